From an optimization exercise on the open Yosys and OpenROAD flow, aimed at small area; shortcuts taken in it are not production practice.
At most, simulation tests tie the RTL to the original design; equivalence was not proved.
Order is by start time. A run may have started before the one above it ended, and the first run may already hold edits.
Some runs may be left out. An edit can pass the tests and still lose a function that they never use.
The RTL of runs 2 to 8, 11, 12, 18 to 20, 27 and 28 was laid out without a check of its function.
No activity file was given, so power comes from the tool's default toggle rates.

==> flow/design.v <==
module alu (
    input clk,
    input [31:0] a,
    input [31:0] b,
    input [4:0] op,
    output reg [31:0] out,
    output reg zflag,       
    output reg nflag,       
    output reg cflag,        
    output reg vflag,        
    output wire sflag,        
    output reg hflag        
);
    assign sflag = nflag ^ vflag;
    always @(posedge clk) begin
        case (op)
            5'h01: begin
                out = a;
            end
            5'h03: begin
                out = a + b;
                cflag = (out < a);
                vflag = (out[31] && a[31]==0 && b[31]==0)||(~out[31] && a[31] && b[31]);    
                hflag = ((a[15:0] + b[15:0]) < a[15:0]);     
                zflag = (out == 0);
                nflag = (out[31]);
            end
            5'h04: begin
                out = a - b;
                cflag = (out > a);
                hflag = ((a[15:0] + b[15:0]) > a[15:0]);     
                zflag = (out == 0);
                nflag = (out[31]);
                vflag = (out[31] && a[31]==0 && b[31]==0)||(~out[31] && a[31] && b[31]);    
            end
            5'h05: begin 
                out = a & b;
                cflag = 0;
                hflag = 0;
                zflag = (out == 0);
                nflag = (out[31]);
                vflag = 0;    
            end
            5'h06: begin
                out = a | b;
                cflag = 0;
                hflag = 0;
                zflag = (out == 0);
                nflag = (out[31]);
                vflag = 0;    
            end
            5'h07: begin
                out = a ^ b;
                cflag = 0;
                hflag = 0;
                zflag = (out == 0);
                nflag = (out[31]);
                vflag = (out[31] && a[31]==0 && b[31]==0)||(~out[31] && a[31] && b[31]);;    
            end
            5'h08: begin 
                out = ~a;
                cflag = 0;
                hflag = 0;
                zflag = (out == 0);
                nflag = (out[31]);
                vflag = 0;    
            end
            5'h09: begin
                out = a << (b-1);
                cflag = out[31];
                hflag = out[15];     
                out = out << 1;
                zflag = (out == 0);
                nflag = (out[31]);
                vflag = (out[31] && a[31]==0 && b[31]==0)||(~out[31] && a[31] && b[31]);;    
            end
            5'h0A: begin
                out = a >> (b-1);
                cflag = out[0];
                hflag = out[16];     
                out = out >> 1;
                zflag = (out == 0);
                nflag = (out[31]);
                vflag = (out[31] && a[31]==0 && b[31]==0)||(~out[31] && a[31] && b[31]);;    
            end
        endcase
    end
endmodule
==> flow/run.sh <==
#!/bin/bash
# synth_recipe.tcl (not shown) runs the flow's synth.tcl, then flattens the netlist and writes it again
# the make line also repeats each setting of config.mk as NAME=value (left out here)
make -C /OpenROAD-flow-scripts/flow DESIGN_CONFIG=/design/flow/config.mk WORK_HOME=/design/flow/orfs CLKGATE_MAP_FILE= SYNTH_SCRIPT=/design/flow/synth_recipe.tcl finish
==> flow/config.mk <==
export PLATFORM = sky130hd
export DESIGN_NAME = alu
export DESIGN_NICKNAME = alu
export VERILOG_FILES = /design/flow/design.v
export SDC_FILE = /design/flow/constraint.sdc
export NUM_CORES = 4
export LEC_CHECK = 0
export CAP_MARGIN = 20
export CORE_MARGIN = 2
export CORE_UTILIZATION = 40
export SLEW_MARGIN = 20
==> flow/constraint.sdc <==
create_clock -name core_clock -period 6.5 [get_ports {clk}]
set_input_delay 1.3000 -clock core_clock [delete_from_list [all_inputs] [get_ports {clk}]]
set_output_delay 1.3000 -clock core_clock [all_outputs]
set_load 0.01 [all_outputs]
==> qor.yml, run 1 <==
job:
  maxCapViolations: 0
power_and_ir_drop:
  seqPwrFrac_pct: 13.2
  vdd_drop_max_mv: 0.1310
  power.density_nw_per_um2: 150.3
  combPwrFrac_pct: 75.1
  power.leakage_uw: 0.006439
  power.share.clock_pct: 11.7
  switching_share_pct: 52.42
  power.switching_uw: 1226
  p_int_uw: 1113
clock_tree:
  htree_levels: 2
  clock_sinks: 37
  clk_pin_slew_worst_paths_ns: 0.08
  cts_setup_buffers: 0
  cts_made_buffers: 5
  cts_root_buf: "clkbuf_16"
  cts_tree: "yes"
  clock_path_buffers: 2
worst_hold_path:
  hp-class: "in -> reg"
  hold_depth: 3
  hp-start: "a[3]"
  min_to: "out[3]"
routing:
  routed_wl_um: 72370
  drtAntennaViolNets: 0
  drt_drc_violations_left: 0
  num_vias: 16160
  first_pass_iters: 8
  routedWlPerCell_um: 30.92
  viasPerCell: 6.904
  dr.first_iter.drc_count: 2427
layout:
  fill_cells: 3270
  final_cell_area_um2: 15570
  nets: 2130
  area_growth_pct: 19.39
  drive_above_1_share_pct: 13.97
synthesis:
  async_flop_share_pct: 0
  ys.flop_type: "edfxtp_1"
  yosys_warnings: 1
  post_synth_num_cell_types: 85
  synth_commonest_cells: "ha_1, nor2_1, a21oi_1"
  synth-edff-count: 37
  ys_ff_latch: 37
  yosysTopAreaCellShare_pct: 15.55
  synth_nets: 1998
  ys_seq_area_share_pct: 8.521
  avgSynthCellArea_um2: 7.392
  yosysTopAreaCell: "ha_1"
  syn_inst: 1764
  synthTopCellsByArea: "ha_1, edfxtp_1, mux4_2"
  yosysMostFrequentCell: "ha_1"
  synth_area_um2: 13040
worst_setup_path:
  start_kind: "primary input"
  crit_arrival_ns: 6.21
  cp.required_ns: 6.55
  cp_max_fo: 3
  crit_type: "in -> reg"
  cp-end-kind: "flip-flop"
global_routing:
  grt_pass1_wl_um: 105100
  grt_pass1_vias: 15220
  antenna_found_initial: 6
  grt-ovfl-total: 0
  grt_max_degree: 79
  grt_usage_pct: 41.91
timing:
  setup_viol: 0
  totalNegativeSetupSlack_ns: 0
  maxSlewHeadroom_pct: 31.90
  worst_slew_pin_slew_ns: 1.012
  slew_violations: 0
  period_share_pct: 94.84
  finalCriticalPeriod_ns: 6.164
  hold_viol: 0
  rsz0062_at_grt: "false"
  fmax_mhz: 162.2
floorplanning:
  die_x_um: 184.5
  io_pins: 108
  die_area_um2: 34060
  start_util_pct: 40.38
  coreArea_um2: 32290
  die_h_um: 184.5
  rows: 66
placement:
  gp_congestion: 1.065
  post_dp_cell_area_um2: 15410
  dp_hpwl_um: 58140
  portBuffers: 107
outcome:
  status: "timing/DRC/antenna clean"
==> critical path, stage by stage <==
cell and delay (ns):
clkdlybuf4s50_1 0.53, inv_1 0.11, ha_1 0.33, or2_2 0.31, a2111oi_0 0.47, buf_4 0.20, o22a_1 0.22, nand3_1 0.23
nand3_1 0.20, a311oi_1 0.14, buf_4 0.17, o211ai_1 0.15, o41ai_1 0.10, a211oi_1 0.47, ha_1 0.35, nor2b_1 0.13
o21ai_0 0.14, nand2b_1 0.07, a21oi_1 0.16, o21ai_0 0.10, o21ai_0 0.19, o211ai_1 0.14
==> power groups by stage <==
stage	Clock [µW]	Sequential, µW	Combinational, µW
2_1_floorplan	0	325	964
3_3_place_gp	0	312	1690
3_5_place_dp	0	313	1690
4_1_cts	274	307	1690
5_1_grt	281	310	1850
6_report	274	308	1760
==> timing repair <==
action                                  4_1_cts  5_1_grt
resized for setup                             0        1
hold buffers                                  0        0
endpoints found under the setup margin        0        1
==> layout by cell type (no fill, tap or decap), types with 48 or more instances in the layout <==
| cell type | Yosys | final |
|---|---|---|
| ha_1 | 162 | 161 |
| buf_4 | 0 | 159 |
| nor2_1 | 156 | 155 |
| a21oi_1 | 144 | 144 |
| nand2_1 | 116 | 116 |
| inv_1 | 115 | 115 |
| clkdlybuf4s50_1 | 0 | 106 |
| o21ai_0 | 87 | 87 |
| mux2i_1 | 60 | 60 |
| nor3_1 | 57 | 57 |
| xnor2_1 | 50 | 48 |
==> cell type report <==
type / instances / area, µm² / area share (%)
Multi-Input combinational cell: 1465 / 10970 / 70.50
Timing Repair Buffer: 269 / 2335 / 15.00
Sequential cell: 37 / 1111 / 7.137
Tap cell: 442 / 553.0 / 3.552
Inverter: 118 / 442.9 / 2.845
Clock buffer: 5 / 125.1 / 0.8037
Clock inverter: 3 / 21.27 / 0.1366
Antenna cell: 2 / 5.005 / 0.03215
==> flip-flops by register name (all words and copies together) (netlist names) <==
register	count
cflag	1
hflag	1
nflag	1
out	32
vflag	1
zflag	1
==> kinds of logic (layout without fill, tap and decap cells) <==
logic type                 Yosys count  count (layout)  synth area share, %
other                                0               2                    0
adders and majority gates          164             164                15.85
AOI/OAI and AO/OA                  550             550                28.28
buffers and inverters              262             395                7.734
muxes                              128             128                13.85
xor gates and xnor gates            61              61                4.097
DFF                                 37              37                8.521
and+or+nand+nor                    562             562                21.67
==> worst max path at each step <==
stage | slack, ns | to | startpoint
5_1_grt | 0.06 | cflag | a[1]
3_3_place_gp | 0.17 | cflag | a[1]
3_5_place_dp | 0.07 | cflag | a[7]
4_1_cts | 0.38 | cflag | a[7]
6_report | 0.34 | cflag | a[1]
2_1_floorplan | 0.85 | zflag | b[0]
==> metal layers <==
| metal | part of all wire [%] | routed length, µm | global-route usage [%] | up-vias |
|---|---|---|---|---|
| li1 | - | - | - | 6956 |
| met1 | 40 | 29050 | 56.30 | 7836 |
| met2 | 44 | 31910 | 65.80 | 1148 |
| met3 | 11 | 7656 | 7.034 | 216 |
| met4 | 5.1 | 3704 | 18.46 | 6 |
| met5 | 0.062 | 45 | 0 | - |
==> stage by stage <==
step,total power (µW),instances,utilization (%),hold slack (ns),setup slack (ns)
floorplan,1289,1764,-,1.595,0.8534
global placement,1999,2331,47.73,2.114,0.1686
detailed placement,2000,2331,47.73,2.107,0.07245
CTS,2275,2339,48.18,1.842,0.3806
global route,2440,2339,48.20,1.899,0.05795
finish,2339,2341,48.21,1.845,0.3356
==> run 2, diff against run 1 <==
==> flow/design.v (replaced) <==
module alu (
    input clk,
    input [31:0] a,
    input [31:0] b,
    input [4:0] op,
    output reg [31:0] out,
    output reg zflag,
    output reg nflag,
    output reg cflag,
    output reg vflag,
    output wire sflag,
    output reg hflag
);
    assign sflag = nflag ^ vflag;
    wire op_ld  = (op == 5'h01);
    wire op_add = (op == 5'h03);
    wire op_sub = (op == 5'h04);
    wire op_and = (op == 5'h05);
    wire op_or  = (op == 5'h06);
    wire op_xor = (op == 5'h07);
    wire op_not = (op == 5'h08);
    wire op_sl  = (op == 5'h09);
    wire op_sr  = (op == 5'h0A);
    wire upd_f  = op_add | op_sub | op_and | op_or | op_xor | op_not | op_sl | op_sr;
    wire upd_o  = upd_f | op_ld;
    wire arith  = op_add | op_sub;
    wire bsel1 = op_add | op_xor | op_and | op_or | op_not;    
    wire bsel0 = op_sub | op_not;                             
    wire [31:0] bb = (b & {32{bsel1}}) | (~b & {32{bsel0}});
    wire [31:0] g  = a & bb;
    wire [31:0] t  = a | bb;
    wire [31:0] q  = a ^ bb;
    wire [7:0] bg, bp;
    genvar k;
    generate
        for (k = 0; k < 8; k = k + 1) begin : blk
            assign bg[k] = g[4*k+3] | (t[4*k+3] & g[4*k+2]) | (t[4*k+3] & t[4*k+2] & g[4*k+1])
                         | (t[4*k+3] & t[4*k+2] & t[4*k+1] & g[4*k]);
            assign bp[k] = t[4*k+3] & t[4*k+2] & t[4*k+1] & t[4*k];
        end
    endgenerate
    wire [8:0] bc;
    assign bc[0] = op_sub;
    generate
        for (k = 0; k < 8; k = k + 1) begin : bcar
            assign bc[k+1] = bg[k] | (bp[k] & bc[k]);
        end
    endgenerate
    wire [32:0] c;
    generate
        for (k = 0; k < 8; k = k + 1) begin : icar
            assign c[4*k]   = bc[k];
            assign c[4*k+1] = g[4*k]   | (t[4*k]   & c[4*k]);
            assign c[4*k+2] = g[4*k+1] | (t[4*k+1] & c[4*k+1]);
            assign c[4*k+3] = g[4*k+2] | (t[4*k+2] & c[4*k+2]);
        end
    endgenerate
    assign c[32] = bc[8];
    wire [31:0] kk  = ({32{arith}} & c[31:0]) | ({32{op_or}} & g) | ({32{op_and}} & t);
    wire [31:0] sum = q ^ kk;
    wire [15:0] hg = a[15:0] & b[15:0];
    wire [15:0] ht = a[15:0] | b[15:0];
    wire [3:0] hbg, hbp;
    generate
        for (k = 0; k < 4; k = k + 1) begin : hblk
            assign hbg[k] = hg[4*k+3] | (ht[4*k+3] & hg[4*k+2]) | (ht[4*k+3] & ht[4*k+2] & hg[4*k+1])
                          | (ht[4*k+3] & ht[4*k+2] & ht[4*k+1] & hg[4*k]);
            assign hbp[k] = ht[4*k+3] & ht[4*k+2] & ht[4*k+1] & ht[4*k];
        end
    endgenerate
    wire hc1 = hbg[0];
    wire hc2 = hbg[1] | (hbp[1] & hc1);
    wire hc3 = hbg[2] | (hbp[2] & hc2);
    wire k16 = hbg[3] | (hbp[3] & hc3);
    wire [4:0] s = b[4:0] - 5'd1;
    wire sh_ok = (b[31:6] == 26'd0) & (b[5] ? (b[4:0] == 5'd0) : (b[4:0] != 5'd0));
    wire [31:0] ar;
    generate
        for (k = 0; k < 32; k = k + 1) begin : rev
            assign ar[k] = a[31-k];
        end
    endgenerate
    wire [31:0] x  = op_sr ? ar : a;
    wire [31:0] x1 = s[0] ? {x[30:0], 1'b0} : x;
    wire [31:0] x2 = s[1] ? {x1[29:0], 2'b0} : x1;
    wire [31:0] x3 = s[2] ? {x2[27:0], 4'b0} : x2;
    wire [31:0] x4 = s[3] ? {x3[23:0], 8'b0} : x3;
    wire [31:0] sh = s[4] ? {x4[15:0], 16'b0} : x4;
    wire [31:0] shr;
    generate
        for (k = 0; k < 31; k = k + 1) begin : rev2
            assign shr[k] = sh[30-k];
        end
    endgenerate
    assign shr[31] = 1'b0;
    wire en_sl = op_sl & sh_ok;
    wire en_sr = op_sr & sh_ok;
    wire sel_sum = op_ld | op_add | op_sub | op_and | op_or | op_xor | op_not;
    wire [31:0] res = ({32{sel_sum}} & sum)
                    | ({32{en_sl}} & {sh[30:0], 1'b0})
                    | ({32{en_sr}} & shr);
    wire vv = (res[31] & ~a[31] & ~b[31]) | (~res[31] & a[31] & b[31]);
    wire z_n = (res == 32'd0);
    wire n_n = res[31];
    wire v_n = (arith | op_xor | op_sl | op_sr) & vv;
    wire c_n = (op_add & c[32]) | (op_sub & ~c[32]) | ((en_sl | en_sr) & sh[31]);
    wire h_n = (op_add & c[16]) | (op_sub & ~k16 & (b[15:0] != 16'd0)) | ((en_sl | en_sr) & sh[15]);
    wire [31:0] out_n = res | ({32{~upd_o}} & out);
    wire [4:0] fl = {zflag, nflag, cflag, vflag, hflag};
    wire [4:0] fl_n = ({5{upd_f}} & {z_n, n_n, c_n, v_n, h_n}) | ({5{~upd_f}} & fl);
    always @(posedge clk) begin
        out <= out_n;
        {zflag, nflag, cflag, vflag, hflag} <= fl_n;
    end
endmodule
==> flow/flow/run.sh (new file) <==
#!/bin/bash
# Own layout flow: the standard ORFS flow (standard.sh) with two changes:
#  - synthesis runs synth_recipe.tcl with Yosys's abc pass pointed at an
#    area-oriented ABC mapping script (flow/abc_area.script);
#  - the port buffers that global placement inserts are buf_1 cells.
set -euo pipefail
W=$(pwd)
{ head -1 synth_recipe.tcl; cat flow/my_abc_proc.tcl; tail -n +2 synth_recipe.tcl; } > my_synth.tcl
export MY_ABC_SCRIPT=$W/flow/abc_area.script
bash standard.sh SYNTH_SCRIPT=$W/my_synth.tcl \
  "BUFFER_PORTS_ARGS=-buffer_cell sky130_fd_sc_hd__buf_1" finish > standard_flow.log 2>&1
==> flow/flow/abc_area.script (new file) <==
strash
dch
map -D 3500
topo
stime -c
buffer -c
upsize -c
dnsize -c
==> flow/flow/my_abc_proc.tcl (new file) <==
# Yosys's abc pass runs the ABC script named by MY_ABC_SCRIPT instead of
# ORFS's abc_area/abc_speed script; everything else is synth_recipe.tcl.
proc abc {args} {
  if {[info exists ::env(MY_ABC_SCRIPT)] && $::env(MY_ABC_SCRIPT) ne ""} {
    set i [lsearch $args -script]
    if {$i >= 0} { set args [lreplace $args [expr {$i+1}] [expr {$i+1}] $::env(MY_ABC_SCRIPT)] }
  }
  puts "my_synth: abc [lsearch -inline -all $args *.script]"
  yosys abc {*}$args
}
==> flow/standard.sh (new file) <==
#!/bin/bash
# synth_recipe.tcl (not shown) runs the flow's synth.tcl, then flattens the netlist and writes it again
# the make line also repeats each setting of config.mk as NAME=value (left out here)
make -C /OpenROAD-flow-scripts/flow DESIGN_CONFIG=/design/flow/config.mk WORK_HOME=/design/flow/orfs CLKGATE_MAP_FILE= SYNTH_SCRIPT=/design/flow/synth_recipe.tcl "${@:-finish}"
--- a/flow/config.mk
+++ b/flow/config.mk
@@ -5,6 +5,7 @@
 export SDC_FILE = /design/flow/constraint.sdc
 export NUM_CORES = 4
 export LEC_CHECK = 0
+export ABC_AREA = 1
 export CAP_MARGIN = 20
 export CORE_MARGIN = 2
 export CORE_UTILIZATION = 40
removed: flow/run.sh
==> run 2 against run 1 <==
Hold slack lost 1.4 ns; critical path type unchanged; largest cell class unchanged; fmax grew 3.5%; combinational power shrank 65%; cell area shrank 51%.
==> qor.yml, run 2 <==
outcome:
  status: "timing/DRC/antenna clean"  # unchanged
synthesis:
  yosys_warnings: 1  # unchanged
  yosysMostFrequentCell: "nand2_1"  # was ha_1
  ys_ff_latch: 37  # unchanged
  async_flop_share_pct: 0  # unchanged
  yosysTopAreaCellShare_pct: 13.68  # was 15.55%
  post_synth_num_cell_types: 60  # was 85
  syn_inst: 1133  # was 1764
  synth_nets: 1268  # was 1998
  synth_area_um2: 6775  # was 13040 µm²
  yosysTopAreaCell: "nand2_1"  # was ha_1
  synth-edff-count: 5  # was 37
  ys.flop_type: "dfxtp_1"  # was edfxtp_1
  avgSynthCellArea_um2: 5.980  # was 7.392 µm²
  ys_seq_area_share_pct: 11.67  # was 8.521%
  synthTopCellsByArea: "nand2_1, ha_1, o21ai_0"  # was ha_1, edfxtp_1, mux4_2
  synth_commonest_cells: "nand2_1, inv_1, o21ai_0"  # was ha_1, nor2_1, a21oi_1
global_routing:
  grt_max_degree: 38  # was 79
  grt-ovfl-total: 0  # unchanged
  antenna_found_initial: 0  # was 6
  grt_pass1_wl_um: 40720  # was 105100 µm
  grt_pass1_vias: 7422  # was 15.22k
  grt_usage_pct: 28.99  # was 41.91%
power_and_ir_drop:
  switching_share_pct: 44.83  # was 52.42%
  power.share.clock_pct: 20.7  # was 11.7%
  vdd_drop_max_mv: 0.1302  # was 0.1310 mV
  power.density_nw_per_um2: 154.9  # was 150.3 nW/µm²
  p_total_uw: 1187  # was 2339 µW
  combPwrFrac_pct: 51.9  # was 75.1%
  power.leakage_uw: 0.003208  # was 0.006439 µW
  seqPwrFrac_pct: 27.4  # was 13.2%
  p_int_uw: 654.8  # was 1113 µW
  power.switching_uw: 532.1  # was 1226 µW
clock_tree:
  htree_levels: 2  # unchanged
  hold_buffers: 0  # unchanged
  cts_root_buf: "clkbuf_16"  # unchanged
  clock_sinks: 37  # unchanged
  cts_tree: "yes"  # unchanged
  cts_setup_buffers: 0  # unchanged
  clock_path_buffers: 2  # unchanged
  clkLatencyLatePin_ns: 0.28
  cts_made_buffers: 5  # unchanged
  clk_pin_slew_worst_paths_ns: 0.06  # was 0.08 ns
worst_hold_path:
  hp-class: "reg -> reg"  # was in -> reg
  hp-start: "out[8]"  # was a[3]
  min_to: "out[8]"  # was out[3]
  hold_depth: 2  # was 3
placement:
  place_ws_ns: 0.2351  # was 0.07245 ns
  dpl.cell_count: 1433  # was 2331
  gp_congestion: 1.005  # was 1.065
  dp_hpwl_um: 21750  # was 58140 µm
  portBuffers: 107  # unchanged
routing:
  drtAntennaViolNets: 0  # unchanged
  drt_drc_violations_left: 0  # unchanged
  dr_wl_met3_um: 1970  # was 7656 µm
  routedWlPerCell_um: 18.27  # was 30.92 µm
  first_pass_iters: 8  # unchanged
  dr.first_iter.drc_count: 711  # was 2427
  met1_length_um: 11500  # was 29050 µm
  highest_layer: "met4"  # was met5
  viasPerCell: 5.580  # was 6.904
  routed-wl-met2_um: 11870  # was 31910 µm
  routed_wl_um: 26330  # was 72370 µm
  num_vias: 8041  # was 16.16k
worst_setup_path:
  cp-end-kind: "flip-flop"  # unchanged
  crit_type: "in -> reg"  # unchanged
  cp_max_fo: 10  # was 3
  max_stage_delay_ns: 0.33  # was 0.53 ns
  rr_startpoint: "out[18]"
  crit_slowest_cell: "nor3_1"  # was clkdlybuf4s50_1
  worstReg2RegEnd: "out[18]"
  cp.required_ns: 6.60  # was 6.55 ns
  cpLargestDelayFamily: "simple AND/OR/NAND/NOR gates"  # was compound AO/OA/AOI/OAI gates
  ff2ff_setup_slack_ns: 5.80
  path_buf_inv: 8  # was 4
  crit_arrival_ns: 6.06  # was 6.21 ns
  start_kind: "primary input"  # unchanged
  ff2ff_path_depth: 1
timing:
  worst_slew_pin_slew_ns: 0.7874  # was 1.012 ns
  hold_viol: 0  # unchanged
  totalNegativeSetupSlack_ns: 0  # unchanged
  slew_violations: 0  # unchanged
  finalCriticalPeriod_ns: 5.954  # was 6.164 ns
  setup_viol: 0  # unchanged
  period_share_pct: 91.60  # was 94.84%
  rsz0062_at_grt: "false"  # unchanged
  fmax_mhz: 167.9  # was 162.2 MHz
  maxSlewHeadroom_pct: 47.38  # was 31.90%
  setup_ws_ns: 0.5457  # was 0.3356 ns
  finClkSkew_ns: 0
floorplanning:
  io_pins: 108  # unchanged
  rows: 47  # was 66
  start_util_pct: 40.86  # was 40.38%
  coreArea_um2: 16580  # was 32290 µm²
  die_area_um2: 17990  # was 34060 µm²
  die_x_um: 134.1  # was 184.5 µm
  die_h_um: 134.1  # was 184.5 µm
job:
  maxCapViolations: 0  # unchanged
layout:
  nets: 1355  # was 2130
  mostFrequentLayoutCells: "nand2_1, inv_1, o21ai_0, buf_1, nor2_1"  # was ha_1, buf_4, nor2_1, a21oi_1, nand2_1
  final_cells: 1441  # was 2341
  antenna_cells: 0  # was 2
  drive_above_1_share_pct: 9.664  # was 13.97%
  fin_util_pct: 46.21  # was 48.21%
  layout_commonest_cell: "nand2_1"  # was ha_1
  area_growth_pct: 13.11  # was 19.39%
-- run 2: cells by family (layout without fill, tap and decap cells) --
family	count (synthesis)	in the layout	synth area share (%)
simple gates	429	429	26.54
compound gates	335	335	31.03
buf+inv	227	315	13.35
fa+ha+maj	65	65	12.00
flops	37	37	11.67
xor+xnor	27	27	3.490
mux	13	13	1.921
-- run 2: timing repair --
item,CTS,global route
resized for setup,0,5
endpoints found under the hold margin,0,0
setup endpoints to repair,0,1
-- run 2: power groups by stage --
stage	combinational, µW	clock (µW)	sequential [µW]
after floorplan	361	0	350
after global placement	600	0	331
after detailed placement	601	0	330
after CTS	605	248	325
after global routing	680	257	329
final	616	246	325
-- run 2: area by class of cell --
cell class / instances / area [µm²]
inverters: 163 / 613.1
flip-flops and latches: 37 / 790.8
well taps: 220 / 275.3
multi-input cells: 869 / 5139
fillers: 1835 / 8920
clock inverters: 2 / 13.76
clock buffers: 6 / 138.9
repair buffers: 144 / 693.2
-- run 2: how the worst max path moves through the flow --
stage               cells after the start         to  slack [ns]  start
floorplan                              41  flip-flop        1.06  op[2]
global placement                       38  flip-flop        0.35  op[2]
detailed placement                     36  flip-flop        0.24  op[2]
CTS                                    36  flip-flop        0.48  op[2]
global route                           37  flip-flop        0.02  op[3]
finish                                 38  flip-flop        0.55  op[2]
-- run 2: per-layer routing --
layer / up-vias / GRT usage (%)
met1: 3663 / 38.53
met2: 316 / 47.58
met3: 53 / 5.064
li1: 4009 / -
met5: - / 0
met4: 0 / 9.766
-- run 2: through the flow --
step	hold slack, ns	area (µm²)
after floorplan	0.4944	6775
after global placement	0.4616	7483
after detailed placement	0.4648	7483
after CTS	0.4738	7636
after global routing	0.4853	7664
final	0.4716	7664
==> run 3, diff against run 2 <==
==> flow/flow/abc_area.script (replaced) <==
strash
dch
map -D 3000
topo
stime -c
buffer -c
upsize -c
dnsize -c
==> run 3 against run 2 <==
First-iteration DRC count grew 22%; routed wire length shrank 0.38%; register-to-register slack gained 0.08 ns; critical path depth shrank 6; largest cell class unchanged; highest routed layer unchanged.
==> qor.yml, run 3 <==
outcome:
  status: "timing/DRC/antenna clean"  # unchanged
routing:
  dr.first_iter.drc_count: 867  # was 711
  first_pass_iters: 6  # was 8
  viasPerCell: 5.623  # was 5.580
  routed_wl_um: 26230  # was 26330 µm
  routed-wl-met2_um: 11940  # was 11870 µm
  dr_wl_met3_um: 2014  # was 1970 µm
  highest_layer: "met4"  # unchanged
  routedWlPerCell_um: 18.29  # was 18.27 µm
  met1_length_um: 11540  # was 11500 µm
  drt_drc_violations_left: 0  # unchanged
  num_vias: 8063  # was 8041
  drtAntennaViolNets: 0  # unchanged
synthesis:
  yosysMostFrequentCell: "nand2_1"  # unchanged
  synth-edff-count: 5  # unchanged
  async_flop_share_pct: 0  # unchanged
  ys_ff_latch: 37  # unchanged
  yosys_warnings: 1  # unchanged
  avgSynthCellArea_um2: 5.958  # was 5.980 µm²
  synthTopCellsByArea: "nand2_1, ha_1, o21ai_0"  # unchanged
  post_synth_num_cell_types: 60  # unchanged
  ys.flop_type: "dfxtp_1"  # unchanged
  yosysTopAreaCell: "nand2_1"  # unchanged
  yosysTopAreaCellShare_pct: 14.27  # was 13.68%
  synth_commonest_cells: "nand2_1, inv_1, o21ai_0"  # unchanged
  synth_area_um2: 6733  # was 6775 µm²
  synth_nets: 1265  # was 1268
  ys_seq_area_share_pct: 11.75  # was 11.67%
  syn_inst: 1130  # was 1133
floorplanning:
  io_pins: 108  # unchanged
  start_util_pct: 40.74  # was 40.86%
  die_h_um: 133.7  # was 134.1 µm
  die_x_um: 133.7  # was 134.1 µm
  die_area_um2: 17890  # was 17990 µm²
  rows: 47  # unchanged
  coreArea_um2: 16520  # was 16580 µm²
clock_tree:
  htree_levels: 2  # unchanged
  cts_tree: "yes"  # unchanged
  clkLatencyLatePin_ns: 0.28  # about the same
  clock_path_buffers: 2  # unchanged
  hold_buffers: 0  # unchanged
  cts_root_buf: "clkbuf_16"  # unchanged
  clk_pin_slew_worst_paths_ns: 0.05  # was 0.06 ns
  clock_sinks: 37  # unchanged
  post_cts_resized: 0  # unchanged
  cts_made_buffers: 5  # unchanged
  cts_setup_buffers: 0  # unchanged
timing:
  finalCriticalPeriod_ns: 6.074  # was 5.954 ns
  maxSlewHeadroom_pct: 35.92  # was 47.38%
  slew_violations: 0  # unchanged
  hold_viol: 0  # unchanged
  finClkSkew_ns: 0  # unchanged
  worst_slew_pin_slew_ns: 0.9589  # was 0.7874 ns
  rsz0062_at_grt: "false"  # unchanged
  fmax_mhz: 164.6  # was 167.9 MHz
  totalNegativeSetupSlack_ns: 0  # unchanged
  setup_viol: 0  # unchanged
  period_share_pct: 93.45  # was 91.60%
power_and_ir_drop:
  power.density_nw_per_um2: 155.4  # was 154.9 nW/µm²
  vdd_drop_max_mv: 0.1304  # was 0.1302 mV
  power.leakage_uw: 0.003204  # was 0.003208 µW
worst_setup_path:
  crit_arrival_ns: 6.20  # was 6.06 ns
  crit_type: "in -> reg"  # unchanged
  start_kind: "primary input"  # unchanged
  cp.required_ns: 6.63  # was 6.60 ns
  crit_slowest_cell: "a221oi_1"  # was nor3_1
  cp-end-kind: "flip-flop"  # unchanged
  max_stage_delay_ns: 0.57  # was 0.33 ns
  cp_max_fo: 7  # was 10
layout:
  fin_util_pct: 45.70  # was 46.21%
  antenna_cells: 0  # unchanged
  drive_above_1_share_pct: 7.578  # was 9.664%
  layout_commonest_cell: "nand2_1"  # unchanged
  nets: 1349  # was 1355
  mostFrequentLayoutCells: "nand2_1, inv_1, o21ai_0, buf_1, nor2_1"  # unchanged
  area_growth_pct: 12.17  # was 13.11%
global_routing:
  grt_max_degree: 48  # was 38
  antenna_found_initial: 0  # unchanged
  grt_pass1_wl_um: 40420  # was 40720 µm
  grt_usage_pct: 28.68  # was 28.99%
  grt_pass1_vias: 7363  # was 7422
  grt-ovfl-total: 0  # unchanged
placement:
  gp_congestion: 0.9647  # was 1.005
  portBuffers: 107  # unchanged
  dp_hpwl_um: 21500  # was 21750 µm
worst_hold_path:
  hp-class: "reg -> reg"  # unchanged
job:
  maxCapViolations: 0  # unchanged
[run 3: cell count changes after synthesis, sizes merged, moves of 2 or more]
| cell | change |
|---|---|
| clkbuf | +2 |
| o21ai | -5 |
| nand4 | +3 |
| nor2 | -9 |
| nand3 | -2 |
| a31oi | +2 |
| nand3b | +2 |
| nand2 | +9 |
| o211ai | -2 |
| a22oi | +2 |
| buf | -4 |
| o221ai | +3 |
[run 3: per-stage QoR]
step / hold WS [ns] / setup WS (ns) / instances / area, µm² / power [µW]
floorplan: 0.4944 / 1.002 / 1130 / 6733 / 709.6
global route: 0.4904 / 0.001982 / 1434 / 7552 / 1252
CTS: 0.4745 / 0.5484 / 1434 / 7552 / 1162
global placement: 0.4625 / 0.2845 / 1427 / 7407 / 922.4
finish: 0.4727 / 0.4261 / 1434 / 7552 / 1174
detailed placement: 0.4653 / 0.2976 / 1427 / 7407 / 921.7
[run 3: metal layers]
layer / vias up / track usage (%)
met3: 47 / 5.061
met2: 357 / 48.12
met4: 0 / 7.920
met1: 3663 / 37.75
li1: 3996 / -
met5: - / 0
[run 3: cell type report]
class / instances / area (µm²)
clock inverter: 1 / 6.256
inverter: 162 / 608.1
multi-input combinational: 869 / 5090
fill: 1826 / 8972
timing repair buffer: 139 / 643.1
clock buffer: 6 / 138.9
sequential: 37 / 790.8
tap: 220 / 275.3
[run 3: cells by family after synthesis]
group | synth area share (%)
mux | 1.784
simple gates | 26.74
compound gates | 31.02
flops | 11.74
fa+ha+maj | 12.08
xor+xnor | 3.512
buf+inv | 13.12
[run 3: path summary, 6_finish.rpt]
kind / slack, ns / depth (start not counted) / from / endpoint
min reg2reg: 0.47 / 2 / out[14] / out[14]
max reg2reg: 5.88 / 1 / out[6] / out[6]
max: 0.43 / 32 / op[2] / flip-flop
min: 0.47 / 2 / out[14] / out[14]
[run 3: critical path, delay by kind of cell]
family	cells	cell delay, ns
buffers and inverters	8	0.70
XOR/XNOR	1	0.19
AO/OA/AOI/OAI	7	1.46
AND/OR/NAND/NOR	15	2.35
adder cells (fa/ha/maj)	1	0.20
[run 3: where the power goes]
part           leakage, µW  internal, µW  switching [µW]
Sequential        0.000309           291            33.1
Clock            0.0000733           150            91.2
Combinational      0.00282           207             401
==> run 4, diff against run 3 <==
==> flow/flow/run.sh (replaced) <==
#!/bin/bash
# Own layout flow: the standard ORFS flow (standard.sh) with two changes:
#  - synthesis runs synth_recipe.tcl with Yosys's abc pass pointed at an
#    area-oriented ABC mapping script (flow/abc_area.script);
#  - no full/half-adder extraction before ABC (ADDER_MAP_FILE empty);
#  - the port buffers that global placement inserts are buf_1 cells.
set -euo pipefail
W=$(pwd)
{ head -1 synth_recipe.tcl; cat flow/my_abc_proc.tcl; tail -n +2 synth_recipe.tcl; } > my_synth.tcl
export MY_ABC_SCRIPT=$W/flow/abc_area.script
bash standard.sh SYNTH_SCRIPT=$W/my_synth.tcl \
  "BUFFER_PORTS_ARGS=-buffer_cell sky130_fd_sc_hd__buf_1" ADDER_MAP_FILE= finish > standard_flow.log 2>&1
==> flow/flow/abc_area.script (replaced) <==
strash
dch
map -D 3000
==> run 4 against run 3 <==
Critical path depth fell by 6; core utilization rose by 1.6 points; non-clock buffer count fell by 13; flip-flop and latch count did not move; highest routed layer unchanged.
==> qor.yml, run 4 <==
outcome:
  status: "timing/DRC/antenna clean"  # unchanged
layout:
  fill_cells: 1639  # was 1826
  antenna_cells: 0  # unchanged
  mostFrequentLayoutCells: "nand2_1, o21ai_0, nor2_1, clkinv_1, buf_1"  # was nand2_1, inv_1, o21ai_0, buf_1, nor2_1
  drive_above_1_share_pct: 3.797  # was 7.578%
  fin_util_pct: 47.26  # was 45.70%
  nets: 1333  # was 1349
  layout_commonest_cell: "nand2_1"  # unchanged
  area_growth_pct: 15.96  # was 12.17%
routing:
  dr.first_iter.drc_count: 869  # was 867
  drtAntennaViolNets: 0  # unchanged
  viasPerCell: 5.894  # was 5.623
  routed_wl_um: 24960  # was 26230 µm
  drt_drc_violations_left: 0  # unchanged
  num_vias: 8534  # was 8063
  first_pass_iters: 8  # was 6
  routedWlPerCell_um: 17.24  # was 18.29 µm
timing:
  rsz0062_at_grt: "false"  # unchanged
  period_share_pct: 85.07  # was 93.45%
  hold_viol: 0  # unchanged
  finalCriticalPeriod_ns: 5.529  # was 6.074 ns
  setup_viol: 0  # unchanged
  finClkSkew_ns: 0  # unchanged
  fmax_mhz: 180.9  # was 164.6 MHz
  slew_violations: 0  # unchanged
  totalNegativeSetupSlack_ns: 0  # unchanged
  worst_slew_pin_slew_ns: 0.7778  # was 0.9589 ns
  maxSlewHeadroom_pct: 47.49  # was 35.92%
synthesis:
  synth-edff-count: 5  # unchanged
  yosysTopAreaCell: "nand2_1"  # unchanged
  synth_area_um2: 5878  # was 6733 µm²
  post_synth_num_cell_types: 37  # was 60
  ys_ff_latch: 37  # unchanged
  ys.flop_type: "dfxtp_1"  # unchanged
  yosysTopAreaCellShare_pct: 20.37  # was 14.27%
  synth_commonest_cells: "nand2_1, o21ai_0, nor2_1"  # was nand2_1, inv_1, o21ai_0
  yosysMostFrequentCell: "nand2_1"  # unchanged
  synth_nets: 1200  # was 1265
  ys_seq_area_share_pct: 13.45  # was 11.75%
  syn_inst: 1130  # unchanged
  avgSynthCellArea_um2: 5.202  # was 5.958 µm²
  yosys_warnings: 1  # unchanged
  synthTopCellsByArea: "nand2_1, o21ai_0, dfxtp_1"  # was nand2_1, ha_1, o21ai_0
  async_flop_share_pct: 0  # unchanged
clock_tree:
  htree_levels: 2  # unchanged
  cts_made_buffers: 5  # unchanged
  clock_sinks: 37  # unchanged
  clk_pin_slew_worst_paths_ns: 0.06  # was 0.05 ns
  clock_path_buffers: 2  # unchanged
  cts_tree: "yes"  # unchanged
  post_cts_resized: 0  # unchanged
  cts_root_buf: "clkbuf_16"  # unchanged
  hold_buffers: 0  # unchanged
  cts_setup_buffers: 0  # unchanged
  clkLatencyLatePin_ns: 0.28  # about the same
placement:
  portBuffers: 107  # unchanged
  gp_congestion: 1.029  # was 0.9647
  dp_hpwl_um: 20160  # was 21500 µm
floorplanning:
  die_h_um: 125.2  # was 133.7 µm
  start_util_pct: 40.75  # was 40.74%
  io_pins: 108  # unchanged
  coreArea_um2: 14420  # was 16520 µm²
  die_area_um2: 15680  # was 17890 µm²
  rows: 44  # was 47
  die_x_um: 125.2  # was 133.7 µm
power_and_ir_drop:
  power.density_nw_per_um2: 161.7  # was 155.4 nW/µm²
  power.leakage_uw: 0.002542  # was 0.003204 µW
  vdd_drop_max_mv: 0.1175  # was 0.1304 mV
global_routing:
  grt_pass1_vias: 7433  # was 7363
  grt_max_degree: 63  # was 48
  antenna_found_initial: 0  # unchanged
  grt_pass1_wl_um: 39540  # was 40420 µm
  grt_usage_pct: 31.07  # was 28.68%
  grt-ovfl-total: 0  # unchanged
worst_setup_path:
  crit_slowest_cell: "a221oi_1"  # unchanged
  start_kind: "primary input"  # unchanged
  cp-end-kind: "flip-flop"  # unchanged
  crit_arrival_ns: 5.65  # was 6.20 ns
  crit_type: "in -> reg"  # unchanged
  path_common_cell: "nor2_1"
  cp.required_ns: 6.62  # was 6.63 ns
  ff2ff_setup_slack_ns: 5.76  # was 5.88 ns
  max_stage_delay_ns: 0.39  # was 0.57 ns
  cp_max_fo: 10  # was 7
job:
  maxCapViolations: 0  # unchanged
worst_hold_path:
  hp-class: "reg -> reg"  # unchanged
run 4: cell types whose count changed after synthesis, moves of 29 or more:
cell	previous run	this run
a21oi_1	41	70
clkbuf_1	43	0
clkinv_1	2	141
ha_1	65	0
inv_1	157	0
nand2_1	256	319
nor2_1	101	160
o21ai_0	133	164
run 4: final timing paths:
kind | start | end | depth (start not counted)
setup / recovery | op[3] | flip-flop | 26
hold / removal | out[2] | out[2] | 2
setup reg to reg | out[17] | out[17] | 2
hold reg to reg | out[2] | out[2] | 2
run 4: layout make-up:
cell class	count	area (µm²)	area share, %
flip-flops and latches	37	790.8	11.60
inverters	141	529.3	7.764
clock inverters	3	17.52	0.2570
well taps	184	230.2	3.377
multi-input cells	952	4579	67.18
repair buffers	126	544.3	7.985
clock buffers	5	125.1	1.836
run 4: metal layers:
layer,track usage (%),wire [µm]
met1,43.22,10530
met2,48.69,10810
met5,0,0
met3,4.151,2530
met4,12.29,1090
run 4: per-stage QoR:
step	hold slack (ns)	std cells	total power [µW]	cell area, µm²	setup WS [ns]
floorplan	0.4771	1130	658.6	5878	0.3222
global placement	0.4440	1440	857.1	6674	0.8325
detailed placement	0.4457	1440	858.5	6674	0.8258
CTS	0.4546	1448	1092	6817	1.080
global route	0.4855	1448	1182	6817	0.4439
finish	0.4529	1448	1102	6817	0.9707
run 4: cells by family after synthesis:
group / Yosys count / share of synthesized area [%]
muxes: 2 / 0.3406
and+or+nand+nor: 582 / 40.23
xor gates and xnor gates: 3 / 0.4471
buffers and inverters: 141 / 9.004
AOI/OAI and AO/OA: 365 / 36.53
DFF: 37 / 13.45
run 4: critical path: cells and delay by family:
family	cells	cell delay, ns
buffers and inverters	1	0.10
AOI/OAI and AO/OA	9	2.10
and+or+nand+nor	16	2.15
run 4: power by group:
part | switching [µW] | internal (µW) | leakage (µW)
sequential | 32.1 | 290 | 0.000309
clock | 94.0 | 140 | 0.0000696
combinational | 378 | 167 | 0.00216
total | 505 | 598 | 0.00254
==> run 5, diff against run 4 <==
==> flow/flow/abc_area.script (replaced) <==
strash
dch
map -D 3000
topo
stime -c
buffer -c
upsize -c
dnsize -c
==> run 5 against run 4 <==
Routed wire length increased by 1.9%; global-route usage decreased by 0.79 points; clock skew unchanged; power decreased by 1.0%; flip-flop and latch count unchanged; via count decreased by 1.9%; final cell count increased by 1.7%; die area increased by 6.2%; clock power decreased by 6%; fmax increased by 2.1%; largest cell class unchanged; highest routed layer unchanged.
==> qor.yml, run 5 <==
outcome:
  status: "timing/DRC/antenna clean"  # unchanged
worst_setup_path:
  cp-end-kind: "flip-flop"  # unchanged
  cpLargestDelayFamily: "simple AND/OR/NAND/NOR gates"  # unchanged
  ff2ff_path_depth: 2  # unchanged
  crit_type: "in -> reg"  # unchanged
  path_common_cell: "nand2_1"  # was nor2_1
  cp.depth: 28  # was 26
  rr_startpoint: "out[14]"  # was out[17]
  ff2ff_setup_slack_ns: 5.79  # was 5.76 ns
  cp-startpoint: "op[3]"  # unchanged
  path_buf_inv: 2  # was 1
  cp_max_fo: 18  # was 10
  cp.required_ns: 6.63  # was 6.62 ns
  start_kind: "primary input"  # unchanged
  worstReg2RegEnd: "out[14]"  # was out[17]
  max_stage_delay_ns: 0.37  # was 0.39 ns
  crit_slowest_cell: "nor2_4"  # was a221oi_1
  crit_arrival_ns: 5.54  # was 5.65 ns
power_and_ir_drop:
  power.leakage_uw: 0.003088  # was 0.002542 µW
  vdd_drop_max_mv: 0.1073  # was 0.1175 mV
  power.density_nw_per_um2: 157.2  # was 161.7 nW/µm²
global_routing:
  grt-ovfl-total: 0  # unchanged
  grt_pass1_vias: 7372  # was 7433
  grt_usage_pct: 30.28  # was 31.07%
  antenna_found_initial: 0  # unchanged
  grt_max_degree: 63  # unchanged
  grt_pass1_wl_um: 39270  # was 39540 µm
floorplanning:
  die_area_um2: 16650  # was 15680 µm²
  rows: 45  # was 44
  coreArea_um2: 15260  # was 14420 µm²
  start_util_pct: 40.98  # was 40.75%
  die_h_um: 129.0  # was 125.2 µm
  io_pins: 108  # unchanged
  die_x_um: 129.0  # was 125.2 µm
timing:
  finClkSkew_ns: 0  # unchanged
  maxSlewHeadroom_pct: 46.76  # was 47.49%
  slew_violations: 0  # unchanged
  totalNegativeSetupSlack_ns: 0  # unchanged
  finalCriticalPeriod_ns: 5.415  # was 5.529 ns
  hold_viol: 0  # unchanged
  worst_slew_pin_slew_ns: 0.7977  # was 0.7778 ns
  fmax_mhz: 184.7  # was 180.9 MHz
  rsz0062_at_grt: "false"  # unchanged
  setup_viol: 0  # unchanged
  period_share_pct: 83.31  # was 85.07%
synthesis:
  yosysTopAreaCellShare_pct: 18.97  # was 20.37%
  synth_area_um2: 6253  # was 5878 µm²
  yosysMostFrequentCell: "nand2_1"  # unchanged
  post_synth_num_cell_types: 60  # was 37
  avgSynthCellArea_um2: 5.237  # was 5.202 µm²
  synth_nets: 1264  # was 1200
  synth-edff-count: 5  # unchanged
  ys_ff_latch: 37  # unchanged
  syn_inst: 1194  # was 1130
  ys.flop_type: "dfxtp_1"  # unchanged
  yosysTopAreaCell: "nand2_1"  # unchanged
  ys_seq_area_share_pct: 12.65  # was 13.45%
  yosys_warnings: 1  # unchanged
  async_flop_share_pct: 0  # unchanged
  synthTopCellsByArea: "nand2_1, o21ai_0, dfxtp_1"  # unchanged
  synth_commonest_cells: "nand2_1, nor2_1, inv_1"  # was nand2_1, o21ai_0, nor2_1
clock_tree:
  cts_made_buffers: 5  # unchanged
  cts_setup_buffers: 0  # unchanged
  cts_tree: "yes"  # unchanged
  htree_levels: 2  # unchanged
  clock_sinks: 37  # unchanged
  clkLatencyLatePin_ns: 0.27  # was 0.28 ns
  cts_root_buf: "clkbuf_16"  # unchanged
  post_cts_resized: 0  # unchanged
  clk_pin_slew_worst_paths_ns: 0.06  # about the same
  hold_buffers: 0  # unchanged
  clock_path_buffers: 2  # unchanged
layout:
  area_growth_pct: 10.96  # was 15.96%
  mostFrequentLayoutCells: "nand2_1, nor2_1, inv_1, o21ai_0, buf_1"  # was nand2_1, o21ai_0, nor2_1, clkinv_1, buf_1
  fin_util_pct: 45.48  # was 47.26%
  final_cells: 1472  # was 1448
  antenna_cells: 0  # unchanged
  nets: 1331  # was 1333
  layout_commonest_cell: "nand2_1"  # unchanged
  fill_cells: 1729  # was 1639
  drive_above_1_share_pct: 4.758  # was 3.797%
placement:
  portBuffers: 107  # unchanged
  gp_congestion: 1.046  # was 1.029
  dp_hpwl_um: 20460  # was 20160 µm
  dpl.cell_count: 1465  # was 1440
routing:
  drt_drc_violations_left: 0  # unchanged
  drtAntennaViolNets: 0  # unchanged
  first_pass_iters: 6  # was 8
  viasPerCell: 5.690  # was 5.894
  num_vias: 8375  # was 8534
  routed_wl_um: 25440  # was 24960 µm
  dr.first_iter.drc_count: 840  # was 869
  routedWlPerCell_um: 17.28  # was 17.24 µm
job:
  maxCapViolations: 0  # unchanged
worst_hold_path:
  hp-class: "reg -> reg"  # unchanged
[run 5: cells by family after synthesis]
family | count (synthesis) | share of synthesized area (%)
AND/OR/NAND/NOR | 582 | 38.84
AO/OA/AOI/OAI | 365 | 35.15
flip-flops | 37 | 12.64
buffers and inverters | 205 | 12.62
XOR/XNOR | 3 | 0.4202
multiplexers | 2 | 0.3201
[run 5: worst min path at each step]
stage                     startpoint      end  cells after the start
after floorplan              out[31]  out[31]                      2
after global placement       out[31]  out[31]                      2
after detailed placement     out[31]  out[31]                      2
after CTS                    out[31]  out[31]                      2
after global routing         out[22]  out[22]                      2
final                        out[31]  out[31]                      2
[run 5: power breakdown]
group	switching [µW]	internal, µW	total, µW	leakage (µW)
Sequential	30.5	290	321	0.000309
Combinational	383	169	552	0.00271
Clock	79.7	139	219	0.0000667
Total	493	598	1090	0.00309
[run 5: cell type report]
| type | instances | area, µm² | share of cell area, % |
|---|---|---|---|
| Inverter | 141 | 529.3 | 7.627 |
| Sequential cell | 37 | 790.8 | 11.40 |
| Clock buffer | 6 | 128.9 | 1.857 |
| Timing Repair Buffer | 124 | 529.3 | 7.627 |
| Tap cell | 211 | 264.0 | 3.805 |
| Clock inverter | 1 | 5.005 | 0.07212 |
| Multi-Input combinational cell | 952 | 4692 | 67.62 |
[run 5: stage by stage]
stage	worst slack, ns	instance area [µm²]	hold slack [ns]	total power (µW)
after floorplan	1.957	6254	0.4770	676.1
after global placement	0.8850	6805	0.4440	860.6
after detailed placement	0.8310	6805	0.4490	864.0
after CTS	1.083	6939	0.4581	1086
after global routing	0.6551	6939	0.4756	1177
final	1.085	6939	0.4522	1091
[run 5: worst min-delay path, stage by stage, from the launching register on]
cell     delay [ns]
dfxtp_1        0.30
inv_1          0.05
o21ai_1        0.05
[run 5: per-layer routing]
layer  vias to the layer above  routed length [µm]  global-route usage, %  part of all wire, %
met3                        44                2400                  3.220                  9.4
met2                       441               11420                  49.80                   45
met5                         -                   0                      0                    0
met4                         0                 794                  8.696                  3.1
li1                       4186                   -                      -                    -
met1                      3704               10830                  42.07                   43
==> run 6, diff against run 5 <==
==> flow/flow/abc_area.script (replaced) <==
strash
dch
map -D 4000
==> run 6 against run 5 <==
Still clean on timing, DRC and antenna; power grew 5.0%; final cell count shrank 1.5%; clock power grew 28%; critical path depth grew 9; sequential share of layout area grew 0.14 points; clock-buffer cell count grew 1; via count grew 0.26%; highest routed layer unchanged.
==> qor.yml, run 6 <==
clock_tree:
  cts_made_buffers: 5  # unchanged
  clock_sinks: 37  # unchanged
  hold_buffers: 0  # unchanged
  clkLatencyLatePin_ns: 0.28  # was 0.27 ns
  clk_pin_slew_worst_paths_ns: 0.06  # about the same
  cts_tree: "yes"  # unchanged
  cts_setup_buffers: 0  # unchanged
  htree_levels: 2  # unchanged
  cts_root_buf: "clkbuf_16"  # unchanged
  clock_path_buffers: 2  # unchanged
synthesis:
  synth_area_um2: 5848  # was 6253 µm²
  async_flop_share_pct: 0  # unchanged
  synth-edff-count: 5  # unchanged
  yosysMostFrequentCell: "nand2_1"  # unchanged
  yosysTopAreaCell: "nand2_1"  # unchanged
  synth_nets: 1199  # was 1264
  synthTopCellsByArea: "nand2_1, o21ai_0, nor2_1"  # was nand2_1, o21ai_0, dfxtp_1
  ys_seq_area_share_pct: 13.52  # was 12.65%
  syn_inst: 1129  # was 1194
  yosysTopAreaCellShare_pct: 18.74  # was 18.97%
  ys_ff_latch: 37  # unchanged
  synth_commonest_cells: "nand2_1, nor2_1, o21ai_0"  # was nand2_1, nor2_1, inv_1
  avgSynthCellArea_um2: 5.180  # was 5.237 µm²
  ys.flop_type: "dfxtp_1"  # unchanged
  post_synth_num_cell_types: 39  # was 60
  yosys_warnings: 1  # unchanged
global_routing:
  grt_pass1_wl_um: 38460  # was 39270 µm
  antenna_found_initial: 0  # unchanged
  grt_usage_pct: 30.58  # was 30.28%
  grt_max_degree: 44  # was 63
  grt_pass1_vias: 7319  # was 7372
  grt-ovfl-total: 0  # unchanged
floorplanning:
  start_util_pct: 40.54  # was 40.98%
  die_area_um2: 15600  # was 16650 µm²
  die_x_um: 124.9  # was 129.0 µm
  die_h_um: 124.9  # was 129.0 µm
  rows: 44  # was 45
  io_pins: 108  # unchanged
  coreArea_um2: 14420  # was 15260 µm²
worst_setup_path:
  cp.required_ns: 6.53  # was 6.63 ns
  rr_startpoint: "out[2]"  # was out[14]
  ff2ff_setup_slack_ns: 5.80  # was 5.79 ns
  crit_type: "in -> reg"  # unchanged
  cp_max_fo: 6  # was 18
  cp-startpoint: "op[4]"  # was op[3]
  worstReg2RegEnd: "out[2]"  # was out[14]
  crit_arrival_ns: 5.99  # was 5.54 ns
  start_kind: "primary input"  # unchanged
  max_stage_delay_ns: 0.33  # was 0.37 ns
  cp-end-kind: "flip-flop"  # unchanged
  path_common_cell: "clkinv_1"  # was nand2_1
  ff2ff_path_depth: 2  # unchanged
  crit_slowest_cell: "a211oi_1"  # was nor2_4
power_and_ir_drop:
  power.density_nw_per_um2: 167.1  # was 157.2 nW/µm²
  power.leakage_uw: 0.002548  # was 0.003088 µW
  p_total_uw: 1146  # was 1091 µW
  vdd_drop_max_mv: 0.1096  # was 0.1073 mV
layout:
  fill_cells: 1634  # was 1729
  mostFrequentLayoutCells: "nand2_1, nor2_1, o21ai_0, clkinv_1, buf_1"  # was nand2_1, nor2_1, inv_1, o21ai_0, buf_1
  final_cells: 1450  # was 1472
  antenna_cells: 0  # unchanged
  drive_above_1_share_pct: 4.186  # was 4.758%
  area_growth_pct: 17.27  # was 10.96%
  layout_commonest_cell: "nand2_1"  # unchanged
  nets: 1335  # was 1331
job:
  maxCapViolations: 0  # unchanged
timing:
  period_share_pct: 91.75  # was 83.31%
  finalCriticalPeriod_ns: 5.964  # was 5.415 ns
  setup_viol: 0  # unchanged
  fmax_mhz: 167.7  # was 184.7 MHz
  hold_viol: 0  # unchanged
  slew_violations: 0  # unchanged
  maxSlewHeadroom_pct: 42.83  # was 46.76%
  finClkSkew_ns: 0  # unchanged
  setup_ws_ns: 0.5361  # was 1.085 ns
  whs_ns: 0.4557  # was 0.4522 ns
  worst_slew_pin_slew_ns: 0.8497  # was 0.7977 ns
worst_hold_path:
  hold_depth: 2  # unchanged
  hp-start: "out[26]"  # was out[31]
  hp-class: "reg -> reg"  # unchanged
routing:
  drtAntennaViolNets: 0  # unchanged
  first_pass_iters: 6  # unchanged
  drt_drc_violations_left: 0  # unchanged
  viasPerCell: 5.791  # was 5.690
  routedWlPerCell_um: 16.96  # was 17.28 µm
  routed_wl_um: 24590  # was 25440 µm
  num_vias: 8397  # was 8375
  dr.first_iter.drc_count: 874  # was 840
placement:
  dp_hpwl_um: 19630  # was 20460 µm
  dpl.cell_count: 1442  # was 1465
  gp_congestion: 0.9948  # was 1.046
  portBuffers: 107  # unchanged
  place_ws_ns: 0.1679  # was 0.8310 ns
outcome:
  status: "timing/DRC/antenna clean"  # unchanged
run 6: how the worst min path moves through the flow:
stage,end
floorplan,out[13]
global placement,out[26]
detailed placement,out[26]
CTS,out[26]
global route,out[15]
finish,out[26]
run 6: cell families after synthesis:
family	Yosys count	synth area share [%]
xor+xnor	2	0.2996
simple gates	569	39.64
mux	1	0.1712
compound gates	367	36.54
buf+inv	153	9.820
flops	37	13.52
run 6: metrics by stage:
stage / utilization, % / setup TNS [ns] / instance area (µm²)
6_report: 47.55 / 0 / 6858
5_1_grt: 47.55 / -0.01738 / 6858
4_1_cts: 47.35 / 0 / 6830
3_5_place_dp: 46.16 / 0 / 6658
3_3_place_gp: 46.16 / 0 / 6658
2_1_floorplan: - / 0 / 5848
run 6: per-layer routing:
metal / track usage [%] / wire, µm
met5: 0 / 0
met4: 12.48 / 1109
met3: 5.971 / 2615
met2: 47.67 / 10550
met1: 41.52 / 10310
run 6: what timing repair did:
action	CTS	global route
endpoints found under the hold margin	0	0
gates resized for setup	0	9
endpoints found under the setup margin	0	3
run 6: final cells by class:
type | count | area (µm²) | share of cell area [%]
Timing Repair Buffer | 129 | 570.5 | 8.320
Multi-Input combinational cell | 939 | 4519 | 65.90
Tap cell | 184 | 230.2 | 3.357
Clock inverter | 1 | 30.03 | 0.4379
Clock buffer | 7 | 142.6 | 2.080
Inverter | 153 | 574.3 | 8.374
Sequential cell | 37 | 790.8 | 11.53
run 6: where the power goes:
part	internal [µW]	leakage, µW	total (µW)	switching [µW]
Sequential	290	0.000309	322	32.6
Combinational	168	0.00216	543	375
Clock	191	0.0000841	281	89.3
Total	649	0.00255	1150	497
run 6: worst max-delay path, delay by kind of cell:
| family | cells | cell delay, ns |
|---|---|---|
| AOI/OAI and AO/OA | 13 | 2.20 |
| and+or+nand+nor | 17 | 1.77 |
| buffers and inverters | 7 | 0.71 |
==> run 7, diff against run 6 <==
==> flow/flow/abc_area.script (replaced) <==
strash
dch
map -D 5000
==> run 7 against run 6 <==
Sequential power is essentially flat; setup slack lost 0.046 ns; critical path type unchanged; routed wire length grew 2.7%; hold slack gained 0.0022 ns; still clean on timing, DRC and antenna; non-clock buffer count grew 22.
==> qor.yml, run 7 <==
synthesis:
  async_flop_share_pct: 0  # unchanged
  synth-edff-count: 5  # unchanged
  synth_nets: 1195  # was 1199
  post_synth_num_cell_types: 38  # was 39
  ys_ff_latch: 37  # unchanged
  synthTopCellsByArea: "nand2_1, o21ai_0, nor2_1"  # unchanged
  synth_commonest_cells: "nand2_1, nor2_1, o21ai_0"  # unchanged
  yosysTopAreaCellShare_pct: 18.55  # was 18.74%
  ys.flop_type: "dfxtp_1"  # unchanged
  yosys_warnings: 1  # unchanged
  yosysMostFrequentCell: "nand2_1"  # unchanged
  ys_seq_area_share_pct: 13.57  # was 13.52%
  yosysTopAreaCell: "nand2_1"  # unchanged
  avgSynthCellArea_um2: 5.179  # was 5.180 µm²
  synth_area_um2: 5827  # was 5848 µm²
  syn_inst: 1125  # was 1129
timing:
  fmax_mhz: 166.4  # was 167.7 MHz
  finClkSkew_ns: 0  # unchanged
  setup_viol: 0  # unchanged
  maxSlewHeadroom_pct: 53.25  # was 42.83%
  finalCriticalPeriod_ns: 6.010  # was 5.964 ns
  worst_slew_pin_slew_ns: 0.6992  # was 0.8497 ns
  period_share_pct: 92.45  # was 91.75%
  slew_violations: 0  # unchanged
  hold_viol: 0  # unchanged
layout:
  fin_util_pct: 49.04  # was 47.55%
  area_growth_pct: 20.94  # was 17.27%
  drive_above_1_share_pct: 7.399  # was 4.186%
  mostFrequentLayoutCells: "nand2_1, nor2_1, o21ai_0, clkinv_1, buf_1"  # unchanged
  final_cell_area_um2: 7047  # was 6858 µm²
  layout_commonest_cell: "nand2_1"  # unchanged
  antenna_cells: 0  # unchanged
  nets: 1353  # was 1335
power_and_ir_drop:
  power.leakage_uw: 0.002659  # was 0.002548 µW
  vdd_drop_max_mv: 0.1157  # was 0.1096 mV
  p_total_uw: 1115  # was 1146 µW
  power.switching_uw: 505.2  # was 496.9 µW
  power.density_nw_per_um2: 158.2  # was 167.1 nW/µm²
  p_int_uw: 609.8  # was 648.9 µW
  seqPwrFrac_pct: 28.9  # was 28.1%
  power.share.clock_pct: 20.8  # was 24.5%
  switching_share_pct: 45.31  # was 43.37%
  combPwrFrac_pct: 50.3  # was 47.4%
clock_tree:
  cts_tree: "yes"  # unchanged
  cts_root_buf: "clkbuf_16"  # unchanged
  cts_made_buffers: 5  # unchanged
  clock_path_buffers: 2  # unchanged
  clkLatencyLatePin_ns: 0.28  # about the same
  clock_sinks: 37  # unchanged
  clk_pin_slew_worst_paths_ns: 0.06  # about the same
  htree_levels: 2  # unchanged
routing:
  num_vias: 8325  # was 8397
  viasPerCell: 5.671  # was 5.791
  routedWlPerCell_um: 17.20  # was 16.96 µm
  routed_wl_um: 25250  # was 24590 µm
  dr.first_iter.drc_count: 863  # was 874
  drt_drc_violations_left: 0  # unchanged
  first_pass_iters: 5  # was 6
  drtAntennaViolNets: 0  # unchanged
floorplanning:
  die_area_um2: 15550  # was 15600 µm²
  coreArea_um2: 14370  # was 14420 µm²
  die_x_um: 124.7  # was 124.9 µm
  io_pins: 108  # unchanged
  rows: 44  # unchanged
  start_util_pct: 40.55  # was 40.54%
  die_h_um: 124.7  # was 124.9 µm
worst_setup_path:
  cp-end-kind: "flip-flop"  # unchanged
  path_common_cell: "nor2_1"  # was clkinv_1
  max_stage_delay_ns: 0.54  # was 0.33 ns
  cp.required_ns: 6.62  # was 6.53 ns
  crit_slowest_cell: "or4_2"  # was a211oi_1
  cp_max_fo: 4  # was 6
  crit_arrival_ns: 6.13  # was 5.99 ns
  crit_type: "in -> reg"  # unchanged
  start_kind: "primary input"  # unchanged
global_routing:
  antenna_found_initial: 0  # unchanged
  grt_pass1_wl_um: 39260  # was 38460 µm
  grt_pass1_vias: 7276  # was 7319
  grt-ovfl-total: 0  # unchanged
  grt_usage_pct: 31.52  # was 30.58%
  grt_max_degree: 53  # was 44
placement:
  post_dp_cell_area_um2: 6770  # was 6658 µm²
  dp_hpwl_um: 20450  # was 19630 µm
  portBuffers: 107  # unchanged
  gp_congestion: 1.027  # was 0.9948
worst_hold_path:
  hp-class: "reg -> reg"  # unchanged
job:
  maxCapViolations: 0  # unchanged
outcome:
  status: "timing/DRC/antenna clean"  # unchanged
## run 7: cell types whose count changed after synthesis, moves of 3 or more
cell and change:
nand2_1 -4, a21oi_1 +3, o21ai_0 -3, o211ai_1 -3, nor2_1 +8, nand3_1 -4
nand3b_1 +3, nor3_1 -4, o21a_1 -3
## run 7: path summary, 6_finish.rpt
path,from,end,slack [ns],depth (start not counted)
min,out[2],out[2],0.46,2
max reg2reg,out[11],out[11],5.81,2
max,op[1],flip-flop,0.49,33
min reg2reg,out[2],out[2],0.46,2
## run 7: layout make-up
| class | count | area, µm² |
|---|---|---|
| clock buffers | 5 | 125.1 |
| flip-flops and latches | 37 | 790.8 |
| well taps | 184 | 230.2 |
| fillers | 1610 | 7322 |
| repair buffers | 151 | 752.0 |
| inverters | 151 | 566.8 |
| multi-input cells | 937 | 4564 |
| clock inverters | 3 | 17.52 |
## run 7: per-layer routing
layer	track usage, %	wire length (µm)
met2	50.66	11210
met4	9.716	774
met3	4.381	2040
met5	0	0
met1	43.67	11230
## run 7: cells by family (layout without fill, tap and decap cells)
family,count (synthesis),count (layout),synth area share [%]
multiplexers,1,1,0.1718
XOR/XNOR,2,2,0.3007
AND/OR/NAND/NOR,570,570,39.98
flip-flops,37,37,13.57
AO/OA/AOI/OAI,364,364,36.25
buffers and inverters,151,310,9.727
## run 7: power groups by stage
stage	logic, µW	registers [µW]	clock network (µW)
final	560	322	232
after global routing	625	329	248
after CTS	540	322	237
after detailed placement	538	326	0
after global placement	538	325	0
after floorplan	309	349	0
## run 7: worst max-delay path, delay by kind of cell
kind / cells / cell delay [ns]
AOI/OAI and AO/OA: 8 / 1.48
and+or+nand+nor: 16 / 2.39
buffers and inverters: 9 / 0.94
## run 7: through the flow
step           instances  hold slack [ns]   TNS, ns  setup WS (ns)
4_1_cts             1461           0.4575         0         0.2952
6_report            1468           0.4579         0         0.4904
3_5_place_dp        1453           0.4495         0        0.03168
2_1_floorplan       1125           0.4771         0        0.03597
5_1_grt             1468           0.4872  -0.06617       -0.04312
3_3_place_gp        1453           0.4422         0         0.1347
## run 7: timing repair
| action | in CTS | in global routing |
|---|---|---|
| setup endpoints to repair | 0 | 7 |
| resized for setup | 0 | 29 |
| buffers inserted | 0 | 7 |
| hold buffers | 0 | 0 |
==> run 8, diff against run 7 <==
==> flow/flow/abc_area.script (replaced) <==
strash
dch
map -D 3000
--- a/flow/config.mk
+++ b/flow/config.mk
@@ -9,4 +9,7 @@
 export CAP_MARGIN = 20
 export CORE_MARGIN = 2
 export CORE_UTILIZATION = 40
+export CTS_BUF_LIST = sky130_fd_sc_hd__clkbuf_8
+export CTS_CLUSTER_DIAMETER = 100
+export CTS_CLUSTER_SIZE = 40
 export SLEW_MARGIN = 20
==> run 8 against run 7 <==
Routed wire length fell by 1.4%; clock skew did not move; cell area fell by 4.1%.
==> qor.yml, run 8 <==
outcome:
  status: "timing/DRC/antenna clean"  # unchanged
synthesis:
  yosysMostFrequentCell: "nand2_1"  # unchanged
  synth_nets: 1200  # was 1195
  synth_commonest_cells: "nand2_1, o21ai_0, nor2_1"  # was nand2_1, nor2_1, o21ai_0
  avgSynthCellArea_um2: 5.202  # was 5.179 µm²
  yosys_warnings: 1  # unchanged
  synthTopCellsByArea: "nand2_1, o21ai_0, dfxtp_1"  # was nand2_1, o21ai_0, nor2_1
  synthXorXnorAreaFrac_pct: 0.4470  # was 0.3006%
  ys.flop_type: "dfxtp_1"  # unchanged
  async_flop_share_pct: 0  # unchanged
  yosysTopAreaCellShare_pct: 20.37  # was 18.55%
  synth_top_family_by_area: "simple AND/OR/NAND/NOR gates"  # unchanged
  synth-simple-area-share_pct: 40.23  # was 39.98%
  synth_area_um2: 5878  # was 5827 µm²
  ys_seq_area_share_pct: 13.45  # was 13.57%
  synth_fa_ha_area_share_pct: 0  # unchanged
  ys_ff_latch: 37  # unchanged
  post_synth_num_cell_types: 37  # was 38
  synth_compound_area_share_pct: 36.53  # was 36.25%
  synth_mux_area_share_pct: 0.3406  # was 0.1718%
  synth-edff-count: 5  # unchanged
  yosysTopAreaCell: "nand2_1"  # unchanged
  syn_inst: 1130  # was 1125
worst_setup_path:
  start_kind: "primary input"  # unchanged
  ff2ff_setup_slack_ns: 5.75  # was 5.81 ns
  crit_arrival_ns: 5.67  # was 6.13 ns
  cp.required_ns: 6.64  # was 6.62 ns
  cp_max_fo: 30  # was 4
  crit_type: "in -> reg"  # unchanged
  ff2ff_path_depth: 2  # unchanged
  cp-end-kind: "flip-flop"  # unchanged
  rr_startpoint: "out[17]"  # was out[11]
  worstReg2RegEnd: "out[17]"  # was out[11]
clock_tree:
  cts_tree: "yes"  # unchanged
  cts_setup_buffers: 0  # unchanged
  clkLatencyLatePin_ns: 0.29  # was 0.28 ns
  clock_path_buffers: 2  # unchanged
  post_cts_resized: 0  # unchanged
  clock_sinks: 37  # unchanged
  cts_made_buffers: 5  # unchanged
  clk_pin_slew_worst_paths_ns: 0.08  # was 0.06 ns
  hold_buffers: 0  # unchanged
  htree_levels: 2  # unchanged
  cts_root_buf: "clkbuf_8"  # was clkbuf_16
timing:
  worst_slew_pin_slew_ns: 0.7573  # was 0.6992 ns
  rsz0062_at_grt: "false"
  finClkSkew_ns: 0  # unchanged
  hold_viol: 0  # unchanged
  finalCriticalPeriod_ns: 5.531  # was 6.010 ns
  setup_viol: 0  # unchanged
  period_share_pct: 85.10  # was 92.45%
  slew_violations: 0  # unchanged
  totalNegativeSetupSlack_ns: 0  # unchanged
  maxSlewHeadroom_pct: 49.37  # was 53.25%
  fmax_mhz: 180.8  # was 166.4 MHz
power_and_ir_drop:
  power.density_nw_per_um2: 151.9  # was 158.2 nW/µm²
  vdd_drop_max_mv: 0.09711  # was 0.1157 mV
  power.leakage_uw: 0.002517  # was 0.002659 µW
  p_total_uw: 1027  # was 1115 µW
routing:
  dr.first_iter.drc_count: 989  # was 863
  first_pass_iters: 6  # was 5
  num_vias: 8501  # was 8325
  routedWlPerCell_um: 17.20  # about the same
  drtAntennaViolNets: 0  # unchanged
  viasPerCell: 5.871  # was 5.671
  routed_wl_um: 24910  # was 25250 µm
  drt_drc_violations_left: 0  # unchanged
global_routing:
  grt_max_degree: 63  # was 53
  grt_pass1_wl_um: 39560  # was 39260 µm
  antenna_found_initial: 0  # unchanged
  grt-ovfl-total: 0  # unchanged
  grt_usage_pct: 31.14  # was 31.52%
  grt_pass1_vias: 7424  # was 7276
worst_hold_path:
  hp-start: "out[2]"  # unchanged
  hold_depth: 2  # unchanged
  hp-class: "reg -> reg"  # unchanged
  min_to: "out[2]"  # unchanged
floorplanning:
  rows: 44  # unchanged
  die_x_um: 125.2  # was 124.7 µm
  die_h_um: 125.2  # was 124.7 µm
  io_pins: 108  # unchanged
  start_util_pct: 40.75  # was 40.55%
  coreArea_um2: 14420  # was 14370 µm²
  die_area_um2: 15680  # was 15550 µm²
layout:
  area_growth_pct: 15.01  # was 20.94%
  fill_cells: 1645  # was 1610
  nets: 1333  # was 1353
  final_cell_area_um2: 6760  # was 7047 µm²
  fin_util_pct: 46.87  # was 49.04%
  mostFrequentLayoutCells: "nand2_1, o21ai_0, nor2_1, clkinv_1, buf_1"  # was nand2_1, nor2_1, o21ai_0, clkinv_1, buf_1
  layout_commonest_cell: "nand2_1"  # unchanged
  antenna_cells: 0  # unchanged
  drive_above_1_share_pct: 3.797  # was 7.399%
placement:
  portBuffers: 107  # unchanged
  gp_congestion: 1.029  # was 1.027
  dp_hpwl_um: 20160  # was 20450 µm
  post_dp_cell_area_um2: 6674  # was 6770 µm²
job:
  maxCapViolations: 0  # unchanged
-- run 8: through the flow --
stage / setup slack (ns) / hold slack [ns] / cells
6_report: 0.9686 / 0.4553 / 1448
5_1_grt: 0.4695 / 0.4894 / 1448
4_1_cts: 1.099 / 0.4574 / 1448
3_5_place_dp: 0.8258 / 0.4457 / 1440
3_3_place_gp: 0.8325 / 0.4440 / 1440
2_1_floorplan: 0.3222 / 0.4771 / 1130
-- run 8: logic make-up after synthesis --
kind of cell,after synthesis
AND/OR/NAND/NOR,582
XOR/XNOR,3
multiplexers,2
AO/OA/AOI/OAI,365
buffers and inverters,141
flip-flops,37
-- run 8: worst max-delay path: stages --
cell,delay [ns]
buf_1,0.11
clkinv_1,0.19
buf_4,0.29
nand3_1,0.15
nor2_1,0.07
clkinv_1,0.08
nor2_1,0.08
nor2_2,0.53
clkinv_1,0.73
a31oi_1,0.52
o22ai_1,0.18
a21oi_1,0.39
nand3_1,0.14
nor3_1,0.21
nand4_1,0.15
nor3_1,0.19
nand4_1,0.14
nor3_1,0.19
-- run 8: area by class of cell --
| class | instances | area, µm² | area share (%) |
|---|---|---|---|
| clock buffer | 5 | 68.82 | 1.018 |
| clock inverter | 3 | 17.52 | 0.2591 |
| inverter | 141 | 529.3 | 7.829 |
| multi-input combinational | 952 | 4579 | 67.74 |
| sequential | 37 | 790.8 | 11.70 |
| tap | 184 | 230.2 | 3.406 |
| timing repair buffer | 126 | 544.3 | 8.051 |
-- run 8: how the worst max path moves through the flow --
stage                     startpoint         to  depth (start not counted)
after detailed placement       op[3]  flip-flop                         26
final                           b[0]  flip-flop                         18
after CTS                      op[3]  flip-flop                         26
after floorplan                op[1]  flip-flop                         17
after global routing           op[3]  flip-flop                         26
after global placement          b[0]  flip-flop                         18
-- run 8: metal layers --
layer  routed length [µm]  vias up  global-route usage, %
li1                     -     4210                      -
met1                10400     3739                  43.28
met2                10640      480                  48.66
met3                 2689       72                  4.279
met4                 1176        0                  12.55
met5                    0        -                      0
-- run 8: power by group --
part           switching (µW)  leakage (µW)  total (µW)  internal, µW
logic                     378       0.00216         546           167
registers                32.3      0.000309         322           289
clock network            85.8     0.0000439         160          74.0
==> run 9, diff against run 8 <==
--- a/flow/design.v
+++ b/flow/design.v
@@ -12,20 +12,21 @@
     output reg hflag
 );
     assign sflag = nflag ^ vflag;
-    wire op_ld  = (op == 5'h01);
-    wire op_add = (op == 5'h03);
-    wire op_sub = (op == 5'h04);
-    wire op_and = (op == 5'h05);
-    wire op_or  = (op == 5'h06);
-    wire op_xor = (op == 5'h07);
-    wire op_not = (op == 5'h08);
-    wire op_sl  = (op == 5'h09);
-    wire op_sr  = (op == 5'h0A);
-    wire upd_f  = op_add | op_sub | op_and | op_or | op_xor | op_not | op_sl | op_sr;
-    wire upd_o  = upd_f | op_ld;
+    wire valid  = ~op[4] & ((~op[3] & (op[2] | op[0])) | (op[3] & ~op[2] & ~(op[1] & op[0])));
+    wire op_ld  = ~op[3] & ~op[2] & ~op[1];           
+    wire upd_o  = valid;
+    wire upd_f  = valid & ~op_ld;
+    wire op_add = ~op[2] & op[1] & op[0];             
+    wire op_sub = op[2] & ~op[1] & ~op[0];            
+    wire op_and = op[2] & ~op[1] & op[0];             
+    wire op_or  = op[2] & op[1] & ~op[0];             
+    wire op_xor = op[2] & op[1] & op[0];              
+    wire op_sh  = op[3] & (op[1] | op[0]);            
+    wire op_sl  = op[3] & op[0];                      
+    wire op_sr  = op[3] & op[1];                      
     wire arith  = op_add | op_sub;
-    wire bsel1 = op_add | op_xor | op_and | op_or | op_not;    
-    wire bsel0 = op_sub | op_not;                             
+    wire bsel1 = op[1] | op[3] | (op[2] & op[0]);       
+    wire bsel0 = ~op[1] & ~op[0] & (op[2] | op[3]);     
     wire [31:0] bb = (b & {32{bsel1}}) | (~b & {32{bsel0}});
     wire [31:0] g  = a & bb;
     wire [31:0] t  = a | bb;
@@ -40,7 +41,7 @@
         end
     endgenerate
     wire [8:0] bc;
-    assign bc[0] = op_sub;
+    assign bc[0] = op[2];    
     generate
         for (k = 0; k < 8; k = k + 1) begin : bcar
             assign bc[k+1] = bg[k] | (bp[k] & bc[k]);
@@ -80,7 +81,7 @@
             assign ar[k] = a[31-k];
         end
     endgenerate
-    wire [31:0] x  = op_sr ? ar : a;
+    wire [31:0] x  = op[1] ? ar : a;
     wire [31:0] x1 = s[0] ? {x[30:0], 1'b0} : x;
     wire [31:0] x2 = s[1] ? {x1[29:0], 2'b0} : x1;
     wire [31:0] x3 = s[2] ? {x2[27:0], 4'b0} : x2;
@@ -93,23 +94,27 @@
         end
     endgenerate
     assign shr[31] = 1'b0;
-    wire en_sl = op_sl & sh_ok;
-    wire en_sr = op_sr & sh_ok;
-    wire sel_sum = op_ld | op_add | op_sub | op_and | op_or | op_xor | op_not;
+    wire en_sl = valid & op_sl & sh_ok;
+    wire en_sr = valid & op_sr & sh_ok;
+    wire sel_sum = valid & ~op_sh;
     wire [31:0] res = ({32{sel_sum}} & sum)
                     | ({32{en_sl}} & {sh[30:0], 1'b0})
                     | ({32{en_sr}} & shr);
     wire vv = (res[31] & ~a[31] & ~b[31]) | (~res[31] & a[31] & b[31]);
     wire z_n = (res == 32'd0);
     wire n_n = res[31];
-    wire v_n = (arith | op_xor | op_sl | op_sr) & vv;
-    wire c_n = (op_add & c[32]) | (op_sub & ~c[32]) | ((en_sl | en_sr) & sh[31]);
-    wire h_n = (op_add & c[16]) | (op_sub & ~k16 & (b[15:0] != 16'd0)) | ((en_sl | en_sr) & sh[15]);
+    wire v_n = (arith | op_xor | op_sh) & vv;
+    wire c_n = (arith & (c[32] ^ op[2])) | (op_sh & sh_ok & sh[31]);
+    wire h_n = (op_add & c[16]) | (op_sub & ~k16 & (b[15:0] != 16'd0)) | (op_sh & sh_ok & sh[15]);
     wire [31:0] out_n = res | ({32{~upd_o}} & out);
-    wire [4:0] fl = {zflag, nflag, cflag, vflag, hflag};
-    wire [4:0] fl_n = ({5{upd_f}} & {z_n, n_n, c_n, v_n, h_n}) | ({5{~upd_f}} & fl);
     always @(posedge clk) begin
         out <= out_n;
-        {zflag, nflag, cflag, vflag, hflag} <= fl_n;
+        if (upd_f) begin
+            zflag <= z_n;
+            nflag <= n_n;
+            cflag <= c_n;
+            vflag <= v_n;
+            hflag <= h_n;
+        end
     end
 endmodule
==> run 9 against run 8 <==
Still clean on timing, DRC and antenna; final cell count decreased by 1.5%; die area down 2.1%; routed wire length grew 0.21%; global-route usage rose by 1.4 points; non-clock buffer count is 10 higher; fmax down 5.2%; synthesized area is 2.2% lower; clock-buffer cell count increased by 1; via count down 3.4%; largest cell class unchanged; highest routed layer unchanged.
==> qor.yml, run 9 <==
placement:
  gp_congestion: 1.000  # was 1.029
  dpl.cell_count: 1418  # was 1440
  portBuffers: 107  # unchanged
  dp_hpwl_um: 20160  # about the same
worst_hold_path:
  hold_depth: 2  # unchanged
  hp-class: "reg -> reg"  # unchanged
  hp-start: "out[19]"  # was out[2]
clock_tree:
  cts_setup_buffers: 0  # unchanged
  cts_root_buf: "clkbuf_8"  # unchanged
  post_cts_resized: 0  # unchanged
  clock_path_buffers: 2  # unchanged
  hold_buffers: 0  # unchanged
  cts_made_buffers: 5  # unchanged
  htree_levels: 2  # unchanged
  clkLatencyLatePin_ns: 0.30  # was 0.29 ns
  cts_tree: "yes"  # unchanged
  clk_pin_slew_worst_paths_ns: 0.07  # was 0.08 ns
  clock_sinks: 37  # unchanged
job:
  maxCapViolations: 0  # unchanged
timing:
  hold_viol: 0  # unchanged
  slew_violations: 0  # unchanged
  setup_viol: 0  # unchanged
  finalCriticalPeriod_ns: 5.834  # was 5.531 ns
  finClkSkew_ns: 0  # unchanged
  rsz0062_at_grt: "false"  # unchanged
  fmax_mhz: 171.4  # was 180.8 MHz
  period_share_pct: 89.75  # was 85.10%
  maxSlewHeadroom_pct: 23.41  # was 49.37%
  worst_slew_pin_slew_ns: 1.143  # was 0.7573 ns
  totalNegativeSetupSlack_ns: 0  # unchanged
worst_setup_path:
  crit_type: "in -> reg"  # unchanged
  cp-startpoint: "op[0]"  # was b[0]
  start_kind: "primary input"  # unchanged
  cp.required_ns: 6.66  # was 6.64 ns
  ff2ff_path_depth: 1  # was 2
  rr_startpoint: "out[23]"  # was out[17]
  cp-end-kind: "flip-flop"  # unchanged
  cp_max_fo: 28  # was 30
  crit_arrival_ns: 6.00  # was 5.67 ns
synthesis:
  yosys_warnings: 1  # unchanged
  synth-edff-count: 5  # unchanged
  synthTopCellsByArea: "nand2_1, nor2_1, o21ai_0"  # was nand2_1, o21ai_0, dfxtp_1
  synth_nets: 1172  # was 1200
  ys_seq_area_share_pct: 13.76  # was 13.45%
  post_synth_num_cell_types: 39  # was 37
  yosysMostFrequentCell: "nand2_1"  # unchanged
  ys.flop_type: "dfxtp_1"  # unchanged
  synth_commonest_cells: "nand2_1, nor2_1, clkinv_1"  # was nand2_1, o21ai_0, nor2_1
  yosysTopAreaCellShare_pct: 20.96  # was 20.37%
  syn_inst: 1102  # was 1130
  synth_area_um2: 5748  # was 5878 µm²
  yosysTopAreaCell: "nand2_1"  # unchanged
  async_flop_share_pct: 0  # unchanged
  ys_ff_latch: 37  # unchanged
  avgSynthCellArea_um2: 5.216  # was 5.202 µm²
floorplanning:
  die_h_um: 123.9  # was 125.2 µm
  start_util_pct: 41.25  # was 40.75%
  die_area_um2: 15350  # was 15680 µm²
  io_pins: 108  # unchanged
  rows: 43  # was 44
  coreArea_um2: 13930  # was 14420 µm²
  die_x_um: 123.9  # was 125.2 µm
global_routing:
  grt_max_degree: 62  # was 63
  grt-ovfl-total: 0  # unchanged
  grt_usage_pct: 32.55  # was 31.14%
  grt_pass1_vias: 7221  # was 7424
  antenna_found_initial: 0  # unchanged
  grt_pass1_wl_um: 38210  # was 39560 µm
power_and_ir_drop:
  vdd_drop_max_mv: 0.08862  # was 0.09711 mV
  power.leakage_uw: 0.002686  # was 0.002517 µW
  power.density_nw_per_um2: 159.2  # was 151.9 nW/µm²
routing:
  drtAntennaViolNets: 0  # unchanged
  routedWlPerCell_um: 17.50  # was 17.20 µm
  first_pass_iters: 7  # was 6
  drt_drc_violations_left: 0  # unchanged
  dr.first_iter.drc_count: 849  # was 989
  routed_wl_um: 24960  # was 24910 µm
  viasPerCell: 5.758  # was 5.871
  num_vias: 8211  # was 8501
layout:
  final_cells: 1426  # was 1448
  nets: 1315  # was 1333
  fin_util_pct: 48.05  # was 46.87%
  regArea_um2: 790.8  # unchanged
  layout_commonest_cell: "nand2_1"  # unchanged
  fill_cells: 1611  # was 1645
  antenna_cells: 0  # unchanged
  multi_input_area_um2: 4466  # was 4579 µm²
  largest_register_ffs: 32
  area_growth_pct: 16.48  # was 15.01%
  mostFrequentLayoutCells: "nand2_1, nor2_1, clkinv_1, o21ai_0, buf_1"  # was nand2_1, o21ai_0, nor2_1, clkinv_1, buf_1
  drive_above_1_share_pct: 4.173  # was 3.797%
outcome:
  status: "timing/DRC/antenna clean"  # unchanged
## run 9: changes by cell type after synthesis, moves of 5 or more
cell / previous run / this run
nand4_1: 20 / 8
o21ai_0: 164 / 133
o221ai_1: 7 / 15
a22oi_1: 5 / 10
o211ai_1: 25 / 9
a211oi_1: 6 / 12
a21o_2: 0 / 6
clkinv_1: 141 / 134
nand3_1: 53 / 31
nor2_1: 160 / 185
a221oi_1: 6 / 16
## run 9: cells by family after synthesis
kind of cell | synth area share (%)
AOI/OAI and AO/OA | 37.66
xor gates and xnor gates | 0.1524
buffers and inverters | 8.751
DFF | 13.76
muxes | 0.1741
and+or+nand+nor | 39.51
## run 9: final cells by class
type                            instances  share of cell area [%]
Multi-Input combinational cell        931                   66.70
Sequential cell                        37                   11.81
Timing Repair Buffer                  136                   9.269
Inverter                              134                   7.513
Tap cell                              180                   3.364
Clock buffer                            6                   1.233
Clock inverter                          2                  0.1121
## run 9: stage by stage
stage	area (µm²)	hold slack, ns	total power [µW]	setup slack, ns
2_1_floorplan	5748	0.4761	675.4	0.2978
3_3_place_gp	6605	0.4376	884.2	0.5560
3_5_place_dp	6605	0.4400	886.4	0.4303
4_1_cts	6695	0.4550	1057	0.7115
5_1_grt	6695	0.4682	1154	0.03095
6_report	6695	0.4509	1066	0.6663
## run 9: per-layer routing
| layer | vias up | wire length [µm] | GRT usage (%) | part of all wire (%) |
|---|---|---|---|---|
| li1 | 4133 | - | - | - |
| met1 | 3593 | 10950 | 43.73 | 44 |
| met2 | 406 | 10840 | 52.40 | 43 |
| met3 | 79 | 1931 | 4.350 | 7.7 |
| met4 | 0 | 1245 | 13.28 | 5.0 |
| met5 | - | 0 | 0 | 0 |
## run 9: path summary, 6_finish.rpt
kind,endpoint,slack (ns)
min reg2reg,out[19],0.45
min,out[19],0.45
max reg2reg,out[23],5.90
max,zflag,0.67
## run 9: worst max-delay path, cell delays in order
cell and delay (ns):
buf_1 0.20, nor2_1 0.11, o21ai_2 0.12, buf_4 0.36, nor2_1 0.07, a21oi_1 0.17, nand2_1 0.13, a21oi_1 0.13
o21ai_0 0.09, a31oi_1 0.15, o21a_1 0.18, nor3_1 0.05, or2_2 0.33, a221oi_1 0.34, buf_4 0.20, a21oi_1 0.09
o21ai_0 0.22, o21ai_0 0.11, a221oi_1 0.36, a21oi_1 0.13, a221oi_1 0.48, nand4_1 0.14, nor3_1 0.25, nand4_1 0.16
nor2_1 0.12
## run 9: power breakdown
part | internal, µW | leakage (µW) | switching, µW | total (µW)
sequential | 275 | 0.000310 | 20.1 | 295
clock | 83.4 | 0.0000538 | 86.9 | 170
combinational | 189 | 0.00232 | 411 | 601
==> run 10, diff against run 9 <==
==> flow/flow/abc_area.script (replaced) <==
strash
&get -n
&dch
&nf -R 1000
&put
--- a/flow/config.mk
+++ b/flow/config.mk
@@ -12,4 +12,5 @@
 export CTS_BUF_LIST = sky130_fd_sc_hd__clkbuf_8
 export CTS_CLUSTER_DIAMETER = 100
 export CTS_CLUSTER_SIZE = 40
+export GPL_TIMING_DRIVEN = 0
 export SLEW_MARGIN = 20
==> run 10 against run 9 <==
Still clean on timing, DRC and antenna; combinational power rose by 11%; sequential power rose by 2%; clock-buffer cell count fell by 1; hold slack got worse by 0.012 ns; clock power fell by 9%; synthesized cell count fell by 21%; fmax fell by 8.1%; setup slack got worse by 0.51 ns; sequential share of layout area fell by 0.22 points; clock skew did not move; final cell count fell by 16%; critical path type unchanged; critical endpoint unchanged; largest cell class unchanged; highest routed layer unchanged.
==> qor.yml, run 10 <==
worst_setup_path:
  cp.required_ns: 6.61  # was 6.66 ns
  crit_slowest_cell: "or4_1"  # was a221oi_1
  crit_arrival_ns: 6.46  # was 6.00 ns
  path_buf_inv: 3  # unchanged
  cp_max_fo: 13  # was 28
  crit_type: "in -> reg"  # unchanged
  cpLargestDelayFamily: "simple AND/OR/NAND/NOR gates"  # was compound AO/OA/AOI/OAI gates
  start_kind: "primary input"  # unchanged
  max_stage_delay_ns: 0.49  # was 0.48 ns
  cp-end-kind: "flip-flop"  # unchanged
job:
  maxCapViolations: 0  # unchanged
timing:
  fmax_mhz: 157.5  # was 171.4 MHz
  period_share_pct: 97.65  # was 89.75%
  finClkSkew_ns: 0  # unchanged
  totalNegativeSetupSlack_ns: 0  # unchanged
  worst_slew_pin_slew_ns: 0.8715  # was 1.143 ns
  slew_violations: 0  # unchanged
  maxSlewHeadroom_pct: 41.90  # was 23.41%
  finalCriticalPeriod_ns: 6.347  # was 5.834 ns
  hold_viol: 0  # unchanged
  setup_viol: 0  # unchanged
floorplanning:
  die_h_um: 121.1  # was 123.9 µm
  io_pins: 108  # unchanged
  coreArea_um2: 13300  # was 13930 µm²
  rows: 42  # was 43
  die_x_um: 121.1  # was 123.9 µm
  die_area_um2: 14650  # was 15350 µm²
  start_util_pct: 41.22  # was 41.25%
global_routing:
  grt_pass1_vias: 6174  # was 7221
  met1_usage_pct: 40.75  # was 43.73%
  grt-ovfl-total: 0  # unchanged
  busiest_layer: "met2"  # unchanged
  grt_pass1_wl_um: 33870  # was 38210 µm
  grt_util_met3_pct: 4.276  # was 4.350%
  use_met2_pct: 48.14  # was 52.40%
  antenna_found_initial: 0  # unchanged
  grt_usage_pct: 29.63  # was 32.55%
  grt_max_degree: 41  # was 62
synthesis:
  synth_commonest_cells: "nand2_1, nor2_1, o21ai_0"  # was nand2_1, nor2_1, clkinv_1
  avgSynthCellArea_um2: 6.306  # was 5.216 µm²
  yosysTopAreaCellShare_pct: 13.08  # was 20.96%
  ys_ff_latch: 37  # unchanged
  yosysTopAreaCell: "nand2_1"  # unchanged
  yosys_warnings: 1  # unchanged
  ys.flop_type: "dfxtp_1"  # unchanged
  ys_seq_area_share_pct: 14.43  # was 13.76%
  synthTopCellsByArea: "nand2_1, dfxtp_1, o21ai_0"  # was nand2_1, nor2_1, o21ai_0
  synth_area_um2: 5480  # was 5748 µm²
  syn_inst: 869  # was 1102
  synth-edff-count: 5  # unchanged
  yosysMostFrequentCell: "nand2_1"  # unchanged
  synth_nets: 939  # was 1172
  post_synth_num_cell_types: 51  # was 39
  async_flop_share_pct: 0  # unchanged
clock_tree:
  htree_levels: 2  # unchanged
  cts_made_buffers: 5  # unchanged
  cts_tree: "yes"  # unchanged
  clkLatencyLatePin_ns: 0.29  # was 0.30 ns
  hold_buffers: 0  # unchanged
  clock_sinks: 37  # unchanged
  cts_root_buf: "clkbuf_8"  # unchanged
  clock_path_buffers: 2  # unchanged
  clk_pin_slew_worst_paths_ns: 0.08  # was 0.07 ns
routing:
  drt_drc_violations_left: 0  # unchanged
  routed_wl_um: 22860  # was 24960 µm
  drtAntennaViolNets: 0  # unchanged
  first_pass_iters: 6  # was 7
  routedWlPerCell_um: 19.14  # was 17.50 µm
  dr.first_iter.drc_count: 703  # was 849
  num_vias: 7340  # was 8211
  viasPerCell: 6.147  # was 5.758
layout:
  drive_above_1_share_pct: 9.136  # was 4.173%
  largest_register_ffs: 32  # unchanged
  mostFrequentLayoutCells: "nand2_1, nor2_1, buf_1, o21ai_0, a21oi_1"  # was nand2_1, nor2_1, clkinv_1, o21ai_0, buf_1
  layout_commonest_cell: "nand2_1"  # unchanged
  area_growth_pct: 24.47  # was 16.48%
  nets: 1087  # was 1315
  multi_input_area_um2: 4964  # was 4466 µm²
  regArea_um2: 790.8  # unchanged
  antenna_cells: 0  # unchanged
  fill_cells: 1414  # was 1611
  final_cell_area_um2: 6822  # was 6695 µm²
placement:
  gp_congestion: 0.9963  # was 1.000
  post_dp_cell_area_um2: 6321  # was 6605 µm²
  dp_hpwl_um: 17110  # was 20160 µm
  portBuffers: 107  # unchanged
power_and_ir_drop:
  power.density_nw_per_um2: 164.6  # was 159.2 nW/µm²
  p_int_uw: 591.9  # was 547.5 µW
  switching_share_pct: 47.29  # was 48.63%
  p_total_uw: 1123  # was 1066 µW
  seqPwrFrac_pct: 26.7  # was 27.7%
  power.share.clock_pct: 13.8  # was 16.0%
  power.leakage_uw: 0.002678  # was 0.002686 µW
  combPwrFrac_pct: 59.5  # was 56.4%
  vdd_drop_max_mv: 0.08316  # was 0.08862 mV
  power.switching_uw: 531.1  # was 518.3 µW
outcome:
  status: "timing/DRC/antenna clean"  # unchanged
worst_hold_path:
  hp-class: "reg -> reg"  # unchanged
-- run 10: power groups by stage --
stage	sequential [µW]	combinational, µW	clock [µW]
floorplan	324	364	0
global placement	303	585	0
detailed placement	305	604	0
CTS	300	624	154
global route	306	725	165
finish	300	668	155
-- run 10: final timing paths --
| kind | startpoint | endpoint | slack (ns) | depth (start not counted) |
|---|---|---|---|---|
| max | op[1] | zflag | 0.15 | 27 |
| min | out[29] | out[29] | 0.44 | 2 |
| max reg2reg | out[19] | out[19] | 5.92 | 1 |
| min reg2reg | out[29] | out[29] | 0.44 | 2 |
-- run 10: repair_timing --
item | 4_1_cts | 5_1_grt
pin swaps | 9 | 22
endpoints found under the setup margin | 10 | 2
buffers inserted | 7 | 11
gates cloned | 3 | 2
resized for setup | 26 | 41
-- run 10: cell families (layout without fill, tap and decap cells) --
family                     count (synthesis)  count (layout)  synth area share [%]
AOI/OAI and AO/OA                        322             324                 36.83
xor gates and xnor gates                  29              29                 4.635
adders and majority gates                  1               1                0.1827
buffers and inverters                      5             150                0.3425
DFF                                       37              37                 14.43
muxes                                     48              48                 9.886
and+or+nand+nor                          427             429                 33.70
-- run 10: final cells by class --
type	instances	area share, %
Tap cell	176	3.228
Inverter	5	0.2751
Sequential cell	37	11.59
Clock inverter	3	0.2568
Timing Repair Buffer	137	10.88
Clock buffer	5	1.009
Multi-Input combinational cell	831	72.76
-- run 10: tightest hold or removal path, delay by kind of cell (launching register included) --
family	cells	cell delay, ns
DFF	1	0.31
and+or+nand+nor	2	0.09
-- run 10: per-layer routing --
layer / routed length [µm] / vias up
li1: - / 3575
met1: 9835 / 3352
met2: 10320 / 371
met3: 2093 / 42
met4: 609 / 0
met5: 0 / -
-- run 10: through the flow --
stage	cells	setup WS [ns]	utilization (%)	hold slack, ns
after floorplan	869	0.1779	-	0.4625
after global placement	1152	-3.807	45.90	0.4233
after detailed placement	1163	-1.496	47.54	0.4290
after CTS	1181	0.0008522	49.44	0.4398
after global routing	1194	-0.02964	51.31	0.4648
final	1194	0.1528	51.31	0.4393
==> run 11, diff against run 10 <==
--- a/flow/design.v
+++ b/flow/design.v
@@ -81,25 +81,28 @@
             assign ar[k] = a[31-k];
         end
     endgenerate
-    wire [31:0] x  = op[1] ? ar : a;
-    wire [31:0] x1 = s[0] ? {x[30:0], 1'b0} : x;
+    wire [31:0] x1 = ({32{~op[1] & ~s[0]}} & a) | ({32{~op[1] & s[0]}} & {a[30:0], 1'b0})
+                   | ({32{op[1] & ~s[0]}} & ar) | ({32{op[1] & s[0]}} & {ar[30:0], 1'b0});
     wire [31:0] x2 = s[1] ? {x1[29:0], 2'b0} : x1;
     wire [31:0] x3 = s[2] ? {x2[27:0], 4'b0} : x2;
     wire [31:0] x4 = s[3] ? {x3[23:0], 8'b0} : x3;
-    wire [31:0] sh = s[4] ? {x4[15:0], 16'b0} : x4;
-    wire [31:0] shr;
-    generate
-        for (k = 0; k < 31; k = k + 1) begin : rev2
-            assign shr[k] = sh[30-k];
-        end
-    endgenerate
-    assign shr[31] = 1'b0;
+    wire [31:0] sh = s[4] ? {x4[15:0], 16'b0} : x4;    
     wire en_sl = valid & op_sl & sh_ok;
     wire en_sr = valid & op_sr & sh_ok;
     wire sel_sum = valid & ~op_sh;
+    wire sl0 = en_sl & ~s[4], sl1 = en_sl & s[4];
+    wire sr0 = en_sr & ~s[4], sr1 = en_sr & s[4];
+    wire [31:0] x4r;     
+    generate
+        for (k = 0; k < 32; k = k + 1) begin : rev3
+            assign x4r[k] = x4[31-k];
+        end
+    endgenerate
     wire [31:0] res = ({32{sel_sum}} & sum)
-                    | ({32{en_sl}} & {sh[30:0], 1'b0})
-                    | ({32{en_sr}} & shr);
+                    | ({32{sl0}} & {x4[30:0], 1'b0})
+                    | ({32{sl1}} & {x4[14:0], 17'b0})
+                    | ({32{sr0}} & {1'b0, x4r[31:1]})
+                    | ({32{sr1}} & {17'b0, x4r[31:17]});
     wire vv = (res[31] & ~a[31] & ~b[31]) | (~res[31] & a[31] & b[31]);
     wire z_n = (res == 32'd0);
     wire n_n = res[31];
--- a/flow/config.mk
+++ b/flow/config.mk
@@ -12,5 +12,4 @@
 export CTS_BUF_LIST = sky130_fd_sc_hd__clkbuf_8
 export CTS_CLUSTER_DIAMETER = 100
 export CTS_CLUSTER_SIZE = 40
-export GPL_TIMING_DRIVEN = 0
 export SLEW_MARGIN = 20
==> run 11 against run 10 <==
Synthesized area down 0.84%; clock-buffer cell count unchanged; non-clock buffer count is 40 higher; register-to-register slack worse by 0.02 ns; core utilization grew 0.18 points; power rose by 8.9%; sequential power barely moved; via count is 4.4% higher; cell area about the same.
==> qor.yml, run 11 <==
outcome:
  status: "timing/DRC/antenna clean"  # unchanged
floorplanning:
  coreArea_um2: 13240  # was 13300 µm²
  rows: 42  # unchanged
  die_x_um: 120.6  # was 121.1 µm
  die_area_um2: 14530  # was 14650 µm²
  io_pins: 108  # unchanged
  die_h_um: 120.6  # was 121.1 µm
  start_util_pct: 41.03  # was 41.22%
worst_setup_path:
  crit_arrival_ns: 6.22  # was 6.46 ns
  cp.required_ns: 6.61  # about the same
  cp_max_fo: 21  # was 13
  crit_type: "in -> reg"  # unchanged
  cp-end-kind: "flip-flop"  # unchanged
  start_kind: "primary input"  # unchanged
timing:
  finClkSkew_ns: 0  # unchanged
  rsz0062_at_grt: "false"
  fmax_mhz: 163.6  # was 157.5 MHz
  finalCriticalPeriod_ns: 6.112  # was 6.347 ns
  hold_viol: 0  # unchanged
  setup_viol: 0  # unchanged
  slew_violations: 0  # unchanged
  worst_slew_pin_slew_ns: 0.9213  # was 0.8715 ns
  totalNegativeSetupSlack_ns: 0  # unchanged
  period_share_pct: 94.03  # was 97.65%
  maxSlewHeadroom_pct: 38.28  # was 41.90%
placement:
  dpl.cell_count: 1227  # was 1163
  portBuffers: 107  # unchanged
  gp_congestion: 1.027  # was 0.9963
  dp_hpwl_um: 19150  # was 17110 µm
global_routing:
  antenna_found_initial: 0  # unchanged
  grt_usage_pct: 31.99  # was 29.63%
  grt-ovfl-total: 0  # unchanged
  grt_pass1_vias: 6672  # was 6174
  grt_max_degree: 33  # was 41
  grt_pass1_wl_um: 36820  # was 33870 µm
layout:
  final_cells: 1235  # was 1194
  layout_commonest_cell: "nand2_1"  # unchanged
  mostFrequentLayoutCells: "nand2_1, nor2_1, buf_1, o21ai_0, buf_4"  # was nand2_1, nor2_1, buf_1, o21ai_0, a21oi_1
  largest_register_ffs: 32  # unchanged
  area_growth_pct: 25.49  # was 24.47%
  drive_above_1_share_pct: 8.404  # was 9.136%
  fin_util_pct: 51.49  # was 51.31%
  nets: 1128  # was 1087
  antenna_cells: 0  # unchanged
job:
  maxCapViolations: 0  # unchanged
synthesis:
  synth_area_um2: 5434  # was 5480 µm²
  yosysTopAreaCellShare_pct: 14.58  # was 13.08%
  ys_seq_area_share_pct: 14.55  # was 14.43%
  yosysTopAreaCell: "nand2_1"  # unchanged
  async_flop_share_pct: 0  # unchanged
  synth_nets: 944  # was 939
  yosys_warnings: 1  # unchanged
  ys.flop_type: "dfxtp_1"  # unchanged
  post_synth_num_cell_types: 45  # was 51
  yosysMostFrequentCell: "nand2_1"  # unchanged
  synth_commonest_cells: "nand2_1, nor2_1, o21ai_0"  # unchanged
  avgSynthCellArea_um2: 6.217  # was 6.306 µm²
  syn_inst: 874  # was 869
  synth-edff-count: 5  # unchanged
  synthTopCellsByArea: "nand2_1, dfxtp_1, o21ai_0"  # unchanged
  ys_ff_latch: 37  # unchanged
power_and_ir_drop:
  power.density_nw_per_um2: 179.4  # was 164.6 nW/µm²
  power.leakage_uw: 0.002748  # was 0.002678 µW
  vdd_drop_max_mv: 0.1075  # was 0.08316 mV
  p_total_uw: 1223  # was 1123 µW
worst_hold_path:
  hp-class: "reg -> reg"  # unchanged
clock_tree:
  hold_buffers: 0  # unchanged
  htree_levels: 2  # unchanged
  clk_pin_slew_worst_paths_ns: 0.07  # was 0.08 ns
  cts_root_buf: "clkbuf_8"  # unchanged
  clkLatencyLatePin_ns: 0.29  # about the same
  cts_tree: "yes"  # unchanged
  cts_made_buffers: 5  # unchanged
  clock_sinks: 37  # unchanged
  clock_path_buffers: 2  # unchanged
routing:
  first_pass_iters: 11  # was 6
  routed_wl_um: 23710  # was 22860 µm
  drt_drc_violations_left: 0  # unchanged
  dr.first_iter.drc_count: 1143  # was 703
  drtAntennaViolNets: 0  # unchanged
  viasPerCell: 6.203  # was 6.147
  num_vias: 7661  # was 7340
  routedWlPerCell_um: 19.19  # was 19.14 µm
==> run 11: cell types whose count changed after synthesis, moves of 7 or more <==
cell | previous run | this run
o211ai_1 | 15 | 7
a222oi_1 | 0 | 39
xnor2_1 | 21 | 32
mux2_1 | 19 | 0
or2_0 | 11 | 19
o221ai_1 | 36 | 23
mux2i_1 | 26 | 9
nor3_1 | 23 | 16
a21boi_0 | 0 | 14
nand2_1 | 191 | 211
a21oi_1 | 71 | 60
==> run 11: worst max-delay path: stages <==
cell and delay, ns:
buf_1 0.15, buf_4 0.24, nor2_1 0.21, buf_12 0.23
a222oi_1 0.31, a21boi_0 0.36, a21oi_1 0.17, o21ai_1 0.26
a21oi_1 0.14, a222oi_1 0.35, o21ai_0 0.23, nand2b_1 0.19
or4_1 0.41, or4_1 0.47, nor4_1 0.26, nand4b_1 0.14
nor3_1 0.17, nand3_1 0.11, nor3_1 0.14, nand3_1 0.12
nor4_1 0.26
==> run 11: through the flow <==
stage | hold slack (ns) | setup WS, ns | cell area [µm²]
2_1_floorplan | 0.4625 | 0.1436 | 5434
3_3_place_gp | 0.4235 | -0.01497 | 6650
3_5_place_dp | 0.4283 | -0.1369 | 6650
4_1_cts | 0.4379 | 0.1314 | 6784
5_1_grt | 0.4552 | 0.01958 | 6819
6_report | 0.4333 | 0.3879 | 6819
==> run 11: layout make-up <==
cell class,instances,area [µm²]
Timing Repair Buffer,177,968.4
Clock buffer,5,68.82
Inverter,2,7.507
Clock inverter,3,65.06
Tap cell,176,220.2
Multi-Input combinational cell,835,4698
Fill cell,1426,6424
Sequential cell,37,790.8
==> run 11: per-layer routing <==
layer / share of wire (%) / global-route usage (%) / vias up / wire length [µm]
met2: 43 / 50.49 / 412 / 10300
met4: 4.7 / 14.39 / 0 / 1114
met5: 0 / 0 / - / 0
met3: 9.1 / 3.585 / 69 / 2159
met1: 43 / 43.72 / 3463 / 10140
li1: - / - / 3717 / -
==> run 11: report_power, final <==
part           internal (µW)  leakage [µW]  switching (µW)
Combinational            250       0.00237             443
Clock                    152     0.0000681            78.0
Sequential               278      0.000309            21.7
==> run 11: kinds of logic after synthesis <==
family | count (synthesis) | share of synthesized area (%)
DFF | 37 | 14.55
AOI/OAI and AO/OA | 339 | 41.47
muxes | 9 | 1.658
xor gates and xnor gates | 41 | 6.608
buffers and inverters | 2 | 0.1382
and+or+nand+nor | 446 | 35.57
==> run 11: final timing paths <==
path,cells after the start,slack (ns),endpoint,start
hold / removal,2,0.43,out[18],out[18]
hold reg to reg,2,0.43,out[18],out[18]
setup reg to reg,1,5.90,out[5],out[5]
setup / recovery,21,0.39,zflag,op[1]
==> run 11: repair_timing <==
item	4_1_cts	5_1_grt
setup endpoints to repair	0	4
hold endpoints to repair	0	0
setup buffers	0	0
gates resized for setup	0	14
==> run 12, diff against run 11 <==
==> flow/flow/abc_area.script (replaced) <==
strash
dch
map -D 3000
==> run 12 against run 11 <==
Clock power is 6% lower; synthesized cell count is 20% higher; critical endpoint unchanged; hold slack better by 0.021 ns; setup slack better by 0.22 ns; combinational power is 14% lower; die area is 6.4% higher; final cell count is 12% higher; routed wire length is 9.7% higher; clock-buffer cell count is 1 higher; clock skew stayed put; fmax is 3.8% higher.
==> qor.yml, run 12 <==
worst_setup_path:
  path_buf_inv: 3  # unchanged
  crit_type: "in -> reg"  # unchanged
  crit_slowest_cell: "buf_4"  # was or4_1
  ff2ff_setup_slack_ns: 5.87  # was 5.90 ns
  worstReg2RegEnd: "out[4]"  # was out[5]
  cp_max_fo: 28  # was 21
  max_stage_delay_ns: 0.35  # was 0.47 ns
  cpLargestDelayFamily: "simple AND/OR/NAND/NOR gates"  # unchanged
  start_kind: "primary input"  # unchanged
  crit_arrival_ns: 6.05  # was 6.22 ns
  cp-startpoint: "op[1]"  # unchanged
  cp-end-kind: "flip-flop"  # unchanged
  ff2ff_path_depth: 2  # was 1
  cp.required_ns: 6.66  # was 6.61 ns
  rr_startpoint: "out[4]"  # was out[5]
timing:
  rsz0062_at_grt: "false"  # unchanged
  worst_slew_pin_slew_ns: 0.9301  # was 0.9213 ns
  finalCriticalPeriod_ns: 5.888  # was 6.112 ns
  period_share_pct: 90.59  # was 94.03%
  slew_violations: 0  # unchanged
  hold_viol: 0  # unchanged
  maxSlewHeadroom_pct: 37.57  # was 38.28%
  whs_ns: 0.4540  # was 0.4333 ns
  totalNegativeSetupSlack_ns: 0  # unchanged
  finClkSkew_ns: 0  # unchanged
  fmax_mhz: 169.8  # was 163.6 MHz
  setup_viol: 0  # unchanged
layout:
  area_growth_pct: 17.13  # was 25.49%
  layout_commonest_cell: "nand2_1"  # unchanged
  fill_cells: 1587  # was 1426
  largest_register_ffs: 32  # unchanged
  fin_util_pct: 48.51  # was 51.49%
  mostFrequentLayoutCells: "nand2_1, nor2_1, clkinv_1, o21ai_0, buf_1"  # was nand2_1, nor2_1, buf_1, o21ai_0, buf_4
  drive_above_1_share_pct: 5.426  # was 8.404%
  nets: 1267  # was 1128
routing:
  routed_wl_um: 26000  # was 23710 µm
  dr.first_iter.drc_count: 822  # was 1143
  viasPerCell: 5.984  # was 6.203
  first_pass_iters: 6  # was 11
  drt_drc_violations_left: 0  # unchanged
  routedWlPerCell_um: 18.85  # was 19.19 µm
  num_vias: 8252  # was 7661
  drtAntennaViolNets: 0  # unchanged
placement:
  gp_congestion: 1.022  # was 1.027
  dp_hpwl_um: 20920  # was 19150 µm
  portBuffers: 107  # unchanged
worst_hold_path:
  hold_depth: 2  # unchanged
  min_to: "out[21]"  # was out[18]
  hp-class: "reg -> reg"  # unchanged
  hp-start: "out[21]"  # was out[18]
power_and_ir_drop:
  p_total_uw: 1109  # was 1223 µW
  power.density_nw_per_um2: 163.4  # was 179.4 nW/µm²
  power.leakage_uw: 0.002560  # was 0.002748 µW
  vdd_drop_max_mv: 0.09625  # was 0.1075 mV
clock_tree:
  clock_sinks: 37  # unchanged
  cts_root_buf: "clkbuf_8"  # unchanged
  cts_setup_buffers: 0  # unchanged
  cts_made_buffers: 5  # unchanged
  clkLatencyLatePin_ns: 0.30  # was 0.29 ns
  cts_tree: "yes"  # unchanged
  htree_levels: 2  # unchanged
  clk_pin_slew_worst_paths_ns: 0.08  # was 0.07 ns
  clock_path_buffers: 2  # unchanged
synthesis:
  ys.flop_type: "dfxtp_1"  # unchanged
  synth_nets: 1122  # was 944
  synth_mux_area_share_pct: 1.210  # was 1.658%
  yosysMostFrequentCell: "nand2_1"  # unchanged
  yosys_warnings: 1  # unchanged
  yosysTopAreaCellShare_pct: 15.03  # was 14.58%
  syn_inst: 1052  # was 874
  synthXorXnorAreaFrac_pct: 0.7559  # was 6.608%
  async_flop_share_pct: 0  # unchanged
  ys_ff_latch: 37  # unchanged
  synth_compound_area_share_pct: 42.16  # was 41.47%
  synth_area_um2: 5793  # was 5434 µm²
  synth_fa_ha_area_share_pct: 0  # unchanged
  post_synth_num_cell_types: 38  # was 45
  avgSynthCellArea_um2: 5.507  # was 6.217 µm²
  synth-edff-count: 5  # unchanged
  ys_seq_area_share_pct: 13.65  # was 14.55%
  synth_commonest_cells: "nand2_1, nor2_1, clkinv_1"  # was nand2_1, nor2_1, o21ai_0
  synth-simple-area-share_pct: 32.51  # was 35.57%
  yosysTopAreaCell: "nand2_1"  # unchanged
  synth_top_family_by_area: "compound AO/OA/AOI/OAI gates"  # unchanged
  synthTopCellsByArea: "nand2_1, o21ai_0, dfxtp_1"  # was nand2_1, dfxtp_1, o21ai_0
global_routing:
  grt-ovfl-total: 0  # unchanged
  antenna_found_initial: 1  # was 0
  grt_pass1_vias: 7583  # was 6672
  grt_max_degree: 35  # was 33
  grt_usage_pct: 32.89  # was 31.99%
  grt_pass1_wl_um: 40990  # was 36820 µm
outcome:
  status: "timing/DRC/antenna clean"  # unchanged
floorplanning:
  start_util_pct: 41.41  # was 41.03%
  io_pins: 108  # unchanged
  die_x_um: 124.3  # was 120.6 µm
  die_h_um: 124.3  # was 120.6 µm
  rows: 43  # was 42
  die_area_um2: 15460  # was 14530 µm²
  coreArea_um2: 13990  # was 13240 µm²
job:
  maxCapViolations: 0  # unchanged
==> run 12: cell types whose count changed in the layout (fill, tap and decap cells not counted), moves of 29 or more <==
| cell | change |
|---|---|
| xnor2_1 | -30 |
| a222oi_1 | -39 |
| o21ai_0 | +37 |
| clkinv_1 | +147 |
| buf_4 | -35 |
| o22ai_1 | +29 |
| nor2_1 | +33 |
==> run 12: per-stage QoR <==
stage | setup WS (ns) | cells | instance area [µm²]
after floorplan | 0.6484 | 1052 | 5793
after global placement | 0.4400 | 1370 | 6658
after detailed placement | 0.3085 | 1370 | 6658
after CTS | 0.6182 | 1378 | 6778
after global routing | 0.09380 | 1378 | 6783
final | 0.6115 | 1379 | 6785
==> run 12: routing by layer <==
layer / up-vias / GRT usage (%) / share of wire, %
met5: - / 0 / 0
met4: 0 / 10.97 / 3.7
li1: 4062 / - / -
met3: 67 / 7.131 / 10
met2: 441 / 51.88 / 43
met1: 3682 / 44.46 / 43
==> run 12: tightest hold or removal path, stage by stage (launching register included) <==
cell and delay [ns]:
dfxtp_1 0.31, nand2_1 0.06, nand2_1 0.04
==> run 12: cells by family after synthesis <==
logic type / after synthesis
and+or+nand+nor: 466
AOI/OAI and AO/OA: 387
buffers and inverters: 150
DFF: 37
muxes: 7
xor gates and xnor gates: 5
==> run 12: how the worst max path moves through the flow <==
stage	end	slack, ns	cells after the start
after floorplan	zflag	0.65	22
after global placement	zflag	0.44	27
after detailed placement	zflag	0.31	27
after CTS	zflag	0.62	27
after global routing	zflag	0.09	29
final	zflag	0.61	26
==> run 12: cell type report <==
type / count / area (µm²) / area share [%]
clock buffer: 6 / 82.58 / 1.217
multi-input combinational: 865 / 4449 / 65.57
timing repair buffer: 138 / 634.4 / 9.349
sequential: 37 / 790.8 / 11.65
clock inverter: 2 / 37.54 / 0.5532
tap: 180 / 225.2 / 3.319
antenna: 1 / 2.502 / 0.03688
inverter: 150 / 563.0 / 8.298
==> run 12: timing repair <==
item                       in CTS  in global routing
hold buffers                    0                  0
setup endpoints to repair       0                  1
resized for setup               0                  2
==> run 12: report_power, final <==
part / leakage [µW] / total (µW) / switching [µW] / internal, µW
Combinational: 0.00219 / 595 / 407 / 188
Sequential: 0.000310 / 298 / 22.7 / 275
Clock: 0.0000574 / 216 / 90.7 / 125
==> run 13, diff against run 12 <==
--- a/flow/design.v
+++ b/flow/design.v
@@ -4,7 +4,7 @@
     input [31:0] b,
     input [4:0] op,
     output reg [31:0] out,
-    output reg zflag,
+    output wire zflag,
     output reg nflag,
     output reg cflag,
     output reg vflag,
@@ -81,39 +81,39 @@
             assign ar[k] = a[31-k];
         end
     endgenerate
-    wire [31:0] x1 = ({32{~op[1] & ~s[0]}} & a) | ({32{~op[1] & s[0]}} & {a[30:0], 1'b0})
-                   | ({32{op[1] & ~s[0]}} & ar) | ({32{op[1] & s[0]}} & {ar[30:0], 1'b0});
+    wire [31:0] x  = op[1] ? ar : a;
+    wire [31:0] x1 = s[0] ? {x[30:0], 1'b0} : x;
     wire [31:0] x2 = s[1] ? {x1[29:0], 2'b0} : x1;
     wire [31:0] x3 = s[2] ? {x2[27:0], 4'b0} : x2;
     wire [31:0] x4 = s[3] ? {x3[23:0], 8'b0} : x3;
-    wire [31:0] sh = s[4] ? {x4[15:0], 16'b0} : x4;    
+    wire [31:0] sh = s[4] ? {x4[15:0], 16'b0} : x4;
+    wire [31:0] shr;
+    generate
+        for (k = 0; k < 31; k = k + 1) begin : rev2
+            assign shr[k] = sh[30-k];
+        end
+    endgenerate
+    assign shr[31] = 1'b0;
     wire en_sl = valid & op_sl & sh_ok;
     wire en_sr = valid & op_sr & sh_ok;
     wire sel_sum = valid & ~op_sh;
-    wire sl0 = en_sl & ~s[4], sl1 = en_sl & s[4];
-    wire sr0 = en_sr & ~s[4], sr1 = en_sr & s[4];
-    wire [31:0] x4r;     
-    generate
-        for (k = 0; k < 32; k = k + 1) begin : rev3
-            assign x4r[k] = x4[31-k];
-        end
-    endgenerate
     wire [31:0] res = ({32{sel_sum}} & sum)
-                    | ({32{sl0}} & {x4[30:0], 1'b0})
-                    | ({32{sl1}} & {x4[14:0], 17'b0})
-                    | ({32{sr0}} & {1'b0, x4r[31:1]})
-                    | ({32{sr1}} & {17'b0, x4r[31:17]});
+                    | ({32{en_sl}} & {sh[30:0], 1'b0})
+                    | ({32{en_sr}} & shr);
     wire vv = (res[31] & ~a[31] & ~b[31]) | (~res[31] & a[31] & b[31]);
-    wire z_n = (res == 32'd0);
     wire n_n = res[31];
     wire v_n = (arith | op_xor | op_sh) & vv;
     wire c_n = (arith & (c[32] ^ op[2])) | (op_sh & sh_ok & sh[31]);
     wire h_n = (op_add & c[16]) | (op_sub & ~k16 & (b[15:0] != 16'd0)) | (op_sh & sh_ok & sh[15]);
+    reg z_live, z_save;
+    assign zflag = z_live ? (out == 32'd0) : z_save;
+    wire op_ldv = valid & op_ld;
     wire [31:0] out_n = res | ({32{~upd_o}} & out);
     always @(posedge clk) begin
         out <= out_n;
+        if (upd_f | op_ldv) z_live <= upd_f;
+        if (op_ldv) z_save <= zflag;
         if (upd_f) begin
-            zflag <= z_n;
             nflag <= n_n;
             cflag <= c_n;
             vflag <= v_n;
==> run 13 against run 12 <==
Sequential power grew 8.7%; setup slack gained 0.11 ns; routed wire length shrank 8.1%; largest cell class unchanged; hold slack better by 0.082 ns; power rose by 7.3%; flip-flop and latch count increased by 1; clock power rose by 16%; critical path type unchanged; still clean.
==> qor.yml, run 13 <==
power_and_ir_drop:
  p_total_uw: 1190  # was 1109 µW
  seqPwrFrac_pct: 27.2  # was 26.9%
  p_int_uw: 644.5  # was 588.4 µW
  power.share.clock_pct: 21.1  # was 19.4%
  vdd_drop_max_mv: 0.09004  # was 0.09625 mV
  switching_share_pct: 45.84  # was 46.93%
  combPwrFrac_pct: 51.7  # was 53.7%
  power.leakage_uw: 0.002455  # was 0.002560 µW
  power.switching_uw: 545.4  # was 520.3 µW
  power.density_nw_per_um2: 180.9  # was 163.4 nW/µm²
worst_setup_path:
  ff2ff_path_depth: 3  # was 2
  cp_max_fo: 12  # was 28
  cp-end-kind: "flip-flop"  # unchanged
  crit_type: "in -> reg"  # unchanged
  start_kind: "primary input"  # unchanged
  rr_startpoint: "out[7]"  # was out[4]
  crit_arrival_ns: 5.82  # was 6.05 ns
  ff2ff_setup_slack_ns: 5.04  # was 5.87 ns
  cp.required_ns: 6.54  # was 6.66 ns
  worstReg2RegEnd: "z_save"  # was out[4]
global_routing:
  grt_max_degree: 62  # was 35
  grt_pass1_wl_um: 35980  # was 40990 µm
  grt_pass1_vias: 6564  # was 7583
  grt-ovfl-total: 0  # unchanged
  grt_usage_pct: 31.22  # was 32.89%
  antenna_found_initial: 0  # was 1
synthesis:
  async_flop_share_pct: 0  # unchanged
  yosysMostFrequentCell: "nand2_1"  # unchanged
  yosys_warnings: 1  # unchanged
  ys_seq_area_share_pct: 14.56  # was 13.65%
  synthTopCellsByArea: "nand2_1, o21ai_0, dfxtp_1"  # unchanged
  yosysTopAreaCellShare_pct: 17.85  # was 15.03%
  avgSynthCellArea_um2: 5.353  # was 5.507 µm²
  synth_area_um2: 5637  # was 5793 µm²
  ys.flop_type: "dfxtp_1"  # unchanged
  ys_ff_latch: 38  # was 37
  yosysTopAreaCell: "nand2_1"  # unchanged
  post_synth_num_cell_types: 35  # was 38
  synth_commonest_cells: "nand2_1, nor2_1, o21ai_0"  # was nand2_1, nor2_1, clkinv_1
  synth_nets: 1123  # was 1122
  syn_inst: 1053  # was 1052
  synth-edff-count: 6  # was 5
floorplanning:
  coreArea_um2: 13830  # was 13990 µm²
  die_area_um2: 15060  # was 15460 µm²
  rows: 43  # unchanged
  start_util_pct: 40.77  # was 41.41%
  io_pins: 108  # unchanged
  die_x_um: 122.7  # was 124.3 µm
  die_h_um: 122.7  # was 124.3 µm
timing:
  finalCriticalPeriod_ns: 5.781  # was 5.888 ns
  worst_slew_pin_slew_ns: 0.9718  # was 0.9301 ns
  totalNegativeSetupSlack_ns: 0  # unchanged
  period_share_pct: 88.93  # was 90.59%
  setup_viol: 0  # unchanged
  whs_ns: 0.5362  # was 0.4540 ns
  fmax_mhz: 173.0  # was 169.8 MHz
  rsz0062_at_grt: "false"  # unchanged
  finClkSkew_ns: 0.004154  # was 0 ns
  hold_viol: 0  # unchanged
  maxSlewHeadroom_pct: 35.06  # was 37.57%
  slew_violations: 0  # unchanged
layout:
  area_growth_pct: 16.67  # was 17.13%
  nets: 1258  # was 1267
  mostFrequentLayoutCells: "nand2_1, nor2_1, o21ai_0, clkinv_1, buf_1"  # was nand2_1, nor2_1, clkinv_1, o21ai_0, buf_1
  drive_above_1_share_pct: 3.448  # was 5.426%
  largest_register_ffs: 32  # unchanged
  layout_commonest_cell: "nand2_1"  # unchanged
  fill_cells: 1570  # was 1587
  antenna_cells: 0  # was 1
clock_tree:
  clkLatencyLatePin_ns: 0.29  # was 0.30 ns
  clock_sinks: 38  # was 37
  post_cts_resized: 0  # unchanged
  cts_made_buffers: 5  # unchanged
  cts_tree: "yes"  # unchanged
  htree_levels: 2  # unchanged
  cts_root_buf: "clkbuf_8"  # unchanged
  clk_pin_slew_worst_paths_ns: 0.08  # about the same
  clock_path_buffers: 2  # unchanged
  hold_buffers: 0  # unchanged
  cts_setup_buffers: 0  # unchanged
job:
  maxCapViolations: 0  # unchanged
routing:
  num_vias: 7963  # was 8252
  drt_drc_violations_left: 0  # unchanged
  first_pass_iters: 7  # was 6
  drtAntennaViolNets: 0  # unchanged
  routed_wl_um: 23900  # was 26000 µm
  routedWlPerCell_um: 17.45  # was 18.85 µm
  viasPerCell: 5.817  # was 5.984
  dr.first_iter.drc_count: 1161  # was 822
worst_hold_path:
  hp-class: "reg -> reg"  # unchanged
  min_to: "out[18]"  # was out[21]
  hp-start: "out[18]"  # was out[21]
  hold_depth: 2  # unchanged
placement:
  gp_congestion: 0.9736  # was 1.022
  portBuffers: 107  # unchanged
  dp_hpwl_um: 19060  # was 20920 µm
outcome:
  status: "timing/DRC/antenna clean"  # unchanged
==> run 13: per-layer routing <==
metal | vias to the layer above | global-route usage (%) | share of wire, %
met5 | - | 0 | 0
met4 | 0 | 13.07 | 4.6
met3 | 55 | 4.554 | 9.5
met2 | 406 | 45.34 | 41
met1 | 3521 | 45.60 | 44
li1 | 3981 | - | -
==> run 13: how the worst max path moves through the flow <==
stage           from  endpoint  slack [ns]  cells after the start
6_report       op[2]     vflag        0.72                     28
5_1_grt        op[2]     vflag        0.13                     28
4_1_cts        op[2]     vflag        0.85                     28
3_5_place_dp   op[2]     vflag        0.59                     28
3_3_place_gp   op[2]     vflag        0.76                     26
2_1_floorplan  op[3]     vflag        0.23                     25
==> run 13: cell type report <==
type | count | area, µm² | share of cell area [%]
multi-input cells | 884 | 4335 | 65.92
flip-flops and latches | 38 | 820.8 | 12.48
repair buffers | 128 | 560.5 | 8.524
inverters | 131 | 491.7 | 7.477
well taps | 180 | 225.2 | 3.425
clock buffers | 6 | 82.58 | 1.256
clock inverters | 2 | 60.06 | 0.9132
==> run 13: power by group through the flow <==
stage | Sequential [µW] | Clock (µW) | Combinational (µW)
floorplan | 337 | 0 | 363
global placement | 327 | 0 | 595
detailed placement | 328 | 0 | 598
CTS | 322 | 250 | 600
global route | 328 | 262 | 680
finish | 324 | 251 | 615
==> run 13: cell families after synthesis <==
| logic type | synth area share, % |
|---|---|
| compound gates | 37.96 |
| mux | 0.3552 |
| simple gates | 36.05 |
| fa+ha+maj | 0.1776 |
| buf+inv | 8.724 |
| xor+xnor | 2.175 |
| flops | 14.56 |
==> run 13: stage by stage <==
step | setup slack (ns) | instance area, µm² | cells | utilization (%)
global placement | 0.7564 | 6434 | 1361 | 46.53
finish | 0.7195 | 6576 | 1369 | 47.56
floorplan | 0.2299 | 5637 | 1053 | -
CTS | 0.8496 | 6576 | 1369 | 47.56
global route | 0.1313 | 6576 | 1369 | 47.56
detailed placement | 0.5885 | 6434 | 1361 | 46.53
==> run 13: worst max-delay path, cell delays in order <==
cell and delay [ns]:
buf_1 0.19, nand2_1 0.14, nand2_1 0.30, nand2_1 0.15, o21ai_0 0.11, nor2_1 0.30, o21ai_0 0.13, a221o_2 0.39
a31oi_1 0.36, nor2_1 0.07, or2_2 0.30, a21boi_0 0.24, nor3_1 0.08, or2_2 0.30, nand4_1 0.07, nand2_1 0.08
a21oi_1 0.19, a21oi_1 0.15, a21oi_1 0.20, nand2_1 0.12, nand2_1 0.09, nand2_1 0.05, nand2_1 0.05, nand3_1 0.07
nand2_1 0.14, clkinv_1 0.10, nand3_1 0.07, a32oi_1 0.06
==> run 14, diff against run 13 <==
==> flow/flow/abc_area.script (replaced) <==
strash
&get -n
&dch
&nf -R 1000
&put
--- a/flow/config.mk
+++ b/flow/config.mk
@@ -9,7 +9,7 @@
 export CAP_MARGIN = 20
 export CORE_MARGIN = 2
 export CORE_UTILIZATION = 40
-export CTS_BUF_LIST = sky130_fd_sc_hd__clkbuf_8
+export CTS_BUF_LIST = sky130_fd_sc_hd__clkbuf_4
 export CTS_CLUSTER_DIAMETER = 100
 export CTS_CLUSTER_SIZE = 40
 export SLEW_MARGIN = 20
==> run 14 against run 13 <==
Still clean on timing, DRC and antenna; clock skew increased by 0.0033 ns; cell area fell by 2.3%; setup slack got worse by 0.19 ns; die area fell by 2.6%; register-to-register slack lost 0.09 ns; power fell by 6.0%; sequential share of layout area increased by 0.30 points; non-clock buffer count rose by 4; largest power group unchanged.
==> qor.yml, run 14 <==
worst_setup_path:
  start_kind: "primary input"  # unchanged
  crit_type: "in -> reg"  # unchanged
  ff2ff_path_depth: 4  # was 3
  cp_max_fo: 32  # was 12
  crit_slowest_cell: "o311ai_2"  # was a221o_2
  crit_arrival_ns: 6.18  # was 5.82 ns
  ff2ff_setup_slack_ns: 4.95  # was 5.04 ns
  cp-end-kind: "flip-flop"  # unchanged
  max_stage_delay_ns: 0.38  # was 0.39 ns
  worstReg2RegEnd: "z_save"  # unchanged
  cp-startpoint: "op[1]"  # was op[2]
  path_common_cell: "nand2_1"  # unchanged
  rr_startpoint: "out[7]"  # unchanged
  cp.required_ns: 6.71  # was 6.54 ns
timing:
  finClkSkew_ns: 0.007408  # was 0.004154 ns
  slew_violations: 0  # unchanged
  fmax_mhz: 167.6  # was 173.0 MHz
  finalCriticalPeriod_ns: 5.966  # was 5.781 ns
  worst_slew_pin_slew_ns: 0.9462  # was 0.9718 ns
  setup_viol: 0  # unchanged
  period_share_pct: 91.78  # was 88.93%
  totalNegativeSetupSlack_ns: 0  # unchanged
  maxSlewHeadroom_pct: 36.92  # was 35.06%
  rsz0062_at_grt: "false"  # unchanged
  hold_viol: 0  # unchanged
outcome:
  status: "timing/DRC/antenna clean"  # unchanged
synthesis:
  synth_nets: 960  # was 1123
  syn_inst: 890  # was 1053
  yosysMostFrequentCell: "nand2_1"  # unchanged
  yosys_warnings: 1  # unchanged
  async_flop_share_pct: 0  # unchanged
  synthTopCellsByArea: "nand2_1, o21ai_0, dfxtp_1"  # unchanged
  ys.flop_type: "dfxtp_1"  # unchanged
  yosysTopAreaCellShare_pct: 13.27  # was 17.85%
  synth_area_um2: 5487  # was 5637 µm²
  yosysTopAreaCell: "nand2_1"  # unchanged
  ys_ff_latch: 38  # unchanged
  avgSynthCellArea_um2: 6.165  # was 5.353 µm²
  ys_seq_area_share_pct: 14.96  # was 14.56%
  synth-edff-count: 6  # unchanged
  synth_commonest_cells: "nand2_1, nor2_1, o21ai_0"  # unchanged
  post_synth_num_cell_types: 46  # was 35
power_and_ir_drop:
  power.density_nw_per_um2: 174.2  # was 180.9 nW/µm²
  power.leakage_uw: 0.002401  # was 0.002455 µW
  p_total_uw: 1119  # was 1190 µW
  vdd_drop_max_mv: 0.06808  # was 0.09004 mV
layout:
  fill_cells: 1486  # was 1570
  mostFrequentLayoutCells: "nand2_1, nor2_1, o21ai_0, buf_1, a21oi_1"  # was nand2_1, nor2_1, o21ai_0, clkinv_1, buf_1
  layout_commonest_cell: "nand2_1"  # unchanged
  nets: 1099  # was 1258
  drive_above_1_share_pct: 4.078  # was 3.448%
  antenna_cells: 0  # unchanged
  area_growth_pct: 17.08  # was 16.67%
  largest_register_ffs: 32  # unchanged
global_routing:
  busiest_layer: "met2"  # was met1
  grt_max_degree: 61  # was 62
  grt_pass1_vias: 6253  # was 6564
  grt-ovfl-total: 0  # unchanged
  antenna_found_initial: 0  # unchanged
  met1_usage_pct: 43.26  # was 45.60%
  use_met2_pct: 47.02  # was 45.34%
  grt_pass1_wl_um: 34000  # was 35980 µm
  grt_util_met3_pct: 1.739  # was 4.554%
  grt_usage_pct: 29.62  # was 31.22%
floorplanning:
  die_area_um2: 14670  # was 15060 µm²
  start_util_pct: 41.27  # was 40.77%
  die_h_um: 121.1  # was 122.7 µm
  coreArea_um2: 13300  # was 13830 µm²
  io_pins: 108  # unchanged
  die_x_um: 121.1  # was 122.7 µm
  rows: 42  # was 43
routing:
  drt_drc_violations_left: 0  # unchanged
  drtAntennaViolNets: 0  # unchanged
  routed_wl_um: 21860  # was 23900 µm
  num_vias: 7162  # was 7963
  viasPerCell: 5.939  # was 5.817
  dr.first_iter.drc_count: 710  # was 1161
  first_pass_iters: 5  # was 7
  routedWlPerCell_um: 18.12  # was 17.45 µm
worst_hold_path:
  min_to: "out[30]"  # was out[18]
  hp-start: "out[30]"  # was out[18]
  hold_depth: 2  # unchanged
  hp-class: "reg -> reg"  # unchanged
clock_tree:
  cts_tree: "yes"  # unchanged
  clk_pin_slew_worst_paths_ns: 0.11  # was 0.08 ns
  cts_root_buf: "clkbuf_4"  # was clkbuf_8
  cts_made_buffers: 5  # unchanged
  clock_sinks: 38  # unchanged
  htree_levels: 2  # unchanged
  clkLatencyLatePin_ns: 0.35  # was 0.29 ns
  clock_path_buffers: 2  # unchanged
placement:
  dp_hpwl_um: 17570  # was 19060 µm
  portBuffers: 107  # unchanged
  gp_congestion: 0.9740  # was 0.9736
job:
  maxCapViolations: 0  # unchanged
==> run 14: what timing repair did <==
item,CTS,global route
resized for setup,0,6
setup endpoints to repair,0,3
buffers inserted,0,0
hold buffers,0,0
==> run 14: power breakdown <==
part / leakage [µW] / internal [µW] / switching [µW] / total, µW
sequential: 0.000319 / 285 / 35.5 / 320
combinational: 0.00204 / 223 / 417 / 639
clock: 0.0000450 / 79.6 / 79.7 / 159
==> run 14: worst max-delay path by stage <==
| stage | end | slack, ns |
|---|---|---|
| after floorplan | vflag | 0.05 |
| after global placement | vflag | 0.03 |
| after detailed placement | vflag | -0.19 |
| after CTS | vflag | 0.17 |
| after global routing | vflag | 0.08 |
| final | vflag | 0.53 |
==> run 14: per-layer routing <==
layer	up-vias	share of wire (%)
met2	299	45
met1	3259	46
li1	3575	-
met3	29	7.3
met5	-	0
met4	0	2.3
==> run 14: layout make-up <==
type | instances | area, µm² | share of cell area, %
clock buffer | 5 | 37.54 | 0.5843
sequential | 38 | 820.8 | 12.78
multi-input combinational | 847 | 4682 | 72.89
tap | 176 | 220.2 | 3.428
clock inverter | 3 | 40.04 | 0.6233
inverter | 5 | 18.77 | 0.2922
timing repair buffer | 132 | 604.3 | 9.408
==> run 14: per-stage QoR <==
step	util, %	instance area [µm²]	hold WS (ns)	setup slack [ns]	instances
6_report	48.32	6424	0.5019	0.5341	1206
5_1_grt	48.32	6424	0.5210	0.07522	1206
4_1_cts	48.19	6407	0.5036	0.1653	1206
3_5_place_dp	47.61	6330	0.4794	-0.1927	1198
3_3_place_gp	47.61	6330	0.4734	0.03385	1198
2_1_floorplan	-	5487	0.4783	0.04760	890
==> run 14: logic make-up (layout without fill, tap and decap cells) <==
group                      count (synthesis)  after routing  synth area share [%]
AOI/OAI and AO/OA                        332            332                 36.28
xor gates and xnor gates                  35             35                 5.587
adders and majority gates                  1              1                0.1824
buffers and inverters                      5            145                0.3421
DFF                                       38             38                 14.96
muxes                                     47             47                 9.259
and+or+nand+nor                          432            432                 33.39
==> run 14: critical path, delay by kind of cell <==
family	cells	cell delay, ns
and+or+nand+nor	9	1.18
AOI/OAI and AO/OA	14	3.05
buffers and inverters	2	0.33
muxes	1	0.32
==> run 15, diff against run 14 <==
--- a/flow/config.mk
+++ b/flow/config.mk
@@ -9,7 +9,7 @@
 export CAP_MARGIN = 20
 export CORE_MARGIN = 2
 export CORE_UTILIZATION = 40
-export CTS_BUF_LIST = sky130_fd_sc_hd__clkbuf_4
+export CTS_BUF_LIST = sky130_fd_sc_hd__clkbuf_8
 export CTS_CLUSTER_DIAMETER = 100
 export CTS_CLUSTER_SIZE = 40
 export SLEW_MARGIN = 20
==> run 15 against run 14 <==
Still clean; die area unchanged; clock skew down 0.0020 ns; clock-buffer cell count unchanged; synthesized area is the same; critical path type unchanged; largest power group unchanged.
==> qor.yml, run 15 <==
worst_setup_path:
  cp-end-kind: "flip-flop"  # unchanged
  crit_type: "in -> reg"  # unchanged
  cp.required_ns: 6.65  # was 6.71 ns
  crit_arrival_ns: 6.18  # about the same
  start_kind: "primary input"  # unchanged
  path_common_cell: "nand2_1"  # unchanged
  cp_max_fo: 32  # unchanged
  max_stage_delay_ns: 0.38  # about the same
  crit_slowest_cell: "o311ai_2"  # unchanged
  cpLargestDelayFamily: "compound AO/OA/AOI/OAI gates"  # unchanged
  path_buf_inv: 2  # unchanged
power_and_ir_drop:
  seqPwrFrac_pct: 27.7  # was 28.6%
  power.share.clock_pct: 17.1  # was 14.2%
  combPwrFrac_pct: 55.2  # was 57.1%
  power.leakage_uw: 0.002414  # was 0.002401 µW
  power.switching_uw: 538.2  # was 531.9 µW
  p_int_uw: 620.7  # was 587.2 µW
  power.density_nw_per_um2: 179.5  # was 174.2 nW/µm²
  switching_share_pct: 46.44  # was 47.53%
  vdd_drop_max_mv: 0.07502  # was 0.06808 mV
routing:
  num_vias: 7109  # was 7162
  first_pass_iters: 5  # unchanged
  dr.first_iter.drc_count: 732  # was 710
  drt_drc_violations_left: 0  # unchanged
  routedWlPerCell_um: 18.16  # was 18.12 µm
  drtAntennaViolNets: 0  # unchanged
  viasPerCell: 5.895  # was 5.939
  routed_wl_um: 21900  # was 21860 µm
timing:
  hold_viol: 0  # unchanged
  maxSlewHeadroom_pct: 36.74  # was 36.92%
  fmax_mhz: 165.7  # was 167.6 MHz
  totalNegativeSetupSlack_ns: 0  # unchanged
  rsz0062_at_grt: "false"  # unchanged
  finClkSkew_ns: 0.005388  # was 0.007408 ns
  period_share_pct: 92.83  # was 91.78%
  worst_slew_pin_slew_ns: 0.9489  # was 0.9462 ns
  setup_viol: 0  # unchanged
  slew_violations: 0  # unchanged
  whs_ns: 0.4974  # was 0.5019 ns
  finalCriticalPeriod_ns: 6.034  # was 5.966 ns
layout:
  fin_util_pct: 48.55  # was 48.32%
  layout_commonest_cell: "nand2_1"  # unchanged
  largest_register_ffs: 32  # unchanged
  mostFrequentLayoutCells: "nand2_1, nor2_1, o21ai_0, buf_1, a21oi_1"  # unchanged
  area_growth_pct: 17.65  # was 17.08%
  drive_above_1_share_pct: 4.078  # unchanged
  nets: 1099  # unchanged
  antenna_cells: 0  # unchanged
  final_cell_area_um2: 6455  # was 6424 µm²
clock_tree:
  htree_levels: 2  # unchanged
  clkLatencyLatePin_ns: 0.30  # was 0.35 ns
  cts_tree: "yes"  # unchanged
  clk_pin_slew_worst_paths_ns: 0.07  # was 0.11 ns
  clock_path_buffers: 2  # unchanged
  cts_made_buffers: 5  # unchanged
  hold_buffers: 0  # unchanged
  clock_sinks: 38  # unchanged
  post_cts_resized: 0  # unchanged
  cts_root_buf: "clkbuf_8"  # was clkbuf_4
  cts_setup_buffers: 0  # unchanged
synthesis:
  async_flop_share_pct: 0  # unchanged
  synth_area_um2: 5487  # unchanged
  synthTopCellsByArea: "nand2_1, o21ai_0, dfxtp_1"  # unchanged
  yosys_warnings: 1  # unchanged
  post_synth_num_cell_types: 46  # unchanged
  yosysTopAreaCell: "nand2_1"  # unchanged
  synth-edff-count: 6  # unchanged
  ys.flop_type: "dfxtp_1"  # unchanged
  yosysMostFrequentCell: "nand2_1"  # unchanged
  ys_seq_area_share_pct: 14.96  # unchanged
  synth_nets: 960  # unchanged
  yosysTopAreaCellShare_pct: 13.27  # unchanged
  ys_ff_latch: 38  # unchanged
  syn_inst: 890  # unchanged
  avgSynthCellArea_um2: 6.165  # unchanged
  synth_commonest_cells: "nand2_1, nor2_1, o21ai_0"  # unchanged
floorplanning:
  rows: 42  # unchanged
  start_util_pct: 41.27  # unchanged
  die_h_um: 121.1  # unchanged
  die_area_um2: 14670  # unchanged
  die_x_um: 121.1  # unchanged
  coreArea_um2: 13300  # unchanged
  io_pins: 108  # unchanged
global_routing:
  grt-ovfl-total: 0  # unchanged
  grt_pass1_wl_um: 34150  # was 34000 µm
  antenna_found_initial: 0  # unchanged
  grt_pass1_vias: 6246  # was 6253
  grt_usage_pct: 29.71  # was 29.62%
  grt_max_degree: 61  # unchanged
outcome:
  status: "timing/DRC/antenna clean"  # unchanged
job:
  maxCapViolations: 0  # unchanged
placement:
  portBuffers: 107  # unchanged
  gp_congestion: 0.9740  # unchanged
  post_dp_cell_area_um2: 6330  # unchanged
  dp_hpwl_um: 17570  # unchanged
worst_hold_path:
  hp-class: "reg -> reg"  # unchanged
## run 15: worst paths after layout
| path | slack, ns | to | cells after the start | startpoint |
|---|---|---|---|---|
| max | 0.47 | vflag | 26 | op[1] |
| min | 0.50 | out[0] | 1 | out[0] |
| max reg2reg | 4.99 | z_save | 4 | out[7] |
| min reg2reg | 0.50 | out[0] | 1 | out[0] |
## run 15: power groups by stage
| stage | Combinational [µW] | Sequential [µW] | Clock [µW] |
|---|---|---|---|
| 2_1_floorplan | 372 | 340 | 0 |
| 3_3_place_gp | 622 | 326 | 0 |
| 3_5_place_dp | 624 | 327 | 0 |
| 4_1_cts | 626 | 321 | 197 |
| 5_1_grt | 705 | 327 | 211 |
| 6_report | 640 | 321 | 198 |
## run 15: layout make-up
| type | instances | area, µm² |
|---|---|---|
| flip-flops and latches | 38 | 820.8 |
| multi-input cells | 847 | 4682 |
| well taps | 176 | 220.2 |
| inverters | 5 | 18.77 |
| repair buffers | 132 | 604.3 |
| clock inverters | 3 | 40.04 |
| clock buffers | 5 | 68.82 |
| fillers | 1483 | 6840 |
## run 15: cells by family after synthesis
family                   count (synthesis)  share of synthesized area [%]
AND/OR/NAND/NOR                        432                          33.39
AO/OA/AOI/OAI                          332                          36.28
multiplexers                            47                          9.259
flip-flops                              38                          14.96
XOR/XNOR                                35                          5.587
buffers and inverters                    5                         0.3421
adder cells (fa/ha/maj)                  1                         0.1824
## run 15: layer usage
| layer | GRT usage, % | part of all wire, % | up-vias |
|---|---|---|---|
| met3 | 1.833 | 6.1 | 33 |
| met5 | 0 | 0 | - |
| met1 | 43.43 | 47 | 3241 |
| met4 | 7.922 | 2.2 | 0 |
| met2 | 47.16 | 45 | 268 |
| li1 | - | - | 3567 |
## run 15: per-stage QoR
stage / instances / setup slack, ns / power, µW
global route: 1206 / 0.009403 / 1243
finish: 1206 / 0.4661 / 1159
CTS: 1206 / 0.09545 / 1145
floorplan: 890 / 0.04760 / 711.6
detailed placement: 1198 / -0.1927 / 950.5
global placement: 1198 / 0.03385 / 947.7
==> run 16, diff against run 15 <==
--- a/flow/config.mk
+++ b/flow/config.mk
@@ -6,10 +6,10 @@
 export NUM_CORES = 4
 export LEC_CHECK = 0
 export ABC_AREA = 1
-export CAP_MARGIN = 20
+export CAP_MARGIN = 0
 export CORE_MARGIN = 2
 export CORE_UTILIZATION = 40
 export CTS_BUF_LIST = sky130_fd_sc_hd__clkbuf_8
 export CTS_CLUSTER_DIAMETER = 100
 export CTS_CLUSTER_SIZE = 40
-export SLEW_MARGIN = 20
+export SLEW_MARGIN = 0
==> run 16 against run 15 <==
Still clean on timing, DRC and antenna; synthesized area stayed put; cell area stayed put; global-route usage unchanged; setup slack unchanged; routed wire length unchanged; sequential power about the same; clock-buffer cell count unchanged; die area did not move; first-iteration DRC count did not move; register-to-register slack about the same; critical path type unchanged.
==> qor.yml, run 16 <==
floorplanning:
  coreArea_um2: 13300  # unchanged
  die_h_um: 121.1  # unchanged
  die_area_um2: 14670  # unchanged
  io_pins: 108  # unchanged
  start_util_pct: 41.27  # unchanged
  die_x_um: 121.1  # unchanged
  rows: 42  # unchanged
routing:
  drtAntennaViolNets: 0  # unchanged
  first_pass_iters: 5  # unchanged
  viasPerCell: 5.895  # unchanged
  drt_drc_violations_left: 0  # unchanged
  num_vias: 7109  # unchanged
  routedWlPerCell_um: 18.16  # unchanged
  routed_wl_um: 21900  # unchanged
  dr.first_iter.drc_count: 732  # unchanged
synthesis:
  ys.flop_type: "dfxtp_1"  # unchanged
  async_flop_share_pct: 0  # unchanged
  post_synth_num_cell_types: 46  # unchanged
  ys_seq_area_share_pct: 14.96  # unchanged
  synth-edff-count: 6  # unchanged
  synth_commonest_cells: "nand2_1, nor2_1, o21ai_0"  # unchanged
  yosysMostFrequentCell: "nand2_1"  # unchanged
  synth_nets: 960  # unchanged
  yosysTopAreaCell: "nand2_1"  # unchanged
  synthTopCellsByArea: "nand2_1, o21ai_0, dfxtp_1"  # unchanged
  syn_inst: 890  # unchanged
  ys_ff_latch: 38  # unchanged
  synth_area_um2: 5487  # unchanged
  yosys_warnings: 1  # unchanged
  avgSynthCellArea_um2: 6.165  # unchanged
  yosysTopAreaCellShare_pct: 13.27  # unchanged
layout:
  drive_above_1_share_pct: 4.078  # unchanged
  antenna_cells: 0  # unchanged
  final_cells: 1206  # unchanged
  nets: 1099  # unchanged
  fill_cells: 1483  # unchanged
  area_growth_pct: 17.65  # unchanged
  fin_util_pct: 48.55  # unchanged
  layout_commonest_cell: "nand2_1"  # unchanged
  largest_register_ffs: 32  # unchanged
  mostFrequentLayoutCells: "nand2_1, nor2_1, o21ai_0, buf_1, a21oi_1"  # unchanged
job:
  maxCapViolations: 0  # unchanged
clock_tree:
  cts_root_buf: "clkbuf_8"  # unchanged
  clkLatencyLatePin_ns: 0.30  # about the same
  clock_path_buffers: 2  # unchanged
  clk_pin_slew_worst_paths_ns: 0.07  # about the same
  cts_setup_buffers: 0  # unchanged
  cts_made_buffers: 5  # unchanged
  htree_levels: 2  # unchanged
  hold_buffers: 0  # unchanged
  clock_sinks: 38  # unchanged
  cts_tree: "yes"  # unchanged
placement:
  portBuffers: 107  # unchanged
  dpl.cell_count: 1198  # unchanged
  gp_congestion: 0.9740  # unchanged
  dp_hpwl_um: 17570  # unchanged
  place_ws_ns: -0.1927  # unchanged
worst_setup_path:
  crit_slowest_cell: "o311ai_2"  # unchanged
  start_kind: "primary input"  # unchanged
  max_stage_delay_ns: 0.38  # about the same
  path_common_cell: "nand2_1"  # unchanged
  cp-end-kind: "flip-flop"  # unchanged
  cp.required_ns: 6.65  # about the same
  path_buf_inv: 2  # unchanged
  crit_type: "in -> reg"  # unchanged
  cp_max_fo: 32  # unchanged
  cpLargestDelayFamily: "compound AO/OA/AOI/OAI gates"  # unchanged
  ff2ff_setup_slack_ns: 4.99  # about the same
  crit_arrival_ns: 6.18  # about the same
timing:
  totalNegativeSetupSlack_ns: 0  # unchanged
  finClkSkew_ns: 0.005388  # unchanged
  rsz0062_at_grt: "false"  # unchanged
  setup_ws_ns: 0.4661  # unchanged
  maxSlewHeadroom_pct: 36.74  # unchanged
  setup_viol: 0  # unchanged
  finalCriticalPeriod_ns: 6.034  # unchanged
  worst_slew_pin_slew_ns: 0.9489  # unchanged
  hold_viol: 0  # unchanged
  period_share_pct: 92.83  # unchanged
  fmax_mhz: 165.7  # unchanged
  slew_violations: 0  # unchanged
global_routing:
  grt_pass1_wl_um: 34150  # unchanged
  grt_usage_pct: 29.71  # unchanged
  grt-ovfl-total: 0  # unchanged
  grt_max_degree: 61  # unchanged
  grt_pass1_vias: 6246  # unchanged
  antenna_found_initial: 0  # unchanged
power_and_ir_drop:
  power.leakage_uw: 0.002414  # unchanged
  p_total_uw: 1159  # unchanged
  vdd_drop_max_mv: 0.07502  # unchanged
  power.density_nw_per_um2: 179.5  # unchanged
outcome:
  status: "timing/DRC/antenna clean"  # unchanged
worst_hold_path:
  hp-class: "reg -> reg"  # unchanged
[run 16: cell counts after synthesis]
No cell type changed its count.
[run 16: what timing repair did]
| action | in CTS | in global routing |
|---|---|---|
| setup endpoints to repair | 0 | 4 |
| resized for setup | 0 | 6 |
| endpoints found under the hold margin | 0 | 0 |
[run 16: path summary, 6_finish.rpt]
path                from      to  depth (start not counted)
setup / recovery   op[1]   vflag                         26
hold / removal    out[0]  out[0]                          1
setup reg to reg  out[7]  z_save                          4
hold reg to reg   out[0]  out[0]                          1
[run 16: logic make-up after synthesis]
group / synth area share, %
buffers and inverters: 0.3421
XOR/XNOR: 5.587
multiplexers: 9.259
AND/OR/NAND/NOR: 33.39
adder cells (fa/ha/maj): 0.1824
AO/OA/AOI/OAI: 36.28
flip-flops: 14.96
[run 16: power breakdown]
part / leakage [µW] / switching, µW / internal [µW]
registers: 0.000319 / 35.7 / 285
logic: 0.00204 / 417 / 223
clock network: 0.0000579 / 85.1 / 113
total: 0.00241 / 538 / 621
[run 16: final cells by class]
cell class | instances | area, µm² | share of cell area, %
Clock buffer | 5 | 68.82 | 1.066
Clock inverter | 3 | 40.04 | 0.6203
Inverter | 5 | 18.77 | 0.2908
Multi-Input combinational cell | 847 | 4682 | 72.53
Sequential cell | 38 | 820.8 | 12.72
Tap cell | 176 | 220.2 | 3.412
Timing Repair Buffer | 132 | 604.3 | 9.362
[run 16: per-layer routing]
layer	up-vias	part of all wire, %	track usage, %
met2	268	45	47.16
met3	33	6.1	1.833
li1	3567	-	-
met1	3241	47	43.43
met5	-	0	0
met4	0	2.2	7.922
[run 16: through the flow]
stage	hold slack (ns)	instance area (µm²)
global placement	0.4734	6330
global route	0.5147	6455
CTS	0.4951	6439
detailed placement	0.4794	6330
finish	0.4974	6455
floorplan	0.4783	5487
==> run 17, diff against run 16 <==
--- a/flow/config.mk
+++ b/flow/config.mk
@@ -6,10 +6,11 @@
 export NUM_CORES = 4
 export LEC_CHECK = 0
 export ABC_AREA = 1
-export CAP_MARGIN = 0
+export CAP_MARGIN = 20
 export CORE_MARGIN = 2
 export CORE_UTILIZATION = 40
 export CTS_BUF_LIST = sky130_fd_sc_hd__clkbuf_8
 export CTS_CLUSTER_DIAMETER = 100
 export CTS_CLUSTER_SIZE = 40
-export SLEW_MARGIN = 0
+export GPL_TIMING_DRIVEN = 0
+export SLEW_MARGIN = 20
==> run 17 against run 16 <==
Still clean on timing, DRC and antenna; cell area up 1.8%; power down 2.2%; combinational power up 2%; clock skew up 0.00074 ns; die area unchanged; routed wire length up 0.13%; synthesized cell count unchanged; critical endpoint unchanged; largest cell class unchanged.
==> qor.yml, run 17 <==
worst_setup_path:
  max_stage_delay_ns: 0.39  # was 0.38 ns
  crit_slowest_cell: "mux2_1"  # was o311ai_2
  crit_type: "in -> reg"  # unchanged
  rr_startpoint: "out[6]"  # was out[7]
  cp-startpoint: "op[1]"  # unchanged
  cp-end-kind: "flip-flop"  # unchanged
  crit_arrival_ns: 6.43  # was 6.18 ns
  start_kind: "primary input"  # unchanged
  path_common_cell: "nand2_1"  # unchanged
  cp.required_ns: 6.64  # was 6.65 ns
  cp_max_fo: 19  # was 32
synthesis:
  post_synth_num_cell_types: 46  # unchanged
  async_flop_share_pct: 0  # unchanged
  ys_ff_latch: 38  # unchanged
  ys_seq_area_share_pct: 14.96  # unchanged
  yosysMostFrequentCell: "nand2_1"  # unchanged
  yosysTopAreaCell: "nand2_1"  # unchanged
  synth_area_um2: 5487  # unchanged
  yosysTopAreaCellShare_pct: 13.27  # unchanged
  syn_inst: 890  # unchanged
  avgSynthCellArea_um2: 6.165  # unchanged
  yosys_warnings: 1  # unchanged
  synthTopCellsByArea: "nand2_1, o21ai_0, dfxtp_1"  # unchanged
  synth_commonest_cells: "nand2_1, nor2_1, o21ai_0"  # unchanged
  synth_nets: 960  # unchanged
  ys.flop_type: "dfxtp_1"  # unchanged
  synth-edff-count: 6  # unchanged
power_and_ir_drop:
  power.density_nw_per_um2: 172.5  # was 179.5 nW/µm²
  power.leakage_uw: 0.002427  # was 0.002414 µW
  p_total_uw: 1133  # was 1159 µW
  vdd_drop_max_mv: 0.06591  # was 0.07502 mV
timing:
  hold_viol: 0  # unchanged
  whs_ns: 0.4846  # was 0.4974 ns
  fmax_mhz: 158.9  # was 165.7 MHz
  slew_violations: 0  # unchanged
  period_share_pct: 96.80  # was 92.83%
  setup_viol: 0  # unchanged
  worst_slew_pin_slew_ns: 0.9732  # was 0.9489 ns
  finClkSkew_ns: 0.006132  # was 0.005388 ns
  maxSlewHeadroom_pct: 35.09  # was 36.74%
  finalCriticalPeriod_ns: 6.292  # was 6.034 ns
placement:
  dp_hpwl_um: 16900  # was 17570 µm
  gp_congestion: 0.9747  # was 0.9740
  portBuffers: 107  # unchanged
clock_tree:
  cts_root_buf: "clkbuf_8"  # unchanged
  clock_sinks: 38  # unchanged
  clk_pin_slew_worst_paths_ns: 0.07  # about the same
  cts_made_buffers: 5  # unchanged
  cts_tree: "yes"  # unchanged
  htree_levels: 2  # unchanged
  clock_path_buffers: 2  # unchanged
  clkLatencyLatePin_ns: 0.30  # about the same
global_routing:
  use_met2_pct: 46.42  # was 47.16%
  busiest_layer: "met2"  # unchanged
  antenna_found_initial: 0  # unchanged
  grt-ovfl-total: 0  # unchanged
  grt_util_met3_pct: 1.833  # unchanged
  grt_pass1_vias: 6066  # was 6246
  grt_max_degree: 45  # was 61
  grt_pass1_wl_um: 33470  # was 34150 µm
  grt_usage_pct: 29.09  # was 29.71%
  met1_usage_pct: 42.53  # was 43.43%
floorplanning:
  die_area_um2: 14670  # unchanged
  die_x_um: 121.1  # unchanged
  start_util_pct: 41.27  # unchanged
  rows: 42  # unchanged
  coreArea_um2: 13300  # unchanged
  die_h_um: 121.1  # unchanged
  io_pins: 108  # unchanged
routing:
  viasPerCell: 5.922  # was 5.895
  routedWlPerCell_um: 18.29  # was 18.16 µm
  routed_wl_um: 21930  # was 21900 µm
  drt_drc_violations_left: 0  # unchanged
  drtAntennaViolNets: 0  # unchanged
  first_pass_iters: 5  # unchanged
  num_vias: 7101  # was 7109
  dr.first_iter.drc_count: 625  # was 732
layout:
  regArea_um2: 820.8  # unchanged
  layout_commonest_cell: "nand2_1"  # unchanged
  fin_util_pct: 49.41  # was 48.55%
  fill_cells: 1455  # was 1483
  multi_input_area_um2: 4812  # was 4682 µm²
  mostFrequentLayoutCells: "nand2_1, nor2_1, o21ai_0, buf_1, a21oi_1"  # unchanged
  antenna_cells: 0  # unchanged
  drive_above_1_share_pct: 5.279  # was 4.078%
  largest_register_ffs: 32  # unchanged
  nets: 1092  # was 1099
  area_growth_pct: 19.73  # was 17.65%
outcome:
  status: "timing/DRC/antenna clean"  # unchanged
worst_hold_path:
  hp-start: "out[31]"  # was out[0]
  hp-class: "reg -> reg"  # unchanged
job:
  maxCapViolations: 0  # unchanged
run 17: changes by cell type in the layout (fill, tap and decap cells not counted), sizes merged:
cell and delta:
bufinv -1, nand2 +2, buf -9, inv +1
run 17: layout make-up:
type | count | area share (%)
Clock inverter | 3 | 0.1905
Tap cell | 176 | 3.352
Timing Repair Buffer | 123 | 9.371
Multi-Input combinational cell | 849 | 73.26
Inverter | 5 | 0.2857
Clock buffer | 5 | 1.048
Sequential cell | 38 | 12.50
run 17: cells by family (layout without fill, tap and decap cells):
kind of cell    Yosys count  after routing  share of synthesized area (%)
simple gates            432            434                          33.39
flops                    38             38                          14.96
compound gates          332            332                          36.28
mux                      47             47                          9.259
buf+inv                   5            136                         0.3421
fa+ha+maj                 1              1                         0.1824
xor+xnor                 35             35                          5.587
run 17: what timing repair did:
action	in CTS	in global routing
setup buffers	0	4
pin swaps	1	4
cloned	1	2
hold buffers	0	0
setup endpoints to repair	9	3
resized for setup	15	11
run 17: worst max-delay path, delay by kind of cell:
kind,cells,cell delay (ns)
AO/OA/AOI/OAI,13,2.71
buffers and inverters,3,0.61
AND/OR/NAND/NOR,11,1.41
multiplexers,1,0.39
run 17: worst paths after layout:
kind | end | slack (ns) | cells past startpoint
setup / recovery | vflag | 0.21 | 28
hold / removal | out[31] | 0.48 | 2
setup reg to reg | z_save | 5.09 | 4
hold reg to reg | out[31] | 0.48 | 2
run 17: metal layers:
metal	wire, µm	share of wire, %
met1	10090	46
met2	9878	45
met3	1463	6.7
met4	504	2.3
met5	0	0
run 17: report_power, final:
part	total, µW	switching (µW)	internal (µW)
Clock	156	83.5	72.2
Combinational	655	424	231
Sequential	322	37.3	285
Total	1130	545	588
run 17: through the flow:
| stage | setup TNS, ns | setup WS [ns] | area [µm²] | std cells |
|---|---|---|---|---|
| 5_1_grt | -0.01874 | -0.01874 | 6569 | 1199 |
| 3_3_place_gp | -58.29 | -3.732 | 6108 | 1173 |
| 3_5_place_dp | -7.811 | -1.520 | 6331 | 1184 |
| 6_report | 0 | 0.2082 | 6569 | 1199 |
| 2_1_floorplan | 0 | 0.04760 | 5487 | 890 |
| 4_1_cts | 0 | 0.005856 | 6474 | 1193 |
==> run 18, diff against run 17 <==
--- a/flow/design.v
+++ b/flow/design.v
@@ -86,20 +86,23 @@
     wire [31:0] x2 = s[1] ? {x1[29:0], 2'b0} : x1;
     wire [31:0] x3 = s[2] ? {x2[27:0], 4'b0} : x2;
     wire [31:0] x4 = s[3] ? {x3[23:0], 8'b0} : x3;
-    wire [31:0] sh = s[4] ? {x4[15:0], 16'b0} : x4;
-    wire [31:0] shr;
-    generate
-        for (k = 0; k < 31; k = k + 1) begin : rev2
-            assign shr[k] = sh[30-k];
-        end
-    endgenerate
-    assign shr[31] = 1'b0;
+    wire [31:0] sh = s[4] ? {x4[15:0], 16'b0} : x4;    
     wire en_sl = valid & op_sl & sh_ok;
     wire en_sr = valid & op_sr & sh_ok;
     wire sel_sum = valid & ~op_sh;
+    wire sl0 = en_sl & ~s[4], sl1 = en_sl & s[4];
+    wire sr0 = en_sr & ~s[4], sr1 = en_sr & s[4];
+    wire [31:0] x4r;     
+    generate
+        for (k = 0; k < 32; k = k + 1) begin : rev3
+            assign x4r[k] = x4[31-k];
+        end
+    endgenerate
     wire [31:0] res = ({32{sel_sum}} & sum)
-                    | ({32{en_sl}} & {sh[30:0], 1'b0})
-                    | ({32{en_sr}} & shr);
+                    | ({32{sl0}} & {x4[30:0], 1'b0})
+                    | ({32{sl1}} & {x4[14:0], 17'b0})
+                    | ({32{sr0}} & {1'b0, x4r[31:1]})
+                    | ({32{sr1}} & {17'b0, x4r[31:17]});
     wire vv = (res[31] & ~a[31] & ~b[31]) | (~res[31] & a[31] & b[31]);
     wire n_n = res[31];
     wire v_n = (arith | op_xor | op_sh) & vv;
--- a/flow/config.mk
+++ b/flow/config.mk
@@ -12,5 +12,4 @@
 export CTS_BUF_LIST = sky130_fd_sc_hd__clkbuf_8
 export CTS_CLUSTER_DIAMETER = 100
 export CTS_CLUSTER_SIZE = 40
-export GPL_TIMING_DRIVEN = 0
 export SLEW_MARGIN = 20
==> run 18 against run 17 <==
Fmax up 4.5%; register-to-register slack worse by 0.14 ns; core utilization down 0.78 points; clock power is 13% higher; combinational power fell by 5.5%; hold slack better by 0.0040 ns; largest cell class unchanged; largest power group unchanged.
==> qor.yml, run 18 <==
outcome:
  status: "timing/DRC/antenna clean"  # unchanged
synthesis:
  synth_nets: 959  # was 960
  synth_top_family_by_area: "compound AO/OA/AOI/OAI gates"  # unchanged
  synth_mux_area_share_pct: 8.662  # was 9.259%
  synth_commonest_cells: "nand2_1, nor2_1, o21ai_0"  # unchanged
  synthXorXnorAreaFrac_pct: 3.689  # was 5.587%
  synth-edff-count: 6  # unchanged
  synth_fa_ha_area_share_pct: 0.1833  # was 0.1824%
  synthTopCellsByArea: "o21ai_0, dfxtp_1, nand2_1"  # was nand2_1, o21ai_0, dfxtp_1
  ys_ff_latch: 38  # unchanged
  ys_seq_area_share_pct: 15.03  # was 14.96%
  yosysMostFrequentCell: "nand2_1"  # unchanged
  syn_inst: 889  # was 890
  yosysTopAreaCell: "o21ai_0"  # was nand2_1
  async_flop_share_pct: 0  # unchanged
  ys.flop_type: "dfxtp_1"  # unchanged
  yosys_warnings: 1  # unchanged
  avgSynthCellArea_um2: 6.142  # was 6.165 µm²
  synth_area_um2: 5460  # was 5487 µm²
  synth-simple-area-share_pct: 33.59  # was 33.39%
  synth_compound_area_share_pct: 38.36  # was 36.28%
  yosysTopAreaCellShare_pct: 12.83  # was 13.27%
  post_synth_num_cell_types: 44  # was 46
global_routing:
  grt_pass1_vias: 6386  # was 6066
  grt_pass1_wl_um: 35380  # was 33470 µm
  grt_max_degree: 36  # was 45
  grt_usage_pct: 31.13  # was 29.09%
  grt-ovfl-total: 0  # unchanged
  antenna_found_initial: 0  # unchanged
timing:
  finClkSkew_ns: 0.008934  # was 0.006132 ns
  slew_violations: 0  # unchanged
  period_share_pct: 92.65  # was 96.80%
  maxSlewHeadroom_pct: 30.12  # was 35.09%
  rsz0062_at_grt: "false"
  worst_slew_pin_slew_ns: 1.045  # was 0.9732 ns
  setup_viol: 0  # unchanged
  finalCriticalPeriod_ns: 6.022  # was 6.292 ns
  fmax_mhz: 166.0  # was 158.9 MHz
  hold_viol: 0  # unchanged
  totalNegativeSetupSlack_ns: 0  # unchanged
clock_tree:
  cts_root_buf: "clkbuf_8"  # unchanged
  clock_sinks: 38  # unchanged
  cts_setup_buffers: 0  # unchanged
  hold_buffers: 0  # unchanged
  clk_pin_slew_worst_paths_ns: 0.08  # was 0.07 ns
  cts_made_buffers: 5  # unchanged
  clock_path_buffers: 2  # unchanged
  cts_tree: "yes"  # unchanged
  post_cts_resized: 0  # was 15
  clkLatencyLatePin_ns: 0.30  # about the same
  htree_levels: 2  # unchanged
worst_setup_path:
  cp.required_ns: 6.56  # was 6.64 ns
  crit_type: "in -> reg"  # unchanged
  start_kind: "primary input"  # unchanged
  cp-end-kind: "flip-flop"  # unchanged
  cp_max_fo: 6  # was 19
  crit_arrival_ns: 6.08  # was 6.43 ns
layout:
  area_growth_pct: 18.40  # was 19.73%
  fin_util_pct: 48.63  # was 49.41%
  largest_register_ffs: 32  # unchanged
  fill_cells: 1453  # was 1455
  antenna_cells: 0  # unchanged
  nets: 1104  # was 1092
  mostFrequentLayoutCells: "nand2_1, nor2_1, o21ai_0, buf_1, a21oi_1"  # unchanged
  layout_commonest_cell: "nand2_1"  # unchanged
  drive_above_1_share_pct: 4.831  # was 5.279%
routing:
  num_vias: 7435  # was 7101
  drt_drc_violations_left: 0  # unchanged
  first_pass_iters: 6  # was 5
  dr.first_iter.drc_count: 923  # was 625
  drtAntennaViolNets: 0  # unchanged
  routed_wl_um: 23330  # was 21930 µm
  routedWlPerCell_um: 19.26  # was 18.29 µm
  viasPerCell: 6.140  # was 5.922
worst_hold_path:
  hp-class: "reg -> reg"  # unchanged
placement:
  gp_congestion: 0.9487  # was 0.9747
  dp_hpwl_um: 18470  # was 16900 µm
  portBuffers: 107  # unchanged
floorplanning:
  die_x_um: 120.8  # was 121.1 µm
  io_pins: 108  # unchanged
  die_area_um2: 14600  # was 14670 µm²
  coreArea_um2: 13300  # unchanged
  start_util_pct: 41.07  # was 41.27%
  die_h_um: 120.8  # was 121.1 µm
  rows: 42  # unchanged
power_and_ir_drop:
  power.density_nw_per_um2: 173.2  # was 172.5 nW/µm²
  vdd_drop_max_mv: 0.07822  # was 0.06591 mV
  power.leakage_uw: 0.002375  # was 0.002427 µW
  p_total_uw: 1119  # was 1133 µW
job:
  maxCapViolations: 0  # unchanged
[run 18: kinds of logic after synthesis]
logic type	after synthesis
flops	38
simple gates	426
xor+xnor	23
compound gates	349
fa+ha+maj	1
mux	45
buf+inv	7
[run 18: cell type report]
type                    count  area (µm²)  share of cell area [%]
clock inverters             2       12.51                  0.1935
well taps                 176       220.2                   3.406
clock buffers               6       82.58                   1.277
flip-flops and latches     38       820.8                   12.70
inverters                   7       26.28                  0.4064
multi-input cells         844        4667                   72.19
repair buffers            138       635.6                   9.832
[run 18: power by group]
| part | switching, µW | leakage (µW) | internal [µW] |
|---|---|---|---|
| registers | 39.6 | 0.000320 | 284 |
| clock network | 91.6 | 0.0000472 | 85.3 |
| logic | 406 | 0.00201 | 213 |
[run 18: final timing paths]
kind | startpoint | endpoint | slack [ns] | cells after the start
min reg2reg | out[0] | out[0] | 0.49 | 2
max | op[2] | vflag | 0.48 | 28
max reg2reg | out[7] | z_save | 4.95 | 4
min | out[0] | out[0] | 0.49 | 2
[run 18: per-stage QoR]
step | instance area [µm²] | hold WS [ns] | setup WS [ns] | cells
after floorplan | 5460 | 0.4783 | 0.3227 | 889
after global placement | 6352 | 0.4726 | 0.1974 | 1203
after detailed placement | 6352 | 0.4787 | 0.01598 | 1203
after CTS | 6447 | 0.4916 | 0.3051 | 1211
after global routing | 6465 | 0.5319 | 0.02760 | 1211
final | 6465 | 0.4886 | 0.4775 | 1211
[run 18: per-layer routing]
layer  GRT usage (%)  up-vias  part of all wire, %
met4           11.63        0                  4.2
met5               0        -                    0
met2           47.93      388                   43
li1                -     3628                    -
met3           3.632       44                  9.4
met1           44.26     3375                   43
[run 18: worst max-delay path: stages]
cell and delay, ns:
buf_1 0.12, a211o_1 0.45, nor2_1 0.13, a21oi_1 0.06
or2_0 0.23, a21boi_1 0.25, nor4_1 0.10, o22ai_1 0.27
nor4_1 0.07, or3_1 0.41, a31oi_1 0.30, or3_1 0.18
nand4_1 0.11, nand3_1 0.09, o21ai_0 0.17, a21oi_2 0.25
o311ai_2 0.15, a21oi_1 0.22, nor2_1 0.06, a21oi_1 0.17
nand2b_1 0.10, nand2_1 0.06, o221ai_1 0.12, xnor2_1 0.17
o21ai_0 0.22, a21oi_2 0.08, o21ai_0 0.18, a21oi_1 0.05
==> run 19, diff against run 18 <==
--- a/flow/design.v
+++ b/flow/design.v
@@ -31,32 +31,30 @@
     wire [31:0] g  = a & bb;
     wire [31:0] t  = a | bb;
     wire [31:0] q  = a ^ bb;
-    wire [7:0] bg, bp;
-    genvar k;
+    genvar k, j;
+    wire [15:0] bg, bp;
+    wire [32:0] c;
+    wire [16:0] bc;
+    assign bc[0] = op[2];    
     generate
-        for (k = 0; k < 8; k = k + 1) begin : blk
-            assign bg[k] = g[4*k+3] | (t[4*k+3] & g[4*k+2]) | (t[4*k+3] & t[4*k+2] & g[4*k+1])
-                         | (t[4*k+3] & t[4*k+2] & t[4*k+1] & g[4*k]);
-            assign bp[k] = t[4*k+3] & t[4*k+2] & t[4*k+1] & t[4*k];
+        for (k = 0; k < 16; k = k + 1) begin : blk
+            wire [1:0] gg, pp;
+            assign gg[0] = g[2*k];
+            assign pp[0] = t[2*k];
+            for (j = 1; j < 2; j = j + 1) begin : bj
+                assign gg[j] = g[2*k+j] | (t[2*k+j] & gg[j-1]);
+                assign pp[j] = t[2*k+j] & pp[j-1];
+            end
+            assign bg[k] = gg[1];
+            assign bp[k] = pp[1];
+            assign bc[k+1] = bg[k] | (bp[k] & bc[k]);
+            assign c[2*k] = bc[k];
+            for (j = 1; j < 2; j = j + 1) begin : cj
+                assign c[2*k+j] = g[2*k+j-1] | (t[2*k+j-1] & c[2*k+j-1]);
+            end
         end
     endgenerate
-    wire [8:0] bc;
-    assign bc[0] = op[2];    
-    generate
-        for (k = 0; k < 8; k = k + 1) begin : bcar
-            assign bc[k+1] = bg[k] | (bp[k] & bc[k]);
-        end
-    endgenerate
-    wire [32:0] c;
-    generate
-        for (k = 0; k < 8; k = k + 1) begin : icar
-            assign c[4*k]   = bc[k];
-            assign c[4*k+1] = g[4*k]   | (t[4*k]   & c[4*k]);
-            assign c[4*k+2] = g[4*k+1] | (t[4*k+1] & c[4*k+1]);
-            assign c[4*k+3] = g[4*k+2] | (t[4*k+2] & c[4*k+2]);
-        end
-    endgenerate
-    assign c[32] = bc[8];
+    assign c[32] = bc[16];
     wire [31:0] kk  = ({32{arith}} & c[31:0]) | ({32{op_or}} & g) | ({32{op_and}} & t);
     wire [31:0] sum = q ^ kk;
     wire [15:0] hg = a[15:0] & b[15:0];
@@ -86,23 +84,20 @@
     wire [31:0] x2 = s[1] ? {x1[29:0], 2'b0} : x1;
     wire [31:0] x3 = s[2] ? {x2[27:0], 4'b0} : x2;
     wire [31:0] x4 = s[3] ? {x3[23:0], 8'b0} : x3;
-    wire [31:0] sh = s[4] ? {x4[15:0], 16'b0} : x4;    
+    wire [31:0] sh = s[4] ? {x4[15:0], 16'b0} : x4;
+    wire [31:0] shr;
+    generate
+        for (k = 0; k < 31; k = k + 1) begin : rev2
+            assign shr[k] = sh[30-k];
+        end
+    endgenerate
+    assign shr[31] = 1'b0;
     wire en_sl = valid & op_sl & sh_ok;
     wire en_sr = valid & op_sr & sh_ok;
     wire sel_sum = valid & ~op_sh;
-    wire sl0 = en_sl & ~s[4], sl1 = en_sl & s[4];
-    wire sr0 = en_sr & ~s[4], sr1 = en_sr & s[4];
-    wire [31:0] x4r;     
-    generate
-        for (k = 0; k < 32; k = k + 1) begin : rev3
-            assign x4r[k] = x4[31-k];
-        end
-    endgenerate
     wire [31:0] res = ({32{sel_sum}} & sum)
-                    | ({32{sl0}} & {x4[30:0], 1'b0})
-                    | ({32{sl1}} & {x4[14:0], 17'b0})
-                    | ({32{sr0}} & {1'b0, x4r[31:1]})
-                    | ({32{sr1}} & {17'b0, x4r[31:17]});
+                    | ({32{en_sl}} & {sh[30:0], 1'b0})
+                    | ({32{en_sr}} & shr);
     wire vv = (res[31] & ~a[31] & ~b[31]) | (~res[31] & a[31] & b[31]);
     wire n_n = res[31];
     wire v_n = (arith | op_xor | op_sh) & vv;
==> run 19 against run 18 <==
Via count down 4.2%; synthesized area is 0.69% lower; final cell count rose by 1.1%; critical path depth grew 10; still clean; hold slack worse by 0.0091 ns; clock skew down 0.0015 ns.
==> qor.yml, run 19 <==
timing:
  totalNegativeSetupSlack_ns: 0  # unchanged
  worst_slew_pin_slew_ns: 0.8799  # was 1.045 ns
  period_share_pct: 93.47  # was 92.65%
  finalCriticalPeriod_ns: 6.076  # was 6.022 ns
  hold_viol: 0  # unchanged
  maxSlewHeadroom_pct: 41.34  # was 30.12%
  setup_viol: 0  # unchanged
  setup_ws_ns: 0.4242  # was 0.4775 ns
  slew_violations: 0  # unchanged
  fmax_mhz: 164.6  # was 166.0 MHz
  finClkSkew_ns: 0.007458  # was 0.008934 ns
worst_setup_path:
  crit_arrival_ns: 6.13  # was 6.08 ns
  path_common_cell: "nand3_1"  # was a21oi_1
  cp.required_ns: 6.56  # about the same
  ff2ff_setup_slack_ns: 5.00  # was 4.95 ns
  cp-end-kind: "flip-flop"  # unchanged
  crit_slowest_cell: "o211ai_1"  # was a211o_1
  start_kind: "primary input"  # unchanged
  crit_type: "in -> reg"  # unchanged
  max_stage_delay_ns: 0.38  # was 0.45 ns
  cp_max_fo: 8  # was 6
synthesis:
  avgSynthCellArea_um2: 6.212  # was 6.142 µm²
  ys_seq_area_share_pct: 15.14  # was 15.03%
  post_synth_num_cell_types: 42  # was 44
  synth-simple-area-share_pct: 36.25  # was 33.59%
  yosysTopAreaCellShare_pct: 15.57  # was 12.83%
  syn_inst: 873  # was 889
  synth-edff-count: 6  # unchanged
  yosys_warnings: 1  # unchanged
  synth_top_family_by_area: "simple AND/OR/NAND/NOR gates"  # was compound AO/OA/AOI/OAI gates
  yosysMostFrequentCell: "nand2_1"  # unchanged
  synth_mux_area_share_pct: 9.645  # was 8.662%
  ys_ff_latch: 38  # unchanged
  async_flop_share_pct: 0  # unchanged
  synth_nets: 943  # was 959
  synthXorXnorAreaFrac_pct: 5.653  # was 3.689%
  ys.flop_type: "dfxtp_1"  # unchanged
  synth_area_um2: 5423  # was 5460 µm²
  synthTopCellsByArea: "nand2_1, dfxtp_1, o21ai_0"  # was o21ai_0, dfxtp_1, nand2_1
  synth_compound_area_share_pct: 33.06  # was 38.36%
  synth_fa_ha_area_share_pct: 0.1846  # was 0.1833%
  yosysTopAreaCell: "nand2_1"  # was o21ai_0
  synth_commonest_cells: "nand2_1, o21ai_0, nor2_1"  # was nand2_1, nor2_1, o21ai_0
clock_tree:
  clkLatencyLatePin_ns: 0.29  # was 0.30 ns
  clock_path_buffers: 2  # unchanged
  cts_tree: "yes"  # unchanged
  htree_levels: 2  # unchanged
  cts_root_buf: "clkbuf_8"  # unchanged
  clock_sinks: 38  # unchanged
  clk_pin_slew_worst_paths_ns: 0.07  # was 0.08 ns
  hold_buffers: 0  # unchanged
  cts_made_buffers: 5  # unchanged
routing:
  viasPerCell: 5.819  # was 6.140
  routedWlPerCell_um: 16.85  # was 19.26 µm
  first_pass_iters: 5  # was 6
  routed_wl_um: 20630  # was 23330 µm
  drt_drc_violations_left: 0  # unchanged
  num_vias: 7123  # was 7435
  drtAntennaViolNets: 0  # unchanged
  dr.first_iter.drc_count: 652  # was 923
global_routing:
  grt_pass1_vias: 6135  # was 6386
  grt-ovfl-total: 0  # unchanged
  grt_usage_pct: 27.93  # was 31.13%
  grt_pass1_wl_um: 32390  # was 35380 µm
  grt_max_degree: 64  # was 36
  antenna_found_initial: 0  # unchanged
power_and_ir_drop:
  power.leakage_uw: 0.002660  # was 0.002375 µW
  seqPwrFrac_pct: 28.2  # was 28.9%
  power.switching_uw: 531.5  # was 537.5 µW
  p_int_uw: 605.0  # was 582.0 µW
  combPwrFrac_pct: 57.1  # was 55.3%
  power.share.clock_pct: 14.7  # was 15.8%
  power.density_nw_per_um2: 169.8  # was 173.2 nW/µm²
  vdd_drop_max_mv: 0.07214  # was 0.07822 mV
  switching_share_pct: 46.77  # was 48.01%
layout:
  layout_commonest_cell: "nand2_1"  # unchanged
  mostFrequentLayoutCells: "nand2_1, buf_1, nor2_1, o21ai_0, a21oi_1"  # was nand2_1, nor2_1, o21ai_0, buf_1, a21oi_1
  nets: 1117  # was 1104
  largest_register_ffs: 32  # unchanged
  drive_above_1_share_pct: 8.492  # was 4.831%
  antenna_cells: 0  # unchanged
  fin_util_pct: 50.54  # was 48.63%
  area_growth_pct: 23.42  # was 18.40%
  final_cell_area_um2: 6693  # was 6465 µm²
outcome:
  status: "timing/DRC/antenna clean"  # unchanged
placement:
  dp_hpwl_um: 16490  # was 18470 µm
  post_dp_cell_area_um2: 6521  # was 6352 µm²
  portBuffers: 107  # unchanged
  gp_congestion: 1.010  # was 0.9487
  place_ws_ns: -0.2894  # was 0.01598 ns
floorplanning:
  rows: 42  # unchanged
  die_area_um2: 14500  # was 14600 µm²
  die_h_um: 120.4  # was 120.8 µm
  coreArea_um2: 13240  # was 13300 µm²
  start_util_pct: 40.95  # was 41.07%
  die_x_um: 120.4  # was 120.8 µm
  io_pins: 108  # unchanged
worst_hold_path:
  hp-class: "reg -> reg"  # unchanged
job:
  maxCapViolations: 0  # unchanged
-- run 19: repair_timing --
| action | 4_1_cts | 5_1_grt |
|---|---|---|
| resized for setup | 0 | 20 |
| setup endpoints to repair | 0 | 5 |
| setup buffers | 0 | 2 |
-- run 19: cells by family after synthesis --
group	count (synthesis)
and+or+nand+nor	453
AOI/OAI and AO/OA	295
adders and majority gates	1
muxes	50
DFF	38
buffers and inverters	1
xor gates and xnor gates	35
-- run 19: power by group through the flow --
| stage | clock, µW | combinational [µW] | sequential, µW |
|---|---|---|---|
| 2_1_floorplan | 0 | 360 | 340 |
| 3_3_place_gp | 0 | 625 | 326 |
| 3_5_place_dp | 0 | 626 | 327 |
| 4_1_cts | 168 | 628 | 322 |
| 5_1_grt | 180 | 714 | 328 |
| 6_report | 167 | 649 | 321 |
-- run 19: final timing paths --
| check | to | cells past startpoint | start |
|---|---|---|---|
| worst min-delay path | out[14] | 2 | out[14] |
| worst min register to register | out[14] | 2 | out[14] |
| worst max-delay path | vflag | 38 | op[1] |
| worst max register to register | z_save | 4 | out[23] |
-- run 19: layer usage --
metal | vias up | track usage (%) | share of wire [%]
li1 | 3594 | - | -
met2 | 283 | 43.29 | 44
met1 | 3223 | 41.86 | 47
met3 | 23 | 1.745 | 7.0
met5 | - | 0 | 0
met4 | 0 | 7.195 | 1.9
-- run 19: area by class of cell --
| cell class | count | area, µm² |
|---|---|---|
| Fill cell | 1447 | 6550 |
| Tap cell | 176 | 220.2 |
| Inverter | 1 | 3.754 |
| Timing Repair Buffer | 167 | 862.1 |
| Clock inverter | 2 | 8.758 |
| Sequential cell | 38 | 820.8 |
| Multi-Input combinational cell | 834 | 4695 |
| Clock buffer | 6 | 82.58 |
-- run 19: critical path: cells and delay by family --
kind                   cells  cell delay, ns
AO/OA/AOI/OAI             16            2.51
XOR/XNOR                   1            0.08
buffers and inverters      2            0.27
AND/OR/NAND/NOR           19            1.98
-- run 19: per-stage QoR --
step	cells	power (µW)	hold slack (ns)
floorplan	873	699.7	0.4934
global placement	1213	951.0	0.4683
global route	1224	1221	0.5026
detailed placement	1213	952.9	0.4735
CTS	1221	1117	0.4832
finish	1224	1137	0.4795
==> run 20, diff against run 19 <==
--- a/flow/design.v
+++ b/flow/design.v
@@ -31,30 +31,52 @@
     wire [31:0] g  = a & bb;
     wire [31:0] t  = a | bb;
     wire [31:0] q  = a ^ bb;
-    genvar k, j;
-    wire [15:0] bg, bp;
-    wire [32:0] c;
-    wire [16:0] bc;
-    assign bc[0] = op[2];    
+    wire [7:0] bg, bp;
+    genvar k;
     generate
-        for (k = 0; k < 16; k = k + 1) begin : blk
-            wire [1:0] gg, pp;
-            assign gg[0] = g[2*k];
-            assign pp[0] = t[2*k];
-            for (j = 1; j < 2; j = j + 1) begin : bj
-                assign gg[j] = g[2*k+j] | (t[2*k+j] & gg[j-1]);
-                assign pp[j] = t[2*k+j] & pp[j-1];
-            end
-            assign bg[k] = gg[1];
-            assign bp[k] = pp[1];
-            assign bc[k+1] = bg[k] | (bp[k] & bc[k]);
-            assign c[2*k] = bc[k];
-            for (j = 1; j < 2; j = j + 1) begin : cj
-                assign c[2*k+j] = g[2*k+j-1] | (t[2*k+j-1] & c[2*k+j-1]);
-            end
+        for (k = 0; k < 8; k = k + 1) begin : blk
+            assign bg[k] = g[4*k+3] | (t[4*k+3] & g[4*k+2]) | (t[4*k+3] & t[4*k+2] & g[4*k+1])
+                         | (t[4*k+3] & t[4*k+2] & t[4*k+1] & g[4*k]);
+            assign bp[k] = t[4*k+3] & t[4*k+2] & t[4*k+1] & t[4*k];
         end
     endgenerate
-    assign c[32] = bc[16];
+    wire [8:0] bc;
+    assign bc[0] = op[2];    
+    wire [7:0] g1, p1, g2, p2, g3;
+    generate
+        for (k = 0; k < 8; k = k + 1) begin : pfx
+            if (k % 2 == 1) begin : l1
+                assign g1[k] = bg[k] | (bp[k] & bg[k-1]);
+                assign p1[k] = bp[k] & bp[k-1];
+            end else begin : l1n
+                assign g1[k] = bg[k];
+                assign p1[k] = bp[k];
+            end
+            if (k % 4 >= 2) begin : l2
+                assign g2[k] = g1[k] | (p1[k] & g1[(k/4)*4+1]);
+                assign p2[k] = p1[k] & p1[(k/4)*4+1];
+            end else begin : l2n
+                assign g2[k] = g1[k];
+                assign p2[k] = p1[k];
+            end
+            if (k >= 4) begin : l3
+                assign g3[k] = g2[k] | (p2[k] & (g2[3] | (p2[3] & bc[0])));
+            end else begin : l3n
+                assign g3[k] = g2[k] | (p2[k] & bc[0]);
+            end
+            assign bc[k+1] = g3[k];
+        end
+    endgenerate
+    wire [32:0] c;
+    generate
+        for (k = 0; k < 8; k = k + 1) begin : icar
+            assign c[4*k]   = bc[k];
+            assign c[4*k+1] = g[4*k]   | (t[4*k]   & c[4*k]);
+            assign c[4*k+2] = g[4*k+1] | (t[4*k+1] & c[4*k+1]);
+            assign c[4*k+3] = g[4*k+2] | (t[4*k+2] & c[4*k+2]);
+        end
+    endgenerate
+    assign c[32] = bc[8];
     wire [31:0] kk  = ({32{arith}} & c[31:0]) | ({32{op_or}} & g) | ({32{op_and}} & t);
     wire [31:0] sum = q ^ kk;
     wire [15:0] hg = a[15:0] & b[15:0];
==> run 20 against run 19 <==
Still clean on timing, DRC and antenna; flip-flop and latch count did not move; synthesized area rose by 2.4%; die area increased by 2.3%; sequential share of layout area is 0.39 points higher; critical endpoint unchanged; largest cell class unchanged; highest routed layer is now met5.
==> qor.yml, run 20 <==
outcome:
  status: "timing/DRC/antenna clean"  # unchanged
job:
  maxCapViolations: 0  # unchanged
global_routing:
  grt_pass1_vias: 6230  # was 6135
  grt_max_degree: 53  # was 64
  antenna_found_initial: 1  # was 0
  use_met2_pct: 49.93  # was 43.29%
  grt_util_met3_pct: 2.528  # was 1.745%
  busiest_layer: "met2"  # unchanged
  met1_usage_pct: 43.90  # was 41.86%
  grt-ovfl-total: 0  # unchanged
  grt_usage_pct: 30.81  # was 27.93%
  grt_pass1_wl_um: 35110  # was 32390 µm
layout:
  final_cell_area_um2: 6489  # was 6693 µm²
  fill_cells: 1516  # was 1447
  drive_above_1_share_pct: 3.547  # was 8.492%
  area_growth_pct: 16.85  # was 23.42%
  antenna_cells: 0  # unchanged
  nets: 1084  # was 1117
  layout_commonest_cell: "nand2_1"  # unchanged
  mostFrequentLayoutCells: "nand2_1, o21ai_0, nor2_1, buf_1, a21oi_1"  # was nand2_1, buf_1, nor2_1, o21ai_0, a21oi_1
  largest_register_ffs: 32  # unchanged
placement:
  gp_congestion: 1.002  # was 1.010
  post_dp_cell_area_um2: 6351  # was 6521 µm²
  dp_hpwl_um: 18830  # was 16490 µm
  portBuffers: 107  # unchanged
worst_setup_path:
  start_kind: "primary input"  # unchanged
  cp_max_fo: 13  # was 8
  cp.required_ns: 6.67  # was 6.56 ns
  crit_arrival_ns: 5.82  # was 6.13 ns
  crit_type: "in -> reg"  # unchanged
  cp-end-kind: "flip-flop"  # unchanged
timing:
  setup_viol: 0  # unchanged
  whs_ns: 0.4789  # was 0.4795 ns
  slew_violations: 0  # unchanged
  rsz0062_at_grt: "false"
  period_share_pct: 87.00  # was 93.47%
  totalNegativeSetupSlack_ns: 0  # unchanged
  finalCriticalPeriod_ns: 5.655  # was 6.076 ns
  fmax_mhz: 176.8  # was 164.6 MHz
  hold_viol: 0  # unchanged
  finClkSkew_ns: 0.01074  # was 0.007458 ns
  maxSlewHeadroom_pct: 33.89  # was 41.34%
  worst_slew_pin_slew_ns: 0.9887  # was 0.8799 ns
power_and_ir_drop:
  power.density_nw_per_um2: 185.2  # was 169.8 nW/µm²
  p_total_uw: 1202  # was 1137 µW
  vdd_drop_max_mv: 0.09622  # was 0.07214 mV
  power.leakage_uw: 0.002372  # was 0.002660 µW
clock_tree:
  cts_made_buffers: 5  # unchanged
  cts_root_buf: "clkbuf_8"  # unchanged
  clock_sinks: 38  # unchanged
  cts_tree: "yes"  # unchanged
  cts_setup_buffers: 0  # unchanged
  htree_levels: 2  # unchanged
  post_cts_resized: 0  # unchanged
  clock_path_buffers: 2  # unchanged
  hold_buffers: 0  # unchanged
  clk_pin_slew_worst_paths_ns: 0.09  # was 0.07 ns
  clkLatencyLatePin_ns: 0.31  # was 0.29 ns
synthesis:
  avgSynthCellArea_um2: 6.303  # was 6.212 µm²
  yosysMostFrequentCell: "nand2_1"  # unchanged
  syn_inst: 881  # was 873
  yosys_warnings: 1  # unchanged
  synth_area_um2: 5553  # was 5423 µm²
  ys_seq_area_share_pct: 14.78  # was 15.14%
  ys.flop_type: "dfxtp_1"  # unchanged
  post_synth_num_cell_types: 53  # was 42
  ys_ff_latch: 38  # unchanged
  async_flop_share_pct: 0  # unchanged
  synthTopCellsByArea: "nand2_1, o21ai_0, dfxtp_1"  # was nand2_1, dfxtp_1, o21ai_0
  yosysTopAreaCellShare_pct: 13.18  # was 15.57%
  synth-edff-count: 6  # unchanged
  synth_commonest_cells: "nand2_1, o21ai_0, nor2_1"  # unchanged
  yosysTopAreaCell: "nand2_1"  # unchanged
  synth_nets: 951  # was 943
floorplanning:
  coreArea_um2: 13720  # was 13240 µm²
  die_h_um: 121.8  # was 120.4 µm
  start_util_pct: 40.47  # was 40.95%
  die_x_um: 121.8  # was 120.4 µm
  io_pins: 108  # unchanged
  die_area_um2: 14840  # was 14500 µm²
  rows: 43  # was 42
routing:
  dr.first_iter.drc_count: 798  # was 652
  first_pass_iters: 6  # was 5
  drtAntennaViolNets: 0  # unchanged
  routedWlPerCell_um: 19.39  # was 16.85 µm
  num_vias: 7303  # was 7123
  drt_drc_violations_left: 0  # unchanged
  viasPerCell: 6.111  # was 5.819
  routed_wl_um: 23180  # was 20630 µm
worst_hold_path:
  hp-class: "reg -> reg"  # unchanged
run 20: area by class of cell:
type,count,area (µm²),share of cell area (%)
clock inverter,3,68.82,1.061
sequential,38,820.8,12.65
tap,180,225.2,3.471
multi-input combinational,838,4740,73.04
clock buffer,5,68.82,1.061
timing repair buffer,126,546.8,8.427
inverter,5,18.77,0.2892
run 20: through the flow:
stage / setup WS, ns / utilization, % / instances
global placement: 0.7904 / 46.29 / 1187
detailed placement: 0.6468 / 46.29 / 1187
global route: 0.3245 / 47.30 / 1195
CTS: 0.9316 / 47.30 / 1195
floorplan: 0.6264 / - / 881
finish: 0.8451 / 47.30 / 1195
run 20: worst paths after layout:
check / to / start / cells past startpoint / slack (ns)
max reg2reg: z_save / out[2] / 4 / 5.08
min reg2reg: out[19] / out[19] / 2 / 0.48
min: out[19] / out[19] / 2 / 0.48
max: vflag / op[0] / 21 / 0.85
run 20: where the power goes:
group	switching (µW)	internal (µW)	leakage, µW	total [µW]
combinational	417	219	0.00198	635
clock	91.0	154	0.0000683	245
sequential	37.1	285	0.000319	322
run 20: critical path, stage by stage:
cell      delay [ns]
buf_1           0.20
a211o_1         0.53
nand2_1         0.14
o21ai_0         0.10
or2_0           0.27
a21boi_0        0.53
clkinv_1        0.14
a31oi_1         0.30
o21ai_0         0.25
a21oi_1         0.24
or4_1           0.14
o221ai_1        0.14
a21boi_0        0.30
a21o_1          0.18
nand2_1         0.07
nand3_1         0.08
o221ai_1        0.13
xor2_1          0.20
a22oi_1         0.30
o21ai_0         0.15
a21oi_1         0.14
run 20: logic make-up (layout without fill, tap and decap cells):
logic type / count (synthesis) / in the layout / share of synthesized area (%)
adders and majority gates: 1 / 1 / 0.1803
muxes: 48 / 48 / 9.757
buffers and inverters: 5 / 139 / 0.3380
and+or+nand+nor: 421 / 421 / 32.88
DFF: 38 / 38 / 14.78
AOI/OAI and AO/OA: 339 / 339 / 37.49
xor gates and xnor gates: 29 / 29 / 4.574
run 20: metal layers:
layer / vias to the layer above / share of wire (%)
li1: 3587 / -
met4: 2 / 2.1
met5: - / 0.056
met3: 32 / 8.5
met2: 354 / 45
met1: 3328 / 44
==> run 21, diff against run 20 <==
--- a/flow/design.v
+++ b/flow/design.v
@@ -42,29 +42,9 @@
     endgenerate
     wire [8:0] bc;
     assign bc[0] = op[2];    
-    wire [7:0] g1, p1, g2, p2, g3;
     generate
-        for (k = 0; k < 8; k = k + 1) begin : pfx
-            if (k % 2 == 1) begin : l1
-                assign g1[k] = bg[k] | (bp[k] & bg[k-1]);
-                assign p1[k] = bp[k] & bp[k-1];
-            end else begin : l1n
-                assign g1[k] = bg[k];
-                assign p1[k] = bp[k];
-            end
-            if (k % 4 >= 2) begin : l2
-                assign g2[k] = g1[k] | (p1[k] & g1[(k/4)*4+1]);
-                assign p2[k] = p1[k] & p1[(k/4)*4+1];
-            end else begin : l2n
-                assign g2[k] = g1[k];
-                assign p2[k] = p1[k];
-            end
-            if (k >= 4) begin : l3
-                assign g3[k] = g2[k] | (p2[k] & (g2[3] | (p2[3] & bc[0])));
-            end else begin : l3n
-                assign g3[k] = g2[k] | (p2[k] & bc[0]);
-            end
-            assign bc[k+1] = g3[k];
+        for (k = 0; k < 8; k = k + 1) begin : bcar
+            assign bc[k+1] = bg[k] | (bp[k] & bc[k]);
         end
     endgenerate
     wire [32:0] c;
--- a/flow/config.mk
+++ b/flow/config.mk
@@ -9,7 +9,7 @@
 export CAP_MARGIN = 20
 export CORE_MARGIN = 2
 export CORE_UTILIZATION = 40
-export CTS_BUF_LIST = sky130_fd_sc_hd__clkbuf_8
+export CTS_BUF_LIST = sky130_fd_sc_hd__clkbuf_4 sky130_fd_sc_hd__clkbuf_8
 export CTS_CLUSTER_DIAMETER = 100
 export CTS_CLUSTER_SIZE = 40
 export SLEW_MARGIN = 20
==> run 21 against run 20 <==
Routed wire length down 5.5%; core utilization up 1.3 points; critical path depth up 5; flip-flop and latch count unchanged; highest routed layer is now met4; cell area down 0.52%; non-clock buffer count up 6; sequential power about the same; fmax down 6.3%; clock skew down 0.0054 ns; hold slack better by 0.019 ns; die area down 1.2%.
==> qor.yml, run 21 <==
global_routing:
  grt_usage_pct: 29.71  # was 30.81%
  grt_max_degree: 61  # was 53
  grt_pass1_vias: 6246  # was 6230
  grt-ovfl-total: 0  # unchanged
  grt_pass1_wl_um: 34150  # was 35110 µm
  antenna_found_initial: 0  # was 1
synthesis:
  async_flop_share_pct: 0  # unchanged
  synth_nets: 960  # was 951
  yosysTopAreaCellShare_pct: 13.27  # was 13.18%
  synth_commonest_cells: "nand2_1, nor2_1, o21ai_0"  # was nand2_1, o21ai_0, nor2_1
  synth-simple-area-share_pct: 33.39  # was 32.88%
  ys_seq_area_share_pct: 14.96  # was 14.78%
  syn_inst: 890  # was 881
  synth_compound_area_share_pct: 36.28  # was 37.49%
  yosysMostFrequentCell: "nand2_1"  # unchanged
  synthTopCellsByArea: "nand2_1, o21ai_0, dfxtp_1"  # unchanged
  synthXorXnorAreaFrac_pct: 5.587  # was 4.574%
  avgSynthCellArea_um2: 6.165  # was 6.303 µm²
  synth-edff-count: 6  # unchanged
  synth_area_um2: 5487  # was 5553 µm²
  ys.flop_type: "dfxtp_1"  # unchanged
  post_synth_num_cell_types: 46  # was 53
  ys_ff_latch: 38  # unchanged
  yosys_warnings: 1  # unchanged
  synth_top_family_by_area: "compound AO/OA/AOI/OAI gates"  # unchanged
  synth_fa_ha_area_share_pct: 0.1824  # was 0.1803%
  synth_mux_area_share_pct: 9.259  # was 9.757%
  yosysTopAreaCell: "nand2_1"  # unchanged
outcome:
  status: "timing/DRC/antenna clean"  # unchanged
timing:
  finalCriticalPeriod_ns: 6.034  # was 5.655 ns
  finClkSkew_ns: 0.005388  # was 0.01074 ns
  slew_violations: 0  # unchanged
  maxSlewHeadroom_pct: 36.74  # was 33.89%
  fmax_mhz: 165.7  # was 176.8 MHz
  hold_viol: 0  # unchanged
  period_share_pct: 92.83  # was 87.00%
  whs_ns: 0.4974  # was 0.4789 ns
  rsz0062_at_grt: "false"  # unchanged
  worst_slew_pin_slew_ns: 0.9489  # was 0.9887 ns
  setup_viol: 0  # unchanged
layout:
  mostFrequentLayoutCells: "nand2_1, nor2_1, o21ai_0, buf_1, a21oi_1"  # was nand2_1, o21ai_0, nor2_1, buf_1, a21oi_1
  fill_cells: 1483  # was 1516
  area_growth_pct: 17.65  # was 16.85%
  drive_above_1_share_pct: 4.078  # was 3.547%
  fin_util_pct: 48.55  # was 47.30%
  layout_commonest_cell: "nand2_1"  # unchanged
  final_cells: 1206  # was 1195
  largest_register_ffs: 32  # unchanged
  nets: 1099  # was 1084
  antenna_cells: 0  # unchanged
  final_cell_area_um2: 6455  # was 6489 µm²
floorplanning:
  die_area_um2: 14670  # was 14840 µm²
  die_h_um: 121.1  # was 121.8 µm
  die_x_um: 121.1  # was 121.8 µm
  rows: 42  # was 43
  io_pins: 108  # unchanged
  coreArea_um2: 13300  # was 13720 µm²
  start_util_pct: 41.27  # was 40.47%
clock_tree:
  clk_pin_slew_worst_paths_ns: 0.07  # was 0.09 ns
  cts_root_buf: "clkbuf_8"  # unchanged
  cts_tree: "yes"  # unchanged
  clkLatencyLatePin_ns: 0.30  # was 0.31 ns
  cts_made_buffers: 5  # unchanged
  clock_path_buffers: 2  # unchanged
  clock_sinks: 38  # unchanged
  hold_buffers: 0  # unchanged
  htree_levels: 2  # unchanged
routing:
  routedWlPerCell_um: 18.16  # was 19.39 µm
  viasPerCell: 5.895  # was 6.111
  first_pass_iters: 5  # was 6
  routed_wl_um: 21900  # was 23180 µm
  drtAntennaViolNets: 0  # unchanged
  num_vias: 7109  # was 7303
  dr.first_iter.drc_count: 732  # was 798
  drt_drc_violations_left: 0  # unchanged
job:
  maxCapViolations: 0  # unchanged
worst_setup_path:
  crit_type: "in -> reg"  # unchanged
  crit_arrival_ns: 6.18  # was 5.82 ns
  cp.required_ns: 6.65  # was 6.67 ns
  cp-end-kind: "flip-flop"  # unchanged
  start_kind: "primary input"  # unchanged
  cp_max_fo: 32  # was 13
placement:
  post_dp_cell_area_um2: 6330  # was 6351 µm²
  dpl.cell_count: 1198  # was 1187
  portBuffers: 107  # unchanged
  gp_congestion: 0.9740  # was 1.002
  dp_hpwl_um: 17570  # was 18830 µm
power_and_ir_drop:
  vdd_drop_max_mv: 0.07502  # was 0.09622 mV
  power.leakage_uw: 0.002414  # was 0.002372 µW
  power.density_nw_per_um2: 179.5  # was 185.2 nW/µm²
worst_hold_path:
  hp-class: "reg -> reg"  # unchanged
[run 21: where the power goes]
group,leakage [µW],internal [µW],switching [µW]
logic,0.00204,223,417
clock network,0.0000579,113,85.1
registers,0.000319,285,35.7
[run 21: through the flow]
stage / setup TNS (ns) / setup WS (ns) / power, µW
2_1_floorplan: 0 / 0.04760 / 711.6
3_3_place_gp: 0 / 0.03385 / 947.7
3_5_place_dp: -0.3248 / -0.1927 / 950.5
4_1_cts: 0 / 0.09545 / 1145
5_1_grt: 0 / 0.009403 / 1243
6_report: 0 / 0.4661 / 1159
[run 21: cells by family (layout without fill, tap and decap cells)]
kind of cell / count (synthesis) / after routing
AO/OA/AOI/OAI: 332 / 332
XOR/XNOR: 35 / 35
adder cells (fa/ha/maj): 1 / 1
buffers and inverters: 5 / 145
flip-flops: 38 / 38
multiplexers: 47 / 47
AND/OR/NAND/NOR: 432 / 432
[run 21: final timing paths]
check / cells past startpoint / startpoint / slack, ns / endpoint
hold / removal: 1 / out[0] / 0.50 / out[0]
setup reg to reg: 4 / out[7] / 4.99 / z_save
setup / recovery: 26 / op[1] / 0.47 / vflag
hold reg to reg: 1 / out[0] / 0.50 / out[0]
[run 21: final cells by class]
class	instances	area (µm²)	share of cell area (%)
clock inverters	3	40.04	0.6203
flip-flops and latches	38	820.8	12.72
well taps	176	220.2	3.412
multi-input cells	847	4682	72.53
inverters	5	18.77	0.2908
clock buffers	5	68.82	1.066
repair buffers	132	604.3	9.362
[run 21: critical path, cell delays in order]
cell       delay [ns]
clkbuf_2         0.17
nor2_1           0.18
o21ai_2          0.10
buf_12           0.16
o21ai_1          0.23
or2_0            0.22
nand2_1          0.09
o31ai_2          0.32
o21ai_0          0.23
a21oi_2          0.25
a31oi_1          0.17
nor3_1           0.22
nor3_1           0.11
o22ai_1          0.28
a41oi_1          0.25
o311ai_2         0.38
nand2_1          0.09
nand2_1          0.09
nand2_1          0.06
nand2_1          0.12
a21oi_1          0.07
a2bb2oi_1        0.18
mux2_1           0.32
a21oi_1          0.29
o21ai_0          0.15
a21oi_1          0.14
[run 21: routing by layer]
metal	track usage [%]	vias to the layer above	wire, µm
li1	-	3567	-
met1	43.43	3241	10280
met2	47.16	268	9806
met3	1.833	33	1337
met4	7.922	0	478
met5	0	-	0
[run 21: timing repair]
item	in CTS	in global routing
endpoints found under the setup margin	0	4
buffers inserted	0	0
gates resized for setup	0	6
endpoints found under the hold margin	0	0
==> run 22, diff against run 21 <==
==> flow/flow/abc_area.script (replaced) <==
strash
&get -n
&dch -f
&nf -R 1000
&put
--- a/flow/config.mk
+++ b/flow/config.mk
@@ -9,7 +9,7 @@
 export CAP_MARGIN = 20
 export CORE_MARGIN = 2
 export CORE_UTILIZATION = 40
-export CTS_BUF_LIST = sky130_fd_sc_hd__clkbuf_4 sky130_fd_sc_hd__clkbuf_8
+export CTS_BUF_LIST = sky130_fd_sc_hd__clkbuf_4
 export CTS_CLUSTER_DIAMETER = 100
 export CTS_CLUSTER_SIZE = 40
 export SLEW_MARGIN = 20
==> run 22 against run 21 <==
First-iteration DRC count decreased by 6.4%; die area decreased by 0.55%; critical endpoint unchanged; clock-buffer cell count unchanged; global-route usage increased by 0.22 points; non-clock buffer count decreased by 3; register-to-register slack improved by 0.13 ns; flip-flop and latch count unchanged; clock power decreased by 38%.
==> qor.yml, run 22 <==
timing:
  totalNegativeSetupSlack_ns: 0  # unchanged
  hold_viol: 0  # unchanged
  maxSlewHeadroom_pct: 26.02  # was 36.74%
  period_share_pct: 90.54  # was 92.83%
  fmax_mhz: 169.9  # was 165.7 MHz
  rsz0062_at_grt: "false"  # unchanged
  finClkSkew_ns: 0.01259  # was 0.005388 ns
  slew_violations: 0  # unchanged
  worst_slew_pin_slew_ns: 1.110  # was 0.9489 ns
  setup_ws_ns: 0.6148  # was 0.4661 ns
  setup_viol: 0  # unchanged
  finalCriticalPeriod_ns: 5.885  # was 6.034 ns
worst_setup_path:
  path_common_cell: "nand2_1"  # unchanged
  rr_startpoint: "out[15]"  # was out[7]
  cp-end-kind: "flip-flop"  # unchanged
  worstReg2RegEnd: "z_save"  # unchanged
  crit_slowest_cell: "o31ai_1"  # was o311ai_2
  start_kind: "primary input"  # unchanged
  crit_arrival_ns: 6.07  # was 6.18 ns
  ff2ff_setup_slack_ns: 5.12  # was 4.99 ns
  max_stage_delay_ns: 0.43  # was 0.38 ns
  ff2ff_path_depth: 4  # unchanged
  crit_type: "in -> reg"  # unchanged
  cp.required_ns: 6.69  # was 6.65 ns
  cp_max_fo: 18  # was 32
clock_tree:
  cts_setup_buffers: 0  # unchanged
  htree_levels: 2  # unchanged
  cts_tree: "yes"  # unchanged
  clk_pin_slew_worst_paths_ns: 0.12  # was 0.07 ns
  clock_sinks: 38  # unchanged
  post_cts_resized: 0  # unchanged
  hold_buffers: 0  # unchanged
  cts_root_buf: "clkbuf_4"  # was clkbuf_8
  clock_path_buffers: 2  # unchanged
  clkLatencyLatePin_ns: 0.35  # was 0.30 ns
  cts_made_buffers: 5  # unchanged
synthesis:
  yosysTopAreaCellShare_pct: 13.42  # was 13.27%
  synthTopCellsByArea: "nand2_1, o21ai_0, dfxtp_1"  # unchanged
  synth_compound_area_share_pct: 37.52  # was 36.28%
  async_flop_share_pct: 0  # unchanged
  synth_top_family_by_area: "compound AO/OA/AOI/OAI gates"  # unchanged
  avgSynthCellArea_um2: 6.157  # was 6.165 µm²
  synth-edff-count: 6  # unchanged
  synth_mux_area_share_pct: 8.647  # was 9.259%
  ys_ff_latch: 38  # unchanged
  synth_nets: 956  # was 960
  ys_seq_area_share_pct: 15.05  # was 14.96%
  syn_inst: 886  # was 890
  ys.flop_type: "dfxtp_1"  # unchanged
  synth-simple-area-share_pct: 32.43  # was 33.39%
  yosys_warnings: 1  # unchanged
  synthXorXnorAreaFrac_pct: 5.619  # was 5.587%
  yosysMostFrequentCell: "nand2_1"  # unchanged
  synth_area_um2: 5455  # was 5487 µm²
  synth_fa_ha_area_share_pct: 0.1835  # was 0.1824%
  yosysTopAreaCell: "nand2_1"  # unchanged
  post_synth_num_cell_types: 40  # was 46
  synth_commonest_cells: "nand2_1, o21ai_0, nor2_1"  # was nand2_1, nor2_1, o21ai_0
layout:
  antenna_cells: 0  # unchanged
  mostFrequentLayoutCells: "nand2_1, o21ai_0, nor2_1, buf_1, a21oi_1"  # was nand2_1, nor2_1, o21ai_0, buf_1, a21oi_1
  final_cells: 1199  # was 1206
  nets: 1092  # was 1099
  largest_register_ffs: 32  # unchanged
  drive_above_1_share_pct: 3.812  # was 4.078%
  area_growth_pct: 16.31  # was 17.65%
  layout_commonest_cell: "nand2_1"  # unchanged
power_and_ir_drop:
  seqPwrFrac_pct: 29.7  # was 27.7%
  power.share.clock_pct: 11.3  # was 17.1%
  power.switching_uw: 540.3  # was 538.2 µW
  power.leakage_uw: 0.002339  # was 0.002414 µW
  p_total_uw: 1084  # was 1159 µW
  power.density_nw_per_um2: 170.9  # was 179.5 nW/µm²
  p_int_uw: 544.1  # was 620.7 µW
  vdd_drop_max_mv: 0.06807  # was 0.07502 mV
  combPwrFrac_pct: 59.0  # was 55.2%
  switching_share_pct: 49.83  # was 46.44%
floorplanning:
  start_util_pct: 41.03  # was 41.27%
  die_x_um: 120.8  # was 121.1 µm
  rows: 42  # unchanged
  coreArea_um2: 13300  # unchanged
  die_h_um: 120.8  # was 121.1 µm
  io_pins: 108  # unchanged
  die_area_um2: 14590  # was 14670 µm²
placement:
  place_ws_ns: 0.3283  # was -0.1927 ns
  gp_congestion: 1.007  # was 0.9740
  dpl.cell_count: 1191  # was 1198
  portBuffers: 107  # unchanged
  dp_hpwl_um: 17640  # was 17570 µm
global_routing:
  grt_usage_pct: 29.94  # was 29.71%
  grt_max_degree: 65  # was 61
  grt-ovfl-total: 0  # unchanged
  grt_pass1_wl_um: 33890  # was 34150 µm
  antenna_found_initial: 0  # unchanged
  grt_pass1_vias: 6082  # was 6246
worst_hold_path:
  hp-start: "out[30]"  # was out[0]
  hold_depth: 2  # was 1
  hp-class: "reg -> reg"  # unchanged
  min_to: "out[30]"  # was out[0]
routing:
  routedWlPerCell_um: 18.55  # was 18.16 µm
  met1_length_um: 9819  # was 10280 µm
  routed_wl_um: 22240  # was 21900 µm
  num_vias: 7155  # was 7109
  dr_wl_met3_um: 1972  # was 1337 µm
  routed-wl-met2_um: 9872  # was 9806 µm
  first_pass_iters: 5  # unchanged
  viasPerCell: 5.967  # was 5.895
  drtAntennaViolNets: 0  # unchanged
  highest_layer: "met4"  # unchanged
  drt_drc_violations_left: 0  # unchanged
  dr.first_iter.drc_count: 685  # was 732
job:
  maxCapViolations: 0  # unchanged
outcome:
  status: "timing/DRC/antenna clean"  # unchanged
run 22: worst max-delay path by stage:
stage | startpoint | end | slack, ns | cells past startpoint
final | op[0] | vflag | 0.61 | 28
after global routing | op[0] | vflag | 0.05 | 30
after CTS | op[0] | vflag | 0.72 | 28
after detailed placement | op[0] | vflag | 0.33 | 28
after global placement | op[0] | vflag | 0.58 | 28
after floorplan | op[3] | vflag | 0.34 | 26
run 22: critical path: cells and delay by family:
family,cells,cell delay [ns]
AO/OA/AOI/OAI,15,2.97
AND/OR/NAND/NOR,10,1.31
buffers and inverters,2,0.38
XOR/XNOR,1,0.10
run 22: cell type report:
cell class / instances / area [µm²]
Multi-Input combinational cell: 840 / 4651
Inverter: 8 / 30.03
Tap cell: 176 / 220.2
Clock buffer: 5 / 37.54
Timing Repair Buffer: 129 / 569.3
Sequential cell: 38 / 820.8
Clock inverter: 3 / 16.27
Fill cell: 1458 / 6950
run 22: routing by layer:
layer	vias to the layer above	global-route usage (%)
li1	3583	-
met1	3190	42.68
met2	349	47.00
met3	33	4.104
met4	0	8.430
met5	-	0
run 22: power by group through the flow:
stage          registers [µW]  logic [µW]  clock network [µW]
2_1_floorplan             339         377                   0
3_3_place_gp              326         621                   0
3_5_place_dp              327         625                   0
4_1_cts                   322         626                 123
5_1_grt                   327         703                 134
6_report                  323         640                 122
run 22: per-stage QoR:
step / cell area [µm²] / hold slack (ns) / utilization (%)
final: 6345 / 0.5310 / 47.72
after global routing: 6345 / 0.5631 / 47.72
after CTS: 6344 / 0.5409 / 47.71
after detailed placement: 6290 / 0.5127 / 47.31
after global placement: 6290 / 0.5068 / 47.31
after floorplan: 5455 / 0.5183 / -
run 22: logic make-up (layout without fill, tap and decap cells):
family / Yosys count / after routing
fa+ha+maj: 1 / 1
compound gates: 343 / 343
buf+inv: 8 / 145
simple gates: 416 / 416
xor+xnor: 35 / 35
flops: 38 / 38
mux: 45 / 45
==> run 23, diff against run 22 <==
--- a/flow/config.mk
+++ b/flow/config.mk
@@ -10,6 +10,6 @@
 export CORE_MARGIN = 2
 export CORE_UTILIZATION = 40
 export CTS_BUF_LIST = sky130_fd_sc_hd__clkbuf_4
-export CTS_CLUSTER_DIAMETER = 100
-export CTS_CLUSTER_SIZE = 40
+export CTS_CLUSTER_DIAMETER = 60
+export CTS_CLUSTER_SIZE = 10
 export SLEW_MARGIN = 20
==> run 23 against run 22 <==
Synthesized cell count stayed put; power stayed put; synthesized area stayed put; highest routed layer unchanged; critical path type unchanged; critical path depth stayed put; hold slack stayed put; final cell count stayed put; register-to-register slack hardly changed; clock-buffer cell count stayed put.
==> qor.yml, run 23 <==
outcome:
  status: "timing/DRC/antenna clean"  # unchanged
worst_hold_path:
  hp-class: "reg -> reg"  # unchanged
timing:
  fmax_mhz: 169.9  # unchanged
  whs_ns: 0.5310  # unchanged
  slew_violations: 0  # unchanged
  worst_slew_pin_slew_ns: 1.110  # unchanged
  period_share_pct: 90.54  # unchanged
  totalNegativeSetupSlack_ns: 0  # unchanged
  rsz0062_at_grt: "false"  # unchanged
  finClkSkew_ns: 0.01259  # unchanged
  finalCriticalPeriod_ns: 5.885  # unchanged
  hold_viol: 0  # unchanged
  setup_viol: 0  # unchanged
  maxSlewHeadroom_pct: 26.02  # unchanged
  setup_ws_ns: 0.6148  # unchanged
layout:
  antenna_cells: 0  # unchanged
  mostFrequentLayoutCells: "nand2_1, o21ai_0, nor2_1, buf_1, a21oi_1"  # unchanged
  drive_above_1_share_pct: 3.812  # unchanged
  layout_commonest_cell: "nand2_1"  # unchanged
  area_growth_pct: 16.31  # unchanged
  nets: 1092  # unchanged
  largest_register_ffs: 32  # unchanged
  fill_cells: 1458  # unchanged
  final_cells: 1199  # unchanged
floorplanning:
  rows: 42  # unchanged
  io_pins: 108  # unchanged
  die_h_um: 120.8  # unchanged
  coreArea_um2: 13300  # unchanged
  start_util_pct: 41.03  # unchanged
  die_area_um2: 14590  # unchanged
  die_x_um: 120.8  # unchanged
placement:
  dpl.cell_count: 1191  # unchanged
  place_ws_ns: 0.3283  # unchanged
  dp_hpwl_um: 17640  # unchanged
  gp_congestion: 1.007  # unchanged
  portBuffers: 107  # unchanged
clock_tree:
  cts_root_buf: "clkbuf_4"  # unchanged
  clkLatencyLatePin_ns: 0.35  # about the same
  cts_setup_buffers: 0  # unchanged
  cts_tree: "yes"  # unchanged
  clk_pin_slew_worst_paths_ns: 0.12  # about the same
  htree_levels: 2  # unchanged
  post_cts_resized: 0  # unchanged
  clock_sinks: 38  # unchanged
  cts_made_buffers: 5  # unchanged
  hold_buffers: 0  # unchanged
  clock_path_buffers: 2  # unchanged
synthesis:
  synth_area_um2: 5455  # unchanged
  syn_inst: 886  # unchanged
  avgSynthCellArea_um2: 6.157  # unchanged
  ys.flop_type: "dfxtp_1"  # unchanged
  yosys_warnings: 1  # unchanged
  synth-edff-count: 6  # unchanged
  async_flop_share_pct: 0  # unchanged
  yosysMostFrequentCell: "nand2_1"  # unchanged
  yosysTopAreaCell: "nand2_1"  # unchanged
  synth_commonest_cells: "nand2_1, o21ai_0, nor2_1"  # unchanged
  yosysTopAreaCellShare_pct: 13.42  # unchanged
  ys_ff_latch: 38  # unchanged
  post_synth_num_cell_types: 40  # unchanged
  synth_nets: 956  # unchanged
  ys_seq_area_share_pct: 15.05  # unchanged
  synthTopCellsByArea: "nand2_1, o21ai_0, dfxtp_1"  # unchanged
power_and_ir_drop:
  power.leakage_uw: 0.002339  # unchanged
  p_int_uw: 544.1  # unchanged
  seqPwrFrac_pct: 29.7  # about the same
  vdd_drop_max_mv: 0.06807  # unchanged
  switching_share_pct: 49.83  # unchanged
  power.share.clock_pct: 11.3  # about the same
  power.switching_uw: 540.3  # unchanged
  power.density_nw_per_um2: 170.9  # unchanged
  combPwrFrac_pct: 59.0  # about the same
job:
  maxCapViolations: 0  # unchanged
routing:
  routedWlPerCell_um: 18.55  # unchanged
  routed_wl_um: 22240  # unchanged
  first_pass_iters: 5  # unchanged
  viasPerCell: 5.967  # unchanged
  dr.first_iter.drc_count: 685  # unchanged
  drtAntennaViolNets: 0  # unchanged
  drt_drc_violations_left: 0  # unchanged
  num_vias: 7155  # unchanged
global_routing:
  grt_pass1_vias: 6082  # unchanged
  grt-ovfl-total: 0  # unchanged
  antenna_found_initial: 0  # unchanged
  grt_usage_pct: 29.94  # unchanged
  grt_pass1_wl_um: 33890  # unchanged
  grt_max_degree: 65  # unchanged
worst_setup_path:
  crit_type: "in -> reg"  # unchanged
  path_common_cell: "nand2_1"  # unchanged
  start_kind: "primary input"  # unchanged
  max_stage_delay_ns: 0.43  # about the same
  crit_arrival_ns: 6.07  # about the same
  cp_max_fo: 18  # unchanged
  cp.required_ns: 6.69  # about the same
  crit_slowest_cell: "o31ai_1"  # unchanged
  cp-end-kind: "flip-flop"  # unchanged
-- run 23: through the flow --
step           area (µm²)  power (µW)  utilization (%)
2_1_floorplan        5455       716.3                -
3_3_place_gp         6290       947.0            47.31
3_5_place_dp         6290       952.3            47.31
4_1_cts              6344        1070            47.71
5_1_grt              6345        1164            47.72
6_report             6345        1084            47.72
-- run 23: power groups by stage --
stage | logic (µW) | registers (µW) | clock network (µW)
floorplan | 377 | 339 | 0
global placement | 621 | 326 | 0
detailed placement | 625 | 327 | 0
CTS | 626 | 322 | 123
global route | 703 | 327 | 134
finish | 640 | 323 | 122
-- run 23: routing by layer --
layer / share of wire [%] / up-vias / GRT usage (%)
li1: - / 3583 / -
met1: 44 / 3190 / 42.68
met2: 44 / 349 / 47.00
met3: 8.9 / 33 / 4.104
met4: 2.6 / 0 / 8.430
met5: 0 / - / 0
-- run 23: kinds of logic (layout without fill, tap and decap cells) --
family,Yosys count,count (layout),synth area share (%)
adders and majority gates,1,1,0.1835
DFF,38,38,15.05
xor gates and xnor gates,35,35,5.619
buffers and inverters,8,145,0.5505
muxes,45,45,8.647
AOI/OAI and AO/OA,343,343,37.52
and+or+nand+nor,416,416,32.43
-- run 23: final cells by class --
class,count,area (µm²),share of cell area (%)
repair buffers,129,569.3,8.973
inverters,8,30.03,0.4733
multi-input cells,840,4651,73.30
clock buffers,5,37.54,0.5916
flip-flops and latches,38,820.8,12.94
clock inverters,3,16.27,0.2564
well taps,176,220.2,3.471
-- run 23: worst paths after layout --
path / startpoint / endpoint / slack (ns) / depth (start not counted)
max reg2reg: out[15] / z_save / 5.12 / 4
min reg2reg: out[30] / out[30] / 0.53 / 2
min: out[30] / out[30] / 0.53 / 2
max: op[0] / vflag / 0.61 / 28
-- run 23: worst max-delay path, delay by kind of cell --
family,cells,cell delay [ns]
buffers and inverters,2,0.38
xor gates and xnor gates,1,0.10
and+or+nand+nor,10,1.31
AOI/OAI and AO/OA,15,2.97
==> run 24, diff against run 23 <==
--- a/flow/config.mk
+++ b/flow/config.mk
@@ -9,7 +9,7 @@
 export CAP_MARGIN = 20
 export CORE_MARGIN = 2
 export CORE_UTILIZATION = 40
-export CTS_BUF_LIST = sky130_fd_sc_hd__clkbuf_4
-export CTS_CLUSTER_DIAMETER = 60
-export CTS_CLUSTER_SIZE = 10
+export CTS_BUF_LIST = sky130_fd_sc_hd__clkbuf_8
+export CTS_CLUSTER_DIAMETER = 100
+export CTS_CLUSTER_SIZE = 40
 export SLEW_MARGIN = 20
==> run 24 against run 23 <==
Register-to-register slack gained 0.03 ns; highest routed layer unchanged; cell area increased by 0.57%; still clean; via count hardly changed; largest power group unchanged.
==> qor.yml, run 24 <==
layout:
  layout_commonest_cell: "nand2_1"  # unchanged
  mostFrequentLayoutCells: "nand2_1, o21ai_0, nor2_1, buf_1, a21oi_1"  # unchanged
  area_growth_pct: 16.97  # was 16.31%
  drive_above_1_share_pct: 3.910  # was 3.812%
  largest_register_ffs: 32  # unchanged
  antenna_cells: 0  # unchanged
  nets: 1092  # unchanged
synthesis:
  post_synth_num_cell_types: 40  # unchanged
  synth-simple-area-share_pct: 32.43  # unchanged
  synthTopCellsByArea: "nand2_1, o21ai_0, dfxtp_1"  # unchanged
  synth_area_um2: 5455  # unchanged
  synth_compound_area_share_pct: 37.52  # unchanged
  synth_nets: 956  # unchanged
  ys_ff_latch: 38  # unchanged
  yosys_warnings: 1  # unchanged
  async_flop_share_pct: 0  # unchanged
  avgSynthCellArea_um2: 6.157  # unchanged
  synth_commonest_cells: "nand2_1, o21ai_0, nor2_1"  # unchanged
  yosysTopAreaCellShare_pct: 13.42  # unchanged
  synth_mux_area_share_pct: 8.647  # unchanged
  ys.flop_type: "dfxtp_1"  # unchanged
  synthXorXnorAreaFrac_pct: 5.619  # unchanged
  synth_top_family_by_area: "compound AO/OA/AOI/OAI gates"  # unchanged
  yosysTopAreaCell: "nand2_1"  # unchanged
  yosysMostFrequentCell: "nand2_1"  # unchanged
  syn_inst: 886  # unchanged
  ys_seq_area_share_pct: 15.05  # unchanged
  synth_fa_ha_area_share_pct: 0.1835  # unchanged
  synth-edff-count: 6  # unchanged
worst_setup_path:
  path_common_cell: "nand2_1"  # unchanged
  cp.required_ns: 6.62  # was 6.69 ns
  crit_slowest_cell: "o31ai_2"  # was o31ai_1
  crit_type: "in -> reg"  # unchanged
  cp_max_fo: 18  # unchanged
  cp-end-kind: "flip-flop"  # unchanged
  crit_arrival_ns: 5.98  # was 6.07 ns
  start_kind: "primary input"  # unchanged
  max_stage_delay_ns: 0.36  # was 0.43 ns
timing:
  slew_violations: 0  # unchanged
  finalCriticalPeriod_ns: 5.859  # was 5.885 ns
  finClkSkew_ns: 0.003225  # was 0.01259 ns
  fmax_mhz: 170.7  # was 169.9 MHz
  period_share_pct: 90.13  # was 90.54%
  totalNegativeSetupSlack_ns: 0  # unchanged
  hold_viol: 0  # unchanged
  maxSlewHeadroom_pct: 25.86  # was 26.02%
  rsz0062_at_grt: "false"  # unchanged
  setup_viol: 0  # unchanged
  setup_ws_ns: 0.6414  # was 0.6148 ns
  worst_slew_pin_slew_ns: 1.112  # was 1.110 ns
floorplanning:
  coreArea_um2: 13300  # unchanged
  die_area_um2: 14590  # unchanged
  die_h_um: 120.8  # unchanged
  die_x_um: 120.8  # unchanged
  start_util_pct: 41.03  # unchanged
  rows: 42  # unchanged
  io_pins: 108  # unchanged
clock_tree:
  cts_root_buf: "clkbuf_8"  # was clkbuf_4
  clock_sinks: 38  # unchanged
  clk_pin_slew_worst_paths_ns: 0.08  # was 0.12 ns
  cts_tree: "yes"  # unchanged
  cts_setup_buffers: 0  # unchanged
  clkLatencyLatePin_ns: 0.29  # was 0.35 ns
  htree_levels: 2  # unchanged
  post_cts_resized: 0  # unchanged
  clock_path_buffers: 2  # unchanged
  cts_made_buffers: 5  # unchanged
  hold_buffers: 0  # unchanged
routing:
  routedWlPerCell_um: 18.55  # about the same
  first_pass_iters: 6  # was 5
  dr.first_iter.drc_count: 639  # was 685
  num_vias: 7156  # was 7155
  drtAntennaViolNets: 0  # unchanged
  routed_wl_um: 22250  # was 22240 µm
  viasPerCell: 5.968  # was 5.967
  drt_drc_violations_left: 0  # unchanged
global_routing:
  grt_pass1_wl_um: 33910  # was 33890 µm
  grt-ovfl-total: 0  # unchanged
  grt_max_degree: 65  # unchanged
  antenna_found_initial: 0  # unchanged
  grt_usage_pct: 29.92  # was 29.94%
  grt_pass1_vias: 6093  # was 6082
placement:
  dp_hpwl_um: 17640  # unchanged
  gp_congestion: 1.007  # unchanged
  portBuffers: 107  # unchanged
  place_ws_ns: 0.3283  # unchanged
power_and_ir_drop:
  power.density_nw_per_um2: 176.4  # was 170.9 nW/µm²
  vdd_drop_max_mv: 0.08005  # was 0.06807 mV
  p_total_uw: 1126  # was 1084 µW
  power.leakage_uw: 0.002353  # was 0.002339 µW
job:
  maxCapViolations: 0  # unchanged
outcome:
  status: "timing/DRC/antenna clean"  # unchanged
worst_hold_path:
  hp-class: "reg -> reg"  # unchanged
==> run 24: path summary, 6_finish.rpt <==
path	from	to	slack, ns	cells after the start
max	op[0]	vflag	0.64	28
min	out[1]	out[1]	0.53	2
max reg2reg	out[23]	z_save	5.15	4
min reg2reg	out[1]	out[1]	0.53	2
==> run 24: worst max-delay path, delay by kind of cell <==
kind,cells,cell delay (ns)
AO/OA/AOI/OAI,15,2.89
buffers and inverters,2,0.38
AND/OR/NAND/NOR,10,1.30
XOR/XNOR,1,0.10
==> run 24: logic make-up after synthesis <==
| family | after synthesis |
|---|---|
| multiplexers | 45 |
| adder cells (fa/ha/maj) | 1 |
| flip-flops | 38 |
| buffers and inverters | 8 |
| AND/OR/NAND/NOR | 416 |
| XOR/XNOR | 35 |
| AO/OA/AOI/OAI | 343 |
==> run 24: metal layers <==
metal  routed length [µm]  vias up  global-route usage (%)  part of all wire, %
met3                 1962       31                   4.057                  8.8
li1                     -     3579                       -                    -
met5                    0        -                       0                    0
met4                  609        0                   8.794                  2.7
met1                 9882     3208                   42.60                   44
met2                 9791      338                   46.89                   44
==> run 24: final cells by class <==
| cell class | instances | area, µm² |
|---|---|---|
| timing repair buffer | 129 | 569.3 |
| inverter | 8 | 30.03 |
| tap | 176 | 220.2 |
| multi-input combinational | 840 | 4656 |
| clock inverter | 3 | 16.27 |
| sequential | 38 | 820.8 |
| clock buffer | 5 | 68.82 |
| fill | 1453 | 6914 |
==> run 24: metrics by stage <==
stage / instances / area, µm² / hold WS [ns] / util [%]
after floorplan: 886 / 5455 / 0.5183 / -
after global placement: 1191 / 6290 / 0.5068 / 47.31
after detailed placement: 1191 / 6290 / 0.5127 / 47.31
after CTS: 1199 / 6375 / 0.5305 / 47.95
after global routing: 1199 / 6381 / 0.5517 / 48.00
final: 1199 / 6381 / 0.5276 / 48.00
==> run 24: power by group <==
group	internal, µW	switching [µW]
combinational	219	421
clock	73.5	87.9
sequential	285	38.5
total	578	548
==> run 25, diff against run 24 <==
--- a/flow/config.mk
+++ b/flow/config.mk
@@ -8,7 +8,7 @@
 export ABC_AREA = 1
 export CAP_MARGIN = 20
 export CORE_MARGIN = 2
-export CORE_UTILIZATION = 40
+export CORE_UTILIZATION = 50
 export CTS_BUF_LIST = sky130_fd_sc_hd__clkbuf_8
 export CTS_CLUSTER_DIAMETER = 100
 export CTS_CLUSTER_SIZE = 40
==> run 25 against run 24 <==
Still clean; power increased by 3.3%; critical path depth decreased by 1; setup slack got worse by 0.20 ns; clock-buffer cell count unchanged; sequential share of layout area increased by 0.097 points; routed wire length decreased by 0.95%; fmax decreased by 3.3%; clock skew increased by 0.0039 ns; first-iteration DRC count increased by 21%; via count increased by 3.0%; synthesized area unchanged; largest power group unchanged.
==> qor.yml, run 25 <==
clock_tree:
  cts_tree: "yes"  # unchanged
  cts_setup_buffers: 0  # unchanged
  clkLatencyLatePin_ns: 0.30  # was 0.29 ns
  cts_made_buffers: 5  # unchanged
  clock_sinks: 38  # unchanged
  hold_buffers: 0  # unchanged
  post_cts_resized: 0  # unchanged
  htree_levels: 2  # unchanged
  clock_path_buffers: 2  # unchanged
  clk_pin_slew_worst_paths_ns: 0.07  # was 0.08 ns
  cts_root_buf: "clkbuf_8"  # unchanged
power_and_ir_drop:
  vdd_drop_max_mv: 0.1681  # was 0.08005 mV
  power.leakage_uw: 0.002357  # was 0.002353 µW
  power.density_nw_per_um2: 183.5  # was 176.4 nW/µm²
  power.share.clock_pct: 16.7  # was 14.3%
  combPwrFrac_pct: 55.6  # was 56.9%
  p_int_uw: 616.0  # was 577.8 µW
  seqPwrFrac_pct: 27.7  # was 28.7%
  p_total_uw: 1162  # was 1126 µW
  power.switching_uw: 546.2  # was 547.8 µW
  switching_share_pct: 46.99  # was 48.67%
job:
  maxCapViolations: 0  # unchanged
synthesis:
  yosysTopAreaCell: "nand2_1"  # unchanged
  ys_ff_latch: 38  # unchanged
  synth-edff-count: 6  # unchanged
  avgSynthCellArea_um2: 6.157  # unchanged
  syn_inst: 886  # unchanged
  ys_seq_area_share_pct: 15.05  # unchanged
  yosysMostFrequentCell: "nand2_1"  # unchanged
  yosys_warnings: 1  # unchanged
  synth_area_um2: 5455  # unchanged
  yosysTopAreaCellShare_pct: 13.42  # unchanged
  post_synth_num_cell_types: 40  # unchanged
  async_flop_share_pct: 0  # unchanged
  synth_nets: 956  # unchanged
  synth_commonest_cells: "nand2_1, o21ai_0, nor2_1"  # unchanged
  synthTopCellsByArea: "nand2_1, o21ai_0, dfxtp_1"  # unchanged
  ys.flop_type: "dfxtp_1"  # unchanged
layout:
  antenna_cells: 0  # unchanged
  final_cell_area_um2: 6334  # was 6381 µm²
  nets: 1090  # was 1092
  mostFrequentLayoutCells: "nand2_1, o21ai_0, nor2_1, buf_1, a21oi_1"  # unchanged
  fill_cells: 1117  # was 1453
  drive_above_1_share_pct: 3.428  # was 3.910%
  largest_register_ffs: 32  # unchanged
  final_cells: 1161  # was 1199
  layout_commonest_cell: "nand2_1"  # unchanged
  area_growth_pct: 16.10  # was 16.97%
placement:
  post_dp_cell_area_um2: 6226  # was 6290 µm²
  dp_hpwl_um: 17730  # was 17640 µm
  dpl.cell_count: 1153  # was 1191
  gp_congestion: 0.9617  # was 1.007
  portBuffers: 107  # unchanged
routing:
  routedWlPerCell_um: 18.98  # was 18.55 µm
  drtAntennaViolNets: 0  # unchanged
  first_pass_iters: 7  # was 6
  drt_drc_violations_left: 0  # unchanged
  viasPerCell: 6.348  # was 5.968
  routed_wl_um: 22040  # was 22250 µm
  dr.first_iter.drc_count: 776  # was 639
  num_vias: 7370  # was 7156
timing:
  hold_viol: 0  # unchanged
  slew_violations: 0  # unchanged
  maxSlewHeadroom_pct: 25.66  # was 25.86%
  whs_ns: 0.5399  # was 0.5276 ns
  finClkSkew_ns: 0.007095  # was 0.003225 ns
  period_share_pct: 93.20  # was 90.13%
  worst_slew_pin_slew_ns: 1.115  # was 1.112 ns
  rsz0062_at_grt: "false"  # unchanged
  fmax_mhz: 165.1  # was 170.7 MHz
  setup_viol: 0  # unchanged
  totalNegativeSetupSlack_ns: 0  # unchanged
  finalCriticalPeriod_ns: 6.058  # was 5.859 ns
worst_setup_path:
  ff2ff_setup_slack_ns: 4.73  # was 5.15 ns
  rr_startpoint: "out[23]"  # unchanged
  crit_arrival_ns: 6.18  # was 5.98 ns
  worstReg2RegEnd: "z_save"  # unchanged
  max_stage_delay_ns: 0.41  # was 0.36 ns
  cp_max_fo: 24  # was 18
  path_common_cell: "nand2_1"  # unchanged
  cpLargestDelayFamily: "compound AO/OA/AOI/OAI gates"  # unchanged
  cp-end-kind: "flip-flop"  # unchanged
  path_buf_inv: 2  # unchanged
  cp.depth: 27  # was 28
  crit_type: "in -> reg"  # unchanged
  ff2ff_path_depth: 4  # unchanged
  cp-startpoint: "op[0]"  # unchanged
  crit_slowest_cell: "o31ai_1"  # was o31ai_2
  start_kind: "primary input"  # unchanged
  cp.required_ns: 6.62  # about the same
  worstSetupEndpoint: "vflag"  # unchanged
global_routing:
  grt_pass1_vias: 6251  # was 6093
  antenna_found_initial: 1  # was 0
  grt_pass1_wl_um: 33440  # was 33910 µm
  grt-ovfl-total: 0  # unchanged
  grt_usage_pct: 36.89  # was 29.92%
  grt_max_degree: 65  # unchanged
floorplanning:
  start_util_pct: 50.77  # was 41.03%
  rows: 38  # was 42
  die_x_um: 108.5  # was 120.8 µm
  die_h_um: 108.5  # was 120.8 µm
  coreArea_um2: 10750  # was 13300 µm²
  die_area_um2: 11760  # was 14590 µm²
  io_pins: 108  # unchanged
worst_hold_path:
  hp-class: "reg -> reg"  # unchanged
  hp-start: "out[4]"  # was out[1]
outcome:
  status: "timing/DRC/antenna clean"  # unchanged
run 25: cell types whose count changed in the layout (fill, tap and decap cells not counted), sizes merged:
cell	before	now
clkinv	10	9
bufinv	0	1
inv	0	1
buf	127	125
clkinvlp	1	0
run 25: kinds of logic after synthesis:
kind of cell | after synthesis | share of synthesized area [%]
AND/OR/NAND/NOR | 416 | 32.43
AO/OA/AOI/OAI | 343 | 37.52
multiplexers | 45 | 8.647
flip-flops | 38 | 15.05
XOR/XNOR | 35 | 5.619
buffers and inverters | 8 | 0.5505
adder cells (fa/ha/maj) | 1 | 0.1835
run 25: worst reg2reg max path, delay by kind of cell, from the launching register on:
family / cells / cell delay (ns)
mux: 1 / 0.16
flops: 1 / 0.33
simple gates: 3 / 1.16
run 25: power groups by stage:
stage | Clock, µW | Combinational, µW | Sequential [µW]
after floorplan | 0 | 377 | 339
after global placement | 0 | 613 | 323
after detailed placement | 0 | 624 | 327
after CTS | 195 | 627 | 322
after global routing | 203 | 707 | 327
final | 194 | 646 | 322
run 25: final cells by class:
| cell class | count | area, µm² | area share, % |
|---|---|---|---|
| clock buffers | 5 | 68.82 | 1.087 |
| clock inverters | 3 | 37.54 | 0.5927 |
| inverters | 8 | 30.03 | 0.4741 |
| multi-input cells | 840 | 4647 | 73.37 |
| flip-flops and latches | 38 | 820.8 | 12.96 |
| well taps | 140 | 175.2 | 2.766 |
| repair buffers | 127 | 554.3 | 8.751 |
run 25: layer usage:
layer  global-route usage, %  share of wire (%)
met1                   49.40                 43
met2                   59.69                 45
met3                   5.184                8.9
met4                   14.38                3.5
met5                       0                  0
run 25: worst min path at each step:
stage | to | slack [ns] | depth (start not counted)
4_1_cts | out[4] | 0.54 | 2
3_3_place_gp | out[14] | 0.51 | 2
3_5_place_dp | out[4] | 0.53 | 2
6_report | out[4] | 0.54 | 2
5_1_grt | out[4] | 0.56 | 2
2_1_floorplan | out[31] | 0.52 | 1
run 25: metrics by stage:
step / setup WS, ns / util [%]
after floorplan: 0.3420 / -
after global placement: 0.6627 / 57.94
after detailed placement: 0.2903 / 57.94
after CTS: 0.5937 / 58.93
after global routing: 0.02731 / 58.94
final: 0.4419 / 58.94
==> run 26, diff against run 25 <==
==> flow/flow/abc_area.script (replaced) <==
strash
&get -n
&dch -f -x
&nf -R 1000
&put
--- a/flow/config.mk
+++ b/flow/config.mk
@@ -8,7 +8,7 @@
 export ABC_AREA = 1
 export CAP_MARGIN = 20
 export CORE_MARGIN = 2
-export CORE_UTILIZATION = 50
+export CORE_UTILIZATION = 40
 export CTS_BUF_LIST = sky130_fd_sc_hd__clkbuf_8
 export CTS_CLUSTER_DIAMETER = 100
 export CTS_CLUSTER_SIZE = 40
==> run 26 against run 25 <==
Still clean on timing, DRC and antenna; first-iteration DRC count is 11% higher; setup slack better by 0.062 ns; die area is 24% higher; combinational power hardly changed; synthesized cell count is 0.56% lower; hold slack worse by 0.073 ns; fmax is 1.0% higher; clock power is about 30% higher; via count is 2.2% lower; register-to-register slack better by 0.08 ns; non-clock buffer count is 9 higher.
==> qor.yml, run 26 <==
outcome:
  status: "timing/DRC/antenna clean"  # unchanged
timing:
  maxSlewHeadroom_pct: 32.81  # was 25.66%
  slew_violations: 0  # unchanged
  worst_slew_pin_slew_ns: 1.003  # was 1.115 ns
  setup_viol: 0  # unchanged
  totalNegativeSetupSlack_ns: 0  # unchanged
  finalCriticalPeriod_ns: 5.996  # was 6.058 ns
  finClkSkew_ns: 0.005022  # was 0.007095 ns
  hold_viol: 0  # unchanged
  setup_ws_ns: 0.5041  # was 0.4419 ns
  period_share_pct: 92.24  # was 93.20%
  fmax_mhz: 166.8  # was 165.1 MHz
routing:
  dr.first_iter.drc_count: 861  # was 776
  num_vias: 7209  # was 7370
  drtAntennaViolNets: 0  # unchanged
  routedWlPerCell_um: 18.21  # was 18.98 µm
  drt_drc_violations_left: 0  # unchanged
  viasPerCell: 6.002  # was 6.348
  first_pass_iters: 6  # was 7
  routed_wl_um: 21870  # was 22040 µm
placement:
  place_ws_ns: 0.02264  # was 0.2903 ns
  dp_hpwl_um: 17130  # was 17730 µm
  gp_congestion: 0.9612  # was 0.9617
  dpl.cell_count: 1193  # was 1153
  portBuffers: 107  # unchanged
clock_tree:
  cts_tree: "yes"  # unchanged
  clock_sinks: 38  # unchanged
  post_cts_resized: 0  # unchanged
  clock_path_buffers: 2  # unchanged
  clk_pin_slew_worst_paths_ns: 0.09  # was 0.07 ns
  htree_levels: 2  # unchanged
  cts_made_buffers: 5  # unchanged
  hold_buffers: 0  # unchanged
  cts_setup_buffers: 0  # unchanged
  cts_root_buf: "clkbuf_8"  # unchanged
  clkLatencyLatePin_ns: 0.31  # was 0.30 ns
layout:
  final_cells: 1201  # was 1161
  layout_commonest_cell: "nand2_1"  # unchanged
  fill_cells: 1488  # was 1117
  fin_util_pct: 49.02  # was 58.94%
  nets: 1094  # was 1090
  drive_above_1_share_pct: 4.683  # was 3.428%
  mostFrequentLayoutCells: "nand2_1, nor2_1, o21ai_0, buf_1, a21oi_1"  # was nand2_1, o21ai_0, nor2_1, buf_1, a21oi_1
  largest_register_ffs: 32  # unchanged
  antenna_cells: 0  # unchanged
  area_growth_pct: 19.24  # was 16.10%
synthesis:
  ys_seq_area_share_pct: 15.08  # was 15.05%
  synthTopCellsByArea: "nand2_1, dfxtp_1, o21ai_0"  # was nand2_1, o21ai_0, dfxtp_1
  yosysTopAreaCellShare_pct: 14.48  # was 13.42%
  yosysMostFrequentCell: "nand2_1"  # unchanged
  synth_nets: 951  # was 956
  synth_commonest_cells: "nand2_1, nor2_1, o21ai_0"  # was nand2_1, o21ai_0, nor2_1
  yosys_warnings: 1  # unchanged
  synth_area_um2: 5444  # was 5455 µm²
  synth_fa_ha_area_share_pct: 0.1839  # was 0.1835%
  ys_ff_latch: 38  # unchanged
  post_synth_num_cell_types: 44  # was 40
  yosysTopAreaCell: "nand2_1"  # unchanged
  synth_mux_area_share_pct: 8.895  # was 8.647%
  syn_inst: 881  # was 886
  synth_top_family_by_area: "simple AND/OR/NAND/NOR gates"  # was compound AO/OA/AOI/OAI gates
  synth-edff-count: 6  # unchanged
  avgSynthCellArea_um2: 6.179  # was 6.157 µm²
  synth_compound_area_share_pct: 34.41  # was 37.52%
  ys.flop_type: "dfxtp_1"  # unchanged
  async_flop_share_pct: 0  # unchanged
  synthXorXnorAreaFrac_pct: 5.631  # was 5.619%
  synth-simple-area-share_pct: 35.19  # was 32.43%
worst_setup_path:
  cp.required_ns: 6.66  # was 6.62 ns
  max_stage_delay_ns: 0.33  # was 0.41 ns
  crit_type: "in -> reg"  # unchanged
  crit_arrival_ns: 6.15  # was 6.18 ns
  cp_max_fo: 7  # was 24
  crit_slowest_cell: "or3_1"  # was o31ai_1
  start_kind: "primary input"  # unchanged
  path_common_cell: "nand2_1"  # unchanged
  cp-end-kind: "flip-flop"  # unchanged
global_routing:
  grt_pass1_vias: 6293  # was 6251
  antenna_found_initial: 0  # was 1
  grt-ovfl-total: 0  # unchanged
  grt_pass1_wl_um: 33980  # was 33440 µm
  grt_usage_pct: 29.72  # was 36.89%
  grt_max_degree: 65  # unchanged
floorplanning:
  start_util_pct: 41.11  # was 50.77%
  die_x_um: 120.7  # was 108.5 µm
  rows: 42  # was 38
  die_h_um: 120.7  # was 108.5 µm
  die_area_um2: 14560  # was 11760 µm²
  coreArea_um2: 13240  # was 10750 µm²
  io_pins: 108  # unchanged
power_and_ir_drop:
  switching_share_pct: 45.72  # was 46.99%
  vdd_drop_max_mv: 0.09097  # was 0.1681 mV
  p_int_uw: 660.0  # was 616.0 µW
  power.switching_uw: 555.9  # was 546.2 µW
  seqPwrFrac_pct: 26.4  # was 27.7%
  power.leakage_uw: 0.002536  # was 0.002357 µW
  power.density_nw_per_um2: 187.3  # was 183.5 nW/µm²
  power.share.clock_pct: 20.8  # was 16.7%
  combPwrFrac_pct: 52.8  # was 55.6%
worst_hold_path:
  hp-class: "reg -> reg"  # unchanged
job:
  maxCapViolations: 0  # unchanged
-- run 26: final cells by class --
class	count	area [µm²]	area share (%)
clock inverters	3	68.82	1.060
inverters	9	33.78	0.5204
flip-flops and latches	38	820.8	12.64
well taps	176	220.2	3.392
clock buffers	5	68.82	1.060
multi-input cells	834	4653	71.68
repair buffers	136	625.6	9.638
-- run 26: logic make-up after synthesis --
kind of cell             Yosys count
AO/OA/AOI/OAI                    304
XOR/XNOR                          35
adder cells (fa/ha/maj)            1
buffers and inverters              9
flip-flops                        38
multiplexers                      46
AND/OR/NAND/NOR                  448
-- run 26: path summary, 6_finish.rpt --
path	end	cells past startpoint	slack, ns	from
hold reg to reg	out[0]	2	0.47	out[0]
setup reg to reg	z_save	4	4.81	out[27]
hold / removal	out[0]	2	0.47	out[0]
setup / recovery	vflag	29	0.50	op[2]
-- run 26: metal layers --
| metal | track usage [%] | wire, µm | up-vias |
|---|---|---|---|
| li1 | - | - | 3567 |
| met1 | 40.16 | 9467 | 3241 |
| met2 | 46.75 | 9572 | 346 |
| met3 | 3.632 | 1726 | 55 |
| met4 | 14.32 | 1098 | 0 |
| met5 | 0 | 0 | - |
-- run 26: worst max-delay path, delay by kind of cell --
family                 cells  cell delay (ns)
XOR/XNOR                   1             0.15
AO/OA/AOI/OAI             15             2.31
buffers and inverters      1             0.26
AND/OR/NAND/NOR           12             2.13
-- run 26: power by group through the flow --
stage	sequential [µW]	clock, µW	combinational [µW]
floorplan	339	0	374
global placement	326	0	623
detailed placement	327	0	622
CTS	321	255	626
global route	328	263	709
finish	321	253	643
-- run 26: stage by stage --
stage          hold WS [ns]  power (µW)  cell area [µm²]
2_1_floorplan        0.4742       712.9             5444
4_1_cts              0.4677        1202             6457
3_5_place_dp         0.4534       949.1             6320
3_3_place_gp         0.4519       949.4             6320
6_report             0.4671        1216             6491
5_1_grt              0.4916        1300             6491
==> run 27, diff against run 26 <==
--- a/flow/design.v
+++ b/flow/design.v
@@ -42,9 +42,29 @@
     endgenerate
     wire [8:0] bc;
     assign bc[0] = op[2];    
+    wire [7:0] g1, p1, g2, p2, g3;
     generate
-        for (k = 0; k < 8; k = k + 1) begin : bcar
-            assign bc[k+1] = bg[k] | (bp[k] & bc[k]);
+        for (k = 0; k < 8; k = k + 1) begin : pfx
+            if (k % 2 == 1) begin : l1
+                assign g1[k] = bg[k] | (bp[k] & bg[k-1]);
+                assign p1[k] = bp[k] & bp[k-1];
+            end else begin : l1n
+                assign g1[k] = bg[k];
+                assign p1[k] = bp[k];
+            end
+            if (k % 4 >= 2) begin : l2
+                assign g2[k] = g1[k] | (p1[k] & g1[(k/4)*4+1]);
+                assign p2[k] = p1[k] & p1[(k/4)*4+1];
+            end else begin : l2n
+                assign g2[k] = g1[k];
+                assign p2[k] = p1[k];
+            end
+            if (k >= 4) begin : l3
+                assign g3[k] = g2[k] | (p2[k] & (g2[3] | (p2[3] & bc[0])));
+            end else begin : l3n
+                assign g3[k] = g2[k] | (p2[k] & bc[0]);
+            end
+            assign bc[k+1] = g3[k];
         end
     endgenerate
     wire [32:0] c;
==> flow/flow/abc_area.script (replaced) <==
strash
&get -n
&dch -f
&nf -R 1000
&put
==> run 27 against run 26 <==
Sequential power barely moved; die area rose by 2.2%; routed wire length rose by 2.0%; fmax increased by 7.7%; hold slack worse by 0.0043 ns; critical path depth fell by 5; clock power down 33%; clock-buffer cell count rose by 1; power fell by 5.5%; flip-flop and latch count stayed put; critical path type unchanged; critical endpoint unchanged.
==> qor.yml, run 27 <==
timing:
  finClkSkew_ns: 0.008518  # was 0.005022 ns
  period_share_pct: 85.63  # was 92.24%
  setup_ws_ns: 0.9342  # was 0.5041 ns
  hold_viol: 0  # unchanged
  rsz0062_at_grt: "false"
  worst_slew_pin_slew_ns: 1.090  # was 1.003 ns
  setup_viol: 0  # unchanged
  fmax_mhz: 179.7  # was 166.8 MHz
  maxSlewHeadroom_pct: 27.26  # was 32.81%
  totalNegativeSetupSlack_ns: 0  # unchanged
  finalCriticalPeriod_ns: 5.566  # was 5.996 ns
  slew_violations: 0  # unchanged
placement:
  dpl.cell_count: 1221  # was 1193
  place_ws_ns: 0.6464  # was 0.02264 ns
  portBuffers: 107  # unchanged
  dp_hpwl_um: 17950  # was 17130 µm
  gp_congestion: 0.9401  # was 0.9612
synthesis:
  yosys_warnings: 1  # unchanged
  syn_inst: 915  # was 881
  avgSynthCellArea_um2: 6.086  # was 6.179 µm²
  synth_nets: 985  # was 951
  ys_seq_area_share_pct: 14.74  # was 15.08%
  yosysMostFrequentCell: "nand2_1"  # unchanged
  synth-edff-count: 6  # unchanged
  synth_commonest_cells: "nand2_1, nor2_1, o21ai_0"  # unchanged
  yosysTopAreaCellShare_pct: 13.95  # was 14.48%
  yosysTopAreaCell: "nand2_1"  # unchanged
  async_flop_share_pct: 0  # unchanged
  post_synth_num_cell_types: 43  # was 44
  ys.flop_type: "dfxtp_1"  # unchanged
  synthTopCellsByArea: "nand2_1, dfxtp_1, o21ai_0"  # unchanged
  synth_area_um2: 5569  # was 5444 µm²
  ys_ff_latch: 38  # unchanged
layout:
  final_cells: 1229  # was 1201
  mostFrequentLayoutCells: "nand2_1, nor2_1, o21ai_0, buf_1, a21oi_1"  # unchanged
  layout_commonest_cell: "nand2_1"  # unchanged
  nets: 1118  # was 1094
  area_growth_pct: 16.29  # was 19.24%
  largest_register_ffs: 32  # unchanged
  drive_above_1_share_pct: 3.241  # was 4.683%
  antenna_cells: 0  # unchanged
floorplanning:
  io_pins: 108  # unchanged
  die_area_um2: 14880  # was 14560 µm²
  coreArea_um2: 13720  # was 13240 µm²
  rows: 43  # was 42
  start_util_pct: 40.59  # was 41.11%
  die_x_um: 122.0  # was 120.7 µm
  die_h_um: 122.0  # was 120.7 µm
worst_setup_path:
  rr_startpoint: "out[15]"  # was out[27]
  path_cells: "buf_1, nand2_1, nand2_1, buf_4, nand2_1, o21ai_0, or2_0, nand3_1, nor2_1, a21oi_1, o21ai_0, a21oi_1, or4_1, o211ai_1, o21ai_0, nand2_1, nand2_1, nand3_1, nand3_1, o221ai_1, xnor2_1, o21ai_0, a21oi_1, a311oi_1"
  max_stage_delay_ns: 0.53  # was 0.33 ns
  worstReg2RegEnd: "z_save"  # unchanged
  crit_arrival_ns: 5.69  # was 6.15 ns
  crit_slowest_cell: "or4_1"  # was or3_1
  ff2ff_path_depth: 4  # unchanged
  cp_max_fo: 19  # was 7
  path_common_cell: "nand2_1"  # unchanged
  path_buf_inv: 2  # was 1
  cp.required_ns: 6.63  # was 6.66 ns
  cpLargestDelayFamily: "simple AND/OR/NAND/NOR gates"  # was compound AO/OA/AOI/OAI gates
  ff2ff_setup_slack_ns: 5.08  # was 4.81 ns
  start_kind: "primary input"  # unchanged
  cp-end-kind: "flip-flop"  # unchanged
  crit_type: "in -> reg"  # unchanged
clock_tree:
  clock_path_buffers: 2  # unchanged
  htree_levels: 2  # unchanged
  clock_sinks: 38  # unchanged
  post_cts_resized: 0  # unchanged
  clkLatencyLatePin_ns: 0.30  # was 0.31 ns
  cts_setup_buffers: 0  # unchanged
  clk_pin_slew_worst_paths_ns: 0.08  # was 0.09 ns
  hold_buffers: 0  # unchanged
  cts_made_buffers: 5  # unchanged
  cts_tree: "yes"  # unchanged
  cts_root_buf: "clkbuf_8"  # unchanged
global_routing:
  antenna_found_initial: 0  # unchanged
  grt-ovfl-total: 0  # unchanged
  grt_usage_pct: 29.89  # was 29.72%
  grt_max_degree: 66  # was 65
  grt_pass1_vias: 6229  # was 6293
  grt_pass1_wl_um: 34250  # was 33980 µm
worst_hold_path:
  min_to: "out[3]"  # was out[0]
  hp-class: "reg -> reg"  # unchanged
  hold_depth: 2  # unchanged
  hp-start: "out[3]"  # was out[0]
power_and_ir_drop:
  power.density_nw_per_um2: 177.5  # was 187.3 nW/µm²
  switching_share_pct: 48.69  # was 45.72%
  combPwrFrac_pct: 57.3  # was 52.8%
  p_int_uw: 589.7  # was 660.0 µW
  power.share.clock_pct: 14.7  # was 20.8%
  vdd_drop_max_mv: 0.06875  # was 0.09097 mV
  power.leakage_uw: 0.002398  # was 0.002536 µW
  seqPwrFrac_pct: 28.0  # was 26.4%
  p_total_uw: 1149  # was 1216 µW
  power.switching_uw: 559.6  # was 555.9 µW
outcome:
  status: "timing/DRC/antenna clean"  # unchanged
routing:
  drt_drc_violations_left: 0  # unchanged
  routedWlPerCell_um: 18.15  # was 18.21 µm
  routed_wl_um: 22310  # was 21870 µm
  drtAntennaViolNets: 0  # unchanged
  first_pass_iters: 7  # was 6
  dr.first_iter.drc_count: 755  # was 861
  viasPerCell: 5.861  # was 6.002
  num_vias: 7203  # was 7209
job:
  maxCapViolations: 0  # unchanged
## run 27: cell count changes after synthesis, moves of 5 or more
cell      change
a31oi_1       +7
o221ai_1      +7
xnor2_1      +10
o21ai_0      +19
a222oi_1     -11
nor2_1       +19
mux2i_1       -6
nand3_1       -9
and2_0        +5
o22ai_1       -5
## run 27: power groups by stage
stage | Clock (µW) | Combinational [µW] | Sequential, µW
5_1_grt | 178 | 727 | 328
3_5_place_dp | 0 | 642 | 327
4_1_cts | 171 | 645 | 322
3_3_place_gp | 0 | 643 | 325
6_report | 169 | 659 | 322
2_1_floorplan | 0 | 386 | 341
## run 27: worst reg2reg max path, stage by stage, from the launching register on
cell	delay, ns
dfxtp_1	0.34
nor4_1	0.49
nand4_1	0.15
nor2_1	0.15
mux2_1	0.16
## run 27: worst max-delay path by stage
stage | startpoint | to | cells past startpoint
global route | op[0] | vflag | 24
finish | op[0] | vflag | 24
CTS | op[0] | vflag | 24
global placement | op[0] | vflag | 24
floorplan | op[3] | vflag | 20
detailed placement | op[0] | vflag | 24
## run 27: area by class of cell
type / instances / area [µm²]
clock buffers: 6 / 82.58
clock inverters: 2 / 7.507
fillers: 1503 / 7243
inverters: 10 / 37.54
multi-input cells: 867 / 4756
flip-flops and latches: 38 / 820.8
well taps: 180 / 225.2
repair buffers: 126 / 546.8
## run 27: logic make-up after synthesis
logic type | Yosys count | share of synthesized area, %
and+or+nand+nor | 465 | 35.59
AOI/OAI and AO/OA | 318 | 34.37
xor gates and xnor gates | 41 | 6.448
muxes | 41 | 7.819
DFF | 38 | 14.74
buffers and inverters | 10 | 0.6741
adders and majority gates | 2 | 0.3595
## run 27: layer usage
metal | wire length, µm | vias up | global-route usage, %
met5 | 0 | - | 0
met4 | 788 | 0 | 11.49
met3 | 2261 | 41 | 4.541
met2 | 9387 | 358 | 45.43
met1 | 9872 | 3177 | 42.33
li1 | - | 3627 | -
## run 27: per-stage QoR
| stage | area (µm²) | hold WS [ns] | util (%) |
|---|---|---|---|
| 2_1_floorplan | 5569 | 0.4747 | - |
| 3_3_place_gp | 6386 | 0.4471 | 46.55 |
| 3_5_place_dp | 6386 | 0.4507 | 46.55 |
| 4_1_cts | 6476 | 0.4606 | 47.20 |
| 5_1_grt | 6476 | 0.4945 | 47.20 |
| 6_report | 6476 | 0.4628 | 47.20 |
==> run 28, diff against run 27 <==
==> flow/design.v: back to that of run 18 <==
==> run 28 against run 27 <==
Core utilization increased by 1.5 points; highest routed layer is now met5; register-to-register slack got worse by 0.41 ns; clock skew decreased by 0.0051 ns; sequential power about the same; fmax decreased by 7.8%; final cell count decreased by 3.4%; synthesized area decreased by 1.9%; first-iteration DRC count decreased by 1.6%; hold slack improved by 0.019 ns; via count increased by 0.83%; combinational power decreased by 4.6%.
==> qor.yml, run 28 <==
layout:
  largest_register_ffs: 32  # unchanged
  multi_input_area_um2: 4676  # was 4756 µm²
  layout_commonest_cell: "nand2_1"  # unchanged
  area_growth_pct: 18.52  # was 16.29%
  regArea_um2: 820.8  # unchanged
  drive_above_1_share_pct: 5.045  # was 3.241%
  nets: 1082  # was 1118
  fill_cells: 1448  # was 1503
  mostFrequentLayoutCells: "nand2_1, nor2_1, o21ai_0, buf_1, a21oi_1"  # unchanged
  antenna_cells: 0  # unchanged
global_routing:
  grt_pass1_vias: 6489  # was 6229
  grt_usage_pct: 30.83  # was 29.89%
  grt-ovfl-total: 0  # unchanged
  grt_pass1_wl_um: 34930  # was 34250 µm
  antenna_found_initial: 1  # was 0
  grt_max_degree: 65  # was 66
clock_tree:
  clkLatencyLatePin_ns: 0.30  # about the same
  clk_pin_slew_worst_paths_ns: 0.07  # was 0.08 ns
  clock_sinks: 38  # unchanged
  cts_tree: "yes"  # unchanged
  htree_levels: 2  # unchanged
  cts_made_buffers: 5  # unchanged
  clock_path_buffers: 2  # unchanged
  cts_setup_buffers: 0  # unchanged
  cts_root_buf: "clkbuf_8"  # unchanged
worst_setup_path:
  crit_arrival_ns: 6.19  # was 5.69 ns
  cp_max_fo: 9  # was 19
  path_buf_inv: 3  # was 2
  worstReg2RegEnd: "z_save"  # unchanged
  cp-end-kind: "flip-flop"  # unchanged
  max_stage_delay_ns: 0.42  # was 0.53 ns
  cp.required_ns: 6.65  # was 6.63 ns
  crit_type: "in -> reg"  # unchanged
  crit_slowest_cell: "a211o_1"  # was or4_1
  cpLargestDelayFamily: "compound AO/OA/AOI/OAI gates"  # was simple AND/OR/NAND/NOR gates
  cp-startpoint: "op[2]"  # was op[0]
  ff2ff_path_depth: 4  # unchanged
  ff2ff_setup_slack_ns: 4.67  # was 5.08 ns
  rr_startpoint: "out[23]"  # was out[15]
  start_kind: "primary input"  # unchanged
power_and_ir_drop:
  seqPwrFrac_pct: 28.6  # was 28.0%
  power.density_nw_per_um2: 172.4  # was 177.5 nW/µm²
  power.switching_uw: 528.9  # was 559.6 µW
  power.leakage_uw: 0.002439  # was 0.002398 µW
  vdd_drop_max_mv: 0.1315  # was 0.06875 mV
  power.share.clock_pct: 15.0  # was 14.7%
  p_int_uw: 587.6  # was 589.7 µW
  switching_share_pct: 47.37  # was 48.69%
  p_total_uw: 1116  # was 1149 µW
  combPwrFrac_pct: 56.4  # was 57.3%
routing:
  num_vias: 7263  # was 7203
  drtAntennaViolNets: 0  # unchanged
  drt_drc_violations_left: 0  # unchanged
  first_pass_iters: 6  # was 7
  routedWlPerCell_um: 19.14  # was 18.15 µm
  viasPerCell: 6.119  # was 5.861
  routed_wl_um: 22730  # was 22310 µm
  dr.first_iter.drc_count: 743  # was 755
placement:
  portBuffers: 107  # unchanged
  place_ws_ns: -0.03981  # was 0.6464 ns
  gp_congestion: 1.008  # was 0.9401
  dp_hpwl_um: 17970  # was 17950 µm
floorplanning:
  coreArea_um2: 13300  # was 13720 µm²
  die_area_um2: 14610  # was 14880 µm²
  rows: 42  # was 43
  io_pins: 108  # unchanged
  die_h_um: 120.9  # was 122.0 µm
  die_x_um: 120.9  # was 122.0 µm
  start_util_pct: 41.11  # was 40.59%
job:
  maxCapViolations: 0  # unchanged
worst_hold_path:
  hp-start: "out[31]"  # was out[3]
  hp-class: "reg -> reg"  # unchanged
  hold_depth: 2  # unchanged
  min_to: "out[31]"  # was out[3]
timing:
  rsz0062_at_grt: "false"  # unchanged
  hold_viol: 0  # unchanged
  setup_ws_ns: 0.4639  # was 0.9342 ns
  setup_viol: 0  # unchanged
  finClkSkew_ns: 0.003386  # was 0.008518 ns
  period_share_pct: 92.86  # was 85.63%
  maxSlewHeadroom_pct: 28.94  # was 27.26%
  finalCriticalPeriod_ns: 6.036  # was 5.566 ns
  worst_slew_pin_slew_ns: 1.062  # was 1.090 ns
  slew_violations: 0  # unchanged
  fmax_mhz: 165.7  # was 179.7 MHz
synthesis:
  synth_nets: 935  # was 985
  synthTopCellsByArea: "nand2_1, dfxtp_1, o21ai_0"  # unchanged
  syn_inst: 865  # was 915
  avgSynthCellArea_um2: 6.318  # was 6.086 µm²
  yosysTopAreaCellShare_pct: 12.36  # was 13.95%
  async_flop_share_pct: 0  # unchanged
  ys.flop_type: "dfxtp_1"  # unchanged
  yosysMostFrequentCell: "nand2_1"  # unchanged
  synth_commonest_cells: "nand2_1, nor2_1, o21ai_0"  # unchanged
  ys_seq_area_share_pct: 15.02  # was 14.74%
  post_synth_num_cell_types: 44  # was 43
  synth-edff-count: 6  # unchanged
  ys_ff_latch: 38  # unchanged
  yosysTopAreaCell: "nand2_1"  # unchanged
  synth_area_um2: 5465  # was 5569 µm²
  yosys_warnings: 1  # unchanged
outcome:
  status: "timing/DRC/antenna clean"  # unchanged
[run 28: metal layers]
layer,vias to the layer above,share of wire (%),wire [µm],global-route usage [%]
li1,3557,-,-,-
met1,3263,41,9380,39.95
met2,378,43,9827,48.00
met3,63,10,2263,7.284
met4,2,5.5,1239,14.75
met5,-,0.057,13,0
[run 28: power groups by stage]
stage	logic [µW]	clock network [µW]	registers, µW
3_3_place_gp	608	0	325
6_report	629	167	320
4_1_cts	611	170	319
3_5_place_dp	608	0	325
2_1_floorplan	367	0	337
5_1_grt	691	179	325
[run 28: timing repair]
item | CTS | global route
hold buffers | 0 | 0
setup endpoints to repair | 0 | 3
gates resized for setup | 0 | 5
[run 28: layout make-up]
class	count	area share (%)
multi-input combinational	820	72.18
sequential	38	12.67
timing repair buffer	140	10.06
tap	176	3.400
clock buffer	6	1.275
inverter	7	0.4056
[run 28: worst max-delay path by stage]
stage,endpoint,slack [ns],cells after the start
after floorplan,vflag,0.35,26
after global placement,vflag,0.25,29
after detailed placement,vflag,-0.04,29
after CTS,vflag,0.26,29
after global routing,vflag,0.03,28
final,vflag,0.46,29
[run 28: kinds of logic after synthesis]
family                   Yosys count  synth area share, %
buffers and inverters              7               0.4809
flip-flops                        38                15.02
AND/OR/NAND/NOR                  429                34.32
multiplexers                      59                11.31
AO/OA/AOI/OAI                    307                34.82
XOR/XNOR                          23                3.686
adder cells (fa/ha/maj)            2               0.3663
[run 28: per-stage QoR]
step / cell area, µm² / hold slack [ns] / utilization [%] / instances / setup TNS [ns]
finish: 6477 / 0.4813 / 48.72 / 1187 / 0
global route: 6477 / 0.5470 / 48.72 / 1187 / 0
CTS: 6452 / 0.4851 / 48.53 / 1187 / 0
detailed placement: 6370 / 0.4730 / 47.91 / 1181 / -0.03981
global placement: 6370 / 0.4758 / 47.91 / 1181 / 0
floorplan: 5465 / 0.4783 / - / 865 / 0
[run 28: worst reg2reg max path: stages, from the launching register on]
cell,delay (ns)
dfxtp_1,0.34
nor4_1,0.65
nand4_1,0.18
nor2_1,0.31
mux2_1,0.21

[static timing again, ports no longer ideal]
How much do the figures lean on ideal ports? The routed layouts below were timed once more, with nothing changed but the port constraints. Step 1 (the two cells are an assumption about what drives the block):
set clk [get_ports {clk}]
set_driving_cell -lib_cell sky130_fd_sc_hd__clkbuf_16 $clk
set_driving_cell -lib_cell sky130_fd_sc_hd__buf_2 [delete_from_list [all_inputs] $clk]
Step 2 times the ports against the registers' clock, not the clock port: input delays grow and output delays shrink by t, the midpoint of the rising clock arrivals with the driver on. Three values: ideal, step 1, step 2; two values: the first two.
run	shift t [ns]	setup slack, ns	worst hold slack (ns)	worst data-port slew with drivers (ns)	cell pins on the clock port's net
run 1	0.351	0.336 / 0.359 / 0.007	1.845 / 1.819 / 2.123	0.11	1
run 2	0.309	0.546 / 0.552 / 0.243	0.472 / 0.472 / 0.472	0.03	1
run 3	0.309	0.426 / 0.435 / 0.125	0.473 / 0.473 / 0.473	0.04	1
run 4	0.312	0.971 / 0.986 / 0.673	0.453 / 0.453 / 0.453	0.04	1
run 5	0.300	1.085 / 1.096 / 0.796	0.452 / 0.452 / 0.452	0.03	1
run 6	0.312	0.536 / 0.549 / 0.236	0.456 / 0.456 / 0.456	0.04	1
run 7	0.314	0.490 / 0.505 / 0.191	0.458 / 0.458 / 0.458	0.04	1
run 8	0.322	0.969 / 0.971 / 0.649	0.455 / 0.455 / 0.455	0.04	1
run 9	0.334	0.666 / 0.674 / 0.340	0.451 / 0.451 / 0.451	0.06	1
run 10	0.315	0.153 / 0.146 / -0.169	0.439 / 0.439 / 0.439	0.07	1
run 11	0.312	0.388 / 0.390 / 0.078	0.433 / 0.433 / 0.433	0.03	1
run 12	0.321	0.612 / 0.612 / 0.292	0.454 / 0.454 / 0.454	0.04	1
run 13	0.320	0.719 / 0.728 / 0.409	0.536 / 0.536 / 0.536	0.04	1
run 14	0.379	0.534 / 0.539 / 0.160	0.502 / 0.502 / 0.502	0.04	1
run 15	0.332	0.466 / 0.478 / 0.146	0.497 / 0.497 / 0.497	0.04	1
run 16	0.332	0.466 / 0.478 / 0.146	0.497 / 0.497 / 0.497	0.04	1
run 17	0.325	0.208 / 0.212 / -0.113	0.485 / 0.485 / 0.485	0.04	1
run 18	0.328	0.478 / 0.485 / 0.157	0.489 / 0.489 / 0.489	0.04	1
run 19	0.326	0.424 / 0.439 / 0.113	0.480 / 0.480 / 0.480	0.04	1
run 20	0.336	0.845 / 0.857 / 0.521	0.479 / 0.479 / 0.479	0.11	1
run 21	0.332	0.466 / 0.478 / 0.146	0.497 / 0.497 / 0.497	0.04	1
run 22	0.373	0.615 / 0.613 / 0.239	0.531 / 0.531 / 0.531	0.04	1
run 23	0.373	0.615 / 0.613 / 0.239	0.531 / 0.531 / 0.531	0.04	1
run 24	0.322	0.641 / 0.647 / 0.326	0.528 / 0.528 / 0.528	0.04	1
run 25	0.328	0.442 / 0.449 / 0.121	0.540 / 0.540 / 0.540	0.04	1
run 26	0.340	0.504 / 0.515 / 0.175	0.467 / 0.467 / 0.467	0.05	1
run 27	0.326	0.934 / 0.941 / 0.616	0.463 / 0.463 / 0.463	0.06	1
run 28	0.340	0.464 / 0.468 / 0.128	0.481 / 0.481 / 0.481	0.05	1
With both steps, setup timing fails in run 10 and run 17, where it was met with ideal ports.
